What follows belongs to an exercise in optimizing a design on an open flow for small area; a production flow would make more cautious choices. Function was checked by simulation only, so behaviour that the tests miss may differ from the original. Runs are listed by start time; runs that overlapped did not see each other's results, and the first one shown may already differ from the original design. Some runs may be left out. An edit can pass the tests and still lose a function that they never use. The flow treats the clock pin as an ideal source, which a real chip does not have. Power and IR drop assume default switching activity.

==> design/flow/design.v <==
`timescale 1ns/100ps
module sync_fifo (in,out,clk,rst,is_full,is_empty,rd_en,wr_en,x_dest,y_dest);
	parameter depth=4, data_width=8,nbit=$clog2(depth),addr_width=3;
	input [(data_width+2*addr_width)-1:0] in;
	output [addr_width-1:0] x_dest;
	output [addr_width-1:0] y_dest;
	output logic [(data_width+2*addr_width)-1:0] out;
	input clk;
	input rst;
	output logic is_full;
	output logic is_empty;
	input rd_en;
	input wr_en;
	reg [depth-1:0] [(data_width+2*addr_width)-1:0] mem;
	reg [depth-1:0] count;
	reg [nbit-1:0] head;
	reg [nbit-1:0] tail;
	assign x_dest = mem[tail][data_width+addr_width-1:data_width];
	assign y_dest = mem[tail][data_width+2*addr_width-1: data_width+addr_width];
	always @(posedge clk) begin
		if(rst) begin
			out <= '0;
		end
		else begin
			out <= mem[tail];
		end
	end
	always @(posedge clk) begin
		if (rst==0) begin
			if (wr_en==1 && is_full==0)
				mem[head] <= in;
		end
	end
	always @(posedge clk) begin
		if (rst) begin
			head <= 0;
		end
		else begin
			if (wr_en==1 && is_full==0) begin
				head <= head+1;
			end
		end
	end
	always @(posedge clk) begin
		if (rst) begin
			tail <= 0;
		end
		else begin
			if (rd_en==1 && is_empty==0) begin
				tail <= tail+1;
			end
		end
	end
	always @(posedge clk) begin
	   if (rst) begin
	      count <= 0;
	   end
	   else begin
	      unique case ({rd_en,wr_en})
	         2'b00: count <= count;
	         2'b01: if(!is_full)
						count <= count + 1;
	         2'b10: if(!is_empty)
						count <= count - 1;
	         2'b11: if(is_empty)
						count <= count + 1;
					else if(is_full)
						count <= count - 1;
					else
						count <= count;
	      endcase
	   end
	end
	always @(count) begin
	  	if (count == 0)
			is_empty = 1'b1;
		else
			is_empty = 1'b0;
	end
	always @(count) begin
		if (count < depth)
			is_full = 1'b0;
		else	
			is_full = 1'b1;
	end
endmodule
module fifo (in,out,clk,rst,rd_en,wr_en,is_full,is_empty,x_dest,y_dest);
	parameter n_input=5, data_width=8, addr_width=3;
	input [n_input*(data_width+2*addr_width)-1:0] in;
	input [n_input-1:0] rd_en;
	input [n_input-1:0] wr_en;
	input clk;
	input rst;
	output [n_input*(data_width+2*addr_width)-1:0] out;
	output [n_input-1:0] is_full;
	output [n_input-1:0] is_empty;
	output [n_input*addr_width-1:0] x_dest;
	output [n_input*addr_width-1:0] y_dest;
	localparam W = data_width+2*addr_width;
	sync_fifo fifo_0 (.in(in[0*W +: W]),.out(out[0*W +: W]),.clk(clk),.rst(rst),.is_full(is_full[0]),.is_empty(is_empty[0]),.rd_en(rd_en[0]),.wr_en(wr_en[0]),.x_dest(x_dest[0*addr_width +: addr_width]),.y_dest(y_dest[0*addr_width +: addr_width]));
	sync_fifo fifo_1 (.in(in[1*W +: W]),.out(out[1*W +: W]),.clk(clk),.rst(rst),.is_full(is_full[1]),.is_empty(is_empty[1]),.rd_en(rd_en[1]),.wr_en(wr_en[1]),.x_dest(x_dest[1*addr_width +: addr_width]),.y_dest(y_dest[1*addr_width +: addr_width]));
	sync_fifo fifo_2 (.in(in[2*W +: W]),.out(out[2*W +: W]),.clk(clk),.rst(rst),.is_full(is_full[2]),.is_empty(is_empty[2]),.rd_en(rd_en[2]),.wr_en(wr_en[2]),.x_dest(x_dest[2*addr_width +: addr_width]),.y_dest(y_dest[2*addr_width +: addr_width]));
	sync_fifo fifo_3 (.in(in[3*W +: W]),.out(out[3*W +: W]),.clk(clk),.rst(rst),.is_full(is_full[3]),.is_empty(is_empty[3]),.rd_en(rd_en[3]),.wr_en(wr_en[3]),.x_dest(x_dest[3*addr_width +: addr_width]),.y_dest(y_dest[3*addr_width +: addr_width]));
	sync_fifo fifo_4 (.in(in[4*W +: W]),.out(out[4*W +: W]),.clk(clk),.rst(rst),.is_full(is_full[4]),.is_empty(is_empty[4]),.rd_en(rd_en[4]),.wr_en(wr_en[4]),.x_dest(x_dest[4*addr_width +: addr_width]),.y_dest(y_dest[4*addr_width +: addr_width]));
endmodule
==> design/flow/run.sh <==
#!/bin/bash
# synth_recipe.tcl (not shown) runs the flow's synth.tcl, then flattens the netlist and writes it again
# the make line also repeats each setting of config.mk as NAME=value (left out here)
make -C /OpenROAD-flow-scripts/flow DESIGN_CONFIG=/design/flow/config.mk WORK_HOME=/design/flow/orfs CLKGATE_MAP_FILE= SYNTH_SCRIPT=/design/flow/synth_recipe.tcl finish
==> design/flow/config.mk <==
export PLATFORM = sky130hd
export DESIGN_NAME = fifo
export DESIGN_NICKNAME = fifo
export VERILOG_FILES = /design/flow/design.v
export SDC_FILE = /design/flow/constraint.sdc
export NUM_CORES = 4
export LEC_CHECK = 0
export CAP_MARGIN = 20
export CORE_MARGIN = 2
export CORE_UTILIZATION = 40
export SLEW_MARGIN = 20
==> design/flow/constraint.sdc <==
create_clock -name core_clock -period 8.0 [get_ports {clk}]
set_input_delay 1.6000 -clock core_clock [delete_from_list [all_inputs] [get_ports {clk}]]
set_output_delay 1.6000 -clock core_clock [all_outputs]
set_load 0.01 [all_outputs]
==> results of run 1 <==
==> per-stage QoR <==
stage / util / cell area, um^2 / worst slack (ps)
2_1_floorplan: - / 23600 / 2970
3_3_place_gp: 0.443 / 26000 / 2040
3_5_place_dp: 0.443 / 26000 / 1950
4_1_cts: 0.469 / 27500 / 1300
5_1_grt: 0.469 / 27500 / 1040
6_report: 0.469 / 27500 / 1420
==> worst max-delay path, stage by stage (launching register included) <==
cell             delay (ps)
dfxtp_2                 980
inv_1                   350
ha_1                   1040
mux2_2                  310
a22oi_1                  80
o21ai_0                 220
a21oi_1                  80
a2111oi_0               650
clkdlybuf4s50_1         670
==> placed cells by master, fill, tap and decap left out, types with 30 or more instances in the layout <==
cell type / synthesis / routed
nand2b_1: 78 / 78
mux2i_1: 62 / 62
o22ai_1: 161 / 161
a21oi_1: 66 / 66
clkdlybuf4s50_1: 0 / 190
edfxtp_1: 280 / 280
xnor2_1: 30 / 30
mux4_2: 141 / 141
dfxtp_1: 110 / 106
o2bb2ai_1: 33 / 33
o21ai_0: 69 / 69
o41ai_1: 38 / 38
inv_1: 228 / 228
ha_1: 59 / 58
clkbuf_16: 0 / 50
nor2b_1: 107 / 107
nand2_1: 117 / 117
nand3_1: 59 / 59
nor2_1: 108 / 103
==> synth_stat cells, types with 8 or more instances <==
library cell / n / share of area
a31oi_1: 10 / 0.0026
mux4_2: 141 / 0.13
o21ai_0: 69 / 0.015
a21oi_1: 66 / 0.014
nand3_1: 59 / 0.013
ha_1: 59 / 0.031
buf_1: 14 / 0.0022
o211ai_1: 11 / 0.0035
nor2b_1: 107 / 0.028
buf_4: 15 / 0.0048
xnor2_1: 30 / 0.011
mux2i_1: 62 / 0.026
nand2_1: 117 / 0.019
clkbuf_1: 96 / 0.015
inv_1: 228 / 0.036
a211oi_1: 22 / 0.0070
a22o_1: 13 / 0.0048
o22ai_1: 161 / 0.043
o41ai_1: 38 / 0.014
buf_2: 31 / 0.0066
o2bb2ai_1: 33 / 0.012
a221o_1: 16 / 0.0068
nor2_1: 108 / 0.017
or3_1: 9 / 0.0024
xor2_1: 9 / 0.0033
and2_1: 9 / 0.0024
edfxtp_1: 280 / 0.36
a211o_1: 15 / 0.0056
nand2b_1: 78 / 0.021
nand4_1: 8 / 0.0021
dfxtp_1: 110 / 0.093
==> routing by layer <==
layer	up-vias	GRT usage	share of wire
li1	8288	-	-
met3	129	0.0398	0.076
met5	-	0	0
met2	785	0.335	0.47
met4	0	0.0675	0.029
met1	8983	0.297	0.43
==> worst min-delay path by stage <==
| stage | end |
|---|---|
| after floorplan | fifo_2.head[1] |
| after global placement | fifo_2.head[1] |
| after detailed placement | fifo_2.head[1] |
| after CTS | fifo_2.head[1] |
| after global routing | fifo_4.mem[1] |
| final | fifo_2.head[1] |
==> final cells by class <==
class	instances	area, um^2
Multi-Input combinational cell	1362	11500
Timing Repair Buffer	212	2070
Clock inverter	14	80.1
Tap cell	773	967
Antenna cell	1	2.50
Clock buffer	73	1440
Fill cell	5358	31100
Inverter	234	878
Sequential cell	390	10600
==> cells by family after synthesis <==
group,synth area share
xor gates and xnor gates,0.0184
muxes,0.171
and+or+nand+nor,0.117
adders and majority gates,0.0313
DFF,0.449
AOI/OAI and AO/OA,0.147
buffers and inverters,0.0665
==> state kept, by name, indices dropped and copies added, names as in the netlist, 4 cells and up <==
| signal | cells |
|---|---|
| fifo_2.out | 14 |
| fifo_1.out | 14 |
| fifo_0.out | 14 |
| fifo_0.mem | 56 |
| fifo_1.mem | 56 |
| fifo_2.mem | 56 |
| fifo_3.out | 14 |
| fifo_4.mem | 56 |
| fifo_1.count | 4 |
| fifo_3.mem | 56 |
| fifo_4.out | 14 |
| fifo_3.count | 4 |
| fifo_4.count | 4 |
| fifo_0.count | 4 |
| fifo_2.count | 4 |
==> power breakdown <==
part           switching [mW]  leakage, nW  internal (mW)
logic                    2.82         5.63           2.53
registers               0.532         3.55           2.82
clock network           0.873        0.745           1.23
==> metrics.md, run 1 <==
| Metric | Value |
|---|---|
| Cts bufs inserted | 47 |
| EDFF count, synth | 280 |
| Setup TNS | 0 ps |
| CORE AREA | 58,700 um^2 |
| Final nets | 2,388 |
| HPWL Detailed | 46,400 um |
| Clock root cell | clkbuf_16 |
| Max-cap viol count | 0 |
| Chip width | 247 um |
| Layout area overhead | 16.6% |
| Avg Cell Area, Syn | 11.0 um^2 |
| Fmax | 152 MHz |
| Seq/Total Area, Yosys | 0.449 |
| Die area | 61,000 um^2 |
| Final Hold Fails | 0 |
| Clock tree buffer depth | 3 |
| FF-to-FF End | fifo_0.mem[30] |
| R2R Path Start | fifo_0.head[0] |
| Critical path arrival | 4980 ps |
| Period utilisation layout | 0.822 |
| Chip height | 247 um |
| Setup crit end | y_dest[10] |
| Clock Skew | 13.5 ps |
| Non-Filler Instances | 3,059 |
| Grt total ovfl | 0 |
| Placed cells | 2,970 |
| Post-synthesis cell count | 2,143 |
| Starting DRT DRC Count | 1,953 |
| FFs w/ async S/R, synth | 0 |
| CTS tree | done |
| Worst-path clk slew | 60 ps |
| Worst skew pair latency | 580 ps |
| Routed WL per cell | 21.5 um |
| Gr usage total | 0.213 |
| FF+latch count, synth | 390 |
| R2R Setup Slk | 3700 ps |
| Port bufs | 191 |
| Initial antenna violation count | 1 |
| H-Tree Depth | 2 |
| Max Slew Vio Count | 0 |
| Worst Setup SP | fifo_3.tail[0] |
| Fin crit period | 6580 ps |
| DRT antenna net count | 0 |
| Drc violations | 0 |
| Initial Util | 0.402 |
| Global placer's final weighted congestion | 0.901 |
| Total setup buffers inserted after CTS | 0 |
| Worst-path maximum fanout | 38 |
| Required @ worst endpoint | 6400 ps |
| Worst slew margin | 0.311 |
| Min Hold Slack | 529 ps |
| Overall Power | 10.8 mW |
| Vias per cell | 5.94 |
| R2R depth | 7 |
| Critical path class | reg -> out |
| Sink Count | 390 |
| # setup viols final | 0 |
| I/O pins | 192 |
| Layout cell share with drive strength beyond 1 | 0.115 |
| Post-synth cell types | 68 |
| RSZ-0062 raised after global routing | false |
| Peak supply drop | 0.000265 V |
| Vias in the first global route | 17,600 |
| Least-Margin Pin Slew | 1030 ps |
| Primary FF master, synth | edfxtp_1 |
| First-pass GRT wire length | 103,000 um |
| Hold depth | 2 |
| Warnings from Yosys | 1 |
| Crit path capture type | output port |
| Total number of vias | 18,200 |
| Wirelength, routed | 65,800 um |
| Post-synthesis cell area | 23,600 um^2 |
| Cts hold-fix bufs | 0 |
| Status | finished clean |
| Post-CTS resize count | 0 |
| Pwr/cell area | 392 nW/um^2 |
| Synthesized net count | 2,284 |
| Largest net degree at the start of global routing | 57 |
| Crit path launch type | register |
| DR pass1 iterations | 5 |
| Rows | 89 |
| Worst hold path type | reg -> reg |
| Hold_sp | fifo_2.head[1] |
| LEAKAGE | 9.93 nW |
==> run 2, diff against run 1 <==
==> design/flow/design.v (replaced) <==
`timescale 1ns/100ps
module sync_fifo (in,out,clk,rst,is_full,is_empty,rd_en,wr_en,x_dest,y_dest);
	parameter depth=4, data_width=8,nbit=$clog2(depth),addr_width=3;
	localparam W = data_width+2*addr_width;
	input [W-1:0] in;
	output [addr_width-1:0] x_dest;
	output [addr_width-1:0] y_dest;
	output [W-1:0] out;
	input clk;
	input rst;
	output reg is_full;
	output reg is_empty;
	input rd_en;
	input wr_en;
	reg [W-1:0] mem [0:depth-1];
	reg [1:0] head;
	reg [1:0] tail;
	reg [3:0] prv;
	wire wa = wr_en & ~is_full;
	wire ra = rd_en & ~is_empty;
	wire [1:0] head_inc = {head[0], ~head[1]};
	wire [1:0] tail_inc = {tail[0], ~tail[1]};
	wire [3:0] front = {tail == 2'b10, tail == 2'b11, tail == 2'b01, tail == 2'b00};
	wire [3:0] wslot = {head == 2'b10, head == 2'b11, head == 2'b01, head == 2'b00};
	genvar k;
	generate for (k = 0; k < 4; k = k + 1) begin : g_slot
		always @(posedge clk)
			if (wa && wslot[k])
				mem[k] <= in;
	end endgenerate
	wire [W-1:0] head_flit;
	assign head_flit = ({W{front[0]}} & mem[0]) | ({W{front[1]}} & mem[1]) |
	                   ({W{front[2]}} & mem[2]) | ({W{front[3]}} & mem[3]);
	assign out = ({W{prv[0]}} & mem[0]) | ({W{prv[1]}} & mem[1]) |
	             ({W{prv[2]}} & mem[2]) | ({W{prv[3]}} & mem[3]);
	assign x_dest = head_flit[data_width+addr_width-1:data_width];
	assign y_dest = head_flit[W-1:data_width+addr_width];
	always @(posedge clk) begin
		if (rst) begin
			head <= 2'b00;
			tail <= 2'b00;
			prv <= 4'b0000;
			is_empty <= 1'b1;
			is_full <= 1'b0;
		end
		else begin
			prv <= front;
			if (wa)
				head <= head_inc;
			if (ra)
				tail <= tail_inc;
			if (wa && !ra) begin
				is_empty <= 1'b0;
				is_full <= (head_inc == tail);
			end
			else if (ra && !wa) begin
				is_full <= 1'b0;
				is_empty <= (tail_inc == head);
			end
		end
	end
endmodule
module fifo (in,out,clk,rst,rd_en,wr_en,is_full,is_empty,x_dest,y_dest);
	parameter n_input=5, data_width=8, addr_width=3;
	input [n_input*(data_width+2*addr_width)-1:0] in;
	input [n_input-1:0] rd_en;
	input [n_input-1:0] wr_en;
	input clk;
	input rst;
	output [n_input*(data_width+2*addr_width)-1:0] out;
	output [n_input-1:0] is_full;
	output [n_input-1:0] is_empty;
	output [n_input*addr_width-1:0] x_dest;
	output [n_input*addr_width-1:0] y_dest;
	localparam W = data_width+2*addr_width;
	genvar i;
	generate for (i = 0; i < n_input; i = i + 1) begin : g_ch
		sync_fifo ch (.in(in[i*W +: W]),.out(out[i*W +: W]),.clk(clk),.rst(rst),.is_full(is_full[i]),.is_empty(is_empty[i]),.rd_en(rd_en[i]),.wr_en(wr_en[i]),.x_dest(x_dest[i*addr_width +: addr_width]),.y_dest(y_dest[i*addr_width +: addr_width]));
	end endgenerate
endmodule
==> run 2 against run 1 <==
Net effect:
- largest cell class is now sequential cells
- global-route usage shrank 4.7 points
- largest power group is now registers
- design area shrank 42%
- maximum frequency grew 61%
- clock skew shrank 2.9 ps
- register-to-register slack gained 2500 ps
- highest routed layer unchanged
- utilization grew 4.2 points
- first-iteration DRC count shrank 81%
- combinational power shrank 93%
- sequential share of layout area grew 20 points
- sequential power shrank about 40%
- via count shrank 60%
- still clean
==> metrics.md, run 2 <==
| Metric | Value |
|---|---|
| Post-synthesis cell area | 12,700 um^2 (-46%) |
| Slowest stage delay, CP | 810 ps (-230 ps) |
| Crit path launch type | register |
| Grt total ovfl | 0 (unchanged) |
| Least-Margin Pin Slew | 997 ps (-36.6 ps) |
| Cts bufs inserted | 36 (-23%) |
| Top post-synthesis cells by area | edfxtp_1 66%, a22oi_1 8.3%, dfxtp_1 7.9%, mux4_1 3.1%, mux4_2 2.7% |
| Delay-heaviest family, CP | flip-flops |
| CP Buf/Inv Count | 1 (-1) |
| CORE AREA | 31,400 um^2 (-47%) |
| Post-synth cell types | 32 (-53%) |
| H-Tree Depth | 2 (unchanged) |
| Max-cap viol count | 0 (unchanged) |
| Status | finished clean |
| Period utilisation layout | 0.510 (-0.312) |
| Seq/Total Area, Yosys | 0.742 (+0.292) |
| HPWL Detailed | 17,200 um (-63%) |
| Setup crit end | y_dest[2] |
| Die area | 33,200 um^2 (-46%) |
| Fin crit period | 4080 ps (-2490 ps) |
| First-pass GRT wire length | 42,700 um (-58%) |
| Largest regs | g_ch.ch.mem (280), g_ch.ch.prv (20) |
| Global placer's final weighted congestion | 0.719 (-20%) |
| Pwr/cell area | 240 nW/um^2 (-39%) |
| Initial antenna violation count | 0 (-1) |
| Top cell type's share of synthesized area | 0.663 (+0.307) |
| Most frequent cell after synthesis | edfxtp_1 |
| Max FFs per register | 280 |
| Post-synthesis cell count | 762 (-64%) |
| Vias per cell | 5.30 (-11%) |
| Layout cell share with drive strength beyond 1 | 0.0986 (-0.0161) |
| Final core utilization | 0.511 (+0.0416) |
| Starting DRT DRC Count | 374 (-81%) |
| R2R Path Start | g_ch[1].ch.is_full |
| Crit path capture type | output port |
| Critical path arrival | 2480 ps (-2500 ps) |
| Ant. Diodes | 0 (-1) |
| Register with the most flip-flops | g_ch.ch.mem |
| Fmax | 245 MHz (+61%) |
| LEAKAGE | 5.46 nW (-45%) |
| Warnings from Yosys | 2 (+1) |
| Avg Cell Area, Syn | 16.6 um^2 (+51%) |
| Synth cell count leaders | 280 x edfxtp_1, 140 x a22oi_1, 85 x nand2_1, 50 x dfxtp_1, 25 x clkbuf_1 |
| Sink Count | 330 (-15%) |
| Peak supply drop | 0.000163 V (-38%) |
| Routed WL per cell | 19.9 um (-7.7%) |
| FF-to-FF End | g_ch[1].ch.mem[0][9] |
| Cts hold-fix bufs | 0 (unchanged) |
| Gr usage total | 0.165 (-0.0473) |
| Stages on the worst setup path | 2 (-6) |
| Total number of vias | 7,344 (-60%) |
| Drc violations | 0 (unchanged) |
| R2R depth | 2 (-5) |
| Worst hold path type | reg -> reg |
| Worst-path clk slew | 60 ps (about the same) |
| I/O pins | 192 (unchanged) |
| DRT antenna net count | 0 (unchanged) |
| Initial Util | 0.404 (+0.00166) |
| Primary FF master, synth | edfxtp_1 |
| Rows | 65 (-27%) |
| Place WS | 4120 ps (+2170 ps) |
| Synthesized net count | 849 (-63%) |
| Worst skew pair latency | 510 ps (-70 ps) |
| # setup viols final | 0 (unchanged) |
| Vias in the first global route | 7,656 (-57%) |
| Overall Power | 3.86 mW (-64%) |
| Synth area leader | edfxtp_1 |
| Worst Setup SP | g_ch[0].ch.tail[0] |
| Clock tree buffer depth | 3 (unchanged) |
| Layout Cell Area excl Fill | 16,000 um^2 (-42%) |
| Required @ worst endpoint | 6400 ps (about the same) |
| DR pass1 iterations | 4 (-1) |
| Post-DP Area | 15,000 um^2 (-42%) |
| Total setup buffers inserted after CTS | 0 (unchanged) |
| Clock root cell | clkbuf_16 |
| Max Slew Vio Count | 0 (unchanged) |
| Largest net degree at the start of global routing | 51 (-11%) |
| Chip height | 182 um (-26%) |
| Final nets | 1,043 (-56%) |
| Post-CTS resize count | 0 (unchanged) |
| Chip width | 182 um (-26%) |
| FFs w/ async S/R, synth | 0 (unchanged) |
| Commonest non-fill, non-tap cell in the layout | edfxtp_1 |
| Final worst-path setup slack | 3920 ps (+2490 ps) |
| FF+latch count, synth | 330 (-15%) |
| Worst slew margin | 0.335 (+0.0244) |
| Critical path class | reg -> out |
| Most frequent cells in the layout | 280 x edfxtp_1, 190 x clkdlybuf4s50_1, 140 x a22oi_1 |
| Worst-path maximum fanout | 13 (-66%) |
| Port bufs | 191 (unchanged) |
| Crit-path cells | mux4_1 > clkdlybuf4s50_1 |
| Wirelength, routed | 27,500 um (-58%) |
| R2R Setup Slk | 6210 ps (+2510 ps) |
| Layout area overhead | 26.4% |
| EDFF count, synth | 280 (unchanged) |
| Setup TNS | 0 ps (unchanged) |
| Worst path slowest cell | dfxtp_1 |
| CTS tree | done |
| Final Hold Fails | 0 (unchanged) |
| RSZ-0062 raised after global routing | false |
| Clock Skew | 10.6 ps (-2.88 ps) |
run 2: per-layer routing:
metal | part of all wire | track usage
met3 | 0.058 | 0.0375
met5 | 0 | 0
met2 | 0.48 | 0.277
met1 | 0.44 | 0.216
met4 | 0.025 | 0.0516
run 2: logic make-up after synthesis:
group	Yosys count	synth area share
DFF	330	0.742
buffers and inverters	49	0.0209
AOI/OAI and AO/OA	168	0.0956
xor gates and xnor gates	10	0.00986
adders and majority gates	5	0.00493
muxes	37	0.0632
and+or+nand+nor	163	0.0637
run 2: area by class of cell:
cell class / instances / area (um^2)
Sequential cell: 330 / 9410
Inverter: 3 / 11.3
Tap cell: 402 / 503
Clock inverter: 24 / 120
Multi-Input combinational cell: 383 / 3050
Clock buffer: 42 / 955
Fill cell: 2616 / 15400
Timing Repair Buffer: 202 / 1990
run 2: how the worst min path moves through the flow:
stage	from	end	slack [ps]	depth (start not counted)
3_5_place_dp	g_ch[2].ch.is_full	g_ch[2].ch.is_full	470	2
3_3_place_gp	g_ch[2].ch.is_full	g_ch[2].ch.is_full	470	2
5_1_grt	g_ch[3].ch.is_empty	g_ch[3].ch.is_empty	520	2
4_1_cts	g_ch[2].ch.is_full	g_ch[2].ch.is_full	480	2
6_report	g_ch[2].ch.is_full	g_ch[2].ch.is_full	480	2
2_1_floorplan	g_ch[2].ch.is_full	g_ch[2].ch.is_full	440	2
run 2: stage by stage:
step / hold slack (ps) / instances
after floorplan: 440 / 762
after global placement: 469 / 1320
after detailed placement: 470 / 1320
after CTS: 478 / 1386
after global routing: 522 / 1386
final: 475 / 1386
run 2: worst reg2reg max path: cells and delay by family (launching register included):
kind	cells	cell delay (ps)
DFF	1	330
and+or+nand+nor	2	1080
run 2: power breakdown:
| group | leakage, nW | total (mW) | switching, mW | internal (mW) |
|---|---|---|---|---|
| registers | 2.98 | 2.00 | 0.0618 | 1.94 |
| clock network | 0.532 | 1.50 | 0.642 | 0.856 |
| logic | 1.95 | 0.356 | 0.157 | 0.199 |
==> run 3, diff against run 2 <==
==> design/flow/flow/run.sh (new file) <==
#!/bin/bash
# Standard ORFS layout, with the port buffers and the clock tree built from
# small cells.
set -e
cp standard.sh standard_sh.txt
cp config.mk config_mk.txt
export BUFFER_PORTS_ARGS="-buffer_cell sky130_fd_sc_hd__buf_1"
export CTS_ARGS="-sink_clustering_enable -repair_clock_nets -dont_use_dummy_load -buf_list {sky130_fd_sc_hd__clkbuf_4 sky130_fd_sc_hd__clkbuf_8}"
bash standard.sh > standard.log 2>&1
==> design/flow/standard.sh (new file) <==
#!/bin/bash
# synth_recipe.tcl (not shown) runs the flow's synth.tcl, then flattens the netlist and writes it again
# the make line also repeats each setting of config.mk as NAME=value (left out here)
make -C /OpenROAD-flow-scripts/flow DESIGN_CONFIG=/design/flow/config.mk WORK_HOME=/design/flow/orfs CLKGATE_MAP_FILE= SYNTH_SCRIPT=/design/flow/synth_recipe.tcl "${@:-finish}"
removed: design/flow/run.sh
==> run 3 against run 2 <==
Net effect:
- utilization down 4.8 points
- total power down 12%
- still clean on timing, DRC and antenna
- design area down 9.4%
- first-iteration DRC count up 2.1%
- clock power down 23%
- maximum frequency up 7.8%
- count of clock-buffer cells in the layout up 12
- worst setup slack better by 300 ps
- non-clock buffer count up 1
- via count up 0.44%
- combinational power down 27%
==> metrics.md, run 3 <==
| Metric | Value |
|---|---|
| # setup viols final | 0 (unchanged) |
| Max FFs per register | 280 (unchanged) |
| Top post-synthesis cells by area | edfxtp_1 66%, a22oi_1 8.3%, dfxtp_1 7.9%, mux4_1 3.1%, mux4_2 2.7% |
| First-pass GRT wire length | 41,600 um (-2.7%) |
| Crit path capture type | output port |
| Starting DRT DRC Count | 382 (+2.1%) |
| Clock tree buffer depth | 3 (unchanged) |
| Most frequent cells in the layout | 280 x edfxtp_1, 190 x buf_1, 140 x a22oi_1 |
| Largest regs | g_ch.ch.mem (280), g_ch.ch.prv (20) |
| Wirelength, routed | 26,800 um (-2.6%) |
| DRT antenna net count | 0 (unchanged) |
| LEAKAGE | 4.83 nW (-12%) |
| Fill count | 2,786 (+6.5%) |
| Most frequent cell after synthesis | edfxtp_1 |
| Grt total ovfl | 0 (unchanged) |
| Worst skew pair latency | 560 ps (+50 ps) |
| Synth area leader | edfxtp_1 |
| Synthesized net count | 849 (unchanged) |
| Chip height | 182 um (unchanged) |
| Crit path launch type | register |
| EDFF count, synth | 280 (unchanged) |
| Overall Power | 3.41 mW (-12%) |
| Final core utilization | 0.463 (-0.0482) |
| Largest net degree at the start of global routing | 51 (unchanged) |
| Chip width | 182 um (unchanged) |
| CTS tree | done |
| Commonest non-fill, non-tap cell in the layout | edfxtp_1 |
| Vias in the first global route | 7,517 (-1.8%) |
| Vias per cell | 5.36 (+1.2%) |
| Gr usage total | 0.160 (-0.00547) |
| R2R depth | 2 (unchanged) |
| Post-CTS resize count | 0 (unchanged) |
| Required @ worst endpoint | 6400 ps (about the same) |
| Critical path class | reg -> out |
| Global placer's final weighted congestion | 0.738 (+2.6%) |
| Cts bufs inserted | 54 (+50%) |
| Total number of vias | 7,376 (+0.44%) |
| Setup TNS | 0 ps (unchanged) |
| Post-synth cell types | 32 (unchanged) |
| Register with the most flip-flops | g_ch.ch.mem |
| Post-synthesis cell count | 762 (unchanged) |
| Layout Cell Area excl Fill | 14,500 um^2 (-9.4%) |
| Layout area overhead | 14.5% |
| CORE AREA | 31,400 um^2 (unchanged) |
| Non-Filler Instances | 1,375 (-0.79%) |
| FFs w/ async S/R, synth | 0 (unchanged) |
| Max-cap viol count | 0 (unchanged) |
| Top cell type's share of synthesized area | 0.663 (unchanged) |
| Die area | 33,200 um^2 (unchanged) |
| Min Hold Slack | 490 ps (+15.1 ps) |
| Avg Cell Area, Syn | 16.6 um^2 (unchanged) |
| Status | finished clean |
| Fmax | 264 MHz (+7.8%) |
| Post-synthesis cell area | 12,700 um^2 (unchanged) |
| Critical path arrival | 2190 ps (-290 ps) |
| I/O pins | 192 (unchanged) |
| Pwr/cell area | 235 nW/um^2 (-2.4%) |
| Ant. Diodes | 0 (unchanged) |
| Initial antenna violation count | 1 (+1) |
| Final nets | 1,062 (+1.8%) |
| Worst-path clk slew | 50 ps (about the same) |
| DR pass1 iterations | 4 (unchanged) |
| Peak supply drop | 0.000131 V (-20%) |
| HPWL Detailed | 16,900 um (-1.8%) |
| Fin crit period | 3790 ps (-297 ps) |
| Worst-path maximum fanout | 13 (unchanged) |
| Place WS | 4540 ps (+418 ps) |
| Synth cell count leaders | 280 x edfxtp_1, 140 x a22oi_1, 85 x nand2_1, 50 x dfxtp_1, 25 x clkbuf_1 |
| Layout cell share with drive strength beyond 1 | 0.103 (+0.00420) |
| Max Slew Vio Count | 0 (unchanged) |
| Period utilisation layout | 0.473 (-0.0371) |
| RSZ-0062 raised after global routing | false |
| Placed cells | 1,321 (+0.076%) |
| Post-DP Area | 13,800 um^2 (-7.9%) |
| Sink Count | 330 (unchanged) |
| Final worst-path setup slack | 4210 ps (+297 ps) |
| Clock root cell | clkbuf_8 |
| Final Hold Fails | 0 (unchanged) |
| Worst slew margin | 0.457 (+0.122) |
| Port bufs | 191 (unchanged) |
| Total setup buffers inserted after CTS | 0 (unchanged) |
| Drc violations | 0 (unchanged) |
| Routed WL per cell | 19.5 um (-1.8%) |
| Worst hold path type | reg -> reg |
| Clock Skew | 54.6 ps (+44.0 ps) |
| Primary FF master, synth | edfxtp_1 |
| H-Tree Depth | 2 (unchanged) |
| Cts hold-fix bufs | 0 (unchanged) |
| Warnings from Yosys | 2 (unchanged) |
| Least-Margin Pin Slew | 815 ps (-182 ps) |
| Rows | 65 (unchanged) |
| FF+latch count, synth | 330 (unchanged) |
| Seq/Total Area, Yosys | 0.742 (unchanged) |
| Initial Util | 0.404 (unchanged) |
| Hold depth | 2 (unchanged) |
==> run 3: cell counts after synthesis <==
No cell type changed its count.
==> run 3: final timing paths <==
| path | start | to | slack [ps] |
|---|---|---|---|
| min reg2reg | g_ch[3].ch.is_full | g_ch[3].ch.is_full | 490 |
| max | g_ch[1].ch.tail[0] | x_dest[4] | 4210 |
| max reg2reg | g_ch[1].ch.is_full | g_ch[1].ch.mem[2][9] | 6200 |
| min | g_ch[3].ch.is_full | g_ch[3].ch.is_full | 490 |
==> run 3: cell families after synthesis <==
| kind of cell | Yosys count | share of synthesized area |
|---|---|---|
| mux | 37 | 0.0632 |
| fa+ha+maj | 5 | 0.00493 |
| buf+inv | 49 | 0.0209 |
| xor+xnor | 10 | 0.00986 |
| compound gates | 168 | 0.0956 |
| simple gates | 163 | 0.0637 |
| flops | 330 | 0.742 |
==> run 3: layout make-up <==
cell class                      count  area [um^2]  area share
Tap cell                          402          503      0.0346
Inverter                            3         11.3    0.000775
Multi-Input combinational cell    383         3050       0.210
Timing Repair Buffer              203          808      0.0556
Clock buffer                       54          743      0.0512
Sequential cell                   330         9410       0.648
==> run 3: where the power goes <==
| part | internal [mW] | switching [mW] |
|---|---|---|
| combinational | 0.104 | 0.155 |
| clock | 0.591 | 0.554 |
| sequential | 1.94 | 0.0615 |
==> run 3: worst max-delay path, cell delays in order, from the launching register on <==
cell and delay, ps:
dfxtp_1 780, mux4_1 660, buf_1 180
==> run 3: layer usage <==
metal,vias to the layer above,share of wire,GRT usage
met2,251,0.48,0.263
li1,3438,-,-
met1,3630,0.43,0.210
met3,55,0.069,0.0437
met4,2,0.019,0.0458
met5,-,0.00048,0
==> run 4, diff against run 3 <==
==> design/flow/flow/run.sh (replaced) <==
#!/bin/bash
# Standard ORFS layout, with the port buffers and the clock tree built from
# small cells.
set -e
export BUFFER_PORTS_ARGS="-buffer_cell sky130_fd_sc_hd__buf_1"
export CTS_ARGS="-sink_clustering_enable -repair_clock_nets -dont_use_dummy_load -buf_list {sky130_fd_sc_hd__clkbuf_4} -sink_clustering_size 10 -sink_clustering_max_diameter 60"
bash standard.sh CORE_UTILIZATION=65 finish > standard.log 2>&1
==> run 4 against run 3 <==
Net effect:
- synthesized area unchanged
- largest power group unchanged
- via count is 0.96% higher
- maximum frequency is 2.5% lower
- worst setup slack lost 98 ps
- still clean
- combinational power about the same
==> metrics.md, run 4 <==
| Metric | Value |
|---|---|
| Clock root cell | clkbuf_4 |
| Setup TNS | 0 ps (unchanged) |
| Routed WL per cell | 20.9 um (+7.2%) |
| Commonest non-fill, non-tap cell in the layout | edfxtp_1 |
| LEAKAGE | 4.60 nW (-4.7%) |
| CORE AREA | 19,300 um^2 (-38%) |
| Critical path class | reg -> out |
| Final worst-path setup slack | 4120 ps (-97.6 ps) |
| Grt total ovfl | 0 (unchanged) |
| Vias in the first global route | 7,528 (+0.15%) |
| Register with the most flip-flops | g_ch.ch.mem |
| Synthesized net count | 849 (unchanged) |
| Top cell type's share of synthesized area | 0.663 (unchanged) |
| Rows | 51 (-22%) |
| DRT antenna net count | 0 (unchanged) |
| Layout area overhead | 9.52% |
| Sink Count | 330 (unchanged) |
| Final nets | 1,043 (-1.8%) |
| Post-synthesis cell count | 762 (unchanged) |
| Drc violations | 0 (unchanged) |
| Avg Cell Area, Syn | 16.6 um^2 (unchanged) |
| Vias per cell | 6.10 (+14%) |
| Worst-path clk slew | 110 ps (+60 ps) |
| # setup viols final | 0 (unchanged) |
| Initial antenna violation count | 3 (+2) |
| FFs w/ async S/R, synth | 0 (unchanged) |
| Wirelength, routed | 25,500 um (-4.8%) |
| First-pass GRT wire length | 38,400 um (-7.6%) |
| Seq/Total Area, Yosys | 0.742 (unchanged) |
| EDFF count, synth | 280 (unchanged) |
| DR pass1 iterations | 5 (+1) |
| CTS tree | done |
| Period utilisation layout | 0.485 (+0.0122) |
| Worst Setup SP | g_ch[1].ch.tail[0] |
| Post-synthesis cell area | 12,700 um^2 (unchanged) |
| Synth cell count leaders | 280 x edfxtp_1, 140 x a22oi_1, 85 x nand2_1, 50 x dfxtp_1, 25 x clkbuf_1 |
| Final core utilization | 0.719 (+0.256) |
| Top post-synthesis cells by area | edfxtp_1 66%, a22oi_1 8.3%, dfxtp_1 7.9%, mux4_1 3.1%, mux4_2 2.7% |
| H-Tree Depth | 2 (unchanged) |
| Post-CTS resize count | 0 (unchanged) |
| Cts hold-fix bufs | 0 (unchanged) |
| Fill count | 1,285 (-54%) |
| Global placer's final weighted congestion | 0.787 (+6.6%) |
| Initial Util | 0.656 (+0.252) |
| Multi-input logic area | 3060 um^2 (+0.41%) |
| Largest net degree at the start of global routing | 51 (unchanged) |
| Chip width | 144 um (-21%) |
| Place WS | 4520 ps (-17.4 ps) |
| Slowest stage delay, CP | 810 ps (+30 ps) |
| Worst skew pair latency | 630 ps (+70 ps) |
| Clock Skew | 13.6 ps (-41.0 ps) |
| Pwr/cell area | 213 nW/um^2 (-9.2%) |
| Gr usage total | 0.245 (+0.0855) |
| I/O pins | 192 (unchanged) |
| Critical path arrival | 2280 ps (+90 ps) |
| Required @ worst endpoint | 6400 ps (about the same) |
| Peak supply drop | 0.000152 V (+16%) |
| RSZ-0062 raised after global routing | false |
| Largest regs | g_ch.ch.mem (280), g_ch.ch.prv (20) |
| Layout cell share with drive strength beyond 1 | 0.0849 (-0.0179) |
| Post-synth cell types | 32 (unchanged) |
| Port bufs | 191 (unchanged) |
| Total setup buffers inserted after CTS | 0 (unchanged) |
| Hold_sp | g_ch[1].ch.is_full |
| Worst path slowest cell | dfxtp_1 |
| Overall Power | 2.96 mW (-13%) |
| Starting DRT DRC Count | 400 (+4.7%) |
| Clock tree buffer depth | 3 (unchanged) |
| Max FFs per register | 280 (unchanged) |
| Total number of vias | 7,447 (+0.96%) |
| Warnings from Yosys | 2 (unchanged) |
| Most frequent cells in the layout | 280 x edfxtp_1, 190 x buf_1, 140 x a22oi_1 |
| Chip height | 144 um (-21%) |
| Max-cap viol count | 0 (unchanged) |
| Status | finished clean |
| Cts bufs inserted | 38 (-30%) |
| FF+latch count, synth | 330 (unchanged) |
| Worst slew margin | 0.329 (-0.128) |
| Max Slew Vio Count | 0 (unchanged) |
| Crit path capture type | output port |
| Die area | 20,600 um^2 (-38%) |
| Worst-path maximum fanout | 13 (unchanged) |
| Most frequent cell after synthesis | edfxtp_1 |
| Least-Margin Pin Slew | 1010 ps (+192 ps) |
| Fmax | 257 MHz (-2.5%) |
| Worst hold path type | reg -> reg |
| Crit path launch type | register |
| R2R Path Start | g_ch[3].ch.is_full |
| Crit-path cells | mux4_1 > buf_1 |
| Synth area leader | edfxtp_1 |
| Final Hold Fails | 0 (unchanged) |
| Primary FF master, synth | edfxtp_1 |
| Fin crit period | 3880 ps (+97.6 ps) |
| FF+latch area | 9410 um^2 (unchanged) |
| HPWL Detailed | 16,300 um (-3.4%) |
==> run 4: final timing paths <==
kind / to / slack, ps / cells past startpoint
max: y_dest[5] / 4120 / 2
min: g_ch[1].ch.is_full / 500 / 2
max reg2reg: g_ch[3].ch.mem[0][7] / 6180 / 2
min reg2reg: g_ch[1].ch.is_full / 500 / 2
==> run 4: cells by family (layout without fill, tap and decap cells) <==
logic type	after synthesis	after routing	synth area share
AND/OR/NAND/NOR	163	163	0.0637
adder cells (fa/ha/maj)	5	5	0.00493
AO/OA/AOI/OAI	168	168	0.0956
buffers and inverters	49	241	0.0209
other	0	2	0
flip-flops	330	330	0.742
XOR/XNOR	10	10	0.00986
multiplexers	37	37	0.0632
==> run 4: per-stage QoR <==
stage / std cells / hold slack [ps] / instance area, um^2
6_report: 1221 / 504 / 13900
5_1_grt: 1221 / 529 / 13900
4_1_cts: 1219 / 502 / 13900
3_5_place_dp: 1181 / 485 / 13600
3_3_place_gp: 1181 / 472 / 13600
2_1_floorplan: 762 / 440 / 12700
==> run 4: worst max-delay path, delay by kind of cell, from the launching register on <==
family / cells / cell delay (ps)
DFF: 1 / 810
buffers and inverters: 1 / 160
muxes: 1 / 690
==> run 4: power by group <==
part	switching [mW]	total, mW	internal, mW
registers	0.0622	2.00	1.94
clock network	0.484	0.704	0.220
logic	0.153	0.256	0.104
total	0.699	2.96	2.26
==> run 4: cell type report <==
type / instances / area share
inverters: 3 / 0.000811
repair buffers: 200 / 0.0566
diodes: 2 / 0.000360
well taps: 265 / 0.0239
multi-input cells: 383 / 0.221
clock buffers: 38 / 0.0205
flip-flops and latches: 330 / 0.677
==> run 4: per-layer routing <==
| metal | part of all wire | global-route usage | up-vias |
|---|---|---|---|
| met5 | 0.00051 | 0 | - |
| met4 | 0.023 | 0.0826 | 2 |
| met3 | 0.062 | 0.0520 | 48 |
| met2 | 0.52 | 0.430 | 241 |
| met1 | 0.40 | 0.307 | 3730 |
| li1 | - | - | 3426 |
==> run 5, diff against run 4 <==
==> design/flow/flow/run.sh (replaced) <==
#!/bin/bash
# Standard ORFS layout, with the port buffers and the clock tree built from
# small cells.
set -e
export BUFFER_PORTS_ARGS="-buffer_cell sky130_fd_sc_hd__buf_1"
export CTS_ARGS="-sink_clustering_enable -repair_clock_nets -dont_use_dummy_load -buf_list {sky130_fd_sc_hd__clkbuf_4} -sink_clustering_size 10 -sink_clustering_max_diameter 60"
bash standard.sh CORE_UTILIZATION=40 finish > standard.log 2>&1
==> run 5 against run 4 <==
Net effect:
- via count decreased by 2.3%
- combinational power about the same
- total power increased by 0.65%
- synthesized area unchanged
- global-route usage decreased by 8.6 points
- flip-flop and latch count unchanged
- final cell count increased by 12%
- critical path depth unchanged
- still clean on timing, DRC and antenna
- critical path type unchanged
- count of clock-buffer cells in the layout increased by 1
- synthesized cell count unchanged
- sequential power about the same
==> metrics.md, run 5 <==
| Metric | Value |
|---|---|
| Status | finished clean |
| Multiplexer share of the synthesized area | 0.0632 (unchanged) |
| Final nets | 1,047 (+0.38%) |
| Largest family of logic cells by synthesized area | compound AO/OA/AOI/OAI gates |
| Starting DRT DRC Count | 430 (+7.5%) |
| Compound-cell area share of the yosys netlist | 0.0956 (unchanged) |
| Overall Power | 2.98 mW (+0.65%) |
| Synthesized net count | 849 (unchanged) |
| Top cell type's share of synthesized area | 0.663 (unchanged) |
| Peak supply drop | 0.000130 V (-14%) |
| Clk pwr share | 0.242 (+0.004) |
| Largest regs | g_ch.ch.mem (280), g_ch.ch.prv (20) |
| Worst Setup SP | g_ch[1].ch.tail[0] |
| Fin crit period | 3910 ps (+26.0 ps) |
| FFs w/ async S/R, synth | 0 (unchanged) |
| Avg Cell Area, Syn | 16.6 um^2 (unchanged) |
| Hold depth | 2 (unchanged) |
| Worst slew margin | 0.468 (+0.139) |
| EDFF count, synth | 280 (unchanged) |
| Synth cell count leaders | 280 x edfxtp_1, 140 x a22oi_1, 85 x nand2_1, 50 x dfxtp_1, 25 x clkbuf_1 |
| Global placer's final weighted congestion | 0.738 (-6.2%) |
| Layout Cell Area excl Fill | 14,100 um^2 (+1.4%) |
| Worst-path clk slew | 100 ps (about the same) |
| Post-synthesis adder-cell area fraction | 0.00493 (unchanged) |
| Worst skew pair latency | 630 ps (about the same) |
| Chip height | 182 um (+27%) |
| Primary FF master, synth | edfxtp_1 |
| Total setup buffers inserted after CTS | 0 (unchanged) |
| Max-cap viol count | 0 (unchanged) |
| Drc violations | 0 (unchanged) |
| # setup viols final | 0 (unchanged) |
| FF+latch count, synth | 330 (unchanged) |
| Post-synthesis cell area | 12,700 um^2 (unchanged) |
| Final Hold Fails | 0 (unchanged) |
| Xor/xnor cell area share of the yosys netlist | 0.00986 (unchanged) |
| Post-synth cell types | 32 (unchanged) |
| Clock root cell | clkbuf_4 |
| Initial Util | 0.404 (-0.252) |
| Fmax | 256 MHz (-0.67%) |
| Grt total ovfl | 0 (unchanged) |
| Comb pwr share | 0.087 (about the same) |
| Int Pwr | 2.27 mW (+0.27%) |
| H-Tree Depth | 2 (unchanged) |
| Commonest non-fill, non-tap cell in the layout | edfxtp_1 |
| Final worst-path setup slack | 4090 ps (-26.0 ps) |
| R2R Path Start | g_ch[0].ch.is_full |
| Post-DP Area | 13,800 um^2 (+1.4%) |
| Reg power frac | 0.671 (-0.004) |
| Vias per cell | 5.34 (-12%) |
| Synth area leader | edfxtp_1 |
| Crit path capture type | output port |
| Rows | 65 (+27%) |
| Initial antenna violation count | 3 (unchanged) |
| Simple-Gate Fraction of Synth Area | 0.0637 (unchanged) |
| Pwr/cell area | 211 nW/um^2 (-0.70%) |
| Period utilisation layout | 0.489 (+0.00325) |
| Post-CTS resize count | 0 (unchanged) |
| DR pass1 iterations | 5 (unchanged) |
| Warnings from Yosys | 2 (unchanged) |
| Least-Margin Pin Slew | 797 ps (-209 ps) |
| Required @ worst endpoint | 6400 ps (about the same) |
| FF-to-FF End | g_ch[0].ch.mem[0][11] |
| Sink Count | 330 (unchanged) |
| Critical path arrival | 2310 ps (+30 ps) |
| I/O pins | 192 (unchanged) |
| NetSw | 712 uW (+1.9%) |
| LEAKAGE | 4.62 nW (+0.41%) |
| Seq/Total Area, Yosys | 0.742 (unchanged) |
| Place WS | 4540 ps (+17.4 ps) |
| Layout cell share with drive strength beyond 1 | 0.0887 (+0.00382) |
| Routed WL per cell | 19.6 um (-6.2%) |
| Post-synthesis cell count | 762 (unchanged) |
| HPWL Detailed | 16,900 um (+3.6%) |
| Register with the most flip-flops | g_ch.ch.mem |
| CTS tree | done |
| Max FFs per register | 280 (unchanged) |
| Most frequent cell after synthesis | edfxtp_1 |
| Gr usage total | 0.160 (-0.0856) |
| CORE AREA | 31,400 um^2 (+62%) |
| Worst hold path type | reg -> reg |
| Sw Ratio | 0.239 (+0.00288) |
| Largest net degree at the start of global routing | 51 (unchanged) |
| Critical path class | reg -> out |
| Clock tree buffer depth | 3 (unchanged) |
| DRT antenna net count | 0 (unchanged) |
| R2R Setup Slk | 6220 ps (+40 ps) |
| Worst-path maximum fanout | 13 (unchanged) |
| Hold_sp | g_ch[2].ch.is_full |
| Cts hold-fix bufs | 0 (unchanged) |
| Most frequent cells in the layout | 280 x edfxtp_1, 190 x buf_1, 140 x a22oi_1 |
| Setup TNS | 0 ps (unchanged) |
| Wirelength, routed | 26,700 um (+4.7%) |
| Chip width | 182 um (+27%) |
| Hold endpoint | g_ch[2].ch.is_full |
| Layout area overhead | 11.0% |
| Clock Skew | 47.2 ps (+33.6 ps) |
| Vias in the first global route | 7,420 (-1.4%) |
| Top post-synthesis cells by area | edfxtp_1 66%, a22oi_1 8.3%, dfxtp_1 7.9%, mux4_1 3.1%, mux4_2 2.7% |
| Total number of vias | 7,276 (-2.3%) |
| Crit path launch type | register |
| R2R depth | 3 (+1) |
| Die area | 33,200 um^2 (+61%) |
| Cts bufs inserted | 39 (+2.6%) |
| First-pass GRT wire length | 41,400 um (+7.8%) |
| Port bufs | 191 (unchanged) |
| RSZ-0062 raised after global routing | false |
| Max Slew Vio Count | 0 (unchanged) |
-- run 5: stage by stage --
stage	util	hold WS, ps	instances
2_1_floorplan	-	440	762
3_3_place_gp	0.439	477	1321
3_5_place_dp	0.439	485	1321
4_1_cts	0.448	501	1360
5_1_grt	0.449	534	1362
6_report	0.449	496	1362
-- run 5: cell families (layout without fill, tap and decap cells) --
family	Yosys count	in the layout
flops	330	330
compound gates	168	168
simple gates	163	163
buf+inv	49	245
mux	37	37
xor+xnor	10	10
fa+ha+maj	5	5
other cells	0	2
-- run 5: worst max path at each step --
stage                     slack [ps]                    end
after floorplan                 4580   g_ch[1].ch.mem[0][0]
after global placement          4600  g_ch[1].ch.mem[0][11]
after detailed placement        4540  g_ch[1].ch.mem[0][10]
after CTS                       4040              x_dest[4]
after global routing            3940              x_dest[4]
final                           4090              x_dest[4]
-- run 5: final cells by class --
class,instances,area [um^2]
Fill cell,2834,17300
Sequential cell,330,9410
Inverter,3,11.3
Multi-Input combinational cell,383,3050
Clock buffer,39,293
Tap cell,402,503
Antenna cell,2,5.00
Timing Repair Buffer,203,808
-- run 5: worst max-delay path, cell delays in order, from the launching register on --
cell and delay (ps):
dfxtp_1 850, mux4_1 660, buf_1 180
-- run 5: layer usage --
layer  routed length (um)  up-vias  part of all wire  track usage
met5                   13        -           0.00049            0
met4                  507        2             0.019       0.0435
met3                 1720       40             0.064       0.0431
met2                12800      220              0.48        0.262
met1                11700     3584              0.44        0.212
li1                     -     3430                 -            -
-- run 5: power by group through the flow --
stage / sequential [mW] / clock, mW / combinational (mW)
final: 2.00 / 0.722 / 0.258
after floorplan: 2.00 / 0 / 0.180
after global routing: 2.01 / 0.831 / 0.286
after detailed placement: 2.04 / 0 / 0.262
after global placement: 2.04 / 0 / 0.259
after CTS: 2.00 / 0.763 / 0.263
==> run 6, diff against run 5 <==
==> design/flow/flow/run.sh (replaced) <==
#!/bin/bash
# The standard ORFS layout (standard.sh) with area-oriented changes:
#  - after floorplan, the combinational logic is re-mapped for area (restructure.tcl)
#  - before repair_design, every combinational cell takes its smallest
#    equivalent size (downsize.tcl); repair_design then fixes slew/cap
#  - ports are buffered with buf_1
#  - the clock tree uses clkbuf_4 leaf clusters and no dummy loads
# make's full output goes to standard.log; ORFS keeps each step's log under orfs/logs.
set -e
here=$(pwd)
export POST_FLOORPLAN_TCL=$here/flow/restructure.tcl
export PRE_RESIZE_TCL=$here/flow/downsize.tcl
export BUFFER_PORTS_ARGS="-buffer_cell sky130_fd_sc_hd__buf_1"
export CTS_ARGS="-sink_clustering_enable -repair_clock_nets -dont_use_dummy_load -buf_list {sky130_fd_sc_hd__clkbuf_4} -sink_clustering_size 10 -sink_clustering_max_diameter 60"
bash standard.sh CORE_UTILIZATION=60 finish > standard.log 2>&1
==> design/flow/flow/downsize.tcl (new file) <==
# Give every combinational cell its smallest equivalent; repair_design runs next.
sta::make_equiv_cells [get_libs *]
set n 0
foreach inst [get_cells *] {
  set lc [get_lib_cells -of_objects $inst]
  if {$lc eq "NULL" || $lc eq ""} continue
  set nm [get_name $lc]
  if {[string match "*df*" $nm] || [string match "*dl*" $nm]} continue
  set best $lc
  set ba [get_property $lc area]
  foreach c [sta::find_equiv_cells $lc] {
    if {$c eq "NULL" || $c eq ""} continue
    set cn [get_name $c]
    if {[lsearch -exact $::env(DONT_USE_CELLS) $cn] >= 0} continue
    if {[string match "*lpflow*" $cn] || [string match "*probe*" $cn]} continue
    set a [get_property $c area]
    if {$a < $ba} { set best $c; set ba $a }
  }
  if {$best != $lc} { replace_cell $inst $best; incr n }
}
puts "downsize: resized $n instances"
==> design/flow/flow/restructure.tcl (new file) <==
# Re-map the combinational logic between the registers for area (ABC via OpenROAD).
set rmp_dir $::env(OBJECTS_DIR)/rmp
file mkdir $rmp_dir
set_dont_use $::env(DONT_USE_CELLS)
restructure -target area -liberty_file [lindex $::env(LIB_FILES) 0] \
  -tielo_port sky130_fd_sc_hd__conb_1/LO -tiehi_port sky130_fd_sc_hd__conb_1/HI \
  -work_dir $rmp_dir -abc_logfile $::env(LOG_DIR)/2_1_restructure_abc.log
==> run 6 against run 5 <==
Net effect:
- sequential share of layout area rose by 2.3 points
- maximum frequency down 10%
- highest routed layer is now met4
- still clean
- flip-flop and latch count unchanged
- synthesized cell count did not move
- combinational power is 25% higher
- final cell count fell by 9.2%
- routed wire length up 3.0%
==> metrics.md, run 6 <==
| Metric | Value |
|---|---|
| Seq/Total Area, Yosys | 0.742 (unchanged) |
| Crit path capture type | output port |
| Chip height | 149 um (-18%) |
| Post-CTS resize count | 0 (unchanged) |
| FF+latch count, synth | 330 (unchanged) |
| LEAKAGE | 4.26 nW (-7.7%) |
| Primary FF master, synth | edfxtp_1 |
| Pwr/cell area | 223 nW/um^2 (+5.6%) |
| Critical path class | reg -> out |
| Int Pwr | 2.29 mW (+1.2%) |
| Clock tree buffer depth | 3 (unchanged) |
| Fin crit period | 4370 ps (+457 ps) |
| Largest family of logic cells by synthesized area | compound AO/OA/AOI/OAI gates |
| Sw Ratio | 0.246 (+0.00668) |
| Layout area overhead | 7.31% |
| Peak supply drop | 0.000185 V (+43%) |
| Fill count | 1,548 (-45%) |
| Hold depth | 1 (-1) |
| Reg power frac | 0.664 (-0.007) |
| Top cell type's share of synthesized area | 0.663 (unchanged) |
| Sink Count | 330 (unchanged) |
| Worst slew margin | 0.321 (-0.147) |
| Largest net degree at the start of global routing | 32 (-37%) |
| Max-cap viol count | 0 (unchanged) |
| Total setup buffers inserted after CTS | 0 (unchanged) |
| Register with the most flip-flops | g_ch.ch.mem |
| Period utilisation layout | 0.546 (+0.0571) |
| RSZ-0062 raised after global routing | false |
| Most frequent cells in the layout | 280 x edfxtp_1, 190 x buf_1, 70 x a221o_1, 70 x a22o_1, 50 x dfxtp_1 |
| Slowest stage delay, CP | 780 ps (-70 ps) |
| Setup TNS | 0 ps (unchanged) |
| Top post-synthesis cells by area | edfxtp_1 66%, a22oi_1 8.3%, dfxtp_1 7.9%, mux4_1 3.1%, mux4_2 2.7% |
| Worst hold path type | reg -> reg |
| Post-synthesis cell area | 12,700 um^2 (unchanged) |
| Worst-path clk slew | 100 ps (about the same) |
| Crit-path cells | clkinv_1 > a221oi_1 > a21oi_1 > buf_1 |
| Avg Cell Area, Syn | 16.6 um^2 (unchanged) |
| Starting DRT DRC Count | 604 (+40%) |
| Total number of vias | 7,901 (+8.6%) |
| Die area | 22,300 um^2 (-33%) |
| Vias in the first global route | 7,932 (+6.9%) |
| Clock root cell | clkbuf_4 |
| Simple-Gate Fraction of Synth Area | 0.0637 (unchanged) |
| Post-synth cell types | 32 (unchanged) |
| Worst path slowest cell | dfxtp_1 |
| EDFF count, synth | 280 (unchanged) |
| Post-synthesis adder-cell area fraction | 0.00493 (unchanged) |
| Final Hold Fails | 0 (unchanged) |
| Warnings from Yosys | 2 (unchanged) |
| Wirelength, routed | 27,500 um (+3.0%) |
| Worst skew pair latency | 650 ps (+20 ps) |
| Final nets | 1,043 (-0.38%) |
| CTS tree | done |
| Status | finished clean |
| Least-Margin Pin Slew | 1020 ps (+221 ps) |
| Initial antenna violation count | 3 (unchanged) |
| Xor/xnor cell area share of the yosys netlist | 0.00986 (unchanged) |
| Cts hold-fix bufs | 0 (unchanged) |
| First-pass GRT wire length | 41,700 um (+0.60%) |
| R2R depth | 4 (+1) |
| Synthesized net count | 849 (unchanged) |
| H-Tree Depth | 2 (unchanged) |
| Grt total ovfl | 0 (unchanged) |
| HPWL Detailed | 17,300 um (+1.9%) |
| Cts bufs inserted | 38 (-2.6%) |
| Max Slew Vio Count | 0 (unchanged) |
| Rows | 53 (-18%) |
| Clk pwr share | 0.230 (-0.012) |
| Final core utilization | 0.652 (+0.203) |
| Port bufs | 191 (unchanged) |
| Drc violations | 0 (unchanged) |
| Largest regs | g_ch.ch.mem (280), g_ch.ch.prv (20) |
| Multiplexer share of the synthesized area | 0.0632 (unchanged) |
| DR pass1 iterations | 5 (unchanged) |
| Global placer's final weighted congestion | 0.773 (+4.8%) |
| Post-synthesis cell count | 762 (unchanged) |
| Required @ worst endpoint | 6400 ps (about the same) |
| Worst-path maximum fanout | 17 (+4) |
| I/O pins | 192 (unchanged) |
| # setup viols final | 0 (unchanged) |
| Most frequent cell after synthesis | edfxtp_1 |
| Initial Util | 0.607 (+0.203) |
| Gr usage total | 0.241 (+0.0817) |
| Max FFs per register | 280 (unchanged) |
| Synth cell count leaders | 280 x edfxtp_1, 140 x a22oi_1, 85 x nand2_1, 50 x dfxtp_1, 25 x clkbuf_1 |
| Comb pwr share | 0.106 (+0.019) |
| Synth area leader | edfxtp_1 |
| Vias per cell | 6.39 (+20%) |
| Routed WL per cell | 22.2 um (+13%) |
| Compound-cell area share of the yosys netlist | 0.0956 (unchanged) |
| DRT antenna net count | 0 (unchanged) |
| Crit path launch type | register |
| Clock Skew | 33.9 ps (-13.3 ps) |
| Critical path arrival | 2770 ps (+460 ps) |
| Chip width | 149 um (-18%) |
| NetSw | 746 uW (+4.9%) |
| Fmax | 229 MHz (-10%) |
| FFs w/ async S/R, synth | 0 (unchanged) |
| CORE AREA | 20,900 um^2 (-33%) |
| Layout cell share with drive strength beyond 1 | 0.0417 (-0.0470) |
| Commonest non-fill, non-tap cell in the layout | edfxtp_1 |
-- run 6: cell counts after synthesis --
Identical to the previous run, type by type.
-- run 6: cell type report --
cell class                      count  area, um^2  share of cell area
Antenna cell                        3        7.51            0.000552
Sequential cell                   330        9410               0.691
Timing Repair Buffer              212         821              0.0603
Inverter                           41         154              0.0113
Multi-Input combinational cell    338        2590               0.190
Clock buffer                       38         285              0.0210
Tap cell                          275         344              0.0253
-- run 6: logic make-up (layout without fill, tap and decap cells) --
group,after synthesis,in the layout
AO/OA/AOI/OAI,168,270
XOR/XNOR,10,0
adder cells (fa/ha/maj),5,0
buffers and inverters,49,291
flip-flops,330,330
multiplexers,37,0
other,0,3
AND/OR/NAND/NOR,163,68
-- run 6: worst paths after layout --
path	from	endpoint	slack, ps
hold / removal	g_ch[2].ch.tail[0]	g_ch[2].ch.prv[0]	500
setup reg to reg	g_ch[3].ch.tail[1]	g_ch[3].ch.is_full	5860
hold reg to reg	g_ch[2].ch.tail[0]	g_ch[2].ch.prv[0]	500
setup / recovery	g_ch[3].ch.tail[1]	y_dest[10]	3630
-- run 6: critical path: cells and delay by family (launching register included) --
family / cells / cell delay (ps)
flip-flops: 1 / 780
AO/OA/AOI/OAI: 2 / 560
buffers and inverters: 2 / 800
-- run 6: per-layer routing --
| metal | share of wire | routed length, um | vias up | global-route usage |
|---|---|---|---|---|
| met4 | 0.021 | 573 | 0 | 0.0724 |
| met1 | 0.39 | 10800 | 3893 | 0.312 |
| met3 | 0.099 | 2720 | 42 | 0.0713 |
| met2 | 0.49 | 13400 | 359 | 0.399 |
| met5 | 0 | 0 | - | 0 |
| li1 | - | - | 3607 | - |
-- run 6: power by group through the flow --
| stage | clock (mW) | combinational, mW | sequential, mW |
|---|---|---|---|
| 2_1_floorplan | 0 | 0.180 | 2.00 |
| 3_3_place_gp | 0 | 0.318 | 2.05 |
| 3_5_place_dp | 0 | 0.321 | 2.06 |
| 4_1_cts | 0.728 | 0.323 | 2.02 |
| 5_1_grt | 0.788 | 0.353 | 2.03 |
| 6_report | 0.699 | 0.323 | 2.02 |
-- run 6: per-stage QoR --
stage	power, mW	instance area (um^2)	hold slack [ps]	worst slack (ps)	cells
floorplan	2.18	12700	440	4580	762
global placement	2.37	13500	483	4520	1195
detailed placement	2.38	13300	490	4380	1196
CTS	3.07	13600	494	3670	1234
global route	3.17	13600	504	3420	1236
finish	3.04	13600	500	3630	1237
==> run 7, diff against run 6 <==
--- a/design/flow/flow/run.sh
+++ b/design/flow/flow/run.sh
@@ -12,4 +12,4 @@
 export PRE_RESIZE_TCL=$here/flow/downsize.tcl
 export BUFFER_PORTS_ARGS="-buffer_cell sky130_fd_sc_hd__buf_1"
 export CTS_ARGS="-sink_clustering_enable -repair_clock_nets -dont_use_dummy_load -buf_list {sky130_fd_sc_hd__clkbuf_4} -sink_clustering_size 10 -sink_clustering_max_diameter 60"
-bash standard.sh CORE_UTILIZATION=60 finish > standard.log 2>&1
+bash standard.sh CORE_UTILIZATION=60 GPL_TIMING_DRIVEN=0 SLEW_MARGIN=10 CAP_MARGIN=10 finish > standard.log 2>&1
==> run 7 against run 6 <==
Net effect:
- utilization up 1.1 points
- via count is essentially flat
- non-clock buffer count rose by 7
- sequential share of layout area decreased by 1.1 points
- critical path depth did not move
- worst hold slack got worse by 20 ps
- clock skew increased by 19 ps
- final cell count up 0.40%
- clock power grew 0.9%
- register-to-register slack got worse by 20 ps
- critical endpoint is now y_dest[9]
==> metrics.md, run 7 <==
| Metric | Value |
|---|---|
| DRT antenna net count | 0 (unchanged) |
| Critical path class | reg -> out |
| Routed WL per cell | 22.0 um (-0.99%) |
| Vias in the first global route | 7,772 (-2.0%) |
| FFs w/ async S/R, synth | 0 (unchanged) |
| Most frequent cells in the layout | 280 x edfxtp_1, 200 x buf_1, 70 x a221o_1, 70 x a22o_1, 50 x dfxtp_1 |
| Critical path arrival | 2780 ps (about the same) |
| Multi-input logic area | 2690 um^2 (+3.7%) |
| R2R Setup Slk | 5840 ps (-20 ps) |
| Post-CTS resize count | 0 (unchanged) |
| Post-synthesis cell count | 762 (unchanged) |
| Synthesized net count | 849 (unchanged) |
| Port bufs | 191 (unchanged) |
| Period utilisation layout | 0.547 (+0.00136) |
| Non-Filler Instances | 1,242 (+0.40%) |
| Clock Skew | 53.3 ps (+19.4 ps) |
| WL met2 | 13,300 um (-1.2%) |
| Clock root cell | clkbuf_4 |
| FF+latch count, synth | 330 (unchanged) |
| RSZ-0062 raised after global routing | false |
| Setup TNS | 0 ps (unchanged) |
| Metal-1 WL | 10,900 um (+1.3%) |
| Fin crit period | 4380 ps (+10.9 ps) |
| FF+latch area | 9410 um^2 (unchanged) |
| Hold depth | 1 (unchanged) |
| Total setup buffers inserted after CTS | 0 (unchanged) |
| Crit-path cells | clkinv_1 > a221oi_1 > a21oi_1 > buf_1 |
| Chip height | 149 um (unchanged) |
| Warnings from Yosys | 2 (unchanged) |
| Worst skew pair latency | 670 ps (+20 ps) |
| Crit path capture type | output port |
| Post-synth cell types | 32 (unchanged) |
| CTS tree | done |
| Fill count | 1,517 (-2.0%) |
| Rows | 53 (unchanged) |
| Hold_sp | g_ch[4].ch.tail[0] |
| First-pass GRT wire length | 41,200 um (-1.0%) |
| Gr usage total | 0.241 (-0.000732) |
| Post-synthesis cell area | 12,700 um^2 (unchanged) |
| Worst path slowest cell | dfxtp_1 |
| Max FFs per register | 280 (unchanged) |
| Worst hold path type | reg -> reg |
| Global placer's final weighted congestion | 0.772 (-0.17%) |
| Most frequent cell after synthesis | edfxtp_1 |
| Wirelength, routed | 27,400 um (-0.58%) |
| Synth cell count leaders | 280 x edfxtp_1, 140 x a22oi_1, 85 x nand2_1, 50 x dfxtp_1, 25 x clkbuf_1 |
| I/O pins | 192 (unchanged) |
| Chip width | 149 um (unchanged) |
| Worst-path maximum fanout | 17 (unchanged) |
| Largest regs | g_ch.ch.mem (280), g_ch.ch.prv (20) |
| Least-Margin Pin Slew | 921 ps (-97.4 ps) |
| Final nets | 1,050 (+0.67%) |
| Required @ worst endpoint | 6400 ps (about the same) |
| Initial Util | 0.607 (unchanged) |
| Crit path launch type | register |
| Fmax | 228 MHz (-0.25%) |
| Cts bufs inserted | 38 (unchanged) |
| Final Hold Fails | 0 (unchanged) |
| Max-cap viol count | 0 (unchanged) |
| Top cell type's share of synthesized area | 0.663 (unchanged) |
| Slowest stage delay, CP | 770 ps (about the same) |
| CORE AREA | 20,900 um^2 (unchanged) |
| Layout area overhead | 9.05% |
| HPWL Detailed | 17,700 um (+2.3%) |
| Commonest non-fill, non-tap cell in the layout | edfxtp_1 |
| Starting DRT DRC Count | 576 (-4.6%) |
| Sink Count | 330 (unchanged) |
| Total number of vias | 7,908 (+0.089%) |
| Placed cells | 1,203 (+0.59%) |
| Vias per cell | 6.37 (-0.31%) |
| Pwr/cell area | 221 nW/um^2 (-1.1%) |
| Hold endpoint | g_ch[4].ch.prv[3] |
| DR pass1 iterations | 8 (+3) |
| Die area | 22,300 um^2 (unchanged) |
| Met3 WL post-DR | 2520 um (-7.2%) |
| FF-to-FF End | g_ch[3].ch.is_full |
| Status | finished clean |
| Worst Setup SP | g_ch[3].ch.tail[1] |
| Cts hold-fix bufs | 0 (unchanged) |
| Drc violations | 0 (unchanged) |
| Primary FF master, synth | edfxtp_1 |
| R2R Path Start | g_ch[3].ch.tail[1] |
| Seq/Total Area, Yosys | 0.742 (unchanged) |
| Max Slew Vio Count | 0 (unchanged) |
| Register with the most flip-flops | g_ch.ch.mem |
| EDFF count, synth | 280 (unchanged) |
| Peak supply drop | 0.000151 V (-18%) |
| # setup viols final | 0 (unchanged) |
| Worst-path clk slew | 110 ps (about the same) |
| Clock tree buffer depth | 3 (unchanged) |
| Grt total ovfl | 0 (unchanged) |
| Largest net degree at the start of global routing | 42 (+31%) |
| Synth area leader | edfxtp_1 |
| R2R depth | 4 (unchanged) |
| Top post-synthesis cells by area | edfxtp_1 66%, a22oi_1 8.3%, dfxtp_1 7.9%, mux4_1 3.1%, mux4_2 2.7% |
| Top routing layer in use | met4 |
| Layout cell share with drive strength beyond 1 | 0.0797 (+0.0380) |
| LEAKAGE | 4.36 nW (+2.4%) |
| Avg Cell Area, Syn | 16.6 um^2 (unchanged) |
| H-Tree Depth | 2 (unchanged) |
| Worst slew margin | 0.383 (+0.0616) |
| Initial antenna violation count | 1 (-2) |
## run 7: cells by family after synthesis
kind of cell / after synthesis / synth area share
buffers and inverters: 49 / 0.0209
adders and majority gates: 5 / 0.00493
muxes: 37 / 0.0632
and+or+nand+nor: 163 / 0.0637
AOI/OAI and AO/OA: 168 / 0.0956
DFF: 330 / 0.742
xor gates and xnor gates: 10 / 0.00986
## run 7: how the worst max path moves through the flow
stage,to,slack [ps],cells past startpoint
global placement,g_ch[2].ch.mem[1][1],3820,3
detailed placement,y_dest[9],4340,4
global route,y_dest[9],3370,4
finish,y_dest[9],3620,4
CTS,y_dest[9],3630,4
floorplan,g_ch[1].ch.mem[0][0],4580,2
## run 7: through the flow
step	worst slack (ps)	hold slack [ps]	instance area [um^2]	utilization	power [mW]
2_1_floorplan	4580	440	12700	-	2.18
3_3_place_gp	3820	478	13300	0.634	2.36
3_5_place_dp	4340	492	13500	0.648	2.39
4_1_cts	3630	479	13800	0.662	3.08
5_1_grt	3370	523	13800	0.662	3.18
6_report	3620	480	13800	0.662	3.05
## run 7: worst max-delay path: cells and delay by family (launching register included)
kind | cells | cell delay (ps)
flip-flops | 1 | 770
AO/OA/AOI/OAI | 2 | 560
buffers and inverters | 2 | 810
## run 7: cell type report
cell class,instances,share of cell area
diodes,1,0.000181
plain buffers,10,0.00271
clock buffers,38,0.0206
inverters,41,0.0111
multi-input cells,338,0.194
flip-flops and latches,330,0.680
well taps,275,0.0249
repair buffers,209,0.0660
## run 7: metal layers
| layer | up-vias | track usage |
|---|---|---|
| li1 | 3607 | - |
| met1 | 3912 | 0.322 |
| met2 | 335 | 0.390 |
| met3 | 54 | 0.0664 |
| met4 | 0 | 0.0729 |
| met5 | - | 0 |
## run 7: where the power goes
| group | switching, mW | internal [mW] | total [mW] |
|---|---|---|---|
| combinational | 0.206 | 0.128 | 0.334 |
| sequential | 0.0653 | 1.95 | 2.02 |
| clock | 0.485 | 0.220 | 0.705 |
| total | 0.755 | 2.30 | 3.05 |
==> run 8, diff against run 7 <==
--- a/design/flow/flow/run.sh
+++ b/design/flow/flow/run.sh
@@ -12,4 +12,4 @@
 export PRE_RESIZE_TCL=$here/flow/downsize.tcl
 export BUFFER_PORTS_ARGS="-buffer_cell sky130_fd_sc_hd__buf_1"
 export CTS_ARGS="-sink_clustering_enable -repair_clock_nets -dont_use_dummy_load -buf_list {sky130_fd_sc_hd__clkbuf_4} -sink_clustering_size 10 -sink_clustering_max_diameter 60"
-bash standard.sh CORE_UTILIZATION=60 GPL_TIMING_DRIVEN=0 SLEW_MARGIN=10 CAP_MARGIN=10 finish > standard.log 2>&1
+bash standard.sh CORE_UTILIZATION=60 SLEW_MARGIN=5 CAP_MARGIN=5 finish > standard.log 2>&1
==> run 8 against run 7 <==
Net effect:
- still clean
- register-to-register slack gained 20 ps
- flip-flop and latch count unchanged
- via count about the same
- synthesized cell count did not move
- clock skew is 5.8 ps lower
- final cell count decreased by 0.56%
- design area decreased by 1.8%
- routed wire length up 1.4%
- first-iteration DRC count up 8.3%
- non-clock buffer count shrank 8
- global-route usage is 0.16 points higher
- total power shrank 0.35%
- largest cell class unchanged
- highest routed layer unchanged
==> metrics.md, run 8 <==
| Metric | Value |
|---|---|
| Status | finished clean |
| DR pass1 iterations | 5 (-3) |
| Crit path capture type | output port |
| RSZ-0062 raised after global routing | false |
| DRT antenna net count | 0 (unchanged) |
| Required @ worst endpoint | 6400 ps (about the same) |
| Avg Cell Area, Syn | 16.6 um^2 (unchanged) |
| Stages on the worst setup path | 4 (unchanged) |
| Cts bufs inserted | 38 (unchanged) |
| Starting DRT DRC Count | 624 (+8.3%) |
| Final nets | 1,042 (-0.76%) |
| Worst hold path type | reg -> reg |
| Post-CTS resize count | 0 (unchanged) |
| Rows | 53 (unchanged) |
| Critical path arrival | 2790 ps (about the same) |
| Chip height | 149 um (unchanged) |
| Crit-path cells | clkinv_1 > a221oi_1 > a21oi_1 > buf_1 |
| Worst path slowest cell | dfxtp_1 |
| Metal-1 WL | 11,000 um (+0.48%) |
| Synth cell count leaders | 280 x edfxtp_1, 140 x a22oi_1, 85 x nand2_1, 50 x dfxtp_1, 25 x clkbuf_1 |
| Met3 WL post-DR | 2370 um (-6.0%) |
| Warnings from Yosys | 2 (unchanged) |
| Commonest non-fill, non-tap cell in the layout | edfxtp_1 |
| FFs w/ async S/R, synth | 0 (unchanged) |
| Delay-heaviest family, CP | flip-flops |
| Setup TNS | 0 ps (unchanged) |
| Most frequent cell after synthesis | edfxtp_1 |
| Placed cells | 1,195 (-0.67%) |
| CORE AREA | 20,900 um^2 (unchanged) |
| Layout cell share with drive strength beyond 1 | 0.0407 (-0.0390) |
| Peak supply drop | 0.000146 V (-3.7%) |
| Routed WL per cell | 22.5 um (+2.0%) |
| Top cell type's share of synthesized area | 0.663 (unchanged) |
| Largest net degree at the start of global routing | 42 (unchanged) |
| Period utilisation layout | 0.549 (+0.00165) |
| Least-Margin Pin Slew | 1030 ps (+110 ps) |
| Hold depth | 2 (+1) |
| Final worst-path setup slack | 3610 ps (-13.2 ps) |
| Final Hold Fails | 0 (unchanged) |
| Max Slew Vio Count | 0 (unchanged) |
| Worst-path maximum fanout | 17 (unchanged) |
| R2R depth | 4 (unchanged) |
| Register with the most flip-flops | g_ch.ch.mem |
| Sink Count | 330 (unchanged) |
| Top routing layer in use | met4 |
| Top post-synthesis cells by area | edfxtp_1 66%, a22oi_1 8.3%, dfxtp_1 7.9%, mux4_1 3.1%, mux4_2 2.7% |
| WL met2 | 13,900 um (+4.7%) |
| Seq/Total Area, Yosys | 0.742 (unchanged) |
| Critical path class | reg -> out |
| I/O pins | 192 (unchanged) |
| Drc violations | 0 (unchanged) |
| Initial antenna violation count | 3 (+2) |
| Clock Skew | 47.5 ps (-5.79 ps) |
| Post-synth cell types | 32 (unchanged) |
| Clock root cell | clkbuf_4 |
| Synthesized net count | 849 (unchanged) |
| Clock tree buffer depth | 3 (unchanged) |
| HPWL Detailed | 17,200 um (-2.3%) |
| Total number of vias | 7,903 (-0.063%) |
| Most frequent cells in the layout | 280 x edfxtp_1, 190 x buf_1, 70 x a221o_1, 70 x a22o_1, 50 x dfxtp_1 |
| Vias in the first global route | 7,921 (+1.9%) |
| Worst slew margin | 0.313 (-0.0698) |
| Place WS | 4380 ps (+42.9 ps) |
| Slowest stage delay, CP | 780 ps (about the same) |
| Largest regs | g_ch.ch.mem (280), g_ch.ch.prv (20) |
| Fmax | 228 MHz (-0.30%) |
| Total setup buffers inserted after CTS | 0 (unchanged) |
| Non-Filler Instances | 1,235 (-0.56%) |
| Cts hold-fix bufs | 0 (unchanged) |
| H-Tree Depth | 2 (unchanged) |
| Worst-path clk slew | 120 ps (about the same) |
| Primary FF master, synth | edfxtp_1 |
| Synth area leader | edfxtp_1 |
| # setup viols final | 0 (unchanged) |
| Max-cap viol count | 0 (unchanged) |
| CTS tree | done |
| Vias per cell | 6.40 (+0.50%) |
| Grt total ovfl | 0 (unchanged) |
| Initial Util | 0.607 (unchanged) |
| Die area | 22,300 um^2 (unchanged) |
| Post-synthesis cell count | 762 (unchanged) |
| Global placer's final weighted congestion | 0.773 (+0.17%) |
| Overall Power | 3.04 mW (-0.35%) |
| FF+latch count, synth | 330 (unchanged) |
| Post-synthesis cell area | 12,700 um^2 (unchanged) |
| Fin crit period | 4390 ps (+13.2 ps) |
| EDFF count, synth | 280 (unchanged) |
| Pwr/cell area | 224 nW/um^2 (+1.5%) |
| Worst skew pair latency | 650 ps (-20 ps) |
| Chip width | 149 um (unchanged) |
| Wirelength, routed | 27,800 um (+1.4%) |
| Max FFs per register | 280 (unchanged) |
| Gr usage total | 0.242 (+0.00156) |
| Crit path launch type | register |
| LEAKAGE | 4.25 nW (-2.6%) |
| CP Buf/Inv Count | 2 (unchanged) |
| First-pass GRT wire length | 41,700 um (+1.2%) |
| Layout area overhead | 7.07% |
| Port bufs | 191 (unchanged) |
-- run 8: final timing paths --
| check | startpoint | endpoint | slack [ps] |
|---|---|---|---|
| max | g_ch[3].ch.tail[1] | y_dest[10] | 3610 |
| min | g_ch[0].ch.is_empty | g_ch[0].ch.is_empty | 510 |
| max reg2reg | g_ch[3].ch.tail[1] | g_ch[3].ch.is_full | 5860 |
| min reg2reg | g_ch[0].ch.is_empty | g_ch[0].ch.is_empty | 510 |
-- run 8: worst reg2reg max path, stage by stage, from the launching register on --
cell and delay (ps):
dfxtp_1 780, clkinv_1 640, o22ai_1 350, nor4_1 100
o21a_1 180
-- run 8: cell families (layout without fill, tap and decap cells) --
group / count (synthesis) / count (layout) / share of synthesized area
adder cells (fa/ha/maj): 5 / 0 / 0.00493
buffers and inverters: 49 / 290 / 0.0209
AO/OA/AOI/OAI: 168 / 270 / 0.0956
multiplexers: 37 / 0 / 0.0632
flip-flops: 330 / 330 / 0.742
XOR/XNOR: 10 / 0 / 0.00986
other: 0 / 2 / 0
AND/OR/NAND/NOR: 163 / 68 / 0.0637
-- run 8: through the flow --
step | instance area, um^2 | util | hold WS (ps)
after floorplan | 12700 | - | 440
after global routing | 13600 | 0.650 | 536
final | 13600 | 0.650 | 508
after CTS | 13600 | 0.650 | 511
after detailed placement | 13300 | 0.636 | 493
after global placement | 13500 | 0.644 | 483
-- run 8: final cells by class --
type | instances | area (um^2)
Antenna cell | 2 | 5.00
Clock buffer | 38 | 285
Fill cell | 1563 | 7310
Inverter | 41 | 154
Multi-Input combinational cell | 338 | 2590
Sequential cell | 330 | 9410
Tap cell | 275 | 344
Timing Repair Buffer | 211 | 793
-- run 8: per-layer routing --
layer / up-vias / global-route usage
met5: - / 0
met4: 0 / 0.0657
met3: 42 / 0.0593
met2: 327 / 0.407
met1: 3938 / 0.319
li1: 3596 / -
-- run 8: power breakdown --
part / switching [mW] / total, mW / internal, mW
logic: 0.203 / 0.322 / 0.119
registers: 0.0650 / 2.02 / 1.95
clock network: 0.484 / 0.705 / 0.220
==> run 9, diff against run 8 <==
==> design/flow/flow/run.sh (replaced) <==
#!/bin/bash
# The standard ORFS layout (standard.sh) with area-oriented changes:
#  - after floorplan, the combinational logic is re-mapped for area (restructure.tcl,
#    then aoi.tcl re-maps the 4-way AND-OR reads)
#  - before repair_design, every combinational cell takes its smallest
#    equivalent size (downsize.tcl); repair_design then fixes slew/cap
#  - ports are buffered with buf_1
#  - the clock tree uses clkbuf_4 leaf clusters and no dummy loads
# make's full output goes to standard.log; ORFS keeps each step's log under orfs/logs.
set -e
here=$(pwd)
export POST_FLOORPLAN_TCL=$here/flow/restructure.tcl
export PRE_RESIZE_TCL=$here/flow/downsize.tcl
export BUFFER_PORTS_ARGS="-buffer_cell sky130_fd_sc_hd__buf_1"
export CTS_ARGS="-sink_clustering_enable -repair_clock_nets -dont_use_dummy_load -buf_list {sky130_fd_sc_hd__clkbuf_4} -sink_clustering_size 11 -sink_clustering_max_diameter 60"
bash standard.sh CORE_UTILIZATION=60 SLEW_MARGIN=5 CAP_MARGIN=5 finish > standard.log 2>&1
==> design/flow/flow/aoi.tcl (new file) <==
# Re-map each 4-way AND-OR built as a22o_1 -> a221o_1 (the a22o output used only by
# the a221o's C1 input) into a222oi_1 + two nand2_1:
#   X = A1A2 | B1B2 | (C:A1A2 | C:B1B2)
#     = nand2(a222oi(A1A2, B1B2, C:A1A2), nand2(C:B1, C:B2))
proc aoi_remap {} {
  set db [ord::get_db]
  set blk [ord::get_db_block]
  set m222 [$db findMaster sky130_fd_sc_hd__a222oi_1]
  set mnd [$db findMaster sky130_fd_sc_hd__nand2_1]
  set n 0
  foreach inst [$blk getInsts] {
    if {[[$inst getMaster] getName] ne "sky130_fd_sc_hd__a221o_1"} continue
    set cnet [[$inst findITerm C1] getNet]
    if {$cnet eq "NULL"} continue
    if {[llength [$cnet getBTerms]] != 0} continue
    set its [$cnet getITerms]
    if {[llength $its] != 2} continue
    set drv ""
    foreach it $its { if {[$it isOutputSignal]} { set drv [$it getInst] } }
    if {$drv eq "" || [[$drv getMaster] getName] ne "sky130_fd_sc_hd__a22o_1"} continue
    set xnet [[$inst findITerm X] getNet]
    foreach p {A1 A2 B1 B2} { set o($p) [[$inst findITerm $p] getNet]; set d($p) [[$drv findITerm $p] getNet] }
    set nm [$inst getName]
    set y1 [odb::dbNet_create $blk "${nm}_aoi_y1"]
    set y2 [odb::dbNet_create $blk "${nm}_aoi_y2"]
    set g1 [odb::dbInst_create $blk $m222 "${nm}_aoi_g1"]
    set g2 [odb::dbInst_create $blk $mnd "${nm}_aoi_g2"]
    set g3 [odb::dbInst_create $blk $mnd "${nm}_aoi_g3"]
    odb::dbInst_destroy $inst
    odb::dbInst_destroy $drv
    odb::dbNet_destroy $cnet
    [$g1 findITerm A1] connect $o(A1); [$g1 findITerm A2] connect $o(A2)
    [$g1 findITerm B1] connect $o(B1); [$g1 findITerm B2] connect $o(B2)
    [$g1 findITerm C1] connect $d(A1); [$g1 findITerm C2] connect $d(A2)
    [$g1 findITerm Y] connect $y1
    [$g2 findITerm A] connect $d(B1); [$g2 findITerm B] connect $d(B2)
    [$g2 findITerm Y] connect $y2
    [$g3 findITerm A] connect $y1; [$g3 findITerm B] connect $y2
    [$g3 findITerm Y] connect $xnet
    incr n
  }
  puts "aoi_remap: re-mapped $n AND-OR pairs"
}
--- a/design/flow/flow/restructure.tcl
+++ b/design/flow/flow/restructure.tcl
@@ -5,3 +5,7 @@
 restructure -target area -liberty_file [lindex $::env(LIB_FILES) 0] \
   -tielo_port sky130_fd_sc_hd__conb_1/LO -tiehi_port sky130_fd_sc_hd__conb_1/HI \
   -work_dir $rmp_dir -abc_logfile $::env(LOG_DIR)/2_1_restructure_abc.log
+
+# The 4-way AND-OR reads of the slots: a222oi + 2 nand2 instead of a22o + a221o.
+source [file join [file dirname [info script]] aoi.tcl]
+aoi_remap
==> run 9 against run 8 <==
Net effect:
- final cell count rose by 5.4%
- routed wire length shrank 2.8%
- first-iteration DRC count rose by 35%
- flip-flop and latch count unchanged
- non-clock buffer count unchanged
- largest power group unchanged
- synthesized area is the same
- still clean
==> metrics.md, run 9 <==
| Metric | Value |
|---|---|
| Commonest non-fill, non-tap cell in the layout | edfxtp_1 |
| Clock Skew | 30.3 ps (-17.3 ps) |
| # setup viols final | 0 (unchanged) |
| Overall Power | 2.99 mW (-1.8%) |
| Total setup buffers inserted after CTS | 0 (unchanged) |
| Final core utilization | 0.645 (-0.00527) |
| Initial antenna violation count | 3 (unchanged) |
| Vias in the first global route | 7,825 (-1.2%) |
| Status | finished clean |
| DR pass1 iterations | 6 (+1) |
| Post-synthesis cell count | 762 (unchanged) |
| Least-Margin Pin Slew | 1010 ps (-24.9 ps) |
| Synthesized net count | 849 (unchanged) |
| Primary FF master, synth | edfxtp_1 |
| Max Slew Vio Count | 0 (unchanged) |
| Setup TNS | 0 ps (unchanged) |
| Seq/Total Area, Yosys | 0.742 (unchanged) |
| Largest net degree at the start of global routing | 42 (unchanged) |
| GR peak layer | met2 |
| DRT antenna net count | 0 (unchanged) |
| RSZ-0062 raised after global routing | false |
| Max FFs per register | 280 (unchanged) |
| Largest regs | g_ch.ch.mem (280), g_ch.ch.prv (20) |
| Vias per cell | 6.21 (-3.0%) |
| Critical path arrival | 2740 ps (-50 ps) |
| Post-synthesis cell area | 12,700 um^2 (unchanged) |
| Worst-path clk slew | 120 ps (about the same) |
| Clock tree buffer depth | 3 (unchanged) |
| Total number of vias | 8,081 (+2.3%) |
| Crit-path cells | clkinv_1 > a221oi_1 > a21oi_1 > buf_1 |
| First-pass GRT wire length | 40,700 um (-2.5%) |
| Peak supply drop | 0.000140 V (-3.9%) |
| FF+latch count, synth | 330 (unchanged) |
| Fin crit period | 4340 ps (-50.9 ps) |
| Global placer's final weighted congestion | 0.807 (+4.3%) |
| Top cell type's share of synthesized area | 0.663 (unchanged) |
| Cts hold-fix bufs | 0 (unchanged) |
| Crit path launch type | register |
| Register with the most flip-flops | g_ch.ch.mem |
| Required @ worst endpoint | 6400 ps (about the same) |
| Port bufs | 191 (unchanged) |
| Crit path capture type | output port |
| Gr usage total | 0.237 (-0.00534) |
| Fmax | 230 MHz (+1.2%) |
| Layout cell share with drive strength beyond 1 | 0.0351 (-0.00559) |
| Critical path class | reg -> out |
| HPWL Detailed | 16,800 um (-2.6%) |
| Rows | 53 (unchanged) |
| H-Tree Depth | 2 (unchanged) |
| FFs w/ async S/R, synth | 0 (unchanged) |
| Wirelength, routed | 27,000 um (-2.8%) |
| Most frequent cell after synthesis | edfxtp_1 |
| Min Hold Slack | 493 ps (-15.2 ps) |
| Worst-path maximum fanout | 17 (unchanged) |
| Chip height | 149 um (unchanged) |
| Post-DP Area | 13,200 um^2 (-0.66%) |
| Warnings from Yosys | 2 (unchanged) |
| Final Hold Fails | 0 (unchanged) |
| Avg Cell Area, Syn | 16.6 um^2 (unchanged) |
| Layout area overhead | 6.20% |
| Starting DRT DRC Count | 841 (+35%) |
| Drc violations | 0 (unchanged) |
| Grt total ovfl | 0 (unchanged) |
| CTS tree | done |
| Worst skew pair latency | 630 ps (-20 ps) |
| Post-CTS resize count | 0 (unchanged) |
| Cts bufs inserted | 35 (-7.9%) |
| Met1 usage | 0.322 (+0.00380) |
| Synth cell count leaders | 280 x edfxtp_1, 140 x a22oi_1, 85 x nand2_1, 50 x dfxtp_1, 25 x clkbuf_1 |
| Max-cap viol count | 0 (unchanged) |
| Routed WL per cell | 20.7 um (-7.8%) |
| Worst path slowest cell | dfxtp_1 |
| Worst slew margin | 0.330 (+0.0166) |
| Chip width | 149 um (unchanged) |
| Period utilisation layout | 0.542 (-0.00637) |
| Met2 Use GR | 0.377 (-0.0303) |
| EDFF count, synth | 280 (unchanged) |
| Slowest stage delay, CP | 750 ps (-30 ps) |
| Most frequent cells in the layout | 280 x edfxtp_1, 190 x buf_1, 150 x nand2_1 |
| Synth area leader | edfxtp_1 |
| Sink Count | 330 (unchanged) |
| Final nets | 1,109 (+6.4%) |
| Worst hold path type | reg -> reg |
| LEAKAGE | 4.36 nW (+2.5%) |
| Pwr/cell area | 222 nW/um^2 (-1.0%) |
| Layout Cell Area excl Fill | 13,500 um^2 (-0.81%) |
| CORE AREA | 20,900 um^2 (unchanged) |
| Initial Util | 0.607 (unchanged) |
| I/O pins | 192 (unchanged) |
| Top post-synthesis cells by area | edfxtp_1 66%, a22oi_1 8.3%, dfxtp_1 7.9%, mux4_1 3.1%, mux4_2 2.7% |
| Met3 GRT Util | 0.0596 (+0.000306) |
| Post-synth cell types | 32 (unchanged) |
| Clock root cell | clkbuf_4 |
| Die area | 22,300 um^2 (unchanged) |
[run 9: final timing paths]
path	startpoint	to	slack, ps	depth (start not counted)
setup / recovery	g_ch[2].ch.tail[1]	x_dest[8]	3660	4
hold / removal	g_ch[1].ch.tail[0]	g_ch[1].ch.prv[3]	490	1
setup reg to reg	g_ch[2].ch.tail[1]	g_ch[2].ch.is_full	5910	4
hold reg to reg	g_ch[1].ch.tail[0]	g_ch[1].ch.prv[3]	490	1
[run 9: per-stage QoR]
step / instances / setup WS [ps]
6_report: 1302 / 3660
5_1_grt: 1301 / 3350
4_1_cts: 1300 / 3610
3_5_place_dp: 1265 / 4330
3_3_place_gp: 1265 / 4420
2_1_floorplan: 762 / 4580
[run 9: final cells by class]
cell class	count	area [um^2]
fillers	1640	7420
flip-flops and latches	330	9410
diodes	2	5.00
well taps	275	344
multi-input cells	408	2500
clock buffers	35	263
inverters	41	154
repair buffers	211	793
[run 9: per-layer routing]
layer	part of all wire	vias to the layer above	routed length, um
met4	0.023	2	609
met5	0.00048	-	13
li1	-	3733	-
met3	0.099	59	2680
met1	0.40	3893	10800
met2	0.48	394	12900
[run 9: cell families after synthesis]
group                    share of synthesized area
multiplexers                                0.0632
buffers and inverters                       0.0209
AND/OR/NAND/NOR                             0.0637
flip-flops                                   0.742
adder cells (fa/ha/maj)                    0.00493
AO/OA/AOI/OAI                               0.0956
XOR/XNOR                                   0.00986
[run 9: critical path: cells and delay by family, from the launching register on]
kind / cells / cell delay, ps
DFF: 1 / 750
AOI/OAI and AO/OA: 2 / 570
buffers and inverters: 2 / 800
[run 9: report_power, final]
group	switching (mW)	internal [mW]	leakage [nW]	total [mW]
combinational	0.203	0.101	1.22	0.304
clock	0.466	0.204	0.161	0.669
sequential	0.0629	1.95	2.98	2.02
total	0.732	2.26	4.36	2.99
==> run 10, diff against run 9 <==
--- a/design/flow/flow/run.sh
+++ b/design/flow/flow/run.sh
@@ -12,5 +12,5 @@
 export POST_FLOORPLAN_TCL=$here/flow/restructure.tcl
 export PRE_RESIZE_TCL=$here/flow/downsize.tcl
 export BUFFER_PORTS_ARGS="-buffer_cell sky130_fd_sc_hd__buf_1"
-export CTS_ARGS="-sink_clustering_enable -repair_clock_nets -dont_use_dummy_load -buf_list {sky130_fd_sc_hd__clkbuf_4} -sink_clustering_size 11 -sink_clustering_max_diameter 60"
-bash standard.sh CORE_UTILIZATION=60 SLEW_MARGIN=5 CAP_MARGIN=5 finish > standard.log 2>&1
+export CTS_ARGS="-sink_clustering_enable -repair_clock_nets -dont_use_dummy_load -buf_list {sky130_fd_sc_hd__clkbuf_4} -sink_clustering_size 10 -sink_clustering_max_diameter 60"
+bash standard.sh CORE_UTILIZATION=60 SLEW_MARGIN=5 CAP_MARGIN=5 PLACE_DENSITY=0.75 finish > standard.log 2>&1
==> run 10 against run 9 <==
Net effect:
- global-route usage fell by 0.66 points
- highest routed layer is now met4
- total power rose by 0.96%
- first-iteration DRC count is 1.1% lower
==> metrics.md, run 10 <==
| Metric | Value |
|---|---|
| Worst-path maximum fanout | 17 (unchanged) |
| LEAKAGE | 4.37 nW (+0.32%) |
| I/O pins | 192 (unchanged) |
| Max FFs per register | 280 (unchanged) |
| Largest net degree at the start of global routing | 42 (unchanged) |
| Fin crit period | 4360 ps (+18.8 ps) |
| Final Hold Fails | 0 (unchanged) |
| First-pass GRT wire length | 39,900 um (-2.1%) |
| Primary FF master, synth | edfxtp_1 |
| Largest regs | g_ch.ch.mem (280), g_ch.ch.prv (20) |
| Rows | 53 (unchanged) |
| RSZ-0062 raised after global routing | false |
| Layout area overhead | 6.36% |
| Cts hold-fix bufs | 0 (unchanged) |
| Slowest stage delay, CP | 770 ps (+20 ps) |
| Port bufs | 191 (unchanged) |
| Post-CTS resize count | 0 (unchanged) |
| EDFF count, synth | 280 (unchanged) |
| Comb pwr share | 0.100 (-0.002) |
| Clk pwr share | 0.232 (+0.008) |
| Starting DRT DRC Count | 832 (-1.1%) |
| Initial antenna violation count | 1 (-2) |
| Status | finished clean |
| Worst path slowest cell | dfxtp_1 |
| FF+latch count, synth | 330 (unchanged) |
| Chip height | 149 um (unchanged) |
| Max Slew Vio Count | 0 (unchanged) |
| Overall Power | 3.02 mW (+0.96%) |
| Top post-synthesis cells by area | edfxtp_1 66%, a22oi_1 8.3%, dfxtp_1 7.9%, mux4_1 3.1%, mux4_2 2.7% |
| Routed WL per cell | 20.1 um (-3.1%) |
| Setup TNS | 0 ps (unchanged) |
| Max-cap viol count | 0 (unchanged) |
| Peak supply drop | 0.000145 V (+3.2%) |
| Commonest non-fill, non-tap cell in the layout | edfxtp_1 |
| Least-Margin Pin Slew | 967 ps (-38.0 ps) |
| CORE AREA | 20,900 um^2 (unchanged) |
| Gr usage total | 0.230 (-0.00665) |
| Most frequent cells in the layout | 280 x edfxtp_1, 190 x buf_1, 150 x nand2_1 |
| DRT antenna net count | 0 (unchanged) |
| Synth cell count leaders | 280 x edfxtp_1, 140 x a22oi_1, 85 x nand2_1, 50 x dfxtp_1, 25 x clkbuf_1 |
| Top cell type's share of synthesized area | 0.663 (unchanged) |
| Post-synth cell types | 32 (unchanged) |
| CTS tree | done |
| H-Tree Depth | 2 (unchanged) |
| Vias in the first global route | 7,881 (+0.72%) |
| Sink Count | 330 (unchanged) |
| Global placer's final weighted congestion | 0.801 (-0.64%) |
| Warnings from Yosys | 2 (unchanged) |
| Clock root cell | clkbuf_4 |
| Avg Cell Area, Syn | 16.6 um^2 (unchanged) |
| Crit-path cells | clkinv_1 > a221oi_1 > a21oi_1 > buf_1 |
| Drc violations | 0 (unchanged) |
| Post-synthesis cell area | 12,700 um^2 (unchanged) |
| Post-synthesis cell count | 762 (unchanged) |
| Die area | 22,300 um^2 (unchanged) |
| Critical path arrival | 2760 ps (+20 ps) |
| # setup viols final | 0 (unchanged) |
| Grt total ovfl | 0 (unchanged) |
| Seq/Total Area, Yosys | 0.742 (unchanged) |
| Vias per cell | 6.20 (-0.12%) |
| Wirelength, routed | 26,200 um (-2.9%) |
| Worst skew pair latency | 640 ps (about the same) |
| Required @ worst endpoint | 6400 ps (about the same) |
| Final nets | 1,112 (+0.27%) |
| Worst-path clk slew | 110 ps (about the same) |
| Crit path capture type | output port |
| Sw Ratio | 0.247 (+0.00162) |
| FFs w/ async S/R, synth | 0 (unchanged) |
| Chip width | 149 um (unchanged) |
| Crit path launch type | register |
| DR pass1 iterations | 9 (+3) |
| Most frequent cell after synthesis | edfxtp_1 |
| NetSw | 744 uW (+1.6%) |
| R2R Setup Slk | 5890 ps (-20 ps) |
| Initial Util | 0.607 (unchanged) |
| Total setup buffers inserted after CTS | 0 (unchanged) |
| Cts bufs inserted | 38 (+8.6%) |
| Synthesized net count | 849 (unchanged) |
| Synth area leader | edfxtp_1 |
| Reg power frac | 0.668 (-0.006) |
| Worst slew margin | 0.355 (+0.0253) |
| HPWL Detailed | 16,200 um (-3.7%) |
| Layout cell share with drive strength beyond 1 | 0.0379 (+0.00282) |
| Pwr/cell area | 224 nW/um^2 (+0.81%) |
| Register with the most flip-flops | g_ch.ch.mem |
| Period utilisation layout | 0.545 (+0.00235) |
| Critical path class | reg -> out |
| Worst hold path type | reg -> reg |
| Clock Skew | 29.9 ps (-0.406 ps) |
| Total number of vias | 8,084 (+0.037%) |
| Clock tree buffer depth | 3 (unchanged) |
| Int Pwr | 2.27 mW (+0.74%) |
| Fmax | 229 MHz (-0.43%) |
run 10: layer usage:
metal / global-route usage / vias to the layer above / routed length, um
li1: - / 3748 / -
met1: 0.296 / 3910 / 10400
met2: 0.383 / 370 / 13000
met3: 0.0587 / 56 / 2210
met4: 0.0819 / 0 / 575
met5: 0 / - / 0
run 10: per-stage QoR:
| step | setup WS, ps | instance area (um^2) | util | hold slack, ps | cells |
|---|---|---|---|---|---|
| floorplan | 4580 | 12700 | - | 440 | 762 |
| global placement | 4490 | 13400 | 0.640 | 477 | 1265 |
| detailed placement | 4360 | 13200 | 0.632 | 481 | 1265 |
| CTS | 3650 | 13500 | 0.646 | 497 | 1303 |
| global route | 3430 | 13500 | 0.646 | 526 | 1304 |
| finish | 3640 | 13500 | 0.646 | 496 | 1304 |
run 10: cell families (layout without fill, tap and decap cells):
kind of cell / count (synthesis) / after routing / synth area share
muxes: 37 / 0 / 0.0632
DFF: 330 / 330 / 0.742
xor gates and xnor gates: 10 / 0 / 0.00986
buffers and inverters: 49 / 290 / 0.0209
AOI/OAI and AO/OA: 168 / 200 / 0.0956
adders and majority gates: 5 / 0 / 0.00493
and+or+nand+nor: 163 / 208 / 0.0637
other: 0 / 1 / 0
run 10: power groups by stage:
stage               sequential [mW]  clock (mW)  combinational, mW
CTS                            2.01       0.725              0.303
floorplan                      2.00           0              0.180
global route                   2.02       0.792              0.334
finish                         2.01       0.700              0.303
detailed placement             2.05           0              0.302
global placement               2.05           0              0.307
run 10: area by class of cell:
type                            count  area (um^2)
Multi-Input combinational cell    408         2500
Sequential cell                   330         9410
Antenna cell                        1         2.50
Fill cell                        1540         7400
Timing Repair Buffer              211          793
Tap cell                          275          344
Inverter                           41          154
Clock buffer                       38          285
run 10: worst paths after layout:
path | end | startpoint | cells past startpoint
worst min register to register | g_ch[0].ch.prv[0] | g_ch[0].ch.tail[0] | 1
worst max register to register | g_ch[1].ch.is_full | g_ch[1].ch.tail[1] | 4
worst max-delay path | y_dest[3] | g_ch[1].ch.tail[1] | 4
worst min-delay path | g_ch[0].ch.prv[0] | g_ch[0].ch.tail[0] | 1
run 10: critical path, delay by kind of cell (launching register included):
| family | cells | cell delay (ps) |
|---|---|---|
| buffers and inverters | 2 | 790 |
| AOI/OAI and AO/OA | 2 | 550 |
| DFF | 1 | 770 |
==> run 11, diff against run 10 <==
--- a/design/flow/flow/run.sh
+++ b/design/flow/flow/run.sh
@@ -13,4 +13,4 @@
 export PRE_RESIZE_TCL=$here/flow/downsize.tcl
 export BUFFER_PORTS_ARGS="-buffer_cell sky130_fd_sc_hd__buf_1"
 export CTS_ARGS="-sink_clustering_enable -repair_clock_nets -dont_use_dummy_load -buf_list {sky130_fd_sc_hd__clkbuf_4} -sink_clustering_size 10 -sink_clustering_max_diameter 60"
-bash standard.sh CORE_UTILIZATION=60 SLEW_MARGIN=5 CAP_MARGIN=5 PLACE_DENSITY=0.75 finish > standard.log 2>&1
+bash standard.sh CORE_UTILIZATION=60 SLEW_MARGIN=5 CAP_MARGIN=5 finish > standard.log 2>&1
==> run 11 against run 10 <==
Net effect:
- flip-flop and latch count unchanged
- first-iteration DRC count fell by 2.8%
- die area stayed put
- worst hold slack gained 9.0 ps
- maximum frequency up 1.0%
- sequential power barely moved
- final cell count rose by 0.15%
- synthesized area unchanged
- via count up 0.52%
- synthesized cell count did not move
- sequential share of layout area about the same
- total power decreased by 0.13%
- critical path type unchanged
- largest cell class unchanged
- highest routed layer unchanged
==> metrics.md, run 11 <==
| Metric | Value |
|---|---|
| Clock tree buffer depth | 3 (unchanged) |
| Register with the most flip-flops | g_ch.ch.mem |
| Critical path class | reg -> out |
| Initial Util | 0.607 (unchanged) |
| Avg Cell Area, Syn | 16.6 um^2 (unchanged) |
| Least-Margin Pin Slew | 999 ps (+32.0 ps) |
| EDFF count, synth | 280 (unchanged) |
| Sw Ratio | 0.246 (-0.000928) |
| Cts bufs inserted | 38 (unchanged) |
| Total number of vias | 8,126 (+0.52%) |
| NetSw | 740 uW (-0.51%) |
| Crit path launch type | register |
| Worst slew margin | 0.334 (-0.0213) |
| Comb pwr share | 0.101 (about the same) |
| Sink Count | 330 (unchanged) |
| Primary FF master, synth | edfxtp_1 |
| CORE AREA | 20,900 um^2 (unchanged) |
| Chip height | 149 um (unchanged) |
| HPWL Detailed | 16,800 um (+3.9%) |
| Top cell type's share of synthesized area | 0.663 (unchanged) |
| Vias in the first global route | 7,821 (-0.76%) |
| FF+latch count, synth | 330 (unchanged) |
| R2R depth | 4 (unchanged) |
| Required @ worst endpoint | 6400 ps (about the same) |
| Chip width | 149 um (unchanged) |
| Max-cap viol count | 0 (unchanged) |
| CTS tree | done |
| Total setup buffers inserted after CTS | 0 (unchanged) |
| H-Tree Depth | 2 (unchanged) |
| Setup crit end | x_dest[8] |
| Min Hold Slack | 505 ps (+8.96 ps) |
| Post-synthesis cell area | 12,700 um^2 (unchanged) |
| Cts hold-fix bufs | 0 (unchanged) |
| Layout cell share with drive strength beyond 1 | 0.0379 (unchanged) |
| LEAKAGE | 4.37 nW (about the same) |
| DR pass1 iterations | 5 (-4) |
| # setup viols final | 0 (unchanged) |
| Peak supply drop | 0.000135 V (-6.5%) |
| FFs w/ async S/R, synth | 0 (unchanged) |
| Non-Filler Instances | 1,306 (+0.15%) |
| Clock root cell | clkbuf_4 |
| Top post-synthesis cells by area | edfxtp_1 66%, a22oi_1 8.3%, dfxtp_1 7.9%, mux4_1 3.1%, mux4_2 2.7% |
| Pwr/cell area | 223 nW/um^2 (-0.17%) |
| Synth cell count leaders | 280 x edfxtp_1, 140 x a22oi_1, 85 x nand2_1, 50 x dfxtp_1, 25 x clkbuf_1 |
| Largest regs | g_ch.ch.mem (280), g_ch.ch.prv (20) |
| Worst hold path type | reg -> reg |
| FF-to-FF End | g_ch[2].ch.is_full |
| Place WS | 4330 ps (-29.9 ps) |
| Final nets | 1,112 (unchanged) |
| Max FFs per register | 280 (unchanged) |
| First-pass GRT wire length | 40,800 um (+2.3%) |
| Routed WL per cell | 20.7 um (+3.3%) |
| Clock Skew | 27.0 ps (-2.87 ps) |
| Die area | 22,300 um^2 (unchanged) |
| Synth area leader | edfxtp_1 |
| Fmax | 232 MHz (+1.0%) |
| Most frequent cells in the layout | 280 x edfxtp_1, 190 x buf_1, 150 x nand2_1 |
| Post-CTS resize count | 0 (unchanged) |
| I/O pins | 192 (unchanged) |
| Clk pwr share | 0.230 (-0.002) |
| Status | finished clean |
| Seq/Total Area, Yosys | 0.742 (unchanged) |
| Final Hold Fails | 0 (unchanged) |
| Grt total ovfl | 0 (unchanged) |
| Reg power frac | 0.669 (about the same) |
| Final worst-path setup slack | 3690 ps (+44.6 ps) |
| Gr usage total | 0.237 (+0.00663) |
| Drc violations | 0 (unchanged) |
| Post-synthesis cell count | 762 (unchanged) |
| Global placer's final weighted congestion | 0.807 (+0.65%) |
| Worst-path clk slew | 100 ps (about the same) |
| Post-synth cell types | 32 (unchanged) |
| Warnings from Yosys | 2 (unchanged) |
| Crit path capture type | output port |
| Period utilisation layout | 0.539 (-0.00558) |
| Most frequent cell after synthesis | edfxtp_1 |
| Commonest non-fill, non-tap cell in the layout | edfxtp_1 |
| Largest net degree at the start of global routing | 42 (unchanged) |
| Synthesized net count | 849 (unchanged) |
| R2R Setup Slk | 5890 ps (about the same) |
| RSZ-0062 raised after global routing | false |
| R2R Path Start | g_ch[2].ch.tail[1] |
| Rows | 53 (unchanged) |
| Worst-path maximum fanout | 17 (unchanged) |
| Worst Setup SP | g_ch[2].ch.tail[1] |
| Max Slew Vio Count | 0 (unchanged) |
| Initial antenna violation count | 3 (+2) |
| Starting DRT DRC Count | 809 (-2.8%) |
| Vias per cell | 6.22 (+0.37%) |
| Placed cells | 1,265 (unchanged) |
| Worst skew pair latency | 640 ps (about the same) |
| Port bufs | 191 (unchanged) |
| Critical path arrival | 2710 ps (-50 ps) |
| Int Pwr | 2.27 mW (about the same) |
| Fin crit period | 4310 ps (-44.6 ps) |
| Wirelength, routed | 27,100 um (+3.5%) |
| Layout area overhead | 6.40% (about the same) |
| Setup TNS | 0 ps (unchanged) |
| Overall Power | 3.01 mW (-0.13%) |
| DRT antenna net count | 0 (unchanged) |
## run 11: cells by family after synthesis
logic type / Yosys count / synth area share
AO/OA/AOI/OAI: 168 / 0.0956
XOR/XNOR: 10 / 0.00986
adder cells (fa/ha/maj): 5 / 0.00493
buffers and inverters: 49 / 0.0209
flip-flops: 330 / 0.742
multiplexers: 37 / 0.0632
AND/OR/NAND/NOR: 163 / 0.0637
## run 11: worst max-delay path: stages, from the launching register on
cell and delay, ps:
dfxtp_1 750, clkinv_1 630, a221oi_1 420, a21oi_1 130, buf_1 170
## run 11: cell type report
type	instances	area, um^2
diodes	3	7.51
clock buffers	38	285
fillers	1631	7390
inverters	41	154
multi-input cells	408	2500
flip-flops and latches	330	9410
well taps	275	344
repair buffers	211	793
## run 11: power by group through the flow
| stage | Combinational, mW | Sequential (mW) | Clock [mW] |
|---|---|---|---|
| after floorplan | 0.180 | 2.00 | 0 |
| after global placement | 0.304 | 2.05 | 0 |
| after detailed placement | 0.303 | 2.05 | 0 |
| after CTS | 0.304 | 2.02 | 0.720 |
| after global routing | 0.335 | 2.03 | 0.782 |
| final | 0.304 | 2.02 | 0.693 |
## run 11: worst min path at each step
| stage | from | end | slack [ps] | cells past startpoint |
|---|---|---|---|---|
| 2_1_floorplan | g_ch[2].ch.is_full | g_ch[2].ch.is_full | 440 | 2 |
| 3_3_place_gp | g_ch[0].ch.tail[0] | g_ch[0].ch.prv[3] | 480 | 1 |
| 3_5_place_dp | g_ch[1].ch.tail[0] | g_ch[1].ch.prv[0] | 490 | 1 |
| 4_1_cts | g_ch[1].ch.tail[0] | g_ch[1].ch.prv[0] | 500 | 1 |
| 5_1_grt | g_ch[4].ch.tail[0] | g_ch[4].ch.prv[3] | 530 | 1 |
| 6_report | g_ch[1].ch.tail[0] | g_ch[1].ch.prv[0] | 500 | 1 |
## run 11: metrics by stage
stage / utilization / cell area [um^2]
final: 0.646 / 13500
after global routing: 0.646 / 13500
after CTS: 0.646 / 13500
after detailed placement: 0.632 / 13200
after global placement: 0.640 / 13400
after floorplan: - / 12700
## run 11: per-layer routing
layer  wire length, um  vias up  track usage  part of all wire
met3              2430       53       0.0624             0.090
met4               535        0       0.0795             0.020
met1             11100     3961        0.322              0.41
met2             13100      370        0.377              0.48
met5                 0        -            0                 0
li1                  -     3742            -                 -
==> run 12, diff against run 11 <==
--- a/design/flow/design.v
+++ b/design/flow/design.v
@@ -12,52 +12,40 @@
 	output reg is_empty;
 	input rd_en;
 	input wr_en;
-	reg [W-1:0] mem [0:depth-1];
+	reg [W-1:0] mem [0:3];
 	reg [1:0] head;
 	reg [1:0] tail;
-	reg [3:0] prv;
+	reg popped;
+	reg zero;
 	wire wa = wr_en & ~is_full;
 	wire ra = rd_en & ~is_empty;
-	wire [1:0] head_inc = {head[0], ~head[1]};
-	wire [1:0] tail_inc = {tail[0], ~tail[1]};
+	wire [3:0] wslot = {head == 2'b10, head == 2'b11, head == 2'b01, head == 2'b00};
 	wire [3:0] front = {tail == 2'b10, tail == 2'b11, tail == 2'b01, tail == 2'b00};
-	wire [3:0] wslot = {head == 2'b10, head == 2'b11, head == 2'b01, head == 2'b00};
+	wire head_meets_tail = (head[0] == tail[1]) & (head[1] != tail[0]);
+	wire tail_meets_head = (tail[0] == head[1]) & (tail[1] != head[0]);
 	genvar k;
 	generate for (k = 0; k < 4; k = k + 1) begin : g_slot
 		always @(posedge clk)
-			if (wa && wslot[k])
+			if (wa & wslot[k])
 				mem[k] <= in;
 	end endgenerate
+	wire [3:0] sel = zero ? 4'b0000 : popped ? {front[0], front[3:1]} : front;
 	wire [W-1:0] head_flit;
 	assign head_flit = ({W{front[0]}} & mem[0]) | ({W{front[1]}} & mem[1]) |
 	                   ({W{front[2]}} & mem[2]) | ({W{front[3]}} & mem[3]);
-	assign out = ({W{prv[0]}} & mem[0]) | ({W{prv[1]}} & mem[1]) |
-	             ({W{prv[2]}} & mem[2]) | ({W{prv[3]}} & mem[3]);
+	assign out = ({W{sel[0]}} & mem[0]) | ({W{sel[1]}} & mem[1]) |
+	             ({W{sel[2]}} & mem[2]) | ({W{sel[3]}} & mem[3]);
 	assign x_dest = head_flit[data_width+addr_width-1:data_width];
 	assign y_dest = head_flit[W-1:data_width+addr_width];
 	always @(posedge clk) begin
-		if (rst) begin
-			head <= 2'b00;
-			tail <= 2'b00;
-			prv <= 4'b0000;
-			is_empty <= 1'b1;
-			is_full <= 1'b0;
-		end
-		else begin
-			prv <= front;
-			if (wa)
-				head <= head_inc;
-			if (ra)
-				tail <= tail_inc;
-			if (wa && !ra) begin
-				is_empty <= 1'b0;
-				is_full <= (head_inc == tail);
-			end
-			else if (ra && !wa) begin
-				is_full <= 1'b0;
-				is_empty <= (tail_inc == head);
-			end
-		end
+		zero <= rst;
+		popped <= ra;
+		head[1] <= ~rst & (wa ? head[0] : head[1]);
+		head[0] <= ~rst & (wa ? ~head[1] : head[0]);
+		tail[1] <= ~rst & (ra ? tail[0] : tail[1]);
+		tail[0] <= ~rst & (ra ? ~tail[1] : tail[0]);
+		is_empty <= rst | (~wa & (ra ? tail_meets_head : is_empty));
+		is_full <= ~rst & ~ra & (wa ? head_meets_tail : is_full);
 	end
 endmodule
 module fifo (in,out,clk,rst,rd_en,wr_en,is_full,is_empty,x_dest,y_dest);
==> design/flow/flow/run.sh (replaced) <==
#!/bin/bash
# The standard ORFS layout (standard.sh) with area-oriented changes:
#  - after floorplan, the combinational logic of the standard synthesis is
#    replaced by a hand-written gate-level mapping (handmap.tcl); the
#    registers are kept as synthesized
#  - before repair_design, every combinational cell takes its smallest
#    equivalent size (downsize.tcl); repair_design then fixes slew/cap
#  - ports are buffered with buf_1
#  - the clock tree uses clkbuf_4 leaf clusters and no dummy loads
# make's full output goes to standard.log; ORFS keeps each step's log under orfs/logs.
set -e
here=$(pwd)
export POST_FLOORPLAN_TCL=$here/flow/handmap.tcl
export PRE_RESIZE_TCL=$here/flow/downsize.tcl
export BUFFER_PORTS_ARGS="-buffer_cell sky130_fd_sc_hd__buf_1"
export CTS_ARGS="-sink_clustering_enable -repair_clock_nets -dont_use_dummy_load -buf_list {sky130_fd_sc_hd__clkbuf_4} -sink_clustering_size 10 -sink_clustering_max_diameter 60"
bash standard.sh CORE_UTILIZATION=60 SLEW_MARGIN=5 CAP_MARGIN=5 finish > standard.log 2>&1
==> design/flow/flow/handmap.tcl (new file) <==
# Gate-level mapping of the combinational logic of fifo (rtl/fifo.sv), written
# out by hand for area. It replaces every combinational cell of the standard
# synthesis; the registers (their names and cell types) are kept as they are.
# Each channel's logic follows the equations in rtl/fifo.sv:
#   wa = wr_en & ~is_full, ra = rd_en & ~is_empty
#   slot k is written when wa and head is at k (Gray order 00, 01, 11, 10)
#   head/tail step in Gray order, 0 on reset
#   is_empty' = rst | ~wa & (is_empty | rd_en & (tail + 1 == head))
#   is_full'  = ~rst & ~ra & (is_full | wr_en & (head + 1 == tail))
#   popped' = ra, zero' = rst
#   x/y: 4-way AND-OR of the slots by the decoded tail (front)
#   out: 4-way AND-OR of the slots by sel = zero ? 0 : popped ? front-1 : front
# A 4-way AND-OR is a222oi + nand2 + nand2.

namespace eval hm {
  variable blk
  variable db
  variable uid 0
}

proc hm::net {} {
  variable blk
  variable uid
  incr uid
  return [odb::dbNet_create $blk "hm_n$uid"]
}

# make a cell: master suffix, list of pin net pairs; returns the output net
# (made here when the output pin is given as "")
proc hm::cell {type pins} {
  variable blk
  variable db
  variable uid
  incr uid
  set m [$db findMaster sky130_fd_sc_hd__$type]
  if {$m eq "NULL"} { error "handmap: no master $type" }
  set inst [odb::dbInst_create $blk $m "hm_g$uid"]
  set outnet ""
  foreach {pin n} $pins {
    if {$n eq ""} { set n [hm::net] }
    set it [$inst findITerm $pin]
    if {$it eq "NULL"} { error "handmap: $type has no pin $pin" }
    $it connect $n
    if {[$it isOutputSignal]} { set outnet $n }
  }
  return $outnet
}

proc hm::port {name} {
  variable blk
  set bt [$blk findBTerm $name]
  if {$bt eq "NULL"} { error "handmap: no port $name" }
  return [$bt getNet]
}

proc hm::ff {name} {
  variable blk
  set inst [$blk findInst $name]
  if {$inst eq "NULL"} { error "handmap: no register $name" }
  return $inst
}

proc hm::q {inst} { return [[$inst findITerm Q] getNet] }

proc hm::drive {inst pin n} {
  set it [$inst findITerm $pin]
  if {[$it getNet] ne "NULL"} { $it disconnect }
  $it connect $n
}

# 4-way AND-OR: s0 d0 | s1 d1 | s2 d2 | s3 d3 onto net out (made if "")
proc hm::andor4 {s d out} {
  set y [hm::cell a222oi_1 [list A1 [lindex $s 0] A2 [lindex $d 0] B1 [lindex $s 1] B2 [lindex $d 1] C1 [lindex $s 2] C2 [lindex $d 2] Y ""]]
  set n [hm::cell nand2_1 [list A [lindex $s 3] B [lindex $d 3] Y ""]]
  return [hm::cell nand2_1 [list A $y B $n Y $out]]
}

proc hm::run {} {
  variable blk
  variable db
  set db [ord::get_db]
  set blk [ord::get_db_block]
  set W 14

  # drop the synthesized combinational logic
  set nkeep 0
  set ndel 0
  foreach inst [$blk getInsts] {
    set m [[$inst getMaster] getName]
    if {$m eq "sky130_fd_sc_hd__edfxtp_1" || $m eq "sky130_fd_sc_hd__dfxtp_1"} {
      incr nkeep
      foreach it [$inst getITerms] {
        if {[$it isInputSignal] && [[$it getMTerm] getName] ne "CLK"} {
          if {[$it getNet] ne "NULL"} { $it disconnect }
        }
      }
    } else {
      odb::dbInst_destroy $inst
      incr ndel
    }
  }
  puts "handmap: kept $nkeep registers, removed $ndel cells"

  set rst [hm::port rst]
  set zff [hm::ff {g_ch\[4\].ch.zero$_DFF_P_}]
  hm::drive $zff D $rst
  set z [hm::q $zff]
  set nrst [hm::cell inv_1 [list A $rst Y ""]]

  for {set c 0} {$c < 5} {incr c} {
    set p "g_ch\\\[$c\\\].ch."
    set wr [hm::port "wr_en\[$c\]"]
    set rd [hm::port "rd_en\[$c\]"]
    foreach r {head\\\[1\\\] head\\\[0\\\] tail\\\[1\\\] tail\\\[0\\\] is_empty is_full popped} v {h1 h0 t1 t0 E F P} {
      set ff($v) [hm::ff "${p}${r}\$_DFF_P_"]
    }
    # the flags drive their ports directly
    foreach v {E F} port [list "is_empty\[$c\]" "is_full\[$c\]"] {
      set it [$ff($v) findITerm Q]
      set old [$it getNet]
      $it disconnect
      set pn [hm::port $port]
      foreach bt [$old getBTerms] { }
      $it connect $pn
      if {[llength [$old getITerms]] == 0 && [llength [$old getBTerms]] == 0} { odb::dbNet_destroy $old }
    }
    foreach v {h1 h0 t1 t0 E F P} { set s($v) [hm::q $ff($v)] }
    set nh1 [hm::cell inv_1 [list A $s(h1) Y ""]]
    set nh0 [hm::cell inv_1 [list A $s(h0) Y ""]]
    set nt1 [hm::cell inv_1 [list A $s(t1) Y ""]]
    set nt0 [hm::cell inv_1 [list A $s(t0) Y ""]]
    set wa [hm::cell nor2b_1 [list A $s(F) B_N $wr Y ""]]
    set ra [hm::cell nor2b_1 [list A $s(E) B_N $rd Y ""]]
    set wan [hm::cell inv_1 [list A $wa Y ""]]
    set ran [hm::cell inv_1 [list A $ra Y ""]]
    # write enables
    set u1 [hm::cell nand2_1 [list A $wa B $s(h1) Y ""]]
    set u0 [hm::cell nand2_1 [list A $wa B $nh1 Y ""]]
    set we(0) [hm::cell nor2_1 [list A $u0 B $s(h0) Y ""]]
    set we(1) [hm::cell nor2_1 [list A $u0 B $nh0 Y ""]]
    set we(2) [hm::cell nor2_1 [list A $u1 B $nh0 Y ""]]
    set we(3) [hm::cell nor2_1 [list A $u1 B $s(h0) Y ""]]
    # pointers
    hm::cell a221oi_1 [list A1 $nh0 A2 $wa B1 $nh1 B2 $wan C1 $rst Y [set d [hm::net]]]
    hm::drive $ff(h1) D $d
    hm::cell a221oi_1 [list A1 $s(h1) A2 $wa B1 $nh0 B2 $wan C1 $rst Y [set d [hm::net]]]
    hm::drive $ff(h0) D $d
    hm::cell a221oi_1 [list A1 $nt0 A2 $ra B1 $nt1 B2 $ran C1 $rst Y [set d [hm::net]]]
    hm::drive $ff(t1) D $d
    hm::cell a221oi_1 [list A1 $s(t1) A2 $ra B1 $nt0 B2 $ran C1 $rst Y [set d [hm::net]]]
    hm::drive $ff(t0) D $d
    # flags: x1 & x2 is tail + 1 == head, ~x1 & ~x2 is head + 1 == tail
    set x1 [hm::cell xnor2_1 [list A $s(t0) B $s(h1) Y ""]]
    set x2 [hm::cell xor2_1 [list A $s(t1) B $s(h0) X ""]]
    set g1 [hm::cell a31oi_1 [list A1 $rd A2 $x1 A3 $x2 B1 $s(E) Y ""]]
    hm::cell o21ai_0 [list A1 $wa A2 $g1 B1 $nrst Y [set d [hm::net]]]
    hm::drive $ff(E) D $d
    set hm [hm::cell nor2_1 [list A $x1 B $x2 Y ""]]
    set g2 [hm::cell a21oi_1 [list A1 $wr A2 $hm B1 $s(F) Y ""]]
    hm::cell nor3_1 [list A $rst B $ra C $g2 Y [set d [hm::net]]]
    hm::drive $ff(F) D $d
    hm::drive $ff(P) D $ra
    # front (tail) decode and the slot out reads
    set f0 [hm::cell nor2_1 [list A $s(t1) B $s(t0) Y ""]]
    set f1 [hm::cell nor2_1 [list A $s(t1) B $nt0 Y ""]]
    set f2 [hm::cell nor2_1 [list A $nt1 B $nt0 Y ""]]
    set f3 [hm::cell nor2_1 [list A $nt1 B $s(t0) Y ""]]
    set f [list $f0 $f1 $f2 $f3]
    set sa [hm::cell nor2_1 [list A $z B $s(P) Y ""]]
    set sb [hm::cell nor2b_1 [list A $z B_N $s(P) Y ""]]
    set sel {}
    for {set k 0} {$k < 4} {incr k} {
      lappend sel [hm::cell a22o_1 [list A1 $sa A2 [lindex $f $k] B1 $sb B2 [lindex $f [expr {($k + 1) % 4}]] X ""]]
    }
    # storage
    for {set b 0} {$b < $W} {incr b} {
      set inn [hm::port "in\[[expr {$c * $W + $b}]\]"]
      set d {}
      for {set k 0} {$k < 4} {incr k} {
        set mf [hm::ff "${p}mem\\\[$k\\\]\\\[$b\\\]\$_DFFE_PP_"]
        hm::drive $mf D $inn
        hm::drive $mf DE $we($k)
        lappend d [hm::q $mf]
      }
      hm::andor4 $sel $d [hm::port "out\[[expr {$c * $W + $b}]\]"]
      if {$b >= 8 && $b < 11} {
        hm::andor4 $f $d [hm::port "x_dest\[[expr {$c * 3 + $b - 8}]\]"]
      } elseif {$b >= 11} {
        hm::andor4 $f $d [hm::port "y_dest\[[expr {$c * 3 + $b - 11}]\]"]
      }
    }
  }

  # nets left without connections
  set nd 0
  foreach n [$blk getNets] {
    if {[llength [$n getITerms]] == 0 && [llength [$n getBTerms]] == 0} {
      odb::dbNet_destroy $n
      incr nd
    }
  }
  puts "handmap: removed $nd unconnected nets"
}

hm::run
removed: design/flow/flow/aoi.tcl
removed: design/flow/flow/restructure.tcl
==> run 12 against run 11 <==
Net effect:
- critical endpoint is now out[11]
- synthesized cell count rose by 47%
- non-clock buffer count shrank 1
- combinational power grew 22%
- critical path depth rose by 2
- clock skew fell by 4.0 ps
- largest power group unchanged
- via count decreased by 3.7%
- global-route usage is 3.5 points lower
==> metrics.md, run 12 <==
| Metric | Value |
|---|---|
| Total number of vias | 7,826 (-3.7%) |
| Place WS | 4290 ps (-40.0 ps) |
| Gr usage total | 0.202 (-0.0354) |
| Die area | 26,200 um^2 (+17%) |
| Starting DRT DRC Count | 905 (+12%) |
| Chip width | 162 um (+8.3%) |
| Port bufs | 191 (unchanged) |
| Crit path capture type | output port |
| EDFF count, synth | 280 (unchanged) |
| Largest regs | g_ch.ch.mem (280), g_ch.ch.head (10), g_ch.ch.tail (10) |
| Critical path arrival | 2760 ps (+50 ps) |
| Post-CTS resize count | 0 (unchanged) |
| Final core utilization | 0.547 (-0.0991) |
| Rows | 57 (+7.5%) |
| Max-cap viol count | 0 (unchanged) |
| Peak supply drop | 0.000137 V (+1.1%) |
| Clock Skew | 23.0 ps (-3.96 ps) |
| Worst hold path type | reg -> reg |
| Vias per cell | 5.73 (-7.9%) |
| Clock root cell | clkbuf_4 |
| Period utilisation layout | 0.545 (+0.00582) |
| DRT antenna net count | 0 (unchanged) |
| Most frequent cell after synthesis | edfxtp_1 |
| Worst-path maximum fanout | 14 (-3) |
| Synthesized net count | 1,200 (+41%) |
| Simple-Gate Fraction of Synth Area | 0.0559 (-0.00784) |
| HPWL Detailed | 17,400 um (+3.7%) |
| Global placer's final weighted congestion | 0.832 (+3.1%) |
| Least-Margin Pin Slew | 1300 ps (+303 ps) |
| Status | finished clean |
| NetSw | 759 uW (+2.6%) |
| Warnings from Yosys | 2 (unchanged) |
| FF+latch count, synth | 316 (-4.2%) |
| FFs w/ async S/R, synth | 0 (unchanged) |
| Sink Count | 316 (-4.2%) |
| Fin crit period | 4360 ps (+46.5 ps) |
| Clock tree buffer depth | 3 (unchanged) |
| Max Slew Vio Count | 0 (unchanged) |
| Final Hold Fails | 0 (unchanged) |
| R2R Setup Slk | 5780 ps (-110 ps) |
| Vias in the first global route | 7,775 (-0.59%) |
| Fmax | 229 MHz (-1.1%) |
| Worst slew margin | 0.132 (-0.202) |
| Primary FF master, synth | edfxtp_1 |
| H-Tree Depth | 2 (unchanged) |
| Cts hold-fix bufs | 0 (unchanged) |
| Synth area leader | edfxtp_1 |
| Seq/Total Area, Yosys | 0.611 (-0.131) |
| Multiplexer share of the synthesized area | 0.148 (+0.0844) |
| Overall Power | 2.98 mW (-1.2%) |
| Routed WL per cell | 19.6 um (-5.6%) |
| Xor/xnor cell area share of the yosys netlist | 0.00821 (-0.00165) |
| Pwr/cell area | 223 nW/um^2 (about the same) |
| Top cell type's share of synthesized area | 0.563 (-0.0998) |
| Cts bufs inserted | 37 (-2.6%) |
| Required @ worst endpoint | 6400 ps (about the same) |
| CTS tree | done |
| Total setup buffers inserted after CTS | 0 (unchanged) |
| Commonest non-fill, non-tap cell in the layout | edfxtp_1 |
| Setup TNS | 0 ps (unchanged) |
| Multi-input logic area | 2620 um^2 (+4.6%) |
| Crit path launch type | register |
| Critical path class | reg -> out |
| Largest family of logic cells by synthesized area | multiplexers |
| Grt total ovfl | 0 (unchanged) |
| Post-synthesis cell count | 1,118 (+47%) |
| RSZ-0062 raised after global routing | false |
| Initial antenna violation count | 2 (-1) |
| Chip height | 162 um (+8.3%) |
| DR pass1 iterations | 10 (+5) |
| Reg power frac | 0.645 (-0.024) |
| Top post-synthesis cells by area | edfxtp_1 56%, mux2i_1 6.4%, dfxtp_1 4.8%, mux4_2 4.4%, a21oi_1 4.3% |
| First-pass GRT wire length | 41,300 um (+1.3%) |
| Worst skew pair latency | 620 ps (-20 ps) |
| Compound-cell area share of the yosys netlist | 0.141 (+0.0452) |
| Layout area overhead | -10.7% |
| Layout cell share with drive strength beyond 1 | 0.0375 (-0.000402) |
| Post-synthesis adder-cell area fraction | 0 (-0.00493) |
| Placed cells | 1,326 (+4.8%) |
| Final worst-path setup slack | 3640 ps (-46.5 ps) |
| # setup viols final | 0 (unchanged) |
| Clk pwr share | 0.231 (about the same) |
| Most frequent cells in the layout | 280 x edfxtp_1, 210 x nand2_1, 191 x buf_1 |
| Wirelength, routed | 26,700 um (-1.3%) |
| Non-Filler Instances | 1,365 (+4.5%) |
| Int Pwr | 2.22 mW (-2.4%) |
| I/O pins | 192 (unchanged) |
| Post-synth cell types | 41 (+28%) |
| CORE AREA | 24,400 um^2 (+17%) |
| LEAKAGE | 4.45 nW (+1.8%) |
| Max FFs per register | 280 (unchanged) |
| Comb pwr share | 0.124 (+0.023) |
| Worst-path clk slew | 100 ps (about the same) |
| Synth cell count leaders | 280 x edfxtp_1, 127 x a21oi_1, 95 x mux2i_1, 73 x o21ai_0, 51 x mux2_2 |
| Initial Util | 0.612 (+0.00504) |
| Avg Cell Area, Syn | 13.4 um^2 (-20%) |
| Sw Ratio | 0.255 (+0.00946) |
| Post-synthesis cell area | 14,900 um^2 (+18%) |
| FF+latch area | 9130 um^2 (-3.0%) |
| Final nets | 1,123 (+0.99%) |
| Largest net degree at the start of global routing | 28 (-33%) |
| Fill count | 2,074 (+27%) |
| Register with the most flip-flops | g_ch.ch.mem |
| Drc violations | 0 (unchanged) |
-- run 12: changes by cell type in the layout (fill, tap and decap cells not counted), sizes merged, moves of 6 or more --
cell	delta
nand2	+60
clkinv	-41
nor2	+41
nor3	-33
a22oi	-31
inv	+31
a222oi	+30
a221oi	-28
a21oi	-25
a22o	+20
nor2b	+15
dfxtp	-14
o22ai	-10
o21a	-6
-- run 12: kinds of logic (layout without fill, tap and decap cells) --
group	count (synthesis)	after routing
compound gates	340	155
xor+xnor	14	10
buf+inv	104	278
flops	316	316
mux	176	0
other cells	0	2
simple gates	168	280
-- run 12: per-stage QoR --
stage | hold slack, ps | area (um^2)
floorplan | 468 | 14900
global placement | 503 | 13100
finish | 518 | 13300
CTS | 529 | 13300
detailed placement | 503 | 13100
global route | 553 | 13300
-- run 12: layout make-up --
cell class,count,share of cell area
clock buffer,37,0.0208
timing repair buffer,210,0.0591
antenna,2,0.000375
sequential,316,0.684
multi-input combinational,445,0.196
inverter,31,0.00872
tap,324,0.0304
-- run 12: final timing paths --
check / start / to / depth (start not counted)
min: g_ch[4].ch.is_empty / g_ch[4].ch.popped / 1
min reg2reg: g_ch[4].ch.is_empty / g_ch[4].ch.popped / 1
max reg2reg: g_ch[1].ch.is_full / g_ch[1].ch.mem[1][6] / 4
max: g_ch[0].ch.tail[0] / out[11] / 6
-- run 12: per-layer routing --
layer | global-route usage | wire, um | up-vias
met1 | 0.278 | 11400 | 3774
li1 | - | - | 3682
met3 | 0.0370 | 1900 | 53
met5 | 0 | 0 | -
met4 | 0.0648 | 632 | 0
met2 | 0.328 | 12800 | 317
-- run 12: critical path: stages, from the launching register on --
cell and delay (ps):
dfxtp_1 400, inv_1 100, nor2_1 500, a22o_1 620, a222oi_1 220, nand2_1 140
buf_1 160
-- run 12: power groups by stage --
stage / registers (mW) / clock network, mW / logic [mW]
finish: 1.92 / 0.687 / 0.370
global route: 1.93 / 0.777 / 0.410
CTS: 1.92 / 0.720 / 0.372
detailed placement: 1.96 / 0 / 0.371
global placement: 1.96 / 0 / 0.373
floorplan: 1.93 / 0 / 0.301
==> run 13, diff against run 12 <==
--- a/design/flow/flow/run.sh
+++ b/design/flow/flow/run.sh
@@ -14,4 +14,4 @@
 export PRE_RESIZE_TCL=$here/flow/downsize.tcl
 export BUFFER_PORTS_ARGS="-buffer_cell sky130_fd_sc_hd__buf_1"
 export CTS_ARGS="-sink_clustering_enable -repair_clock_nets -dont_use_dummy_load -buf_list {sky130_fd_sc_hd__clkbuf_4} -sink_clustering_size 10 -sink_clustering_max_diameter 60"
-bash standard.sh CORE_UTILIZATION=60 SLEW_MARGIN=5 CAP_MARGIN=5 finish > standard.log 2>&1
+bash standard.sh CORE_UTILIZATION=72 SLEW_MARGIN=5 CAP_MARGIN=5 finish > standard.log 2>&1
==> run 13 against run 12 <==
Net effect:
- still clean
- register-to-register slack gained 180 ps
- highest routed layer unchanged
- flip-flop and latch count unchanged
- die area down 16%
- total power down 0.33%
==> metrics.md, run 13 <==
| Metric | Value |
|---|---|
| Fin crit period | 4470 ps (+106 ps) |
| Worst slew margin | 0.155 (+0.0229) |
| Slowest stage delay, CP | 670 ps (+50 ps) |
| Grt total ovfl | 0 (unchanged) |
| # setup viols final | 0 (unchanged) |
| Top post-synthesis cells by area | edfxtp_1 56%, mux2i_1 6.4%, dfxtp_1 4.8%, mux4_2 4.4%, a21oi_1 4.3% |
| Worst path slowest cell | a22o_1 |
| Crit-path cells | inv_1 > nor2_1 > a22o_1 > a222oi_1 > nand2_1 > buf_1 |
| Pwr/cell area | 223 nW/um^2 (+0.14%) |
| Port bufs | 191 (unchanged) |
| Vias per cell | 6.06 (+5.6%) |
| Max-cap viol count | 0 (unchanged) |
| Sink Count | 316 (unchanged) |
| FFs w/ async S/R, synth | 0 (unchanged) |
| Routed WL per cell | 20.3 um (+3.6%) |
| First-pass GRT wire length | 40,600 um (-1.7%) |
| Required @ worst endpoint | 6400 ps (about the same) |
| Warnings from Yosys | 2 (unchanged) |
| Cts hold-fix bufs | 0 (unchanged) |
| Vias in the first global route | 7,935 (+2.1%) |
| Layout cell share with drive strength beyond 1 | 0.0355 (-0.00199) |
| Fmax | 224 MHz (-2.4%) |
| Worst hold path type | reg -> reg |
| Final nets | 1,125 (+0.18%) |
| Clock root cell | clkbuf_4 |
| Worst skew pair latency | 620 ps (about the same) |
| Commonest non-fill, non-tap cell in the layout | edfxtp_1 |
| Clock tree buffer depth | 3 (unchanged) |
| Hold depth | 1 (unchanged) |
| Final core utilization | 0.654 (+0.107) |
| Total setup buffers inserted after CTS | 0 (unchanged) |
| EDFF count, synth | 280 (unchanged) |
| Crit path capture type | output port |
| Hold_sp | g_ch[4].ch.is_empty |
| Largest regs | g_ch.ch.mem (280), g_ch.ch.head (10), g_ch.ch.tail (10) |
| DRT antenna net count | 0 (unchanged) |
| Cts bufs inserted | 37 (unchanged) |
| FF-to-FF End | g_ch[1].ch.mem[1][13] |
| Critical path arrival | 2870 ps (+110 ps) |
| Layout area overhead | -11.1% |
| H-Tree Depth | 2 (unchanged) |
| CORE AREA | 20,300 um^2 (-17%) |
| Post-CTS resize count | 0 (unchanged) |
| Period utilisation layout | 0.558 (+0.0133) |
| LEAKAGE | 4.45 nW (about the same) |
| R2R depth | 4 (unchanged) |
| R2R Setup Slk | 5960 ps (+180 ps) |
| Most frequent cells in the layout | 280 x edfxtp_1, 210 x nand2_1, 191 x buf_1 |
| Initial Util | 0.736 (+0.123) |
| Post-synthesis cell area | 14,900 um^2 (unchanged) |
| Post-synthesis cell count | 1,118 (unchanged) |
| FF+latch count, synth | 316 (unchanged) |
| I/O pins | 192 (unchanged) |
| Register with the most flip-flops | g_ch.ch.mem |
| Drc violations | 0 (unchanged) |
| Rows | 52 (-8.8%) |
| Max Slew Vio Count | 0 (unchanged) |
| Clock Skew | 33.6 ps (+10.5 ps) |
| RSZ-0062 raised after global routing | false |
| Synthesized net count | 1,200 (unchanged) |
| Critical path class | reg -> out |
| Initial antenna violation count | 3 (+1) |
| Synth area leader | edfxtp_1 |
| Global placer's final weighted congestion | 0.807 (-2.9%) |
| Max FFs per register | 280 (unchanged) |
| Least-Margin Pin Slew | 1270 ps (-34.3 ps) |
| R2R Path Start | g_ch[1].ch.is_full |
| Gr usage total | 0.238 (+0.0361) |
| Crit path launch type | register |
| Avg Cell Area, Syn | 13.4 um^2 (unchanged) |
| Hold endpoint | g_ch[4].ch.popped |
| Top cell type's share of synthesized area | 0.563 (unchanged) |
| Status | finished clean |
| Most frequent cell after synthesis | edfxtp_1 |
| Largest net degree at the start of global routing | 28 (unchanged) |
| Synth cell count leaders | 280 x edfxtp_1, 127 x a21oi_1, 95 x mux2i_1, 73 x o21ai_0, 51 x mux2_2 |
| Chip width | 148 um (-8.5%) |
| Primary FF master, synth | edfxtp_1 |
| Chip height | 148 um (-8.5%) |
| Starting DRT DRC Count | 942 (+4.1%) |
| HPWL Detailed | 16,900 um (-3.0%) |
| CTS tree | done |
| DR pass1 iterations | 9 (-1) |
| Post-synth cell types | 41 (unchanged) |
| Seq/Total Area, Yosys | 0.611 (unchanged) |
| Die area | 21,900 um^2 (-16%) |
| Worst-path maximum fanout | 14 (unchanged) |
| Wirelength, routed | 26,600 um (-0.30%) |
| Total number of vias | 7,957 (+1.7%) |
| Peak supply drop | 0.000156 V (+14%) |
| Final Hold Fails | 0 (unchanged) |
| Setup TNS | 0 ps (unchanged) |
| Worst-path clk slew | 100 ps (about the same) |
-- run 13: worst max-delay path by stage --
stage | startpoint | slack (ps) | cells after the start | to
after CTS | g_ch[4].ch.tail[1] | 3550 | 6 | out[65]
final | g_ch[4].ch.tail[0] | 3530 | 6 | out[67]
after global routing | g_ch[4].ch.tail[1] | 3330 | 6 | out[67]
after detailed placement | g_ch[4].ch.tail[0] | 4290 | 6 | out[65]
after global placement | g_ch[4].ch.tail[0] | 4290 | 6 | out[65]
after floorplan | wr_en[0] | 4760 | 2 | g_ch[0].ch.mem[3][0]
-- run 13: critical path: cells and delay by family, from the launching register on --
family          cells  cell delay, ps
compound gates      2             860
simple gates        2             600
flops               1             410
buf+inv             2             320
-- run 13: power breakdown --
group	switching [mW]	leakage (nW)	total, mW	internal (mW)
clock network	0.460	0.170	0.674	0.214
registers	0.0363	2.87	1.92	1.88
logic	0.254	1.41	0.373	0.119
-- run 13: cell type report --
| class | count | area (um^2) |
|---|---|---|
| antenna | 3 | 7.51 |
| timing repair buffer | 212 | 796 |
| sequential | 316 | 9130 |
| fill | 1564 | 7020 |
| multi-input combinational | 445 | 2620 |
| tap | 270 | 338 |
| inverter | 31 | 116 |
| clock buffer | 37 | 278 |
-- run 13: cells by family after synthesis --
group / synth area share
xor gates and xnor gates: 0.00821
AOI/OAI and AO/OA: 0.141
and+or+nand+nor: 0.0559
DFF: 0.611
buffers and inverters: 0.0363
muxes: 0.148
-- run 13: layer usage --
layer / up-vias / wire [um] / global-route usage
met5: - / 0 / 0
met4: 0 / 435 / 0.0695
met3: 37 / 2720 / 0.0660
met2: 396 / 13300 / 0.402
met1: 3839 / 10200 / 0.303
li1: 3685 / - / -
-- run 13: stage by stage --
stage          cell area, um^2  setup WS [ps]  cells  hold WS (ps)  power, mW
2_1_floorplan            14900           4760   1118           468       2.23
3_3_place_gp             13100           4290   1274           499       2.32
3_5_place_dp             13000           4290   1274           499       2.33
4_1_cts                  13300           3550   1311           515       2.99
5_1_grt                  13300           3330   1312           538       3.10
6_report                 13300           3530   1314           500       2.97
==> run 14, diff against run 13 <==
--- a/design/flow/flow/run.sh
+++ b/design/flow/flow/run.sh
@@ -13,5 +13,5 @@
 export POST_FLOORPLAN_TCL=$here/flow/handmap.tcl
 export PRE_RESIZE_TCL=$here/flow/downsize.tcl
 export BUFFER_PORTS_ARGS="-buffer_cell sky130_fd_sc_hd__buf_1"
-export CTS_ARGS="-sink_clustering_enable -repair_clock_nets -dont_use_dummy_load -buf_list {sky130_fd_sc_hd__clkbuf_4} -sink_clustering_size 10 -sink_clustering_max_diameter 60"
+export CTS_ARGS="-sink_clustering_enable -repair_clock_nets -dont_use_dummy_load -buf_list {sky130_fd_sc_hd__clkbuf_4} -sink_clustering_size 9 -sink_clustering_max_diameter 50"
 bash standard.sh CORE_UTILIZATION=72 SLEW_MARGIN=5 CAP_MARGIN=5 finish > standard.log 2>&1
==> run 14 against run 13 <==
Net effect:
- clock power grew 3.7%
- total power up 0.86%
- design area up 0.23%
- flip-flop and latch count is the same
- maximum frequency is 0.20% higher
- still clean on timing, DRC and antenna
- critical path type unchanged
- first-iteration DRC count rose by 0.53%
- synthesized area stayed put
- via count up 1.1%
- largest cell class unchanged
- combinational power is essentially flat
- synthesized cell count unchanged
- sequential power hardly changed
- sequential share of layout area shrank 0.15 points
==> metrics.md, run 14 <==
| Metric | Value |
|---|---|
| Pwr/cell area | 225 nW/um^2 (+0.63%) |
| Max Slew Vio Count | 0 (unchanged) |
| Worst-path maximum fanout | 14 (unchanged) |
| Final Hold Fails | 0 (unchanged) |
| EDFF count, synth | 280 (unchanged) |
| Required @ worst endpoint | 6400 ps (about the same) |
| Synth cell count leaders | 280 x edfxtp_1, 127 x a21oi_1, 95 x mux2i_1, 73 x o21ai_0, 51 x mux2_2 |
| Simple-Gate Fraction of Synth Area | 0.0559 (unchanged) |
| Post-DP Area | 13,000 um^2 (unchanged) |
| Placed cells | 1,274 (unchanged) |
| Status | finished clean |
| Primary FF master, synth | edfxtp_1 |
| Worst-path clk slew | 100 ps (about the same) |
| LEAKAGE | 4.47 nW (+0.41%) |
| Warnings from Yosys | 2 (unchanged) |
| Critical path class | reg -> out |
| Top post-synthesis cells by area | edfxtp_1 56%, mux2i_1 6.4%, dfxtp_1 4.8%, mux4_2 4.4%, a21oi_1 4.3% |
| Most frequent cells in the layout | 280 x edfxtp_1, 210 x nand2_1, 191 x buf_1 |
| FFs w/ async S/R, synth | 0 (unchanged) |
| Gr usage total | 0.239 (+0.000951) |
| Xor/xnor cell area share of the yosys netlist | 0.00821 (unchanged) |
| Multi-input logic area | 2620 um^2 (unchanged) |
| FF+latch count, synth | 316 (unchanged) |
| Total setup buffers inserted after CTS | 0 (unchanged) |
| Vias per cell | 6.10 (+0.80%) |
| Cts hold-fix bufs | 0 (unchanged) |
| Fin crit period | 4460 ps (-8.74 ps) |
| Largest family of logic cells by synthesized area | multiplexers |
| Layout Cell Area excl Fill | 13,300 um^2 (+0.23%) |
| CORE AREA | 20,300 um^2 (unchanged) |
| CTS tree | done |
| Min Hold Slack | 533 ps (+32.7 ps) |
| Sink Count | 316 (unchanged) |
| Overall Power | 2.99 mW (+0.86%) |
| Initial Util | 0.736 (unchanged) |
| Routed WL per cell | 20.3 um (+0.35%) |
| Global placer's final weighted congestion | 0.807 (unchanged) |
| Critical path arrival | 2860 ps (about the same) |
| Clock root cell | clkbuf_4 |
| Commonest non-fill, non-tap cell in the layout | edfxtp_1 |
| Vias in the first global route | 7,929 (-0.076%) |
| Largest regs | g_ch.ch.mem (280), g_ch.ch.head (10), g_ch.ch.tail (10) |
| Compound-cell area share of the yosys netlist | 0.141 (unchanged) |
| # setup viols final | 0 (unchanged) |
| Worst path slowest cell | a22o_1 |
| DR pass1 iterations | 10 (+1) |
| Setup TNS | 0 ps (unchanged) |
| Total number of vias | 8,045 (+1.1%) |
| Rows | 52 (unchanged) |
| Period utilisation layout | 0.557 (-0.00109) |
| Post-synthesis cell count | 1,118 (unchanged) |
| HPWL Detailed | 16,900 um (unchanged) |
| Layout cell share with drive strength beyond 1 | 0.0392 (+0.00369) |
| FF+latch area | 9130 um^2 (unchanged) |
| DRT antenna net count | 0 (unchanged) |
| Crit-path cells | inv_1 > nor2_1 > a22o_1 > a222oi_1 > nand2_1 > buf_1 |
| Die area | 21,900 um^2 (unchanged) |
| R2R depth | 4 (unchanged) |
| Fill count | 1,571 (+0.45%) |
| Avg Cell Area, Syn | 13.4 um^2 (unchanged) |
| Top cell type's share of synthesized area | 0.563 (unchanged) |
| Crit path capture type | output port |
| Synthesized net count | 1,200 (unchanged) |
| Clock tree buffer depth | 3 (unchanged) |
| Worst skew pair latency | 650 ps (+30 ps) |
| Worst hold path type | reg -> reg |
| Worst slew margin | 0.147 (-0.00770) |
| RSZ-0062 raised after global routing | false |
| Max-cap viol count | 0 (unchanged) |
| Port bufs | 191 (unchanged) |
| Drc violations | 0 (unchanged) |
| Cts bufs inserted | 41 (+11%) |
| Most frequent cell after synthesis | edfxtp_1 |
| Starting DRT DRC Count | 947 (+0.53%) |
| First-pass GRT wire length | 40,700 um (+0.17%) |
| Initial antenna violation count | 3 (unchanged) |
| Layout area overhead | -10.9% |
| Clock Skew | 53.4 ps (+19.9 ps) |
| Post-synthesis cell area | 14,900 um^2 (unchanged) |
| R2R Setup Slk | 5930 ps (-30 ps) |
| Chip height | 148 um (unchanged) |
| Seq/Total Area, Yosys | 0.611 (unchanged) |
| Least-Margin Pin Slew | 1280 ps (+11.5 ps) |
| Max FFs per register | 280 (unchanged) |
| Multiplexer share of the synthesized area | 0.148 (unchanged) |
| Hold depth | 2 (+1) |
| Final nets | 1,129 (+0.36%) |
| I/O pins | 192 (unchanged) |
| Chip width | 148 um (unchanged) |
| Peak supply drop | 0.000142 V (-8.7%) |
| Post-synth cell types | 41 (unchanged) |
| Grt total ovfl | 0 (unchanged) |
| Wirelength, routed | 26,800 um (+0.66%) |
| Post-CTS resize count | 0 (unchanged) |
| Register with the most flip-flops | g_ch.ch.mem |
| Crit path launch type | register |
| Post-synthesis adder-cell area fraction | 0 (unchanged) |
| Synth area leader | edfxtp_1 |
| Non-Filler Instances | 1,318 (+0.30%) |
| H-Tree Depth | 2 (unchanged) |
| Largest net degree at the start of global routing | 28 (unchanged) |
| Slowest stage delay, CP | 650 ps (-20 ps) |
| Fmax | 224 MHz (+0.20%) |
## run 14: cell counts after synthesis
Identical to the previous run, type by type.
## run 14: power by group
group | internal, mW | switching (mW) | leakage [nW]
Clock | 0.237 | 0.462 | 0.189
Combinational | 0.119 | 0.254 | 1.41
Sequential | 1.88 | 0.0367 | 2.87
Total | 2.24 | 0.753 | 4.47
## run 14: stage by stage
step	worst slack, ps	util
4_1_cts	3530	0.655
6_report	3540	0.656
5_1_grt	3300	0.655
3_5_place_dp	4290	0.640
3_3_place_gp	4290	0.644
2_1_floorplan	4760	-
## run 14: area by class of cell
class / instances / share of cell area
Tap cell: 270 / 0.0254
Inverter: 31 / 0.00874
Multi-Input combinational cell: 445 / 0.196
Clock buffer: 41 / 0.0231
Antenna cell: 3 / 0.000564
Sequential cell: 316 / 0.686
Timing Repair Buffer: 212 / 0.0598
## run 14: path summary, 6_finish.rpt
path,startpoint,to
setup / recovery,g_ch[4].ch.tail[1],out[67]
hold / removal,g_ch[1].ch.is_full,g_ch[1].ch.is_full
setup reg to reg,g_ch[1].ch.is_full,g_ch[1].ch.mem[1][1]
hold reg to reg,g_ch[1].ch.is_full,g_ch[1].ch.is_full
## run 14: logic make-up (layout without fill, tap and decap cells)
logic type / after synthesis / after routing
mux: 176 / 0
flops: 316 / 316
simple gates: 168 / 280
xor+xnor: 14 / 10
other cells: 0 / 3
buf+inv: 104 / 284
compound gates: 340 / 155
## run 14: metal layers
layer  share of wire  vias to the layer above  GRT usage
met2            0.50                      421      0.399
met1            0.39                     3897      0.305
li1                -                     3683          -
met5               0                        -          0
met4           0.018                        0     0.0752
met3           0.097                       44     0.0676
## run 14: worst max-delay path, delay by kind of cell (launching register included)
family	cells	cell delay (ps)
compound gates	2	840
simple gates	2	640
flops	1	430
buf+inv	2	310
==> run 15, diff against run 14 <==
--- a/design/flow/flow/run.sh
+++ b/design/flow/flow/run.sh
@@ -13,5 +13,5 @@
 export POST_FLOORPLAN_TCL=$here/flow/handmap.tcl
 export PRE_RESIZE_TCL=$here/flow/downsize.tcl
 export BUFFER_PORTS_ARGS="-buffer_cell sky130_fd_sc_hd__buf_1"
-export CTS_ARGS="-sink_clustering_enable -repair_clock_nets -dont_use_dummy_load -buf_list {sky130_fd_sc_hd__clkbuf_4} -sink_clustering_size 9 -sink_clustering_max_diameter 50"
+export CTS_ARGS="-sink_clustering_enable -repair_clock_nets -dont_use_dummy_load -buf_list {sky130_fd_sc_hd__clkbuf_4} -sink_clustering_size 10 -sink_clustering_max_diameter 60"
 bash standard.sh CORE_UTILIZATION=72 SLEW_MARGIN=5 CAP_MARGIN=5 finish > standard.log 2>&1
--- a/design/flow/flow/handmap.tcl
+++ b/design/flow/flow/handmap.tcl
@@ -134,12 +134,10 @@
     set wan [hm::cell inv_1 [list A $wa Y ""]]
     set ran [hm::cell inv_1 [list A $ra Y ""]]
     # write enables
-    set u1 [hm::cell nand2_1 [list A $wa B $s(h1) Y ""]]
-    set u0 [hm::cell nand2_1 [list A $wa B $nh1 Y ""]]
-    set we(0) [hm::cell nor2_1 [list A $u0 B $s(h0) Y ""]]
-    set we(1) [hm::cell nor2_1 [list A $u0 B $nh0 Y ""]]
-    set we(2) [hm::cell nor2_1 [list A $u1 B $nh0 Y ""]]
-    set we(3) [hm::cell nor2_1 [list A $u1 B $s(h0) Y ""]]
+    set we(0) [hm::cell and3_1 [list A $wa B $nh1 C $nh0 X ""]]
+    set we(1) [hm::cell and3_1 [list A $wa B $nh1 C $s(h0) X ""]]
+    set we(2) [hm::cell and3_1 [list A $wa B $s(h1) C $s(h0) X ""]]
+    set we(3) [hm::cell and3_1 [list A $wa B $s(h1) C $nh0 X ""]]
     # pointers
     hm::cell a221oi_1 [list A1 $nh0 A2 $wa B1 $nh1 B2 $wan C1 $rst Y [set d [hm::net]]]
     hm::drive $ff(h1) D $d
==> run 15 against run 14 <==
Net effect:
- die area did not move
- flip-flop and latch count unchanged
- final cell count is 2.5% lower
- design area decreased by 0.68%
- global-route usage grew 0.42 points
- sequential power about the same
- critical path depth unchanged
- combinational power down 2%
- count of clock-buffer cells in the layout is 4 lower
- highest routed layer unchanged
==> metrics.md, run 15 <==
| Metric | Value |
|---|---|
| Status | finished clean |
| Total number of vias | 7,954 (-1.1%) |
| Post-synthesis cell count | 1,118 (unchanged) |
| Synth cell count leaders | 280 x edfxtp_1, 127 x a21oi_1, 95 x mux2i_1, 73 x o21ai_0, 51 x mux2_2 |
| Critical path class | reg -> out |
| DR pass1 iterations | 9 (-1) |
| Crit-path cells | inv_1 > nor2_1 > a22o_1 > a222oi_1 > nand2_1 > buf_1 |
| Worst-path maximum fanout | 14 (unchanged) |
| Vias per cell | 6.19 (+1.4%) |
| Crit path launch type | register |
| DRT antenna net count | 0 (unchanged) |
| Overall Power | 2.95 mW (-1.3%) |
| H-Tree Depth | 2 (unchanged) |
| Commonest non-fill, non-tap cell in the layout | edfxtp_1 |
| Fin crit period | 4460 ps (-1.99 ps) |
| Chip width | 148 um (unchanged) |
| Post-CTS resize count | 0 (unchanged) |
| Seq/Total Area, Yosys | 0.611 (unchanged) |
| Synth area leader | edfxtp_1 |
| Layout cell share with drive strength beyond 1 | 0.0366 (-0.00264) |
| FFs w/ async S/R, synth | 0 (unchanged) |
| Critical path arrival | 2860 ps (about the same) |
| RSZ-0062 raised after global routing | false |
| EDFF count, synth | 280 (unchanged) |
| Period utilisation layout | 0.557 (about the same) |
| Most frequent cells in the layout | 280 x edfxtp_1, 200 x nand2_1, 191 x buf_1 |
| Port bufs | 191 (unchanged) |
| Final nets | 1,095 (-3.0%) |
| Worst path slowest cell | a22o_1 |
| Worst-path clk slew | 100 ps (about the same) |
| Largest regs | g_ch.ch.mem (280), g_ch.ch.head (10), g_ch.ch.tail (10) |
| R2R Path Start | g_ch[3].ch.is_full |
| Peak supply drop | 0.000143 V (+0.24%) |
| Crit path capture type | output port |
| R2R Setup Slk | 6130 ps (+200 ps) |
| Worst slew margin | 0.135 (-0.0121) |
| Required @ worst endpoint | 6400 ps (about the same) |
| Global placer's final weighted congestion | 0.896 (+11%) |
| Initial antenna violation count | 3 (unchanged) |
| Register with the most flip-flops | g_ch.ch.mem |
| Hold_sp | g_ch[1].ch.is_empty |
| Post-synthesis cell area | 14,900 um^2 (unchanged) |
| Sink Count | 316 (unchanged) |
| Drc violations | 0 (unchanged) |
| Clock tree buffer depth | 3 (unchanged) |
| Least-Margin Pin Slew | 1300 ps (+18.1 ps) |
| Initial Util | 0.736 (unchanged) |
| First-pass GRT wire length | 41,400 um (+1.7%) |
| Warnings from Yosys | 2 (unchanged) |
| Top cell type's share of synthesized area | 0.563 (unchanged) |
| Fmax | 224 MHz (about the same) |
| # setup viols final | 0 (unchanged) |
| Cts hold-fix bufs | 0 (unchanged) |
| Met3 WL post-DR | 2950 um (+13%) |
| Post-synth cell types | 41 (unchanged) |
| Chip height | 148 um (unchanged) |
| Most frequent cell after synthesis | edfxtp_1 |
| Setup TNS | 0 ps (unchanged) |
| CTS tree | done |
| Avg Cell Area, Syn | 13.4 um^2 (unchanged) |
| Worst hold path type | reg -> reg |
| Total setup buffers inserted after CTS | 0 (unchanged) |
| Final Hold Fails | 0 (unchanged) |
| Pwr/cell area | 224 nW/um^2 (-0.62%) |
| WL met2 | 12,800 um (-4.1%) |
| Layout area overhead | -11.5% |
| Rows | 52 (unchanged) |
| Grt total ovfl | 0 (unchanged) |
| CORE AREA | 20,300 um^2 (unchanged) |
| Die area | 21,900 um^2 (unchanged) |
| Gr usage total | 0.243 (+0.00421) |
| Worst skew pair latency | 620 ps (-30 ps) |
| Largest net degree at the start of global routing | 28 (unchanged) |
| I/O pins | 192 (unchanged) |
| Routed WL per cell | 20.9 um (+2.7%) |
| Max FFs per register | 280 (unchanged) |
| Delay-heaviest family, CP | compound AO/OA/AOI/OAI gates |
| Metal-1 WL | 10,600 um (+2.6%) |
| LEAKAGE | 4.48 nW (+0.35%) |
| Top post-synthesis cells by area | edfxtp_1 56%, mux2i_1 6.4%, dfxtp_1 4.8%, mux4_2 4.4%, a21oi_1 4.3% |
| Worst Setup SP | g_ch[4].ch.tail[1] |
| HPWL Detailed | 17,400 um (+3.3%) |
| Fill count | 1,541 (-1.9%) |
| Top routing layer in use | met4 |
| Max-cap viol count | 0 (unchanged) |
| Cts bufs inserted | 37 (-9.8%) |
| Clock Skew | 33.9 ps (-19.5 ps) |
| Slowest stage delay, CP | 670 ps (+20 ps) |
| Starting DRT DRC Count | 981 (+3.6%) |
| Max Slew Vio Count | 0 (unchanged) |
| Clock root cell | clkbuf_4 |
| Final core utilization | 0.651 (-0.00444) |
| Synthesized net count | 1,200 (unchanged) |
| FF+latch count, synth | 316 (unchanged) |
| Primary FF master, synth | edfxtp_1 |
| CP Buf/Inv Count | 2 (unchanged) |
| Vias in the first global route | 7,812 (-1.5%) |
| Wirelength, routed | 26,800 um (+0.11%) |
==> run 15: cell counts after synthesis <==
Identical to the previous run, type by type.
==> run 15: cells by family (layout without fill, tap and decap cells) <==
family | after synthesis | after routing | synth area share
compound gates | 340 | 155 | 0.141
xor+xnor | 14 | 10 | 0.00821
buf+inv | 104 | 260 | 0.0363
flops | 316 | 316 | 0.611
mux | 176 | 0 | 0.148
other cells | 0 | 4 | 0
simple gates | 168 | 270 | 0.0559
==> run 15: per-stage QoR <==
step	setup WS [ps]	cell area, um^2	instances	hold slack [ps]
after global placement	4260	12900	1244	485
after detailed placement	4240	12900	1244	496
final	3540	13200	1285	525
after global routing	3310	13200	1283	545
after CTS	3530	13200	1281	511
after floorplan	4760	14900	1118	468
==> run 15: final cells by class <==
class | instances | area [um^2] | share of cell area
Sequential cell | 316 | 9130 | 0.691
Multi-Input combinational cell | 435 | 2630 | 0.199
Clock buffer | 37 | 278 | 0.0210
Inverter | 31 | 116 | 0.00880
Antenna cell | 4 | 10.0 | 0.000757
Tap cell | 270 | 338 | 0.0256
Timing Repair Buffer | 192 | 721 | 0.0545
==> run 15: where the power goes <==
group	switching, mW	leakage (nW)	total (mW)	internal [mW]
clock	0.452	0.170	0.666	0.215
sequential	0.0380	2.87	1.92	1.88
combinational	0.248	1.45	0.366	0.118
==> run 15: routing by layer <==
metal | up-vias | global-route usage
met2 | 448 | 0.388
met3 | 36 | 0.0719
met1 | 3831 | 0.331
met5 | - | 0
met4 | 0 | 0.0648
li1 | 3639 | -
==> run 15: worst paths after layout <==
kind / end / cells past startpoint
min reg2reg: g_ch[1].ch.popped / 1
max: out[58] / 6
min: g_ch[1].ch.popped / 1
max reg2reg: g_ch[3].ch.mem[1][4] / 2
==> run 16, diff against run 15 <==
==> design/flow/flow/run.sh (replaced) <==
#!/bin/bash
# The standard ORFS layout (standard.sh) with area-oriented changes:
#  - after floorplan, the combinational logic of the standard synthesis is
#    replaced by a hand-written gate-level mapping (handmap.tcl); the
#    registers are kept as synthesized
#  - before repair_design, every combinational cell takes its smallest
#    equivalent size (downsize.tcl); repair_design then fixes slew/cap
#  - ports are buffered with buf_1
#  - the clock tree uses clkbuf_4 leaf clusters and no dummy loads; after
#    placement, trial trees (cts_trial.tcl) pick the largest cluster size whose
#    estimated flip-flop clock-pin slew stays at or under 118 ps
# Each tool's full output goes to a log here: standard_place.log, cts_trial_N.log,
# standard.log; ORFS keeps each step's log under orfs/logs.
set -e
here=$(pwd)
export POST_FLOORPLAN_TCL=$here/flow/handmap.tcl
export PRE_RESIZE_TCL=$here/flow/downsize.tcl
export BUFFER_PORTS_ARGS="-buffer_cell sky130_fd_sc_hd__buf_1"
settings="CORE_UTILIZATION=72 SLEW_MARGIN=5 CAP_MARGIN=5"
bash standard.sh $settings place > standard_place.log 2>&1

res=$here/orfs/results/sky130hd/fifo/base
export TRIAL_LIB=$FLOW_HOME/platforms/sky130hd/lib/sky130_fd_sc_hd__tt_025C_1v80.lib
export TRIAL_ODB=$res/3_place.odb
export TRIAL_SDC=$res/3_place.sdc
export TRIAL_RC=$FLOW_HOME/platforms/sky130hd/setRC.tcl
export TRIAL_DONT_USE="sky130_fd_sc_hd__probe_p_8 sky130_fd_sc_hd__probec_p_8"
base="-sink_clustering_enable -repair_clock_nets -dont_use_dummy_load -buf_list {sky130_fd_sc_hd__clkbuf_4}"
best="$base -sink_clustering_size 9 -sink_clustering_max_diameter 50"
best_area=1000000
n=0
for cand in "13 60" "12 70" "12 60" "11 60" "10 60"; do
  set -- $cand
  n=$((n + 1))
  args="$base -sink_clustering_size $1 -sink_clustering_max_diameter $2"
  TRIAL_CTS_ARGS="$args" openroad -no_init -exit $here/flow/cts_trial.tcl > cts_trial_$n.log 2>&1 || continue
  line=$(grep '^TRIAL ' cts_trial_$n.log | tail -1 || true)
  area=$(echo "$line" | cut -d' ' -f2)
  slew=$(echo "$line" | cut -d' ' -f3)
  [[ -n "$slew" ]] || continue
  echo "trial $n: $args -> area $area slew $slew" >> cts_trials.txt
  if awk -v s="$slew" -v a="$area" -v b="$best_area" 'BEGIN { exit !(s <= 0.118 && a < b) }'; then
    best="$args"
    best_area=$area
  fi
done
echo "chosen: $best" >> cts_trials.txt
export CTS_ARGS="$best"
bash standard.sh $settings finish > standard.log 2>&1
==> design/flow/flow/cts_trial.tcl (new file) <==
# Trial clock tree on the placed design: prints the clock buffer area and the
# largest flip-flop clock-pin slew for the clock_tree_synthesis arguments in
# $::env(TRIAL_CTS_ARGS). Nothing is written back.
read_liberty $::env(TRIAL_LIB)
read_db $::env(TRIAL_ODB)
read_sdc $::env(TRIAL_SDC)
source $::env(TRIAL_RC)
proc carea {} {
  set a 0
  foreach i [[ord::get_db_block] getInsts] {
    set m [$i getMaster]
    set a [expr {$a + [$m getWidth] * [$m getHeight] / 1e6}]
  }
  return $a
}
set a0 [carea]
set_dont_use $::env(TRIAL_DONT_USE)
repair_clock_inverters
eval clock_tree_synthesis $::env(TRIAL_CTS_ARGS)
set_propagated_clock [all_clocks]
estimate_parasitics -placement
set worst 0
foreach p [get_pins -hierarchical */CLK] {
  foreach s [list [get_property $p slew_max_rise] [get_property $p slew_max_fall]] {
    if {$s > $worst} { set worst $s }
  }
}
puts "TRIAL [expr {[carea] - $a0}] $worst"
==> run 16 against run 15 <==
Net effect:
- routed wire length hardly changed
- flip-flop and latch count stayed put
- final cell count is 0.23% lower
- clock power is 2% lower
==> metrics.md, run 16 <==
| Metric | Value |
|---|---|
| Commonest non-fill, non-tap cell in the layout | edfxtp_1 |
| Initial antenna violation count | 3 (unchanged) |
| Crit-path cells | inv_1 > nor2_1 > a22o_1 > a222oi_1 > nand2_1 > buf_1 |
| Most frequent cells in the layout | 280 x edfxtp_1, 200 x nand2_1, 191 x buf_1 |
| Post-synthesis cell area | 14,900 um^2 (unchanged) |
| Avg Cell Area, Syn | 13.4 um^2 (unchanged) |
| Peak supply drop | 0.000136 V (-4.7%) |
| Worst skew pair latency | 610 ps (about the same) |
| FF+latch count, synth | 316 (unchanged) |
| Clock Skew | 23.5 ps (-10.4 ps) |
| Worst path slowest cell | a22o_1 |
| RSZ-0062 raised after global routing | false |
| Starting DRT DRC Count | 1,098 (+12%) |
| Cts hold-fix bufs | 0 (unchanged) |
| Post-CTS resize count | 0 (unchanged) |
| CORE AREA | 20,300 um^2 (unchanged) |
| Slowest stage delay, CP | 700 ps (+30 ps) |
| Required @ worst endpoint | 6400 ps (about the same) |
| CTS tree | done |
| Top post-synthesis cells by area | edfxtp_1 56%, mux2i_1 6.4%, dfxtp_1 4.8%, mux4_2 4.4%, a21oi_1 4.3% |
| Vias in the first global route | 7,750 (-0.79%) |
| Max-cap viol count | 0 (unchanged) |
| DRT antenna net count | 0 (unchanged) |
| DR pass1 iterations | 8 (-1) |
| Routed WL per cell | 21.0 um (+0.28%) |
| Final nets | 1,092 (-0.27%) |
| Non-Filler Instances | 1,282 (-0.23%) |
| Gr usage total | 0.242 (-0.000695) |
| Worst hold path type | reg -> reg |
| Wirelength, routed | 26,900 um (about the same) |
| Most frequent cell after synthesis | edfxtp_1 |
| # setup viols final | 0 (unchanged) |
| Chip height | 148 um (unchanged) |
| Layout cell share with drive strength beyond 1 | 0.0337 (-0.00287) |
| Die area | 21,900 um^2 (unchanged) |
| Synth area leader | edfxtp_1 |
| FFs w/ async S/R, synth | 0 (unchanged) |
| Worst-path maximum fanout | 14 (unchanged) |
| Rows | 52 (unchanged) |
| Least-Margin Pin Slew | 1290 ps (-3.50 ps) |
| Status | finished clean |
| Crit path capture type | output port |
| Post-synthesis cell count | 1,118 (unchanged) |
| Synth cell count leaders | 280 x edfxtp_1, 127 x a21oi_1, 95 x mux2i_1, 73 x o21ai_0, 51 x mux2_2 |
| EDFF count, synth | 280 (unchanged) |
| Chip width | 148 um (unchanged) |
| Post-synth cell types | 41 (unchanged) |
| First-pass GRT wire length | 41,300 um (-0.20%) |
| Layout area overhead | -11.6% |
| LEAKAGE | 4.47 nW (-0.31%) |
| Placed cells | 1,244 (unchanged) |
| Drc violations | 0 (unchanged) |
| Final core utilization | 0.650 (-0.00111) |
| Primary FF master, synth | edfxtp_1 |
| Fin crit period | 4430 ps (-21.3 ps) |
| Post-DP Area | 12,900 um^2 (unchanged) |
| Worst-path clk slew | 120 ps (+20 ps) |
| Seq/Total Area, Yosys | 0.611 (unchanged) |
| Fill count | 1,525 (-1.0%) |
| Largest regs | g_ch.ch.mem (280), g_ch.ch.head (10), g_ch.ch.tail (10) |
| Port bufs | 191 (unchanged) |
| Sink Count | 316 (unchanged) |
| Total setup buffers inserted after CTS | 0 (unchanged) |
| Pwr/cell area | 223 nW/um^2 (-0.34%) |
| Critical path class | reg -> out |
| Total number of vias | 7,904 (-0.63%) |
| Fmax | 225 MHz (+0.48%) |
| Min Hold Slack | 524 ps (-0.588 ps) |
| Place WS | 4240 ps (unchanged) |
| Top cell type's share of synthesized area | 0.563 (unchanged) |
| Crit path launch type | register |
| Final worst-path setup slack | 3570 ps (+21.3 ps) |
| Worst slew margin | 0.137 (+0.00233) |
| CP Buf/Inv Count | 2 (unchanged) |
| Synthesized net count | 1,200 (unchanged) |
| Period utilisation layout | 0.554 (-0.00266) |
| Vias per cell | 6.17 (-0.40%) |
| Initial Util | 0.736 (unchanged) |
| Critical path arrival | 2830 ps (-30 ps) |
| Warnings from Yosys | 2 (unchanged) |
| Global placer's final weighted congestion | 0.896 (unchanged) |
| Final Hold Fails | 0 (unchanged) |
| Largest net degree at the start of global routing | 28 (unchanged) |
| Max FFs per register | 280 (unchanged) |
| Register with the most flip-flops | g_ch.ch.mem |
| Grt total ovfl | 0 (unchanged) |
| HPWL Detailed | 17,400 um (unchanged) |
| I/O pins | 192 (unchanged) |
| Max Slew Vio Count | 0 (unchanged) |
| R2R Setup Slk | 6120 ps (about the same) |
| Overall Power | 2.94 mW (-0.51%) |
| Cts bufs inserted | 34 (-8.1%) |
| Layout Cell Area excl Fill | 13,200 um^2 (-0.17%) |
| Setup TNS | 0 ps (unchanged) |
| Delay-heaviest family, CP | compound AO/OA/AOI/OAI gates |
-- run 16: cell types whose count changed in the layout (fill, tap and decap cells not counted), sizes merged --
cell / delta
clkbuf: -3
-- run 16: worst paths after layout --
path | start | end | cells after the start
setup / recovery | g_ch[4].ch.tail[1] | out[65] | 6
hold / removal | g_ch[1].ch.is_empty | g_ch[1].ch.popped | 1
setup reg to reg | g_ch[2].ch.is_full | g_ch[2].ch.mem[3][4] | 2
hold reg to reg | g_ch[1].ch.is_empty | g_ch[1].ch.popped | 1
-- run 16: area by class of cell, clock buffers not listed --
cell class                      instances  area (um^2)  area share
Antenna cell                            4         10.0    0.000759
Inverter                               31          116     0.00882
Multi-Input combinational cell        435         2630       0.199
Sequential cell                       316         9130       0.692
Tap cell                              270          338      0.0256
Timing Repair Buffer                  192          721      0.0546
-- run 16: cells by family after synthesis --
family                    after synthesis  synth area share
AOI/OAI and AO/OA                     340             0.141
xor gates and xnor gates               14           0.00821
muxes                                 176             0.148
and+or+nand+nor                       168            0.0559
DFF                                   316             0.611
buffers and inverters                 104            0.0363
-- run 16: report_power, final --
part	switching (mW)	leakage (nW)	internal, mW	total (mW)
clock	0.453	0.156	0.198	0.651
sequential	0.0378	2.87	1.88	1.92
combinational	0.249	1.45	0.118	0.367
total	0.740	4.47	2.20	2.94
-- run 16: per-layer routing --
| metal | vias up | routed length (um) | track usage |
|---|---|---|---|
| met5 | - | 0 | 0 |
| met1 | 3840 | 10800 | 0.334 |
| li1 | 3629 | - | - |
| met3 | 40 | 2770 | 0.0688 |
| met4 | 0 | 481 | 0.0600 |
| met2 | 395 | 12800 | 0.386 |
==> run 17, diff against run 16 <==
--- a/design/flow/flow/handmap.tcl
+++ b/design/flow/flow/handmap.tcl
@@ -8,9 +8,9 @@
 #   is_empty' = rst | ~wa & (is_empty | rd_en & (tail + 1 == head))
 #   is_full'  = ~rst & ~ra & (is_full | wr_en & (head + 1 == tail))
 #   popped' = ra, zero' = rst
-#   x/y: 4-way AND-OR of the slots by the decoded tail (front)
-#   out: 4-way AND-OR of the slots by sel = zero ? 0 : popped ? front-1 : front
-# A 4-way AND-OR is a222oi + nand2 + nand2.
+#   x/y: the slot at the decoded tail (front)
+#   out: 0 if zero, else the slot at popped ? front-1 : front
+# A 4-way select by an inverted one-hot is two o22ai and a nor2 (or nor3 with zero).
 
 namespace eval hm {
   variable blk
@@ -68,11 +68,16 @@
   $it connect $n
 }
 
-# 4-way AND-OR: s0 d0 | s1 d1 | s2 d2 | s3 d3 onto net out (made if "")
-proc hm::andor4 {s d out} {
-  set y [hm::cell a222oi_1 [list A1 [lindex $s 0] A2 [lindex $d 0] B1 [lindex $s 1] B2 [lindex $d 1] C1 [lindex $s 2] C2 [lindex $d 2] Y ""]]
-  set n [hm::cell nand2_1 [list A [lindex $s 3] B [lindex $d 3] Y ""]]
-  return [hm::cell nand2_1 [list A $y B $n Y $out]]
+# 4-way select by an inverted one-hot ns (exactly one ns[k] is 0):
+#   (ns0 | d0) & (ns1 | d1) & (ns2 | d2) & (ns3 | d3), and 0 when zero is 1
+# onto net out: two o22ai and a nor2 (nor3 with zero)
+proc hm::ormux4 {ns d zero out} {
+  set y1 [hm::cell o22ai_1 [list A1 [lindex $ns 0] A2 [lindex $d 0] B1 [lindex $ns 1] B2 [lindex $d 1] Y ""]]
+  set y2 [hm::cell o22ai_1 [list A1 [lindex $ns 2] A2 [lindex $d 2] B1 [lindex $ns 3] B2 [lindex $d 3] Y ""]]
+  if {$zero eq ""} {
+    return [hm::cell nor2_1 [list A $y1 B $y2 Y $out]]
+  }
+  return [hm::cell nor3_1 [list A $zero B $y1 C $y2 Y $out]]
 }
 
 proc hm::run {} {
@@ -158,17 +163,17 @@
     hm::cell nor3_1 [list A $rst B $ra C $g2 Y [set d [hm::net]]]
     hm::drive $ff(F) D $d
     hm::drive $ff(P) D $ra
-    # front (tail) decode and the slot out reads
-    set f0 [hm::cell nor2_1 [list A $s(t1) B $s(t0) Y ""]]
-    set f1 [hm::cell nor2_1 [list A $s(t1) B $nt0 Y ""]]
-    set f2 [hm::cell nor2_1 [list A $nt1 B $nt0 Y ""]]
-    set f3 [hm::cell nor2_1 [list A $nt1 B $s(t0) Y ""]]
-    set f [list $f0 $f1 $f2 $f3]
-    set sa [hm::cell nor2_1 [list A $z B $s(P) Y ""]]
-    set sb [hm::cell nor2b_1 [list A $z B_N $s(P) Y ""]]
-    set sel {}
+    # front (tail) decode, inverted (nf: 0 at the front slot), and the slot
+    # out reads, inverted (nsel = popped ? nf[k+1] : nf[k])
+    set nf0 [hm::cell nand2_1 [list A $nt1 B $nt0 Y ""]]
+    set nf1 [hm::cell nand2_1 [list A $nt1 B $s(t0) Y ""]]
+    set nf2 [hm::cell nand2_1 [list A $s(t1) B $s(t0) Y ""]]
+    set nf3 [hm::cell nand2_1 [list A $s(t1) B $nt0 Y ""]]
+    set nf [list $nf0 $nf1 $nf2 $nf3]
+    set np [hm::cell inv_1 [list A $s(P) Y ""]]
+    set nsel {}
     for {set k 0} {$k < 4} {incr k} {
-      lappend sel [hm::cell a22o_1 [list A1 $sa A2 [lindex $f $k] B1 $sb B2 [lindex $f [expr {($k + 1) % 4}]] X ""]]
+      lappend nsel [hm::cell o22a_1 [list A1 $np A2 [lindex $nf [expr {($k + 1) % 4}]] B1 $s(P) B2 [lindex $nf $k] X ""]]
     }
     # storage
     for {set b 0} {$b < $W} {incr b} {
@@ -180,11 +185,11 @@
         hm::drive $mf DE $we($k)
         lappend d [hm::q $mf]
       }
-      hm::andor4 $sel $d [hm::port "out\[[expr {$c * $W + $b}]\]"]
+      hm::ormux4 $nsel $d $z [hm::port "out\[[expr {$c * $W + $b}]\]"]
       if {$b >= 8 && $b < 11} {
-        hm::andor4 $f $d [hm::port "x_dest\[[expr {$c * 3 + $b - 8}]\]"]
+        hm::ormux4 $nf $d "" [hm::port "x_dest\[[expr {$c * 3 + $b - 8}]\]"]
       } elseif {$b >= 11} {
-        hm::andor4 $f $d [hm::port "y_dest\[[expr {$c * 3 + $b - 11}]\]"]
+        hm::ormux4 $nf $d "" [hm::port "y_dest\[[expr {$c * 3 + $b - 11}]\]"]
       }
     }
   }
==> run 17 against run 16 <==
Net effect:
- still clean
- sequential power about the same
- maximum frequency increased by 1.6%
- die area unchanged
- global-route usage increased by 0.25 points
- clock power increased by 3.4%
- synthesized cell count unchanged
- critical path depth unchanged
- synthesized area unchanged
- highest routed layer unchanged
==> metrics.md, run 17 <==
| Metric | Value |
|---|---|
| Final core utilization | 0.649 (-0.00148) |
| Comb pwr share | 0.134 (+0.009) |
| Multiplexer share of the synthesized area | 0.148 (unchanged) |
| Max Slew Vio Count | 0 (unchanged) |
| Largest net degree at the start of global routing | 34 (+21%) |
| Period utilisation layout | 0.546 (-0.00867) |
| Die area | 21,900 um^2 (unchanged) |
| Status | finished clean |
| Starting DRT DRC Count | 715 (-35%) |
| Top cell type's share of synthesized area | 0.563 (unchanged) |
| Critical path class | reg -> out |
| Drc violations | 0 (unchanged) |
| CTS tree | done |
| Worst slew margin | 0.155 (+0.0181) |
| Clock Skew | 54.3 ps (+30.9 ps) |
| Initial antenna violation count | 0 (-3) |
| Post-synthesis cell count | 1,118 (unchanged) |
| Gr usage total | 0.245 (+0.00247) |
| Final nets | 1,092 (unchanged) |
| DRT antenna net count | 0 (unchanged) |
| Synth cell count leaders | 280 x edfxtp_1, 127 x a21oi_1, 95 x mux2i_1, 73 x o21ai_0, 51 x mux2_2 |
| HPWL Detailed | 17,900 um (+2.3%) |
| RSZ-0062 raised after global routing | false |
| Setup TNS | 0 ps (unchanged) |
| Worst-path clk slew | 110 ps (about the same) |
| Crit-path cells | inv_1 > nand2_1 > o22a_1 > o22ai_1 > nor3_1 > buf_1 |
| Pwr/cell area | 228 nW/um^2 (+2.3%) |
| Rows | 52 (unchanged) |
| Required @ worst endpoint | 6400 ps (about the same) |
| Most frequent cell after synthesis | edfxtp_1 |
| LEAKAGE | 4.11 nW (-8.0%) |
| Initial Util | 0.736 (unchanged) |
| Wirelength, routed | 27,600 um (+2.6%) |
| Post-synth cell types | 41 (unchanged) |
| Chip width | 148 um (unchanged) |
| Global placer's final weighted congestion | 0.867 (-3.2%) |
| Vias in the first global route | 7,973 (+2.9%) |
| Total setup buffers inserted after CTS | 0 (unchanged) |
| Worst path slowest cell | o22a_1 |
| Crit path capture type | output port |
| Max FFs per register | 280 (unchanged) |
| NetSw | 772 uW (+4.4%) |
| I/O pins | 192 (unchanged) |
| Primary FF master, synth | edfxtp_1 |
| Final Hold Fails | 0 (unchanged) |
| Least-Margin Pin Slew | 1270 ps (-27.1 ps) |
| Post-synthesis cell area | 14,900 um^2 (unchanged) |
| Layout cell share with drive strength beyond 1 | 0.0397 (+0.00595) |
| Sw Ratio | 0.257 (+0.00573) |
| DR pass1 iterations | 6 (-2) |
| Compound-cell area share of the yosys netlist | 0.141 (unchanged) |
| Post-CTS resize count | 0 (unchanged) |
| Routed WL per cell | 21.6 um (+2.9%) |
| Fmax | 229 MHz (+1.6%) |
| Synthesized net count | 1,200 (unchanged) |
| EDFF count, synth | 280 (unchanged) |
| Grt total ovfl | 0 (unchanged) |
| Cts hold-fix bufs | 0 (unchanged) |
| First-pass GRT wire length | 41,900 um (+1.4%) |
| Reg power frac | 0.642 (-0.012) |
| Simple-Gate Fraction of Synth Area | 0.0559 (unchanged) |
| Fin crit period | 4370 ps (-69.4 ps) |
| Worst-path maximum fanout | 14 (unchanged) |
| FF+latch count, synth | 316 (unchanged) |
| Largest family of logic cells by synthesized area | multiplexers |
| Warnings from Yosys | 2 (unchanged) |
| Int Pwr | 2.23 mW (+1.3%) |
| Crit path launch type | register |
| Ant. Diodes | 0 (-4) |
| Total number of vias | 8,125 (+2.8%) |
| Most frequent cells in the layout | 280 x edfxtp_1, 200 x o22ai_1, 191 x buf_1 |
| CORE AREA | 20,300 um^2 (unchanged) |
| Sink Count | 316 (unchanged) |
| Chip height | 148 um (unchanged) |
| Clk pwr share | 0.224 (+0.003) |
| Slowest stage delay, CP | 570 ps (-130 ps) |
| Largest regs | g_ch.ch.mem (280), g_ch.ch.head (10), g_ch.ch.tail (10) |
| Worst skew pair latency | 640 ps (+30 ps) |
| Commonest non-fill, non-tap cell in the layout | edfxtp_1 |
| Layout Cell Area excl Fill | 13,200 um^2 (-0.23%) |
| Top post-synthesis cells by area | edfxtp_1 56%, mux2i_1 6.4%, dfxtp_1 4.8%, mux4_2 4.4%, a21oi_1 4.3% |
| Xor/xnor cell area share of the yosys netlist | 0.00821 (unchanged) |
| FFs w/ async S/R, synth | 0 (unchanged) |
| Vias per cell | 6.36 (+3.1%) |
| Peak supply drop | 0.000156 V (+15%) |
| Max-cap viol count | 0 (unchanged) |
| Port bufs | 191 (unchanged) |
| Fill count | 1,549 (+1.6%) |
| Post-synthesis adder-cell area fraction | 0 (unchanged) |
| Synth area leader | edfxtp_1 |
| # setup viols final | 0 (unchanged) |
| Cts bufs inserted | 37 (+8.8%) |
| Worst hold path type | reg -> reg |
| Post-DP Area | 12,900 um^2 (-0.33%) |
| Critical path arrival | 2770 ps (-60 ps) |
| Register with the most flip-flops | g_ch.ch.mem |
| Layout area overhead | -11.8% |
| Avg Cell Area, Syn | 13.4 um^2 (unchanged) |
| Seq/Total Area, Yosys | 0.611 (unchanged) |
-- run 17: changes by cell type in the layout (fill, tap and decap cells not counted), sizes merged --
cell and delta:
a22o -20, nor3 +70, diode -4, a222oi -100, nor2b -5, o22ai +200, nand2 -180, nor2 +5
inv +5, o22a +20, clkbuf +4, buf +1
-- run 17: cells by family (layout without fill, tap and decap cells) --
group / after synthesis / after routing
AOI/OAI and AO/OA: 340 / 255
xor gates and xnor gates: 14 / 10
DFF: 316 / 316
muxes: 176 / 0
buffers and inverters: 104 / 267
and+or+nand+nor: 168 / 160
-- run 17: per-layer routing --
| layer | vias to the layer above | wire (um) | GRT usage |
|---|---|---|---|
| met3 | 55 | 2320 | 0.0537 |
| li1 | 3701 | - | - |
| met5 | - | 0 | 0 |
| met2 | 397 | 13300 | 0.403 |
| met4 | 0 | 567 | 0.0686 |
| met1 | 3972 | 11300 | 0.334 |
-- run 17: power groups by stage --
| stage | Clock, mW | Sequential [mW] | Combinational, mW |
|---|---|---|---|
| after floorplan | 0 | 1.93 | 0.301 |
| after detailed placement | 0 | 1.96 | 0.397 |
| after CTS | 0.697 | 1.93 | 0.399 |
| final | 0.673 | 1.93 | 0.401 |
| after global routing | 0.764 | 1.93 | 0.436 |
| after global placement | 0 | 1.96 | 0.385 |
-- run 17: path summary, 6_finish.rpt --
kind / cells after the start / slack (ps) / startpoint / to
hold / removal: 1 / 510 / g_ch[1].ch.is_empty / g_ch[1].ch.popped
hold reg to reg: 1 / 510 / g_ch[1].ch.is_empty / g_ch[1].ch.popped
setup reg to reg: 2 / 6100 / g_ch[0].ch.is_full / g_ch[0].ch.mem[3][0]
setup / recovery: 6 / 3630 / g_ch[3].ch.tail[0] / out[55]
-- run 17: metrics by stage --
| stage | hold WS, ps | power [mW] | std cells | setup WS [ps] |
|---|---|---|---|---|
| floorplan | 468 | 2.23 | 1118 | 4760 |
| global placement | 491 | 2.35 | 1240 | 4340 |
| detailed placement | 505 | 2.36 | 1241 | 4350 |
| CTS | 517 | 3.02 | 1278 | 3610 |
| global route | 543 | 3.14 | 1278 | 3400 |
| finish | 509 | 3.00 | 1278 | 3630 |
-- run 17: cell type report, clock buffers not listed --
class	count	area [um^2]	share of cell area
repair buffers	194	746	0.0566
multi-input cells	425	2540	0.193
well taps	270	338	0.0257
flip-flops and latches	316	9130	0.693
inverters	36	135	0.0103
-- run 17: worst max-delay path: cells and delay by family, from the launching register on --
kind	cells	cell delay, ps
buf+inv	2	300
simple gates	2	640
flops	1	410
compound gates	2	770
==> run 18, diff against run 17 <==
--- a/design/flow/flow/run.sh
+++ b/design/flow/flow/run.sh
@@ -29,7 +29,7 @@
 best="$base -sink_clustering_size 9 -sink_clustering_max_diameter 50"
 best_area=1000000
 n=0
-for cand in "13 60" "12 70" "12 60" "11 60" "10 60"; do
+for cand in "13 60" "13 50" "12 70" "12 60" "12 50" "11 60" "11 50" "10 60" "10 50"; do
   set -- $cand
   n=$((n + 1))
   args="$base -sink_clustering_size $1 -sink_clustering_max_diameter $2"
--- a/design/flow/flow/handmap.tcl
+++ b/design/flow/flow/handmap.tcl
@@ -171,6 +171,8 @@
     set nf3 [hm::cell nand2_1 [list A $s(t1) B $nt0 Y ""]]
     set nf [list $nf0 $nf1 $nf2 $nf3]
     set np [hm::cell inv_1 [list A $s(P) Y ""]]
+    # the shared zero register reaches each channel's 14 out gates through a buffer
+    set zc [hm::cell buf_1 [list A $z X ""]]
     set nsel {}
     for {set k 0} {$k < 4} {incr k} {
       lappend nsel [hm::cell o22a_1 [list A1 $np A2 [lindex $nf [expr {($k + 1) % 4}]] B1 $s(P) B2 [lindex $nf $k] X ""]]
@@ -185,7 +187,7 @@
         hm::drive $mf DE $we($k)
         lappend d [hm::q $mf]
       }
-      hm::ormux4 $nsel $d $z [hm::port "out\[[expr {$c * $W + $b}]\]"]
+      hm::ormux4 $nsel $d $zc [hm::port "out\[[expr {$c * $W + $b}]\]"]
       if {$b >= 8 && $b < 11} {
         hm::ormux4 $nf $d "" [hm::port "x_dest\[[expr {$c * 3 + $b - 8}]\]"]
       } elseif {$b >= 11} {
==> run 18 against run 17 <==
Net effect:
- combinational power hardly changed
- utilization stayed put
- synthesized area stayed put
- flip-flop and latch count stayed put
- final cell count is 0.16% higher
- clock skew is 23 ps higher
- clock power is 2% lower
- sequential power hardly changed
- global-route usage is 0.26 points lower
- critical path depth stayed put
- via count is 1.9% lower
==> metrics.md, run 18 <==
| Metric | Value |
|---|---|
| Global placer's final weighted congestion | 0.822 (-5.2%) |
| LEAKAGE | 4.11 nW (-0.11%) |
| Layout area overhead | -11.8% (unchanged) |
| Synthesized net count | 1,200 (unchanged) |
| Required @ worst endpoint | 6400 ps (about the same) |
| Period utilisation layout | 0.545 (-0.000721) |
| Final Hold Fails | 0 (unchanged) |
| Top cell type's share of synthesized area | 0.563 (unchanged) |
| Post-DP Area | 12,900 um^2 (unchanged) |
| Crit path capture type | output port |
| Cts bufs inserted | 36 (-2.7%) |
| Fill count | 1,519 (-1.9%) |
| Vias per cell | 6.23 (-2.0%) |
| Top routing layer in use | met4 |
| Starting DRT DRC Count | 539 (-25%) |
| Gr usage total | 0.242 (-0.00261) |
| Synth area leader | edfxtp_1 |
| Initial antenna violation count | 3 (+3) |
| Final core utilization | 0.649 (unchanged) |
| Wirelength, routed | 27,100 um (-1.5%) |
| Max Slew Vio Count | 0 (unchanged) |
| Fin crit period | 4360 ps (-5.77 ps) |
| HPWL Detailed | 17,300 um (-3.0%) |
| Worst slew margin | 0.190 (+0.0343) |
| Chip width | 148 um (unchanged) |
| Primary FF master, synth | edfxtp_1 |
| Pwr/cell area | 227 nW/um^2 (-0.62%) |
| Drc violations | 0 (unchanged) |
| Post-synth cell types | 41 (unchanged) |
| Synth cell count leaders | 280 x edfxtp_1, 127 x a21oi_1, 95 x mux2i_1, 73 x o21ai_0, 51 x mux2_2 |
| Total setup buffers inserted after CTS | 0 (unchanged) |
| CORE AREA | 20,300 um^2 (unchanged) |
| Cts hold-fix bufs | 0 (unchanged) |
| Vias in the first global route | 8,068 (+1.2%) |
| Max FFs per register | 280 (unchanged) |
| Worst-path maximum fanout | 14 (unchanged) |
| Critical path class | reg -> out |
| Most frequent cell after synthesis | edfxtp_1 |
| Most frequent cells in the layout | 280 x edfxtp_1, 200 x o22ai_1, 191 x buf_1 |
| EDFF count, synth | 280 (unchanged) |
| Layout cell share with drive strength beyond 1 | 0.0387 (-0.000954) |
| CTS tree | done |
| Hold_sp | g_ch[0].ch.is_empty |
| Largest regs | g_ch.ch.mem (280), g_ch.ch.head (10), g_ch.ch.tail (10) |
| Worst hold path type | reg -> reg |
| FF-to-FF End | g_ch[3].ch.mem[2][7] |
| Port bufs | 191 (unchanged) |
| Commonest non-fill, non-tap cell in the layout | edfxtp_1 |
| Worst-path clk slew | 110 ps (about the same) |
| Clock Skew | 77.0 ps (+22.6 ps) |
| FF+latch count, synth | 316 (unchanged) |
| RSZ-0062 raised after global routing | false |
| Critical path arrival | 2760 ps (about the same) |
| Fmax | 229 MHz (+0.13%) |
| Die area | 21,900 um^2 (unchanged) |
| Peak supply drop | 0.000129 V (-18%) |
| Seq/Total Area, Yosys | 0.611 (unchanged) |
| Crit path launch type | register |
| Post-synthesis cell area | 14,900 um^2 (unchanged) |
| WL met2 | 13,600 um (+2.4%) |
| Post-CTS resize count | 0 (unchanged) |
| I/O pins | 192 (unchanged) |
| R2R Setup Slk | 6070 ps (-30 ps) |
| R2R Path Start | g_ch[3].ch.is_full |
| Post-synthesis cell count | 1,118 (unchanged) |
| Sink Count | 316 (unchanged) |
| # setup viols final | 0 (unchanged) |
| Layout Cell Area excl Fill | 13,200 um^2 (unchanged) |
| R2R depth | 2 (unchanged) |
| Chip height | 148 um (unchanged) |
| Status | finished clean |
| Setup TNS | 0 ps (unchanged) |
| First-pass GRT wire length | 40,800 um (-2.6%) |
| Final nets | 1,091 (-0.092%) |
| Largest net degree at the start of global routing | 34 (unchanged) |
| Worst skew pair latency | 630 ps (about the same) |
| Hold endpoint | g_ch[0].ch.popped |
| Routed WL per cell | 21.2 um (-1.7%) |
| Hold depth | 1 (unchanged) |
| Avg Cell Area, Syn | 13.4 um^2 (unchanged) |
| Warnings from Yosys | 2 (unchanged) |
| FFs w/ async S/R, synth | 0 (unchanged) |
| Met3 WL post-DR | 1970 um (-15%) |
| Least-Margin Pin Slew | 1220 ps (-51.5 ps) |
| Initial Util | 0.736 (unchanged) |
| Rows | 52 (unchanged) |
| Total number of vias | 7,972 (-1.9%) |
| Register with the most flip-flops | g_ch.ch.mem |
| Max-cap viol count | 0 (unchanged) |
| Top post-synthesis cells by area | edfxtp_1 56%, mux2i_1 6.4%, dfxtp_1 4.8%, mux4_2 4.4%, a21oi_1 4.3% |
| DR pass1 iterations | 5 (-1) |
| Metal-1 WL | 10,800 um (-4.8%) |
| DRT antenna net count | 0 (unchanged) |
| Grt total ovfl | 0 (unchanged) |
[run 18: cell counts after synthesis]
No cell type changed its count.
[run 18: through the flow]
| stage | std cells | setup slack [ps] | hold slack, ps | power (mW) |
|---|---|---|---|---|
| 2_1_floorplan | 1118 | 4760 | 468 | 2.23 |
| 3_3_place_gp | 1240 | 4350 | 487 | 2.35 |
| 3_5_place_dp | 1241 | 4300 | 499 | 2.36 |
| 4_1_cts | 1277 | 3570 | 516 | 3.01 |
| 5_1_grt | 1278 | 3480 | 551 | 3.12 |
| 6_report | 1280 | 3640 | 516 | 2.98 |
[run 18: power breakdown]
group          leakage [nW]  switching, mW  internal [mW]
clock                 0.166          0.449          0.209
sequential             2.87         0.0405           1.88
combinational          1.07          0.270          0.130
[run 18: cell type report, clock buffers not listed]
cell class	count	area (um^2)	share of cell area
flip-flops and latches	316	9130	0.693
multi-input cells	425	2540	0.193
repair buffers	194	746	0.0566
well taps	270	338	0.0257
inverters	36	135	0.0103
diodes	3	7.51	0.000570
[run 18: cells by family after synthesis]
logic type | count (synthesis) | synth area share
AOI/OAI and AO/OA | 340 | 0.141
xor gates and xnor gates | 14 | 0.00821
buffers and inverters | 104 | 0.0363
DFF | 316 | 0.611
muxes | 176 | 0.148
and+or+nand+nor | 168 | 0.0559
[run 18: worst max-delay path, cell delays in order, from the launching register on]
cell and delay, ps:
dfxtp_1 440, inv_1 100, nand2_1 280, o22a_1 620, o22ai_1 170, nor3_1 320
buf_1 200
[run 18: routing by layer]
metal  GRT usage  vias up
li1            -     3711
met1       0.309     3905
met2       0.418      303
met3      0.0506       53
met4      0.0786        0
met5           0        -
[run 18: worst max path at each step]
stage / endpoint / slack (ps) / startpoint
floorplan: g_ch[0].ch.mem[3][0] / 4760 / wr_en[0]
global placement: out[68] / 4350 / g_ch[4].ch.tail[1]
detailed placement: out[68] / 4300 / g_ch[4].ch.tail[1]
CTS: out[68] / 3570 / g_ch[4].ch.tail[1]
global route: out[68] / 3480 / g_ch[4].ch.tail[0]
finish: out[68] / 3640 / g_ch[4].ch.tail[1]
==> run 19, diff against run 18 <==
--- a/design/flow/flow/run.sh
+++ b/design/flow/flow/run.sh
@@ -16,7 +16,7 @@
 export POST_FLOORPLAN_TCL=$here/flow/handmap.tcl
 export PRE_RESIZE_TCL=$here/flow/downsize.tcl
 export BUFFER_PORTS_ARGS="-buffer_cell sky130_fd_sc_hd__buf_1"
-settings="CORE_UTILIZATION=72 SLEW_MARGIN=5 CAP_MARGIN=5"
+settings="CORE_UTILIZATION=80 SLEW_MARGIN=5 CAP_MARGIN=5"
 bash standard.sh $settings place > standard_place.log 2>&1
 
 res=$here/orfs/results/sky130hd/fifo/base
==> run 19 against run 18 <==
Net effect:
- clock power increased by 1%
- sequential power about the same
- utilization rose by 7.5 points
- global-route usage is 2.2 points higher
- synthesized cell count did not move
- worst setup slack improved by 17 ps
- sequential share of layout area up 0.22 points
- design area shrank 0.31%
- first-iteration DRC count up 44%
- routed wire length is 1.4% lower
- flip-flop and latch count unchanged
- still clean on timing, DRC and antenna
- die area fell by 9.7%
==> metrics.md, run 19 <==
| Metric | Value |
|---|---|
| Status | finished clean |
| Cts bufs inserted | 36 (unchanged) |
| Sink Count | 316 (unchanged) |
| Required @ worst endpoint | 6400 ps (about the same) |
| Post-synth cell types | 41 (unchanged) |
| EDFF count, synth | 280 (unchanged) |
| Worst-path clk slew | 110 ps (about the same) |
| Max-cap viol count | 0 (unchanged) |
| Routed WL per cell | 21.6 um (+1.8%) |
| HPWL Detailed | 17,200 um (-0.80%) |
| Wirelength, routed | 26,800 um (-1.4%) |
| Layout Cell Area excl Fill | 13,100 um^2 (-0.31%) |
| Pwr/cell area | 228 nW/um^2 (+0.58%) |
| DR pass1 iterations | 5 (unchanged) |
| Clock Skew | 52.8 ps (-24.2 ps) |
| Crit path capture type | output port |
| Vias per cell | 6.55 (+5.2%) |
| Crit path launch type | register |
| FFs w/ async S/R, synth | 0 (unchanged) |
| Layout cell share with drive strength beyond 1 | 0.0387 (unchanged) |
| Placed cells | 1,200 (-3.3%) |
| Avg Cell Area, Syn | 13.4 um^2 (unchanged) |
| Port bufs | 191 (unchanged) |
| Total number of vias | 8,121 (+1.9%) |
| Most frequent cell after synthesis | edfxtp_1 |
| Worst hold path type | reg -> reg |
| Commonest non-fill, non-tap cell in the layout | edfxtp_1 |
| Drc violations | 0 (unchanged) |
| Primary FF master, synth | edfxtp_1 |
| Place WS | 4340 ps (+41.1 ps) |
| Total setup buffers inserted after CTS | 0 (unchanged) |
| Layout area overhead | -12.1% |
| Top cell type's share of synthesized area | 0.563 (unchanged) |
| Register with the most flip-flops | g_ch.ch.mem |
| Final worst-path setup slack | 3660 ps (+17.2 ps) |
| # setup viols final | 0 (unchanged) |
| Synth cell count leaders | 280 x edfxtp_1, 127 x a21oi_1, 95 x mux2i_1, 73 x o21ai_0, 51 x mux2_2 |
| Post-CTS resize count | 0 (unchanged) |
| R2R depth | 2 (unchanged) |
| FF+latch area | 9130 um^2 (unchanged) |
| Top post-synthesis cells by area | edfxtp_1 56%, mux2i_1 6.4%, dfxtp_1 4.8%, mux4_2 4.4%, a21oi_1 4.3% |
| Die area | 19,800 um^2 (-9.7%) |
| Most frequent cells in the layout | 280 x edfxtp_1, 200 x o22ai_1, 191 x buf_1 |
| Starting DRT DRC Count | 776 (+44%) |
| Least-Margin Pin Slew | 1200 ps (-12.8 ps) |
| Initial antenna violation count | 3 (unchanged) |
| Final nets | 1,091 (unchanged) |
| Period utilisation layout | 0.543 (-0.00215) |
| Fill count | 1,251 (-18%) |
| Cts hold-fix bufs | 0 (unchanged) |
| Worst skew pair latency | 630 ps (about the same) |
| Delay-heaviest family, CP | compound AO/OA/AOI/OAI gates |
| Stages on the worst setup path | 6 (unchanged) |
| CORE AREA | 18,100 um^2 (-11%) |
| Largest net degree at the start of global routing | 30 (-12%) |
| Largest regs | g_ch.ch.mem (280), g_ch.ch.head (10), g_ch.ch.tail (10) |
| Chip height | 141 um (-5.0%) |
| Worst slew margin | 0.198 (+0.00856) |
| Non-Filler Instances | 1,240 (-3.1%) |
| Final Hold Fails | 0 (unchanged) |
| LEAKAGE | 4.11 nW (about the same) |
| Worst-path maximum fanout | 14 (unchanged) |
| Setup TNS | 0 ps (unchanged) |
| CP Buf/Inv Count | 2 (unchanged) |
| Worst path slowest cell | o22a_1 |
| Min Hold Slack | 535 ps (+19.1 ps) |
| Post-synthesis cell area | 14,900 um^2 (unchanged) |
| Rows | 49 (-5.8%) |
| Warnings from Yosys | 2 (unchanged) |
| Global placer's final weighted congestion | 0.904 (+10%) |
| Critical path arrival | 2740 ps (-20 ps) |
| Max FFs per register | 280 (unchanged) |
| Peak supply drop | 0.000177 V (+37%) |
| First-pass GRT wire length | 40,900 um (+0.24%) |
| Fin crit period | 4340 ps (-17.2 ps) |
| Post-DP Area | 12,800 um^2 (-0.34%) |
| Multi-input logic area | 2540 um^2 (unchanged) |
| Slowest stage delay, CP | 590 ps (-30 ps) |
| RSZ-0062 raised after global routing | false |
| Vias in the first global route | 8,057 (-0.14%) |
| Crit-path cells | inv_1 > nand2_1 > o22a_1 > o22ai_1 > nor3_1 > buf_1 |
| DRT antenna net count | 0 (unchanged) |
| Seq/Total Area, Yosys | 0.611 (unchanged) |
| Initial Util | 0.823 (+0.0872) |
| Synth area leader | edfxtp_1 |
| Max Slew Vio Count | 0 (unchanged) |
| Chip width | 141 um (-5.0%) |
| Critical path class | reg -> out |
| Fmax | 230 MHz (+0.40%) |
| Synthesized net count | 1,200 (unchanged) |
| Post-synthesis cell count | 1,118 (unchanged) |
| I/O pins | 192 (unchanged) |
| Gr usage total | 0.264 (+0.0219) |
| CTS tree | done |
| Hold depth | 1 (unchanged) |
| Grt total ovfl | 0 (unchanged) |
| FF+latch count, synth | 316 (unchanged) |
-- run 19: cell counts after synthesis --
No cell type changed its count.
-- run 19: per-stage QoR --
stage	util	total power, mW
2_1_floorplan	-	2.23
3_3_place_gp	0.707	2.34
3_5_place_dp	0.708	2.36
4_1_cts	0.723	3.01
5_1_grt	0.723	3.11
6_report	0.723	2.99
-- run 19: worst paths after layout --
check / from / endpoint / slack, ps
worst max-delay path: g_ch[4].ch.tail[1] / out[65] / 3660
worst min-delay path: g_ch[2].ch.is_empty / g_ch[2].ch.popped / 540
worst max register to register: g_ch[3].ch.is_full / g_ch[3].ch.mem[2][7] / 6160
worst min register to register: g_ch[2].ch.is_empty / g_ch[2].ch.popped / 540
-- run 19: kinds of logic after synthesis --
group | count (synthesis) | share of synthesized area
and+or+nand+nor | 168 | 0.0559
DFF | 316 | 0.611
buffers and inverters | 104 | 0.0363
muxes | 176 | 0.148
xor gates and xnor gates | 14 | 0.00821
AOI/OAI and AO/OA | 340 | 0.141
-- run 19: layout make-up, clock buffers not listed --
| type | instances | share of cell area |
|---|---|---|
| repair buffers | 194 | 0.0574 |
| multi-input cells | 425 | 0.194 |
| inverters | 36 | 0.0103 |
| well taps | 229 | 0.0218 |
| flip-flops and latches | 316 | 0.696 |
| diodes | 4 | 0.000763 |
-- run 19: worst reg2reg max path, cell delays in order, from the launching register on --
cell and delay [ps]:
dfxtp_1 350, nor2b_1 330, and3_1 770
-- run 19: metal layers --
layer,wire length [um],up-vias,part of all wire,track usage
met3,2350,63,0.088,0.0615
li1,-,3707,-,-
met4,610,0,0.023,0.101
met5,0,-,0,0
met2,13500,406,0.50,0.445
met1,10300,3945,0.38,0.338
-- run 19: power breakdown --
| part | switching (mW) | internal [mW] |
|---|---|---|
| Combinational | 0.269 | 0.131 |
| Clock | 0.456 | 0.209 |
| Sequential | 0.0411 | 1.88 |
==> run 20, diff against run 19 <==
--- a/design/flow/flow/run.sh
+++ b/design/flow/flow/run.sh
@@ -6,9 +6,10 @@
 #  - before repair_design, every combinational cell takes its smallest
 #    equivalent size (downsize.tcl); repair_design then fixes slew/cap
 #  - ports are buffered with buf_1
-#  - the clock tree uses clkbuf_4 leaf clusters and no dummy loads; after
-#    placement, trial trees (cts_trial.tcl) pick the largest cluster size whose
-#    estimated flip-flop clock-pin slew stays at or under 118 ps
+#  - the clock tree uses no dummy loads; after placement, trial trees
+#    (cts_trial.tcl) over a few buffer sizes and cluster sizes pick the one
+#    with the least buffer area whose estimated flip-flop clock-pin slew stays
+#    at or under 118 ps
 # Each tool's full output goes to a log here: standard_place.log, cts_trial_N.log,
 # standard.log; ORFS keeps each step's log under orfs/logs.
 set -e
@@ -16,7 +17,7 @@
 export POST_FLOORPLAN_TCL=$here/flow/handmap.tcl
 export PRE_RESIZE_TCL=$here/flow/downsize.tcl
 export BUFFER_PORTS_ARGS="-buffer_cell sky130_fd_sc_hd__buf_1"
-settings="CORE_UTILIZATION=80 SLEW_MARGIN=5 CAP_MARGIN=5"
+settings="CORE_UTILIZATION=72 SLEW_MARGIN=5 CAP_MARGIN=5"
 bash standard.sh $settings place > standard_place.log 2>&1
 
 res=$here/orfs/results/sky130hd/fifo/base
@@ -25,14 +26,15 @@
 export TRIAL_SDC=$res/3_place.sdc
 export TRIAL_RC=$FLOW_HOME/platforms/sky130hd/setRC.tcl
 export TRIAL_DONT_USE="sky130_fd_sc_hd__probe_p_8 sky130_fd_sc_hd__probec_p_8"
-base="-sink_clustering_enable -repair_clock_nets -dont_use_dummy_load -buf_list {sky130_fd_sc_hd__clkbuf_4}"
-best="$base -sink_clustering_size 9 -sink_clustering_max_diameter 50"
+base="-sink_clustering_enable -repair_clock_nets -dont_use_dummy_load"
+best="$base -buf_list {sky130_fd_sc_hd__clkbuf_4} -sink_clustering_size 9 -sink_clustering_max_diameter 50"
 best_area=1000000
 n=0
-for cand in "13 60" "13 50" "12 70" "12 60" "12 50" "11 60" "11 50" "10 60" "10 50"; do
+for cand in "4 13 60" "4 13 50" "4 12 70" "4 12 60" "4 12 50" "4 11 60" "4 11 50" "4 10 60" "4 10 50" \
+            "8 24 70" "8 22 60" "8 20 60" "8 20 50" "8 18 50" "2 7 40" "2 6 40" "2 6 30"; do
   set -- $cand
   n=$((n + 1))
-  args="$base -sink_clustering_size $1 -sink_clustering_max_diameter $2"
+  args="$base -buf_list {sky130_fd_sc_hd__clkbuf_$1} -sink_clustering_size $2 -sink_clustering_max_diameter $3"
   TRIAL_CTS_ARGS="$args" openroad -no_init -exit $here/flow/cts_trial.tcl > cts_trial_$n.log 2>&1 || continue
   line=$(grep '^TRIAL ' cts_trial_$n.log | tail -1 || true)
   area=$(echo "$line" | cut -d' ' -f2)
==> run 20 against run 19 <==
Net effect:
- sequential power about the same
- maximum frequency fell by 0.39%
- flip-flop and latch count stayed put
- design area up 0.31%
- via count shrank 1.8%
- sequential share of layout area decreased by 0.22 points
- routed wire length up 1.4%
- critical path type unchanged
- highest routed layer unchanged
==> metrics.md, run 20 <==
| Metric | Value |
|---|---|
| Sw Ratio | 0.255 (-0.00166) |
| First-pass GRT wire length | 40,800 um (-0.23%) |
| Cts bufs inserted | 36 (unchanged) |
| Critical path class | reg -> out |
| EDFF count, synth | 280 (unchanged) |
| Setup TNS | 0 ps (unchanged) |
| Post-synthesis cell count | 1,118 (unchanged) |
| Crit path launch type | register |
| Grt total ovfl | 0 (unchanged) |
| Crit path capture type | output port |
| Reg power frac | 0.645 (about the same) |
| Routed WL per cell | 21.2 um (-1.8%) |
| Worst hold path type | reg -> reg |
| Global placer's final weighted congestion | 0.822 (-9.1%) |
| Warnings from Yosys | 2 (unchanged) |
| Clk pwr share | 0.221 (-0.002) |
| Register with the most flip-flops | g_ch.ch.mem |
| Post-synthesis cell area | 14,900 um^2 (unchanged) |
| Non-Filler Instances | 1,280 (+3.2%) |
| FF+latch count, synth | 316 (unchanged) |
| Top post-synthesis cells by area | edfxtp_1 56%, mux2i_1 6.4%, dfxtp_1 4.8%, mux4_2 4.4%, a21oi_1 4.3% |
| FFs w/ async S/R, synth | 0 (unchanged) |
| Worst path slowest cell | o22a_1 |
| Rows | 52 (+6.1%) |
| Worst skew pair latency | 630 ps (about the same) |
| Worst slew margin | 0.190 (-0.00856) |
| LEAKAGE | 4.11 nW (about the same) |
| Final nets | 1,091 (unchanged) |
| Least-Margin Pin Slew | 1220 ps (+12.8 ps) |
| Crit-path cells | inv_1 > nand2_1 > o22a_1 > o22ai_1 > nor3_1 > buf_1 |
| Fin crit period | 4360 ps (+17.2 ps) |
| Die area | 21,900 um^2 (+11%) |
| Worst-path clk slew | 110 ps (about the same) |
| I/O pins | 192 (unchanged) |
| Total number of vias | 7,972 (-1.8%) |
| Layout cell share with drive strength beyond 1 | 0.0387 (unchanged) |
| RSZ-0062 raised after global routing | false |
| Placed cells | 1,241 (+3.4%) |
| Synthesized net count | 1,200 (unchanged) |
| Primary FF master, synth | edfxtp_1 |
| Gr usage total | 0.242 (-0.0219) |
| Most frequent cells in the layout | 280 x edfxtp_1, 200 x o22ai_1, 191 x buf_1 |
| Clock Skew | 77.0 ps (+24.2 ps) |
| Multi-input logic area | 2540 um^2 (unchanged) |
| Fill count | 1,519 (+21%) |
| Total setup buffers inserted after CTS | 0 (unchanged) |
| Port bufs | 191 (unchanged) |
| Top cell type's share of synthesized area | 0.563 (unchanged) |
| Status | finished clean |
| Cts hold-fix bufs | 0 (unchanged) |
| Period utilisation layout | 0.545 (+0.00215) |
| Initial Util | 0.736 (-0.0872) |
| Layout area overhead | -11.8% |
| Chip height | 148 um (+5.3%) |
| Slowest stage delay, CP | 620 ps (+30 ps) |
| Largest regs | g_ch.ch.mem (280), g_ch.ch.head (10), g_ch.ch.tail (10) |
| Worst-path maximum fanout | 14 (unchanged) |
| Overall Power | 2.98 mW (-0.26%) |
| Chip width | 148 um (+5.3%) |
| Int Pwr | 2.22 mW (about the same) |
| NetSw | 759 uW (-0.91%) |
| Seq/Total Area, Yosys | 0.611 (unchanged) |
| Min Hold Slack | 516 ps (-19.1 ps) |
| Synth cell count leaders | 280 x edfxtp_1, 127 x a21oi_1, 95 x mux2i_1, 73 x o21ai_0, 51 x mux2_2 |
| # setup viols final | 0 (unchanged) |
| Largest net degree at the start of global routing | 34 (+13%) |
| Pwr/cell area | 227 nW/um^2 (-0.57%) |
| Initial antenna violation count | 3 (unchanged) |
| HPWL Detailed | 17,300 um (+0.80%) |
| CORE AREA | 20,300 um^2 (+12%) |
| Starting DRT DRC Count | 539 (-31%) |
| Drc violations | 0 (unchanged) |
| Post-synth cell types | 41 (unchanged) |
| Critical path arrival | 2760 ps (+20 ps) |
| Max FFs per register | 280 (unchanged) |
| Synth area leader | edfxtp_1 |
| Avg Cell Area, Syn | 13.4 um^2 (unchanged) |
| CTS tree | done |
| FF+latch area | 9130 um^2 (unchanged) |
| Vias in the first global route | 8,068 (+0.14%) |
| Wirelength, routed | 27,100 um (+1.4%) |
| R2R Setup Slk | 6070 ps (-90 ps) |
| DR pass1 iterations | 5 (unchanged) |
| Final Hold Fails | 0 (unchanged) |
| Commonest non-fill, non-tap cell in the layout | edfxtp_1 |
| Required @ worst endpoint | 6400 ps (about the same) |
| Sink Count | 316 (unchanged) |
| DRT antenna net count | 0 (unchanged) |
| Vias per cell | 6.23 (-4.9%) |
| Max Slew Vio Count | 0 (unchanged) |
| Post-CTS resize count | 0 (unchanged) |
| Peak supply drop | 0.000129 V (-27%) |
| Most frequent cell after synthesis | edfxtp_1 |
| Fmax | 229 MHz (-0.39%) |
| Comb pwr share | 0.134 (about the same) |
| Max-cap viol count | 0 (unchanged) |
run 20: stage by stage:
step / area [um^2] / setup WS [ps] / utilization
finish: 13200 / 3640 / 0.649
global route: 13200 / 3480 / 0.648
CTS: 13200 / 3570 / 0.648
detailed placement: 12900 / 4300 / 0.635
global placement: 12900 / 4350 / 0.634
floorplan: 14900 / 4760 / -
run 20: metal layers:
| metal | up-vias | global-route usage | part of all wire | wire [um] |
|---|---|---|---|---|
| met3 | 53 | 0.0506 | 0.072 | 1970 |
| met2 | 303 | 0.418 | 0.50 | 13600 |
| met5 | - | 0 | 0 | 0 |
| met4 | 0 | 0.0786 | 0.027 | 725 |
| li1 | 3711 | - | - | - |
| met1 | 3905 | 0.309 | 0.40 | 10800 |
run 20: path summary, 6_finish.rpt:
kind | start | depth (start not counted) | to
setup reg to reg | g_ch[3].ch.is_full | 2 | g_ch[3].ch.mem[2][7]
setup / recovery | g_ch[4].ch.tail[1] | 6 | out[68]
hold reg to reg | g_ch[0].ch.is_empty | 1 | g_ch[0].ch.popped
hold / removal | g_ch[0].ch.is_empty | 1 | g_ch[0].ch.popped
run 20: area by class of cell, clock buffers not listed:
cell class / count / share of cell area
Antenna cell: 3 / 0.000570
Inverter: 36 / 0.0103
Multi-Input combinational cell: 425 / 0.193
Sequential cell: 316 / 0.693
Tap cell: 270 / 0.0257
Timing Repair Buffer: 194 / 0.0566
run 20: kinds of logic after synthesis:
| family | after synthesis | synth area share |
|---|---|---|
| muxes | 176 | 0.148 |
| xor gates and xnor gates | 14 | 0.00821 |
| buffers and inverters | 104 | 0.0363 |
| and+or+nand+nor | 168 | 0.0559 |
| AOI/OAI and AO/OA | 340 | 0.141 |
| DFF | 316 | 0.611 |
run 20: worst max-delay path: cells and delay by family (launching register included):
| kind | cells | cell delay (ps) |
|---|---|---|
| AO/OA/AOI/OAI | 2 | 790 |
| buffers and inverters | 2 | 300 |
| flip-flops | 1 | 440 |
| AND/OR/NAND/NOR | 2 | 600 |
run 20: power groups by stage:
stage | logic [mW] | registers, mW | clock network, mW
global route | 0.435 | 1.93 | 0.748
finish | 0.400 | 1.92 | 0.658
global placement | 0.387 | 1.96 | 0
detailed placement | 0.398 | 1.96 | 0
CTS | 0.399 | 1.92 | 0.689
floorplan | 0.301 | 1.93 | 0

what the ideal ports hide:
How much do the figures lean on ideal ports? The routed layouts below were timed once more, with nothing changed but the port constraints. Step 1 assumes that a clkbuf_16 drives the clock port and a buf_2 every other input. Step 2 times the ports against the registers' clock, not the clock port: input delays grow and output delays shrink by t, the midpoint of the rising clock arrivals with the driver on. a / b / c = ideal / step 1 / step 2; a / b = the first two.
run	t (ns)	slack for setup (ns)	hold WS [ns]	latest minus earliest clock arrival (ns)	slew at the worst register clock pin (ns)
run 1	0.635	1.422 / 1.364 / 2.000	0.529 / 0.529 / 0.529	0.017 / 0.017	0.06 / 0.06
run 2	0.548	3.917 / 3.870 / 4.388	0.475 / 0.475 / 0.475	0.015 / 0.015	0.06 / 0.06
run 3	0.583	4.214 / 4.169 / 4.752	0.490 / 0.490 / 0.490	0.060 / 0.060	0.06 / 0.06
run 4	0.664	4.116 / 4.075 / 4.739	0.504 / 0.504 / 0.504	0.018 / 0.018	0.11 / 0.11
run 5	0.649	4.090 / 4.046 / 4.695	0.496 / 0.496 / 0.496	0.050 / 0.050	0.11 / 0.11
run 6	0.671	3.633 / 3.594 / 4.265	0.500 / 0.500 / 0.500	0.040 / 0.040	0.11 / 0.11
run 7	0.678	3.623 / 3.586 / 4.264	0.480 / 0.480 / 0.480	0.060 / 0.060	0.11 / 0.11
run 8	0.667	3.609 / 3.567 / 4.234	0.508 / 0.508 / 0.508	0.053 / 0.052	0.12 / 0.12
run 9	0.656	3.660 / 3.618 / 4.274	0.493 / 0.493 / 0.493	0.041 / 0.040	0.12 / 0.12
run 10	0.663	3.642 / 3.601 / 4.264	0.496 / 0.496 / 0.496	0.029 / 0.030	0.11 / 0.11
run 11	0.665	3.686 / 3.644 / 4.308	0.505 / 0.505 / 0.505	0.034 / 0.035	0.11 / 0.11
run 12	0.650	3.640 / 3.598 / 4.248	0.518 / 0.518 / 0.518	0.024 / 0.024	0.12 / 0.12
run 13	0.663	3.533 / 3.492 / 4.155	0.500 / 0.500 / 0.500	0.065 / 0.064	0.11 / 0.11
run 14	0.662	3.542 / 3.505 / 4.167	0.533 / 0.533 / 0.533	0.055 / 0.054	0.10 / 0.10
run 15	0.645	3.544 / 3.502 / 4.147	0.525 / 0.525 / 0.525	0.034 / 0.034	0.11 / 0.11
run 16	0.643	3.565 / 3.526 / 4.169	0.524 / 0.524 / 0.524	0.032 / 0.032	0.12 / 0.12
run 17	0.650	3.635 / 3.598 / 4.248	0.509 / 0.509 / 0.509	0.061 / 0.062	0.11 / 0.11
run 18	0.635	3.640 / 3.601 / 4.236	0.516 / 0.516 / 0.516	0.077 / 0.077	0.11 / 0.11
run 19	0.639	3.658 / 3.622 / 4.260	0.535 / 0.535 / 0.535	0.052 / 0.053	0.12 / 0.12
run 20	0.635	3.640 / 3.601 / 4.236	0.516 / 0.516 / 0.516	0.077 / 0.077	0.11 / 0.11
After both steps every run listed still meets setup and hold.
